Background: an optimization exercise with open tools, aiming at small area. Do not read the settings as production practice. RTL that was checked went through simulation tests only; none was proved equivalent to the original. The runs stand in the order in which they began. Some may have run side by side, so a run need not build on the results above it, and the first need not be the original design. Not every run is shown, and edits may drop behaviour that the tests do not exercise. For run 13, only the layout was checked, not whether the RTL still works. In runs 9 to 18 the design's own scripts or RTL, not TritonCTS, make the clock network. The flow treats the clock pin as an ideal source. Dropping or thinning the clock tree relies on that and would not hold on a real chip. No activity file was given, so power comes from the tool's default toggle rates.

==> flow/design.v <==
`timescale 1ns / 1ps
module spi_master
    #(
        parameter   p_clkfreq = 100_000_000,
        parameter   p_sclkfreq = 1_000_000,
        parameter   p_cpol = 1'b0,
        parameter   p_cpha = 1'b0
    )
    (   
        input   clk_i, 		
        input   rst_i,
        input   en_i,		
        input [7:0] mosi_data_i, 
        input   miso_i,      
        output reg [7:0] miso_data_o,     
        output reg  data_ready_o,
        output reg  cs_o, 		 
        output reg  sclk_o, 		 
        output reg  mosi_o 		 
    );
    localparam p_edgecntrlimdiv2 = p_clkfreq/(p_sclkfreq*2);
    localparam S_IDLE = 0, S_TRANSFER = 1;
    reg state;    
    reg [7:0] write_reg;	
    reg [7:0] read_reg;	
    reg sclk_en;
    reg sclk;
    reg sclk_next;
    reg sclk_rise;
    reg sclk_fall;
    reg mosi_en;
    reg miso_en;
    reg once;
    reg [clogb2(p_edgecntrlimdiv2)-1:0] edgecntr;
    reg [clogb2(15)-1:0] cntr;
    wire [1:0] pol_phase;
    assign pol_phase = {p_cpol,p_cpha};
    always @(pol_phase, sclk_fall, sclk_rise) begin
        if (pol_phase == 2'b00 || pol_phase == 2'b11) begin
            mosi_en <= sclk_fall;
            miso_en	<= sclk_rise;
        end
        else begin
            mosi_en <= sclk_rise;
            miso_en	<= sclk_fall;
        end
    end        
    always @(sclk, sclk_next) begin
        if (sclk == 1 && sclk_next == 0) begin
            sclk_rise <= 1;
        end    
        else begin
            sclk_rise <= 0;
        end 
        if (sclk == 0 && sclk_next == 1) begin
            sclk_fall <= 1;
        end    
        else begin
            sclk_fall <= 0;
        end 	
    end  
    always @(posedge clk_i) begin
        data_ready_o <= 1'b0;
	    sclk_next	<= sclk;
        if (rst_i == 1) begin
            state			<= S_IDLE;
            cs_o			<= 1;
            mosi_o			<= 0;
            sclk_o			<= p_cpol;
            sclk_en			<= 0;
            sclk_next		<= p_cpol;
            once			<= 0;
            cntr			<= 0;
        end
        else
        case (state)
            S_IDLE : begin
                cs_o			<= 1;
                mosi_o			<= 0;
                data_ready_o	<= 0;			
                sclk_en			<= 0;
                cntr			<= 0; 
                if (p_cpol == 0) begin
                    sclk_o	<= 0;
                end    
                else begin
                    sclk_o	<= 1;
                end 	
                if (en_i == 1) begin
                    state		<= S_TRANSFER;
                    sclk_en		<= 1;
                    write_reg	<= mosi_data_i;
                    mosi_o		<= mosi_data_i [7];
                    read_reg	<= 8'h00;
                end 
            end	
            S_TRANSFER : begin	
                cs_o	<= 0;
                mosi_o	<= write_reg[7];
                if (p_cpha == 1) begin	
                    if (cntr == 0) begin
                        sclk_o	<= sclk;
                        if (miso_en == 1) begin
                            read_reg [0]		<=  miso_i;
                            read_reg [7:1]      <=  read_reg [6:0];
                            cntr				<=  cntr + 1;
                            once                <=  1;
                        end 
                    end    			
                    else if (cntr == 8) begin
                        if (once == 1) begin
                            data_ready_o	<= 1;
                            once            <= 0;				       
                        end 					
                        miso_data_o		<= read_reg;
                        if (mosi_en == 1) begin
                            if (en_i == 1) begin
                                write_reg	<= mosi_data_i;
                                mosi_o		<= mosi_data_i[7];	
                                sclk_o		<= sclk;							
                                cntr		<= 0;
                            end    
                            else begin
                                state	<= S_IDLE;
                                cs_o	<= 1;								
                            end 
                        end 
                    end    
                    else if (cntr == 9) begin
                        if (miso_en == 1) begin
                            state	<= S_IDLE;
                            cs_o	<= 1;
                        end 
                    end    						
                    else begin
                        sclk_o	<= sclk;
                        if (miso_en == 1) begin
                            read_reg [0]				<= miso_i;
                            read_reg [7:1] 	<= read_reg [6:0];
                            cntr					<= cntr + 1;
                        end 
                        if (mosi_en == 1) begin
                            mosi_o	<= write_reg [7];
                            write_reg [7:1]	<= write_reg [6:0];
                        end 
                    end 
                end 
                else begin
                    if (cntr == 0) begin
                        sclk_o	<= sclk;					
                        if (miso_en == 1) begin
                            read_reg [0]				<= miso_i;
                            read_reg [7:1] 	<= read_reg [6:0];
                            cntr					<= cntr + 1;
                            once                    <= 1;
                        end
                    end     
                    else if (cntr == 8) begin			
                        if (once == 1) begin
                            data_ready_o    <= 1;
                            once            <= 0;                       
                        end 
                        miso_data_o		<= read_reg;
                        sclk_o			<= sclk;
                        if (mosi_en == 1) begin
                            if (en_i == 1) begin
                                write_reg	<= mosi_data_i;
                                mosi_o		<= mosi_data_i [7];		
                                cntr		<= 0;
                            end    
                            else begin
                                cntr	<= cntr + 1;
                            end 
                            if (miso_en == 1) begin
                                state	<= S_IDLE;
                                cs_o	<= 1;							
                            end 
                        end 
                    end    		
                    else if (cntr == 9) begin
                        if (miso_en == 1) begin
                            state	<= S_IDLE;
                            cs_o	<= 1;
                        end 
                    end    
                    else begin
                        sclk_o	<= sclk;
                        if (miso_en == 1) begin
                            read_reg [0]				<= miso_i;
                            read_reg [7:1] 	<= read_reg [6:0];
                            cntr					<= cntr + 1;
                        end 
                        if (mosi_en == 1) begin
                            write_reg [7:1] 	<= write_reg [6:0];
                        end 
                    end 			
                end           
            end
            default : begin
                state <= S_IDLE;
            end        
        endcase
    end
    always @(posedge clk_i) begin
        if (rst_i == 1) begin
            edgecntr	<= 0;
            sclk		<= p_cpol;
        end
        else if (sclk_en == 1) begin
            if (edgecntr == p_edgecntrlimdiv2-1) begin
                sclk 		<= (! sclk);
                edgecntr	<= 0;
            end    
            else 
                edgecntr	<= edgecntr + 1;
        end          
        else begin
            edgecntr	<= 0;
            if (p_cpol == 0) begin
                sclk	<= 0;
            end    
            else
                sclk	<= 1;
        end 
    end
    function integer clogb2;
    input integer depth;
    for (clogb2=0; depth>0; clogb2=clogb2+1)
    depth = depth >> 1;
    endfunction
endmodule
`timescale 1ns / 1ps
module uart_tx 
	#(parameter p_clkfreq = 100_000_000,  
      parameter p_baudrate= 10_000_000,  
	  parameter p_stopbit = 2,
	  parameter gonbitsys = 10        
	)  											
    (input clk,												
	 input rst,
	 input [gonbitsys-1:0] din_i,
	 input  tx_start_i,              
	 output reg tx_o,
	 output reg tx_done_tick_o       
    );
	localparam p_bittimerlim = p_clkfreq/p_baudrate;
	localparam p_stopbitlim = (p_clkfreq/p_baudrate)*p_stopbit;
	localparam S_IDLE = 2'b00, S_START = 2'b01, S_DATA = 2'b10, S_STOP = 2'b11;
	reg [5:0] bittimer;
	reg [5:0] bitcntr;
	reg [gonbitsys-1:0] shreg;
	reg [1:0] state;
always @(posedge clk) begin
	if (rst == 1'b1) begin
		state			<= S_IDLE;
		tx_o			<= 1'b1;
		tx_done_tick_o	<= 1'b0;
		bittimer		<= 0;
		bitcntr			<= 0;
	end
	else
	case (state)
        S_IDLE : begin
			tx_o			<= 1'b1;
			tx_done_tick_o	<= 1'b0;
			bitcntr			<=  0 ;			
			if (tx_start_i == 1'b1) begin
				state	<= S_START;
				tx_o	<= 1'b0;
				shreg	<= din_i;
			end
		end	
		S_START : begin	
			if (bittimer == p_bittimerlim-1) begin
				state				<= S_DATA;
				tx_o				<= shreg[0];
				shreg[gonbitsys-1]			<= shreg[0];
				shreg[gonbitsys-2:0]	<= shreg[gonbitsys-1:1];
				bittimer			<= 0;
			end	
			else begin
				bittimer			<= bittimer + 1;
			end 
		end
		S_DATA : begin	
			if (bitcntr == gonbitsys-1) begin
				if (bittimer == p_bittimerlim-1) begin
					bitcntr				<= 0;
					state				<= S_STOP;
					tx_o				<= 1'b1;
					bittimer			<= 0;
				end	
				else begin
					bittimer			<= bittimer + 1;					
				end 
			end			
			else begin
				if (bittimer == p_bittimerlim-1) begin
					shreg[gonbitsys-1]			<= shreg[0];
					shreg[gonbitsys-2:0]	<= shreg[gonbitsys-1:1];					
					tx_o				<= shreg[0];
					bitcntr				<= bitcntr + 1;
					bittimer			<= 0;
				end	
				else begin
					bittimer			<= bittimer + 1;					
				end 
			end 
		end	
		S_STOP : begin		
			if (bittimer == p_stopbitlim-1) begin
				state				<= S_IDLE;
				tx_done_tick_o		<= 1'b1;
				bittimer			<= 0;
			end	
			else begin
				bittimer			<= bittimer + 1;				
			end 	
	    end
		default: begin
			state				<= S_IDLE;
		end	
	endcase
end	
endmodule
`timescale 1ns / 1ps
module ADXL362#(   
parameter p_clkfreq = 100_000_000,
parameter p_sclkfreq = 1_000_000,
parameter p_readfreq = 1_000,
parameter p_cpol = 0,
parameter p_cpha = 0)(
input clk_i, 
input rst_i,
input miso_i,
output mosi_o, 	
output sclk_o, 	
output cs_o, 	
output reg [15:0]  ax_o, 	
output reg [15:0] ay_o, 	
output reg [15:0] az_o, 	
output reg ready_o	
);
localparam timer_rd_lim = p_clkfreq/p_readfreq;
localparam S_CONFIGURE = 0, S_MEASURE = 1;
reg [7:0] mosi_data;
reg en;
wire [7:0] miso_data;
wire data_ready;
reg beginread;
reg [2:0] cntr;  
reg [clogb2(timer_rd_lim)-1:0] timer_rd;
reg timer_rd_tick;
reg state;
spi_master dut (
    .clk_i(clk_i),
    .rst_i(rst_i),
    .en_i(en),
    .mosi_data_i(mosi_data),
    .miso_i(miso_i),
    .miso_data_o(miso_data),
    .data_ready_o(data_ready),
    .cs_o(cs_o),
    .sclk_o(sclk_o),
    .mosi_o(mosi_o)
    );
always @(posedge clk_i) begin
    ready_o <= 1'b0;
    if (rst_i == 1) begin
        state		<= S_CONFIGURE;
        mosi_data	<= 0;
        en			<= 0;
        beginread	<= 0;
        cntr		<= 0;
    end
    else
    case (state)
            S_CONFIGURE : begin
                if (timer_rd_tick == 1) begin
                    beginread	<= 1;
                end 
                if (beginread == 1) begin
                    if (cntr == 0) begin
                        en 			<= 1;
                        mosi_data	<= 'h0A;	 
                        if (data_ready == 1) begin
                            mosi_data	<= 'h2D;	 
                            cntr		<= cntr + 1;
                        end 
                    end    
                    else if (cntr == 1) begin
                        if (data_ready == 1) begin
                            mosi_data	<= 'h02;	 
                            cntr		<= cntr + 1;
                        end 
                    end        
                    else if (cntr == 2) begin
                        if (data_ready == 1) begin
                            cntr		<= 0;
                            en			<= 0;
                            state		<= S_MEASURE;
                            beginread	<= 0;
                        end 
                    end 
                end 
            end	
            S_MEASURE : begin
                if (timer_rd_tick == 1) begin
                    beginread	<= 1;
                end 
                if (beginread == 1) begin
                    if (cntr == 0) begin
                        en 			<= 1;
                        mosi_data	<= 'h0B;	 
                        if (data_ready == 1) begin
                            mosi_data	<= 'h0E;	 
                            cntr		<= cntr + 1;
                        end 
                    end    		
                    else if (cntr == 1) begin
                        if (data_ready == 1) begin
                            mosi_data			<= 'h00;	 
                            cntr				<= cntr + 1;
                        end 
                    end    
                    else if (cntr == 2) begin
                        if (data_ready == 1) begin
                            cntr				<= cntr + 1;
                            ax_o [7:0] 	<= miso_data;
                        end 
                    end    
                    else if (cntr == 3) begin
                        if (data_ready == 1) begin
                            cntr		<= cntr + 1;
                            ax_o [15:8]	<= miso_data;
                        end 	
                    end    	
                    else if (cntr == 4) begin
                        if (data_ready == 1) begin
                            cntr				<= cntr + 1;
                            ay_o [7:0]	<= miso_data;
                        end 
                    end    		
                    else if (cntr == 5) begin
                        if (data_ready == 1) begin
                            cntr				<= cntr + 1;
                            ay_o [15:8]	<= miso_data;
                        end 
                    end    	
                    else if (cntr == 6) begin
                        if (data_ready == 1) begin
                            cntr				<= cntr + 1;
                            az_o [7:0]	<= miso_data;
                        end 
                    end    							
                    else if (cntr == 7) begin
                        if (data_ready == 1) begin
                            cntr				<= 0;
                            az_o [15:8]	<= miso_data;
                            ready_o				<= 1;
                            en 					<= 0;
                            beginread			<= 0;
                        end 						
                    end 
                end 
            end
            default : begin
                state <= S_CONFIGURE;
            end 
    endcase        
end    
always @(posedge clk_i) begin
    if (rst_i == 1) begin
		timer_rd 		<= 0;
		timer_rd_tick	<= 1'b0;
    end
    else if (timer_rd == timer_rd_lim-1) begin
		timer_rd 		<= 0;
		timer_rd_tick	<= 1'b1;
    end    
	else begin
		timer_rd 		<= timer_rd + 1;
		timer_rd_tick	<= 0;
	end 
end	
function integer clogb2;
input integer depth;
for (clogb2=0; depth>0; clogb2=clogb2+1)
depth = depth >> 1;
endfunction
endmodule
`timescale 1ns / 1ps
module top#(
parameter p_clkfreq = 100_000_000,
parameter p_sclkfreq = 1_000_000,
parameter p_cpol = 0,
parameter p_cpha = 0,
parameter p_readfreq = 2,
parameter p_baudrate = 115_200,
parameter p_stopbit	= 2    
)(
input   clk,		
input   rst,
input miso_i, 	
output mosi_o, 	
output sclk_o, 	
output cs_o, 	
output  tx		  
);
wire [15:0] ax;
wire [15:0] ay;
wire [15:0] az;
reg [7:0] din;
reg [6*8-1:0] tx_buffer;
wire ready;
reg tx_start;
wire tx_done_tick;
reg sent_trig;
reg [2:0] cntr;
ADXL362 dut (
.clk_i 	(clk   ),
.rst_i  (rst   ),
.miso_i (miso_i),
.mosi_o (mosi_o),
.sclk_o (sclk_o),
.cs_o 	(cs_o  ), 
.ax_o 	(ax    ), 
.ay_o 	(ay    ), 
.az_o 	(az    ), 
.ready_o(ready )
);
uart_tx dut1 (
.clk			(clk         ),             
.rst			(rst         ),
.din_i			(din         ),
.tx_start_i		(tx_start    ),
.tx_o			(tx          ),
.tx_done_tick_o	(tx_done_tick)
);
always @(posedge clk)  begin
    if (rst == 1) begin
        cntr		<= 0;
        sent_trig	<= 0;
        tx_start	<= 0;
    end
    else begin
    if(ready == 1) begin
        tx_buffer	<= {ax,ay,az};
		cntr		<= 6;
		sent_trig	<= 1;
    end 
    din <= tx_buffer[6*8-1 : 5*8];
    if (sent_trig == 1) begin
        if (cntr == 6) begin
            tx_start					<= 1;
			tx_buffer[6*8-1 : 8]	<= tx_buffer[5*8-1 : 0];
			cntr						<= cntr - 1;
        end
        else if(cntr == 0) begin
            tx_start <= 0;
            if (tx_done_tick == 1) begin
				sent_trig	<= 0;
			end 
        end 
        else begin
            if (tx_done_tick == 1) begin
				cntr						<= cntr - 1;
				tx_buffer[6*8-1 : 8]	<= tx_buffer[5*8-1 : 0];
			end 
        end      
    end            
end
end    
endmodule
==> flow/run.sh <==
#!/bin/bash
# synth_recipe.tcl (not shown) runs the flow's synth.tcl, then flattens the netlist and writes it again
# the make line also repeats each setting of config.mk as NAME=value (left out here)
make -C /OpenROAD-flow-scripts/flow DESIGN_CONFIG=/design/flow/config.mk WORK_HOME=/design/flow/orfs CLKGATE_MAP_FILE= SYNTH_SCRIPT=/design/flow/synth_recipe.tcl finish
==> flow/config.mk <==
export PLATFORM = sky130hd
export DESIGN_NAME = top
export DESIGN_NICKNAME = top
export VERILOG_FILES = /design/flow/design.v
export SDC_FILE = /design/flow/constraint.sdc
export NUM_CORES = 4
export LEC_CHECK = 0
export CAP_MARGIN = 20
export CORE_MARGIN = 2
export CORE_UTILIZATION = 40
export SLEW_MARGIN = 20
==> flow/constraint.sdc <==
create_clock -name core_clock -period 10.0 [get_ports {clk}]
set_input_delay 2.0000 -clock core_clock [delete_from_list [all_inputs] [get_ports {clk}]]
set_output_delay 2.0000 -clock core_clock [all_outputs]
set_load 0.01 [all_outputs]
==> Implementation_results.wiki, run 1 <==
{| class="wikitable"
! Metric !! Value
|-
| Outcome || finished clean
|-
| Number of library cell types mapped by synthesis || 59
|-
| Deepest clock path buffer count || 3
|-
| # placed instances || between 1000 and 1500
|-
| Worst r2r path cells || 5
|-
| Crit path kind || primary input to flop
|-
| DRT antenna net count || 0
|-
| Part of the total power dissipated in the clock network || 0.461
|-
| Drt wl/cell || approximately 15 um
|-
| Height of the chip || ~150 um
|-
| Clock Skew || 0.0106 ns
|-
| Port Buf Inserts || 6
|-
| Fraction of registers with async set/reset || 0
|-
| Final worst path period need || about 3.8 ns
|-
| Fill cell total of the finished layout || a little over 2000
|-
| Setup tns final || 0 ns
|-
| Post-DP HPWL || around 10 mm
|-
| Via density per instance || ~5.1
|-
| Leading register cell type out of synthesis || sky130_fd_sc_hd__edfxtp_1
|-
| Max FFs per register || 48
|-
| Routed Wire Length || around 16 mm
|-
| Post-Synthesis Cells || roughly 770
|-
| Initial antenna violation count || 0
|-
| Count of flip-flops with a built-in enable after synthesis || between 100 and 150
|-
| Sequential share of power || 0.492
|-
| Cell chosen for the clock root || sky130_fd_sc_hd__clkbuf_16
|-
| Non-Filler Instances || approximately 1100
|-
| Signed area change from the synthesized netlist to the final layout || 12.8%
|-
| Count of routing violations after the opening detailed-route iteration || 285
|-
| Start point of the worst hold path || dut.az_o[0]$_DFFE_PP_
|-
| Setup repair after global routing missed its margin || false
|-
| Slack of the worst reg-to-reg path || approximately 7.5 ns
|-
| Actual slew at the worst max-slew pin || around 0.9 ns
|-
| Multiplexer share of the synthesized area || 0.0582
|-
| Start point of the critical path || rst
|-
| Class of the most critical hold timing path || flop to flop
|-
| Top register by number of flip-flops || tx_buffer
|-
| CTS tree || built
|-
| Worst hold margin || a little over 0.4 ns
|-
| Overall power || 1.94 mW
|-
| I/O pin total || 7
|-
| Sequential share of the synthesized area || 0.618
|-
| Clock Pin Slew Worst Setup and Hold Paths || 0.06 ns
|-
| Dominant combinational cell family by area after synthesis || simple AND/OR/NAND/NOR gates
|-
| CP cell instances || clkdlybuf4s50_1, buf_4, or3_1, or2_1, nor2_1
|-
| Slew Limit Fails || 0
|-
| Library cell contributing the largest single delay on the critical path || sky130_fd_sc_hd__nor2_1
|-
| Highest clock frequency the design can meet || between 200 and 300 MHz
|-
| Syn nets || 798
|-
| Endpoint with the worst hold slack || tx_buffer[0]$_DFFE_PP_
|-
| Effective utilization at floorplan || 0.410
|-
| Switch Pwr || approximately 0.41 mW
|-
| Largest net degree at the start of global routing || 81
|-
| Compound-Gate Fraction of Synth Area || 0.0926
|-
| Main area contributors after synthesis || sky130_fd_sc_hd__edfxtp_1 46%, sky130_fd_sc_hd__dfxtp_1 16%, sky130_fd_sc_hd__mux2i_1 5.7%, sky130_fd_sc_hd__nand2_1 3.8%, sky130_fd_sc_hd__ha_1 3.6%
|-
| GP Congestion || roughly 0.74
|-
| Average instance area after synthesis || 11.7 um^2
|-
| Worst Path Max Fanout || 31
|-
| Total routing resource utilization after global routing || 0.135
|-
| Endpoint arrival time on the critical path || between 3 and 4 ns
|-
| Maximum cell stage delay along the critical path || between 0.5 and 0.6 ns
|-
| Worst Setup Slack, final || 6.18 ns
|-
| Top cells by count, synth || 138 x sky130_fd_sc_hd__edfxtp_1, 90 x sky130_fd_sc_hd__nand2_1, 71 x sky130_fd_sc_hd__nor2_1, 70 x sky130_fd_sc_hd__dfxtp_1, 54 x sky130_fd_sc_hd__o21ai_0
|-
| Overall die area || ~24000 um^2
|-
| Leakage || 3.33 nW
|-
| Yosys warns || 5
|-
| Area share of the largest cell type after synthesis || 0.462
|-
| # resized after CTS || 0
|-
| Endpoint of the lowest-slack register-to-register path || dut.ax_o[12]$_DFFE_PP_
|-
| Standard-cell rows || 54
|-
| Cell area after synthesis || 8970 um^2
|-
| Total number of H-tree levels || 1
|-
| Area of the multi-input gates || about 3200 um^2
|-
| Clock Sinks || ~210
|-
| Die Wd || ~150 um
|-
| Inserted Diodes || 0
|-
| WHS Path Cells || 0
|-
| Number of buffers added for setup after CTS || 0
|-
| Adder and majority cell fraction of the synthesized area || 0.0363
|-
| Global-route wire length before repair || between 20 and 30 mm
|-
| Post-synthesis sequential element count || ~210
|-
| Final hold viol count || 0
|-
| DR pass1 iterations || 4
|-
| Storage cell area || between 5000 and 6000 um^2
|-
| Core Region || between 20000 and 25000 um^2
|-
| Worst Setup Slack post-DPL || around 5.3 ns
|-
| Peak supply drop || around 0.11 mV
|-
| CTS Hold Bufs || 0
|-
| Worst slew slack as a fraction of its limit || 0.386
|-
| PD cells || 192 nW/um^2
|-
| Via count of the routed design || between 5000 and 6000
|-
| Synthesized-area fraction occupied by xor and xnor cells || 0.0312
|-
| Number of global-route vias before repair || 5331
|-
| Final setup violating endpoints || 0
|-
| Portion of total power attributed to combinational logic || 0.048
|-
| Max-cap violation count || 0
|-
| Pint || ~1.5 mW
|-
| TritonCTS buffer count || 23
|-
| Synthesized-area fraction occupied by and/or/nand/nor cells || 0.137
|-
| Kind of launch point of the worst setup path || primary input
|-
| Fraction of layout instances using a drive strength above 1 || 0.0773
|-
| Final clock period utilization by the worst path || 0.382
|-
| Reg2reg start || dut.cntr[0]$_SDFFE_PP0P_
|-
| WP data required || between 10 and 15 ns
|-
| Number of design rule violations left after detail routing || 0
|-
| Worst setup EP type || flop
|-
| Clock network latency to the later pin of the worst-skew pair || 0.50 ns
|-
| Biggest registers after layout || tx_buffer: 48 flops, dut.timer_rd: 17 flops
|-
| Total overflow reported by the global router || 0
|-
| Cell type with the largest total area after synthesis || sky130_fd_sc_hd__edfxtp_1
|-
| Cell with the most instances after synthesis || sky130_fd_sc_hd__edfxtp_1
|-
| Nets || roughly 800
|-
| Net switching fraction of the power || 0.211
|}
[final cells by class]
class                      count  share of cell area
sequential                   208               0.548
multi-input combinational    500               0.317
clock buffer                  30              0.0634
tap                          280              0.0346
clock inverter                12              0.0168
inverter                      28              0.0104
timing repair buffer          11             0.00964
[worst max-delay path by stage]
stage	endpoint	slack, ns	depth (start not counted)
final	dut.ay_o[14]$_DFFE_PP_	6.18	5
after global placement	dut.ay_o[3]$_DFFE_PP_	5.37	5
after CTS	dut.ay_o[0]$_DFFE_PP_	5.82	5
after global routing	dut.ay_o[13]$_DFFE_PP_	6.08	5
after floorplan	dut.dut.write_reg[1]$_DFFE_PP_	5.56	3
after detailed placement	dut.ay_o[5]$_DFFE_PP_	5.31	5
[worst max-delay path, delay by kind of cell]
kind / cells / cell delay, ns
simple gates: 3 / 1.29
buf+inv: 2 / 0.65
[logic make-up (layout without fill, tap and decap cells)]
group / count (synthesis) / count (layout)
simple gates: 259 / 259
flops: 208 / 208
compound gates: 131 / 131
buf+inv: 61 / 81
mux: 52 / 52
xor+xnor: 32 / 32
fa+ha+maj: 26 / 26
[power groups by stage]
| stage | Clock (mW) | Sequential [mW] | Combinational [mW] |
|---|---|---|---|
| detailed placement | 0 | 0.974 | 0.0937 |
| global placement | 0 | 0.973 | 0.0930 |
| finish | 0.895 | 0.955 | 0.0929 |
| floorplan | 0 | 0.969 | 0.0744 |
| CTS | 0.915 | 0.955 | 0.0942 |
| global route | 0.953 | 0.958 | 0.106 |
[placed cells by master (no fill, tap or decap), drive strengths merged, types with 6 or more instances in the layout]
cell type,n
clkdlybuf4s50,6
clkinv,6
mux2i,51
xor2,16
o21ai,54
edfxtp,138
dfxtp,70
clkbuf,30
inv,29
o22ai,9
nor3,6
nand4,8
xnor2,16
and3,10
nor2,71
nand3,21
nor2b,10
ha,26
nor3b,7
nand2,91
a21boi,12
nor4,6
a21oi,21
[metrics by stage]
stage           util  cell area [um^2]
6_report       0.463             10100
5_1_grt        0.463             10100
4_1_cts        0.461             10100
3_5_place_dp   0.424              9290
3_3_place_gp   0.424              9290
2_1_floorplan      -              8970
[metal layers]
metal / vias to the layer above / GRT usage / wire length, um
met5: - / 0 / 0
met4: 0 / 0.0345 / 296
met3: 22 / 0.0242 / 414
met2: 51 / 0.219 / 7230
met1: 2607 / 0.188 / 7920
li1: 2765 / - / -
==> run 2: changes to the inputs <==
==> flow/design.v (replaced) <==
`timescale 1ns / 1ps
module top#(
parameter p_clkfreq = 100_000_000,
parameter p_sclkfreq = 1_000_000,
parameter p_cpol = 0,
parameter p_cpha = 0,
parameter p_readfreq = 2,
parameter p_baudrate = 115_200,
parameter p_stopbit	= 2    
)(
input   clk,		
input   rst,
input miso_i, 	
output mosi_o, 	
output sclk_o, 	
output cs_o, 	
output  tx		  
);
reg [5:0] p;     
reg [3:0] hb;    
reg [6:0] by;    
reg wa;          
reg wb;          
wire pw = p[5] & p[4] & p[0];           
wire hw = pw & (&hb);                   
wire bw = hw & (&by[6:2]);              
wire tick = (&by[6:2]) & (&hb) & p[5] & p[3] & p[2] & ~p[1] & p[0];
always @(posedge clk) begin
    if (rst) begin
        p  <= 6'd46;
        hb <= 4'd15;
        by <= 7'd124;
        wa <= 1'b0;
        wb <= 1'b0;
    end else begin
        p <= pw ? 6'd0 : p + 6'd1;
        if (pw) hb <= hb + 4'd1;
        if (hw) by <= bw ? 7'd0 : by + 7'd1;
        if (tick) begin
            wa <= 1'b1;
            wb <= wa;
        end
    end
end
wire cs_act = wa & (wb ? (by[6:3] == 4'd0 || (by == 7'd8 && hb == 4'd0))
                       : (by < 7'd3     || (by == 7'd3 && hb == 4'd0)));
assign cs_o   = ~cs_act;
assign sclk_o = cs_act & hb[0];
reg [7:0] mbyte;
always @(*) begin
    mbyte = 8'h00;
    if (wb) begin
        if (by == 7'd0) mbyte = 8'h0B;
        if (by == 7'd1) mbyte = 8'h0E;
    end else begin
        if (by == 7'd0) mbyte = 8'h0A;
        if (by == 7'd1) mbyte = 8'h2D;
        if (by == 7'd2) mbyte = 8'h02;
    end
end
reg mosi_r;
always @(posedge clk) begin
    if (rst) mosi_r <= 1'b0;
    else     mosi_r <= wa & mbyte[~hb[3:1]] & ~hw;
end
assign mosi_o = mosi_r;
reg [48:0] r;
wire cap = pw & ~hb[0] & (by[6:3] == 4'd0);
always @(posedge clk) begin
    r <= {r[0], r[48:1]};
    if (cap) begin
        case (by[2:1])
            2'd2:    r[33] <= miso_i;
            2'd3:    r[18] <= miso_i;
            default: r[48] <= miso_i;
        endcase
    end
end
reg act;
reg [3:0] ut;    
reg [3:0] us;    
wire ustart = wb & (by == 7'd7) & (hb == 4'd15) & (p == 6'd4);
wire uend   = (by == 7'd8) & (hb == 4'd14) & (p == 6'd40);
reg act_n;
reg [3:0] ut_n, us_n;
always @(*) begin
    act_n = ustart | (act & ~uend);
    ut_n = ut + 4'd1;
    us_n = us;
    if (ustart || us == 4'd12) begin
        ut_n = 4'd0;
        us_n = 4'd15;
    end else if (ut == 4'd9) begin
        ut_n = 4'd0;
        us_n = us + 4'd1;
    end
end
reg tap;
always @(*) begin
    case (us_n[2:0])
        3'd0: tap = r[19];
        3'd1: tap = r[7];
        3'd2: tap = r[44];
        3'd3: tap = r[32];
        3'd4: tap = r[20];
        3'd5: tap = r[8];
        3'd6: tap = r[45];
        default: tap = r[33];
    endcase
end
reg tx_r;
always @(posedge clk) begin
    ut <= ut_n;
    us <= us_n;
    if (rst) begin
        act  <= 1'b0;
        tx_r <= 1'b1;
    end else begin
        act <= act_n;
        if (!act_n)              tx_r <= 1'b1;
        else if (us_n == 4'd15)  tx_r <= 1'b0;
        else if (!us_n[3])       tx_r <= (ut_n == 4'd0) ? tap : tx_r;
        else                     tx_r <= (us_n[3:1] != 3'b100);
    end
end
assign tx = tx_r;
endmodule
==> Implementation_results.wiki, run 2 <==
{| class="wikitable"
! Metric !! Value
|-
| Total routing resource utilization after global routing || 0.149 (+0.0144)
|-
| Cell with the most instances after synthesis || sky130_fd_sc_hd__dfxtp_1
|-
| Sequential share of the synthesized area || 0.539 (-0.0795)
|-
| DR pass1 iterations || 4 (unchanged)
|-
| Nets || 313 (-61%)
|-
| Commonest non-fill, non-tap cell in the layout || sky130_fd_sc_hd__dfxtp_1
|-
| Average instance area after synthesis || 10.2 um^2 (-13%)
|-
| Biggest registers after layout || r: 49 flops, by: 7 flops, p: 6 flops
|-
| # resized after CTS || 0 (unchanged)
|-
| Setup tns final || 0 ns (unchanged)
|-
| Final hold viol count || 0 (unchanged)
|-
| CP cell instances || nor3_1, nand2_1, a21oi_1, o21ai_0, nor2_1, clkdlybuf4s50_1
|-
| Peak supply drop || 0.177 mV (+67%)
|-
| Effective utilization at floorplan || 0.409 (-0.000624)
|-
| Syn nets || 304 (-62%)
|-
| CTS tree || built
|-
| Library cell contributing the largest single delay on the critical path || sky130_fd_sc_hd__clkdlybuf4s50_1
|-
| Worst slew slack as a fraction of its limit || 0.645 (+0.259)
|-
| Setup repair after global routing missed its margin || false
|-
| Slew Limit Fails || 0 (unchanged)
|-
| Cell type with the largest total area after synthesis || sky130_fd_sc_hd__dfxtp_1
|-
| DRT antenna net count || 0 (unchanged)
|-
| Leading register cell type out of synthesis || sky130_fd_sc_hd__dfxtp_1
|-
| WP data required || 8.00 ns (-2.13 ns)
|-
| Outcome || finished clean
|-
| Via count of the routed design || 2050 (-62%)
|-
| Fraction of layout instances using a drive strength above 1 || 0.103 (+0.0253)
|-
| Overall die area || 8040 um^2 (-66%)
|-
| Deepest clock path buffer count || 2 (-1)
|-
| Post-DP HPWL || 3.73 mm (-63%)
|-
| Non-Filler Instances || 401 (-62%)
|-
| Height of the chip || 89.7 um (-42%)
|-
| Leakage || 1.37 nW (-59%)
|-
| Clock Sinks || 79 (-62%)
|-
| Clock Pin Slew Worst Setup and Hold Paths || 0.08 ns (+0.02 ns)
|-
| Number of design rule violations left after detail routing || 0 (unchanged)
|-
| CTS Hold Bufs || 0 (unchanged)
|-
| Number of buffers added for setup after CTS || 0 (unchanged)
|-
| Class of the most critical hold timing path || flop to flop
|-
| Global-route wire length before repair || 8.95 mm (-67%)
|-
| Count of routing violations after the opening detailed-route iteration || 57 (-80%)
|-
| Endpoint arrival time on the critical path || 2.18 ns (-1.77 ns)
|-
| Commonest cells after routing, fill and taps aside || 79 x sky130_fd_sc_hd__dfxtp_1, 25 x sky130_fd_sc_hd__nand2_1, 21 x sky130_fd_sc_hd__nor2_1, 16 x sky130_fd_sc_hd__a21oi_1, 15 x sky130_fd_sc_hd__o21ai_0
|-
| I/O pin total || 7 (unchanged)
|-
| Post-Synthesis Cells || 288 (-63%)
|-
| Core Region || 7180 um^2 (-67%)
|-
| Top cells by count, synth || 79 x sky130_fd_sc_hd__dfxtp_1, 25 x sky130_fd_sc_hd__nand2_1, 21 x sky130_fd_sc_hd__nor2_1, 16 x sky130_fd_sc_hd__a21oi_1, 15 x sky130_fd_sc_hd__o21ai_0
|-
| Cell area after synthesis || 2940 um^2 (-67%)
|-
| Cell chosen for the clock root || sky130_fd_sc_hd__clkbuf_8
|-
| Top register by number of flip-flops || r
|-
| Routed Wire Length || 5.37 mm (-66%)
|-
| TritonCTS buffer count || 9 (-61%)
|-
| Die Wd || 89.7 um (-42%)
|-
| Port Buf Inserts || 6 (unchanged)
|-
| Crit path kind || flop to primary output
|-
| Max FFs per register || 49 (+2.1%)
|-
| Yosys warns || 1 (-4)
|-
| Via density per instance || 5.11 (+0.37%)
|-
| Area share of the largest cell type after synthesis || 0.539 (+0.0767)
|-
| Number of library cell types mapped by synthesis || 52 (-12%)
|-
| Largest net degree at the start of global routing || 15 (-81%)
|-
| Highest clock frequency the design can meet || 239 MHz (-8.5%)
|-
| Count of flip-flops with a built-in enable after synthesis || 0 (-100%)
|-
| Number of global-route vias before repair || 1899 (-64%)
|-
| Signed area change from the synthesized netlist to the final layout || 11.8%
|-
| Final worst path period need || 4.18 ns (+0.354 ns)
|-
| Maximum cell stage delay along the critical path || 0.53 ns (about the same)
|-
| Worst setup EP type || primary output
|-
| Final setup violating endpoints || 0 (unchanged)
|-
| Final non-filler cell area || 3280 um^2 (-68%)
|-
| Initial antenna violation count || 0 (unchanged)
|-
| Total number of H-tree levels || 3 (+2)
|-
| Cell area after placement || 3090 um^2 (-67%)
|-
| Max-cap violation count || 0 (unchanged)
|-
| Drt wl/cell || 13.4 um (-9.8%)
|-
| Main area contributors after synthesis || sky130_fd_sc_hd__dfxtp_1 54%, sky130_fd_sc_hd__ha_1 5.5%, sky130_fd_sc_hd__nand2_1 3.2%, sky130_fd_sc_hd__a21oi_1 2.7%, sky130_fd_sc_hd__nor2_1 2.7%
|-
| Worst Path Max Fanout || 6 (-81%)
|-
| Total overflow reported by the global router || 0 (unchanged)
|-
| # placed instances || 385 (-63%)
|-
| Kind of cell adding the most delay to the critical path || simple AND/OR/NAND/NOR gates
|-
| GP Congestion || 0.888 (+20%)
|-
| PD cells || 185 nW/um^2 (-3.7%)
|-
| Inserted Diodes || 0 (unchanged)
|-
| Standard-cell rows || 31 (-43%)
|-
| Final clock period utilization by the worst path || 0.418 (+0.0354)
|-
| Kind of launch point of the worst setup path || flop
|-
| Clock network latency to the later pin of the worst-skew pair || 0.34 ns (-0.16 ns)
|-
| Fraction of registers with async set/reset || 0 (unchanged)
|-
| Overall power || 0.607 mW (-69%)
|-
| Actual slew at the worst max-slew pin || 0.529 ns (-0.390 ns)
|-
| Clock Skew || 0.00708 ns (-0.00348 ns)
|-
| Number of buffer and inverter instances along the worst setup path || 1 (-1)
|-
| Post-synthesis sequential element count || 79 (-62%)
|}
==> run 2: cell types whose count changed after synthesis, moves of 9 or more <==
cell and change:
sky130_fd_sc_hd__clkbuf_1 -16, sky130_fd_sc_hd__nand2_1 -65, sky130_fd_sc_hd__xor2_1 -11, sky130_fd_sc_hd__ha_1 -13, sky130_fd_sc_hd__xnor2_1 -12, sky130_fd_sc_hd__inv_1 -14
sky130_fd_sc_hd__dfxtp_1 +9, sky130_fd_sc_hd__a21boi_0 -10, sky130_fd_sc_hd__nand3_1 -9, sky130_fd_sc_hd__o21ai_0 -39, sky130_fd_sc_hd__nor2_1 -50, sky130_fd_sc_hd__edfxtp_1 -138
sky130_fd_sc_hd__mux2i_1 -46
==> run 2: where the power goes <==
| group | internal, mW | leakage [nW] | total [mW] | switching, mW |
|---|---|---|---|---|
| Sequential | 0.323 | 0.642 | 0.338 | 0.0153 |
| Clock | 0.117 | 0.0891 | 0.227 | 0.110 |
| Combinational | 0.0193 | 0.636 | 0.0419 | 0.0226 |
==> run 2: logic make-up (layout without fill, tap and decap cells) <==
logic type | Yosys count | after routing | share of synthesized area
simple gates | 102 | 102 | 0.190
flops | 79 | 79 | 0.539
compound gates | 54 | 54 | 0.127
buf+inv | 22 | 36 | 0.0294
fa+ha+maj | 13 | 13 | 0.0554
xor+xnor | 9 | 9 | 0.0268
mux | 9 | 9 | 0.0324
==> run 2: worst paths after layout <==
| path | end | startpoint | slack [ns] | depth (start not counted) |
|---|---|---|---|---|
| hold / removal | r[21]$_DFF_P_ | r[22]$_DFF_P_ | 0.33 | 0 |
| hold reg to reg | r[21]$_DFF_P_ | r[22]$_DFF_P_ | 0.33 | 0 |
| setup / recovery | sclk_o | by[5]$_SDFFE_PP1P_ | 5.82 | 6 |
| setup reg to reg | tx_r$_SDFFE_PP1P_ | us[0]$_DFF_P_ | 7.93 | 8 |
==> run 2: cell type report <==
cell class                      instances  area [um^2]
Clock inverter                          6         70.1
Multi-Input combinational cell        187         1270
Sequential cell                        79         1580
Tap cell                               99          124
Timing Repair Buffer                    6         60.1
Clock buffer                           10          128
Fill cell                             680         3890
Inverter                               14         52.6
==> run 2: stage by stage <==
stage / worst slack [ns] / hold slack [ns] / util
after global routing: 5.63 / 0.330 / 0.458
after CTS: 5.82 / 0.331 / 0.458
after global placement: 6.21 / 0.312 / 0.430
after floorplan: 6.66 / 0.310 / -
final: 5.82 / 0.330 / 0.458
after detailed placement: 6.17 / 0.312 / 0.430
==> run 2: worst register-to-register path, cell delays in order, from the launching register on <==
cell,delay (ns)
sky130_fd_sc_hd__dfxtp_1,0.51
sky130_fd_sc_hd__inv_1,0.20
sky130_fd_sc_hd__ha_1,0.42
sky130_fd_sc_hd__mux2i_1,0.23
sky130_fd_sc_hd__o211ai_1,0.11
sky130_fd_sc_hd__nand3_1,0.10
sky130_fd_sc_hd__nand3_1,0.07
sky130_fd_sc_hd__o22ai_1,0.22
sky130_fd_sc_hd__a22oi_1,0.09
==> run 2: layer usage <==
layer,share of wire,vias to the layer above,global-route usage
met5,0,-,0
met4,0.011,0,0.0611
met3,0.032,5,0.0411
met2,0.48,27,0.245
met1,0.48,981,0.185
li1,-,1037,-
==> run 3: changes to the inputs <==
--- a/flow/config.mk
+++ b/flow/config.mk
@@ -7,2 +7,3 @@
 export LEC_CHECK = 0
+export ABC_AREA = 1
 export CAP_MARGIN = 20
==> Implementation_results.wiki, run 3 <==
{| class="wikitable"
! Metric !! Value
|-
| Number of global-route vias before repair || 1904 (+0.26%)
|-
| Average instance area after synthesis || 9.14 um^2 (-10%)
|-
| Initial antenna violation count || 0 (unchanged)
|-
| Worst Path Max Fanout || 4 (-2)
|-
| Main area contributors after synthesis || sky130_fd_sc_hd__dfxtp_1 54%, sky130_fd_sc_hd__nand2_1 6.8%, sky130_fd_sc_hd__ha_1 5.6%, sky130_fd_sc_hd__inv_1 5.4%, sky130_fd_sc_hd__a21oi_1 2.9%
|-
| Overall die area || 7960 um^2 (-0.98%)
|-
| Final worst path period need || 4.19 ns (+0.0134 ns)
|-
| Leading register cell type out of synthesis || sky130_fd_sc_hd__dfxtp_1
|-
| # placed instances || 422 (+9.6%)
|-
| Biggest registers after layout || r: 49 flops, by: 7 flops, p: 6 flops
|-
| Endpoint arrival time on the critical path || 2.19 ns (about the same)
|-
| Final clock period utilization by the worst path || 0.419 (+0.00134)
|-
| I/O pin total || 7 (unchanged)
|-
| Cell area after synthesis || 2910 um^2 (-1.0%)
|-
| Height of the chip || 89.2 um (-0.49%)
|-
| Deepest clock path buffer count || 2 (unchanged)
|-
| Total overflow reported by the global router || 0 (unchanged)
|-
| Final setup violating endpoints || 0 (unchanged)
|-
| Share of the core filled with cells in the final layout || 0.458 (about the same)
|-
| Die Wd || 89.2 um (-0.49%)
|-
| Clock Pin Slew Worst Setup and Hold Paths || 0.08 ns (about the same)
|-
| Total routing resource utilization after global routing || 0.143 (-0.00644)
|-
| Slack of the worst reg-to-reg path || 8.07 ns (+0.14 ns)
|-
| Largest net degree at the start of global routing || 16 (+1)
|-
| Crit path kind || flop to primary output
|-
| Commonest cells after routing, fill and taps aside || 79 x sky130_fd_sc_hd__dfxtp_1, 53 x sky130_fd_sc_hd__nand2_1, 42 x sky130_fd_sc_hd__inv_1, 20 x sky130_fd_sc_hd__nor2_1, 17 x sky130_fd_sc_hd__a21oi_1
|-
| Effective utilization at floorplan || 0.407 (-0.00198)
|-
| Slew Limit Fails || 0 (unchanged)
|-
| Top register by number of flip-flops || r
|-
| PD cells || 176 nW/um^2 (-4.8%)
|-
| TritonCTS buffer count || 9 (unchanged)
|-
| Syn nets || 334 (+9.9%)
|-
| Drt wl/cell || 11.1 um (-17%)
|-
| Port Buf Inserts || 6 (unchanged)
|-
| Yosys warns || 1 (unchanged)
|-
| Fraction of layout instances using a drive strength above 1 || 0.142 (+0.0389)
|-
| Clock Sinks || 79 (unchanged)
|-
| Setup tns final || 0 ns (unchanged)
|-
| Class of the most critical hold timing path || flop to flop
|-
| Cell chosen for the clock root || sky130_fd_sc_hd__clkbuf_8
|-
| Number of buffer and inverter instances along the worst setup path || 2 (+1)
|-
| Cell with the most instances after synthesis || sky130_fd_sc_hd__dfxtp_1
|-
| Total number of H-tree levels || 3 (unchanged)
|-
| Max-cap violation count || 0 (unchanged)
|-
| CTS Hold Bufs || 0 (unchanged)
|-
| Via density per instance || 4.61 (-9.9%)
|-
| Overall power || 0.575 mW (-5.3%)
|-
| DRT antenna net count || 0 (unchanged)
|-
| Final hold viol count || 0 (unchanged)
|-
| Inserted Diodes || 0 (unchanged)
|-
| Global-route wire length before repair || 8.65 mm (-3.4%)
|-
| Dominant cell type by count on the critical path || sky130_fd_sc_hd__nor2_1
|-
| Post-Synthesis Cells || 318 (+10%)
|-
| Outcome || finished clean
|-
| CP cell instances || nor3_4, inv_1, nor2_1, nand2_1, a21oi_1, o221ai_1, nor2_1, clkdlybuf4s50_1
|-
| Number of buffers added for setup after CTS || 0 (unchanged)
|-
| # resized after CTS || 0 (unchanged)
|-
| Library cell contributing the largest single delay on the critical path || sky130_fd_sc_hd__clkdlybuf4s50_1
|-
| Standard-cell rows || 31 (unchanged)
|-
| Number of design rule violations left after detail routing || 0 (unchanged)
|-
| Top cells by count, synth || 79 x sky130_fd_sc_hd__dfxtp_1, 53 x sky130_fd_sc_hd__nand2_1, 42 x sky130_fd_sc_hd__inv_1, 20 x sky130_fd_sc_hd__nor2_1, 17 x sky130_fd_sc_hd__a21oi_1
|-
| GP Congestion || 0.879 (-1.0%)
|-
| Nets || 350 (+12%)
|-
| Core Region || 7140 um^2 (-0.54%)
|-
| Kind of cell adding the most delay to the critical path || simple AND/OR/NAND/NOR gates
|-
| Non-Filler Instances || 438 (+9.2%)
|-
| Via count of the routed design || 2017 (-1.6%)
|-
| Sequential share of the synthesized area || 0.544 (+0.00556)
|-
| Signed area change from the synthesized netlist to the final layout || 12.4%
|-
| Highest clock frequency the design can meet || 239 MHz (-0.32%)
|-
| Area share of the largest cell type after synthesis || 0.544 (+0.00556)
|-
| Worst setup EP type || primary output
|-
| Setup repair after global routing missed its margin || false
|-
| Peak supply drop || 0.109 mV (-38%)
|-
| Clock network latency to the later pin of the worst-skew pair || 0.34 ns (about the same)
|-
| Worst slew slack as a fraction of its limit || 0.604 (-0.0408)
|-
| Clock Skew || 0.00815 ns (+0.00108 ns)
|-
| Leakage || 1.50 nW (+9.7%)
|-
| CTS tree || built
|-
| Count of flip-flops with a built-in enable after synthesis || 0 (unchanged)
|-
| Max FFs per register || 49 (unchanged)
|-
| Actual slew at the worst max-slew pin || 0.592 ns (+0.0634 ns)
|-
| Post-DP HPWL || 3.60 mm (-3.4%)
|-
| WP data required || 8.00 ns (about the same)
|-
| DR pass1 iterations || 5 (+1)
|-
| Routed Wire Length || 4.87 mm (-9.2%)
|-
| Post-synthesis sequential element count || 79 (unchanged)
|-
| Number of library cell types mapped by synthesis || 35 (-33%)
|-
| Fraction of registers with async set/reset || 0 (unchanged)
|-
| Maximum cell stage delay along the critical path || 0.54 ns (about the same)
|-
| Kind of launch point of the worst setup path || flop
|-
| Commonest non-fill, non-tap cell in the layout || sky130_fd_sc_hd__dfxtp_1
|-
| Count of routing violations after the opening detailed-route iteration || 65 (+14%)
|-
| Cell type with the largest total area after synthesis || sky130_fd_sc_hd__dfxtp_1
|}
[run 3: cell types whose count changed in the layout (fill, tap and decap cells not counted), moves of 4 or more]
cell	delta
sky130_fd_sc_hd__inv_1	+28
sky130_fd_sc_hd__mux2i_1	-5
sky130_fd_sc_hd__and3_1	-5
sky130_fd_sc_hd__nor2_2	+8
sky130_fd_sc_hd__nor2_4	+4
sky130_fd_sc_hd__nand2_1	+28
sky130_fd_sc_hd__nand3_2	+4
sky130_fd_sc_hd__mux2_2	-4
[run 3: area by class of cell]
cell class	instances	area, um^2
fill	731	3870
sequential	79	1580
multi-input combinational	193	1150
inverter	45	171
clock buffer	10	128
tap	99	124
timing repair buffer	6	60.1
clock inverter	6	52.6
[run 3: through the flow]
step / instance area [um^2] / worst slack (ns) / hold WS, ns
after global routing: 3270 / 5.60 / 0.332
after floorplan: 2910 / 6.66 / 0.310
after global placement: 3090 / 6.20 / 0.310
after detailed placement: 3090 / 6.16 / 0.312
after CTS: 3270 / 5.77 / 0.327
final: 3270 / 5.81 / 0.327
[run 3: final timing paths]
kind                           start           endpoint  cells past startpoint
setup / recovery  by[4]$_SDFFE_PP1P_             sclk_o                      8
hold / removal         r[36]$_DFF_P_      r[35]$_DFF_P_                      0
setup reg to reg  hb[1]$_SDFFE_PP1P_  tx_r$_SDFFE_PP1P_                     14
hold reg to reg        r[36]$_DFF_P_      r[35]$_DFF_P_                      0
[run 3: kinds of logic after synthesis]
kind of cell | share of synthesized area
and+or+nand+nor | 0.241
DFF | 0.544
buffers and inverters | 0.0603
AOI/OAI and AO/OA | 0.0809
adders and majority gates | 0.0560
xor gates and xnor gates | 0.0177
[run 3: power breakdown]
part           leakage (nW)  internal (mW)  switching [mW]  total, mW
Combinational         0.770         0.0126          0.0226     0.0352
Sequential            0.644          0.321         0.00818      0.329
Clock                0.0858         0.0945           0.116      0.210
[run 3: routing by layer]
metal	routed length (um)	track usage	vias to the layer above
met4	60	0.0529	0
met1	2480	0.195	921
met2	2130	0.212	31
li1	-	-	1061
met3	197	0.0462	4
met5	0	0	-
==> run 4: changes to the inputs <==
==> flow/flow/run.sh (new file) <==
#!/bin/bash
# Standard layout, except that the combinational logic of the standard
# synthesis is re-mapped by Yosys/ABC's default area-oriented mapping.
# Registers (names, count, cell types) are kept exactly as the standard
# synthesis made them. Each tool writes its own log in this folder.
set -euo pipefail
LIB=$FLOW_HOME/platforms/sky130hd/lib/sky130_fd_sc_hd__tt_025C_1v80.lib
R=orfs/results/$FLOW_PLATFORM/top/base

bash standard.sh ABC_AREA=1 synth > synth.log 2>&1
cp $R/1_2_yosys.v std_synth.v

python3 flow/comblib.py $LIB comb.lib > comblib.log 2>&1
cat > remap.ys <<EOS
read_liberty -ignore_miss_func comb.lib
read_liberty -lib -ignore_redef $LIB
read_verilog -defer std_synth.v
hierarchy -top $FLOW_TOP
flatten
opt -purge
abc -liberty $LIB -dont_use sky130_fd_sc_hd__lpflow_* -dont_use sky130_fd_sc_hd__probe*
read_liberty -lib -ignore_redef $LIB
opt_clean -purge
splitnets
opt_clean -purge
hilomap -singleton -hicell sky130_fd_sc_hd__conb_1 HI -locell sky130_fd_sc_hd__conb_1 LO
insbuf -buf sky130_fd_sc_hd__buf_4 A X
check -assert -mapped
stat -liberty $LIB
write_verilog -noattr -nohex -nodec remapped.v
EOS
yosys -s remap.ys > remap.log 2>&1
cp remapped.v $R/1_2_yosys.v
rm -f $R/1_synth.odb $R/1_synth.sdc
bash standard.sh finish > layout.log 2>&1
==> flow/flow/comblib.py (new file) <==
# writes a liberty holding only the combinational cells of the input liberty
import re,sys
src=open(sys.argv[1]).read()
out=[]; i=src.find('cell (')
head=src[:i]
pos=i; cells=[]
while True:
    j=src.find('cell (',pos)
    if j<0: break
    # find matching brace
    k=src.find('{',j); depth=1; m=k+1
    while depth:
        c=src[m]
        if c=='{': depth+=1
        elif c=='}': depth-=1
        m+=1
    block=src[j:m]
    if not re.search(r'\b(ff|latch|statetable)\s*\(',block):
        cells.append(block)
    pos=m
open(sys.argv[2],'w').write(head+'\n'.join(cells)+'\n}\n')
print(len(cells))
==> flow/standard.sh (new file) <==
#!/bin/bash
# synth_recipe.tcl (not shown) runs the flow's synth.tcl, then flattens the netlist and writes it again
# the make line also repeats each setting of config.mk as NAME=value (left out here)
make -C /OpenROAD-flow-scripts/flow DESIGN_CONFIG=/design/flow/config.mk WORK_HOME=/design/flow/orfs CLKGATE_MAP_FILE= SYNTH_SCRIPT=/design/flow/synth_recipe.tcl "${@:-finish}"
--- a/flow/config.mk
+++ b/flow/config.mk
@@ -7,3 +7,2 @@
 export LEC_CHECK = 0
-export ABC_AREA = 1
 export CAP_MARGIN = 20
removed: flow/run.sh
==> Implementation_results.wiki, run 4 <==
{| class="wikitable"
! Metric !! Value
|-
| Max FFs per register || 49 (unchanged)
|-
| Highest clock frequency the design can meet || 219 MHz (-8.2%)
|-
| Average instance area after synthesis || 10.8 um^2 (+18%)
|-
| Total routing resource utilization after global routing || 0.145 (+0.00178)
|-
| Max-cap violation count || 0 (unchanged)
|-
| Global-route wire length before repair || 7.07 mm (-18%)
|-
| Worst setup EP type || primary output
|-
| Total number of H-tree levels || 3 (unchanged)
|-
| Switch Pwr || 0.145 mW (-1.1%)
|-
| Part of the total power dissipated in the clock network || 0.416 (+0.050)
|-
| Final clock period utilization by the worst path || 0.457 (+0.0376)
|-
| Commonest non-fill, non-tap cell in the layout || sky130_fd_sc_hd__dfxtp_1
|-
| Worst Setup Slack post-DPL || 5.80 ns (-0.360 ns)
|-
| Port Buf Inserts || 6 (unchanged)
|-
| Pint || 0.449 mW (+5.0%)
|-
| Kind of launch point of the worst setup path || flop
|-
| Die Wd || 81.9 um (-8.2%)
|-
| DR pass1 iterations || 4 (-1)
|-
| Crit path kind || flop to primary output
|-
| Clock network latency to the later pin of the worst-skew pair || 0.36 ns (+0.02 ns)
|-
| Height of the chip || 81.9 um (-8.2%)
|-
| Worst slew slack as a fraction of its limit || 0.356 (-0.247)
|-
| Slew Limit Fails || 0 (unchanged)
|-
| Net switching fraction of the power || 0.244 (-0.0113)
|-
| Biggest registers after layout || r: 49 flops, by: 7 flops, p: 6 flops
|-
| Effective utilization at floorplan || 0.413 (+0.00558)
|-
| Overall die area || 6710 um^2 (-16%)
|-
| Count of routing violations after the opening detailed-route iteration || 118 (+82%)
|-
| Worst Path Max Fanout || 6 (+2)
|-
| Cell area after synthesis || 2430 um^2 (-16%)
|-
| GP Congestion || 0.866 (-1.5%)
|-
| Final worst path period need || 4.57 ns (+0.376 ns)
|-
| Portion of total power attributed to combinational logic || 0.032 (-0.029)
|-
| Cell chosen for the clock root || sky130_fd_sc_hd__clkbuf_8
|-
| Clock Pin Slew Worst Setup and Hold Paths || 0.09 ns (about the same)
|-
| Top register by number of flip-flops || r
|-
| Endpoint arrival time on the critical path || 2.57 ns (+0.38 ns)
|-
| Syn nets || 228 (-32%)
|-
| Commonest cells after routing, fill and taps aside || 79 x sky130_fd_sc_hd__dfxtp_1, 17 x sky130_fd_sc_hd__nand2_1, 16 x sky130_fd_sc_hd__nor2_1, 15 x sky130_fd_sc_hd__a21oi_1, 13 x sky130_fd_sc_hd__o21ai_0
|-
| Actual slew at the worst max-slew pin || 0.953 ns (+0.360 ns)
|-
| Sequential share of power || 0.552 (-0.021)
|-
| WP data required || 8.00 ns (about the same)
|-
| I/O pin total || 7 (unchanged)
|-
| Via count of the routed design || 1663 (-18%)
|-
| DRT antenna net count || 0 (unchanged)
|-
| Number of global-route vias before repair || 1446 (-24%)
|-
| Setup tns final || 0 ns (unchanged)
|-
| Number of design rule violations left after detail routing || 0 (unchanged)
|-
| CTS Hold Bufs || 0 (unchanged)
|-
| Routed Wire Length || 4.27 mm (-12%)
|-
| Initial antenna violation count || 0 (unchanged)
|-
| Setup repair after global routing missed its margin || false
|-
| Post-DP HPWL || 2.87 mm (-20%)
|-
| Leakage || 1.05 nW (-30%)
|-
| Worst hold margin || 0.328 ns (+0.00118 ns)
|-
| Fraction of layout instances using a drive strength above 1 || 0.0648 (-0.0768)
|-
| TritonCTS buffer count || 9 (unchanged)
|-
| Drt wl/cell || 13.3 um (+19%)
|-
| Clock Sinks || 79 (unchanged)
|-
| CTS tree || built
|-
| Class of the most critical hold timing path || flop to flop
|-
| Peak supply drop || 0.126 mV (+16%)
|-
| Final hold viol count || 0 (unchanged)
|-
| Final setup violating endpoints || 0 (unchanged)
|-
| Slack of the worst reg-to-reg path || 7.06 ns (-1.01 ns)
|-
| Deepest clock path buffer count || 2 (unchanged)
|-
| Signed area change from the synthesized netlist to the final layout || 15.0%
|-
| Yosys warns || 1 (unchanged)
|-
| Share of the core filled with cells in the final layout || 0.475 (+0.0170)
|-
| Standard-cell rows || 28 (-9.7%)
|-
| Overall power || 0.594 mW (+3.4%)
|-
| Clock Skew || 0.00889 ns (+0.000738 ns)
|-
| Largest net degree at the start of global routing || 17 (+1)
|-
| Core Region || 5890 um^2 (-18%)
|-
| Number of buffers added for setup after CTS || 0 (unchanged)
|-
| Worst Setup Slack, final || 5.43 ns (-0.376 ns)
|-
| Total overflow reported by the global router || 0 (unchanged)
|-
| Outcome || finished clean
|-
| # resized after CTS || 0 (unchanged)
|-
| Nets || 245 (-30%)
|-
| Via density per instance || 5.16 (+12%)
|-
| Post-Synthesis Cells || 225 (-29%)
|-
| Inserted Diodes || 0 (unchanged)
|-
| PD cells || 213 nW/um^2 (+21%)
|}
-- run 4: worst max-delay path: stages (launching register included) --
cell	delay, ns
sky130_fd_sc_hd__dfxtp_1	0.34
sky130_fd_sc_hd__or3_1	0.46
sky130_fd_sc_hd__or4_1	0.52
sky130_fd_sc_hd__o221ai_1	0.16
sky130_fd_sc_hd__nand2_1	0.09
sky130_fd_sc_hd__nor2_1	0.09
sky130_fd_sc_hd__clkdlybuf4s50_1	0.54
-- run 4: layout make-up --
cell class | count | area, um^2
clock inverter | 7 | 86.3
timing repair buffer | 6 | 60.1
clock buffer | 9 | 124
sequential | 79 | 1580
inverter | 8 | 30.0
tap | 75 | 93.8
fill | 555 | 3090
multi-input combinational | 138 | 818
-- run 4: power groups by stage --
stage / clock [mW] / combinational (mW) / sequential [mW]
6_report: 0.247 / 0.0191 / 0.328
5_1_grt: 0.268 / 0.0215 / 0.329
4_1_cts: 0.254 / 0.0191 / 0.328
3_5_place_dp: 0 / 0.0190 / 0.335
3_3_place_gp: 0 / 0.0189 / 0.335
2_1_floorplan: 0 / 0.0143 / 0.333
-- run 4: metal layers --
layer | wire length [um] | vias to the layer above | global-route usage
met4 | 77 | 0 | 0.0750
met5 | 0 | - | 0
met1 | 2270 | 770 | 0.205
met2 | 1720 | 24 | 0.183
li1 | - | 862 | -
met3 | 207 | 7 | 0.0604
-- run 4: worst paths after layout --
check	startpoint	to	cells after the start
setup / recovery	by[5]$_SDFFE_PP1P_	sclk_o	6
hold / removal	r[17]$_DFF_P_	r[16]$_DFF_P_	0
setup reg to reg	by[0]$_SDFFE_PP0P_	tx_r$_SDFFE_PP1P_	8
hold reg to reg	r[17]$_DFF_P_	r[16]$_DFF_P_	0
-- run 4: per-stage QoR --
stage	cell area, um^2	std cells
2_1_floorplan	2430	225
3_3_place_gp	2580	306
3_5_place_dp	2580	306
4_1_cts	2790	322
5_1_grt	2790	322
6_report	2790	322
==> run 5: changes to the inputs <==
==> flow/design.v (replaced) <==
`timescale 1ns / 1ps
module top#(
parameter p_clkfreq = 100_000_000,
parameter p_sclkfreq = 1_000_000,
parameter p_cpol = 0,
parameter p_cpha = 0,
parameter p_readfreq = 2,
parameter p_baudrate = 115_200,
parameter p_stopbit	= 2
)(
input   clk,
input   rst,
input miso_i,
output mosi_o,
output sclk_o,
output cs_o,
output  tx
);
reg [5:0] p;     
reg [3:0] hb;    
reg [6:0] by;    
reg wa;          
reg wb;          
reg act;         
wire pw  = p[5] & p[4] & p[0];          
wire p9  = p[3] & p[0];                 
wire h12 = hb == 4'd12;                 
wire hw  = pw & (&hb);                  
wire bw  = hw & (&by[6:2]);             
wire tick = (&by[6:2]) & (&hb) & p[5] & p[3] & p[2] & ~p[1] & p[0];
wire entry = wb & ~act & (by == 7'd7) & (&hb) & (p == 6'd4);
wire leave = act & h12 & (by == 7'd12);
always @(posedge clk) begin
    if (rst) begin
        p  <= 6'd46;
        hb <= 4'd15;
        by <= 7'd124;
    end else if (leave) begin
        p  <= 6'd41;
        hb <= 4'd14;
        by <= 7'd8;
    end else if (entry) begin
        p  <= 6'd0;
    end else if (act) begin
        p <= (p9 | h12) ? 6'd0 : p + 6'd1;
        if (h12)     hb <= 4'd15;
        else if (p9) hb <= hb + 4'd1;
        if (h12)     by <= by + 7'd1;
    end else begin
        p <= pw ? 6'd0 : p + 6'd1;
        if (pw) hb <= hb + 4'd1;
        if (hw) by <= bw ? 7'd0 : by + 7'd1;
    end
end
always @(posedge clk) begin
    if (rst) begin
        wa  <= 1'b0;
        wb  <= 1'b0;
        act <= 1'b0;
    end else begin
        if (tick) begin
            wa <= 1'b1;
            wb <= wa;
        end
        act <= entry | (act & ~leave);
    end
end
wire p_lt5 = ~p[3] & (~p[2] | ~(p[1] | p[0]));    
wire cs_act = wa & (wb ? (act ? ((by == 7'd7) & (hb == 4'd15 || !hb[3] || (hb == 4'd8 && p_lt5)))
                              : (by[6:3] == 4'd0 || (by == 7'd8 && hb == 4'd0)))
                       : (by < 7'd3 || (by == 7'd3 && hb == 4'd0)));
assign cs_o   = ~cs_act;
assign sclk_o = act ? ((by == 7'd7) & (hb == 4'd15 || hb < 4'd3 || (hb == 4'd3 && p_lt5)))
                    : cs_act & hb[0];
reg [7:0] mbyte;
always @(*) begin
    mbyte = 8'h00;
    if (wb) begin
        if (by == 7'd0) mbyte = 8'h0B;
        if (by == 7'd1) mbyte = 8'h0E;
    end else begin
        if (by == 7'd0) mbyte = 8'h0A;
        if (by == 7'd1) mbyte = 8'h2D;
        if (by == 7'd2) mbyte = 8'h02;
    end
end
reg mosi_r;
always @(posedge clk) begin
    if (rst) mosi_r <= 1'b0;
    else     mosi_r <= wa & mbyte[~hb[3:1]] & ~hw;
end
assign mosi_o = mosi_r;
reg [48:0] r;
wire cap = pw & ~hb[0] & (by[6:3] == 4'd0);
always @(posedge clk) begin
    r <= {r[0], r[48:1]};
    if (cap) begin
        case (by[2:1])
            2'd2:    r[33] <= miso_i;
            2'd3:    r[18] <= miso_i;
            default: r[48] <= miso_i;
        endcase
    end
end
wire       act_n = entry | (act & ~leave);
wire [3:0] hb_n  = (act & h12) ? 4'd15 : (act & p9) ? hb + 4'd1 : hb;
wire       p0_n  = entry | (act & (p9 | h12));
reg tap;
always @(*) begin
    case (hb_n[2:0])
        3'd0: tap = r[19];
        3'd1: tap = r[7];
        3'd2: tap = r[44];
        3'd3: tap = r[32];
        3'd4: tap = r[20];
        3'd5: tap = r[8];
        3'd6: tap = r[45];
        default: tap = r[33];
    endcase
end
reg tx_r;
always @(posedge clk) begin
    if (rst)                  tx_r <= 1'b1;
    else if (!act_n)          tx_r <= 1'b1;
    else if (hb_n == 4'd15)   tx_r <= 1'b0;
    else if (!hb_n[3])        tx_r <= p0_n ? tap : tx_r;
    else                      tx_r <= (hb_n[3:1] != 3'b100);
end
assign tx = tx_r;
endmodule
==> flow/run.sh (new file) <==
#!/bin/bash
# synth_recipe.tcl (not shown) runs the flow's synth.tcl, then flattens the netlist and writes it again
# the make line also repeats each setting of config.mk as NAME=value (left out here)
make -C /OpenROAD-flow-scripts/flow DESIGN_CONFIG=/design/flow/config.mk WORK_HOME=/design/flow/orfs CLKGATE_MAP_FILE= SYNTH_SCRIPT=/design/flow/synth_recipe.tcl finish
--- a/flow/config.mk
+++ b/flow/config.mk
@@ -7,2 +7,3 @@
 export LEC_CHECK = 0
+export ABC_AREA = 1
 export CAP_MARGIN = 20
removed: flow/flow/run.sh
removed: flow/flow/comblib.py
removed: flow/standard.sh
==> Implementation_results.wiki, run 5 <==
{| class="wikitable"
! Metric !! Value
|-
| Global Route met3 Usage || 0.0543 (-0.00615)
|-
| Area share of the largest cell type after synthesis || 0.521
|-
| Largest net degree at the start of global routing || 15 (-2)
|-
| Commonest non-fill, non-tap cell in the layout || sky130_fd_sc_hd__dfxtp_1
|-
| Cell area after synthesis || 2730 um^2 (+12%)
|-
| Clock Pin Slew Worst Setup and Hold Paths || 0.08 ns (about the same)
|-
| Fill cell total of the finished layout || 644 (+16%)
|-
| Overall die area || 7500 um^2 (+12%)
|-
| CTS tree || built
|-
| Fraction of layout instances using a drive strength above 1 || 0.103 (+0.0382)
|-
| Met1 global-route usage || 0.215 (+0.00972)
|-
| Endpoint of the lowest-slack register-to-register path || tx_r$_SDFFE_PP1P_
|-
| Drt wl/cell || 13.2 um (-0.25%)
|-
| Core Region || 6680 um^2 (+14%)
|-
| Nets || 346 (+41%)
|-
| Overall power || 0.595 mW (about the same)
|-
| Setup repair after global routing missed its margin || false
|-
| Worst Path Max Fanout || 4 (-2)
|-
| Port Buf Inserts || 6 (unchanged)
|-
| Clock Sinks || 71 (-10%)
|-
| Reg2reg start || hb[0]$_SDFFE_PP1P_
|-
| Clock Skew || 0.0106 ns (+0.00169 ns)
|-
| Leading register cell type out of synthesis || sky130_fd_sc_hd__dfxtp_1
|-
| Post-synthesis sequential element count || 71
|-
| Dominant cell type by count on the critical path || sky130_fd_sc_hd__inv_1
|-
| GRT met2 Usage || 0.262 (+0.0786)
|-
| Kind of launch point of the worst setup path || flop
|-
| Final clock period utilization by the worst path || 0.440 (-0.0167)
|-
| Number of global-route vias before repair || 2050 (+42%)
|-
| Start point of the critical path || by[0]$_SDFFE_PP0P_
|-
| Class of the most critical hold timing path || flop to flop
|-
| Crit path to || sclk_o
|-
| Inserted Diodes || 0 (unchanged)
|-
| GP Congestion || 0.904 (+4.3%)
|-
| Outcome || finished clean
|-
| Final worst path period need || 4.40 ns (-0.167 ns)
|-
| CP cell instances || inv_1, ha_1, inv_1, nor2_1, a31oi_1, o211ai_1, nand2_1, o21ai_0, clkdlybuf4s50_1
|-
| WHS Path Cells || 0 (unchanged)
|-
| Via density per instance || 5.14 (-0.56%)
|-
| Signed area change from the synthesized netlist to the final layout || 12.8%
|-
| Post-DP HPWL || 3.99 mm (+39%)
|-
| Max FFs per register || 49 (unchanged)
|-
| Top cells by count, synth || 71 x sky130_fd_sc_hd__dfxtp_1, 61 x sky130_fd_sc_hd__nand2_1, 45 x sky130_fd_sc_hd__inv_1, 30 x sky130_fd_sc_hd__nand3_1, 19 x sky130_fd_sc_hd__nor2_1
|-
| Actual slew at the worst max-slew pin || 0.369 ns (-0.583 ns)
|-
| Endpoint arrival time on the critical path || 2.40 ns (-0.17 ns)
|-
| Max-cap violation count || 0 (unchanged)
|-
| Initial antenna violation count || 0 (unchanged)
|-
| Routed Wire Length || 5.56 mm (+30%)
|-
| DRT antenna net count || 0 (unchanged)
|-
| Top register by number of flip-flops || r
|-
| Die Wd || 86.6 um (+5.7%)
|-
| Worst r2r path cells || 14 (+6)
|-
| Highest clock frequency the design can meet || 227 MHz (+3.8%)
|-
| Height of the chip || 86.6 um (+5.7%)
|-
| Cell type with the largest total area after synthesis || sky130_fd_sc_hd__dfxtp_1
|-
| Main area contributors after synthesis || sky130_fd_sc_hd__dfxtp_1 52%, sky130_fd_sc_hd__nand2_1 8.4%, sky130_fd_sc_hd__inv_1 6.2%, sky130_fd_sc_hd__nand3_1 5.5%, sky130_fd_sc_hd__ha_1 3.7%
|-
| Sequential share of the synthesized area || 0.521
|-
| # resized after CTS || 0 (unchanged)
|-
| Number of buffers added for setup after CTS || 0 (unchanged)
|-
| Setup tns final || 0 ns (unchanged)
|-
| TritonCTS buffer count || 9 (unchanged)
|-
| Slack of the worst reg-to-reg path || 7.90 ns (+0.84 ns)
|-
| Slew Limit Fails || 0 (unchanged)
|-
| CTS Hold Bufs || 0 (unchanged)
|-
| Post-Synthesis Cells || 320 (+42%)
|-
| Clock network latency to the later pin of the worst-skew pair || 0.34 ns (-0.02 ns)
|-
| Average instance area after synthesis || 8.53 um^2 (-21%)
|-
| I/O pin total || 7 (unchanged)
|-
| Crit path kind || flop to primary output
|-
| Total number of H-tree levels || 3 (unchanged)
|-
| Library cell contributing the largest single delay on the critical path || sky130_fd_sc_hd__clkdlybuf4s50_1
|-
| Worst slew slack as a fraction of its limit || 0.752 (+0.396)
|-
| Leakage || 1.45 nW (+39%)
|-
| Cell with the most instances after synthesis || sky130_fd_sc_hd__dfxtp_1
|-
| Biggest registers after layout || r: 49 flops, by: 7 flops, p: 6 flops
|-
| DR pass1 iterations || 4 (unchanged)
|-
| Maximum cell stage delay along the critical path || 0.55 ns (about the same)
|-
| Effective utilization at floorplan || 0.408 (-0.00441)
|-
| Number of library cell types mapped by synthesis || 35
|-
| WP data required || 8.00 ns (about the same)
|-
| Final setup violating endpoints || 0 (unchanged)
|-
| Commonest cells after routing, fill and taps aside || 71 x sky130_fd_sc_hd__dfxtp_1, 61 x sky130_fd_sc_hd__nand2_1, 45 x sky130_fd_sc_hd__inv_1, 30 x sky130_fd_sc_hd__nand3_1, 19 x sky130_fd_sc_hd__nor2_1
|-
| Peak-usage layer in the global routing report || met2
|-
| Worst setup EP type || primary output
|-
| Final hold viol count || 0 (unchanged)
|-
| Global-route wire length before repair || 9.65 mm (+36%)
|-
| Deepest clock path buffer count || 2 (unchanged)
|-
| Via count of the routed design || 2157 (+30%)
|-
| Total overflow reported by the global router || 0 (unchanged)
|-
| Peak supply drop || 0.149 mV (+18%)
|-
| Cell chosen for the clock root || sky130_fd_sc_hd__clkbuf_8
|-
| Count of flip-flops with a built-in enable after synthesis || 0
|-
| PD cells || 193 nW/um^2 (-9.2%)
|-
| Syn nets || 331 (+45%)
|-
| Fraction of registers with async set/reset || 0
|-
| Standard-cell rows || 30 (+7.1%)
|-
| Count of routing violations after the opening detailed-route iteration || 99 (-16%)
|-
| Yosys warns || 1 (unchanged)
|-
| Total routing resource utilization after global routing || 0.166 (+0.0212)
|-
| Number of design rule violations left after detail routing || 0 (unchanged)
|}
==> run 5: per-layer routing <==
metal / vias up / wire (um)
li1: 1086 / -
met1: 998 / 2680
met2: 63 / 2490
met3: 10 / 298
met4: 0 / 96
met5: - / 0
==> run 5: final cells by class <==
cell class	instances	area (um^2)	share of cell area
clock buffer	9	124	0.0402
timing repair buffer	6	60.1	0.0195
multi-input combinational	198	1100	0.359
sequential	71	1420	0.462
clock inverter	7	80.1	0.0260
tap	80	100	0.0325
inverter	49	189	0.0614
==> run 5: how the worst min path moves through the flow <==
stage | start | to | slack, ns
final | r[46]$_DFF_P_ | r[45]$_DFF_P_ | 0.33
after global routing | r[46]$_DFF_P_ | r[45]$_DFF_P_ | 0.33
after CTS | r[23]$_DFF_P_ | r[22]$_DFF_P_ | 0.33
after detailed placement | r[1]$_DFF_P_ | r[0]$_DFF_P_ | 0.31
after global placement | r[1]$_DFF_P_ | r[0]$_DFF_P_ | 0.31
after floorplan | r[1]$_DFF_P_ | r[0]$_DFF_P_ | 0.31
==> run 5: through the flow <==
step,cell area (um^2),hold slack [ns],cells,worst slack [ns],utilization
finish,3080,0.327,420,5.60,0.461
global route,3080,0.331,420,5.37,0.461
CTS,3080,0.329,420,5.57,0.461
detailed placement,2870,0.312,404,5.95,0.430
global placement,2870,0.310,404,6.02,0.430
floorplan,2730,0.310,320,6.48,-
==> run 5: critical path, delay by kind of cell, from the launching register on <==
kind,cells,cell delay (ns)
AO/OA/AOI/OAI,3,0.45
buffers and inverters,3,0.74
adder cells (fa/ha/maj),1,0.23
flip-flops,1,0.35
AND/OR/NAND/NOR,2,0.30
==> run 5: where the power goes <==
part           internal (mW)  switching, mW
registers              0.290         0.0120
logic                 0.0201         0.0383
clock network          0.119          0.116
==> run 5: kinds of logic (layout without fill, tap and decap cells) <==
family                   after synthesis  after routing  share of synthesized area
AND/OR/NAND/NOR                      142            142                      0.253
flip-flops                            71             71                      0.521
buffers and inverters                 51             71                     0.0747
AO/OA/AOI/OAI                         45             45                      0.105
adder cells (fa/ha/maj)                8              8                     0.0367
XOR/XNOR                               3              3                    0.00963
==> run 6: changes to the inputs <==
==> flow/flow/run.sh (new file) <==
#!/bin/bash
# Standard layout, except that the combinational logic of the standard
# synthesis is re-mapped by Yosys/ABC's default area-oriented mapping.
# Registers (names, count, cell types) are kept exactly as the standard
# synthesis made them. Each tool writes its own log in this folder.
set -euo pipefail
LIB=$FLOW_HOME/platforms/sky130hd/lib/sky130_fd_sc_hd__tt_025C_1v80.lib
R=orfs/results/$FLOW_PLATFORM/top/base

bash standard.sh synth > synth.log 2>&1
cp $R/1_2_yosys.v std_synth.v

python3 flow/comblib.py $LIB comb.lib > comblib.log 2>&1
cat > remap.ys <<EOS
read_liberty -ignore_miss_func comb.lib
read_liberty -lib -ignore_redef $LIB
read_verilog -defer std_synth.v
hierarchy -top $FLOW_TOP
flatten
opt -purge
abc -liberty $LIB -dont_use sky130_fd_sc_hd__lpflow_* -dont_use sky130_fd_sc_hd__probe*
read_liberty -lib -ignore_redef $LIB
opt_clean -purge
splitnets
opt_clean -purge
hilomap -singleton -hicell sky130_fd_sc_hd__conb_1 HI -locell sky130_fd_sc_hd__conb_1 LO
insbuf -buf sky130_fd_sc_hd__buf_4 A X
check -assert -mapped
stat -liberty $LIB
write_verilog -noattr -nohex -nodec remapped.v
EOS
yosys -s remap.ys > remap.log 2>&1
cp remapped.v $R/1_2_yosys.v
rm -f $R/1_synth.odb $R/1_synth.sdc
bash standard.sh finish > layout.log 2>&1
==> flow/flow/comblib.py (new file) <==
# writes a liberty holding only the combinational cells of the input liberty
import re,sys
src=open(sys.argv[1]).read()
out=[]; i=src.find('cell (')
head=src[:i]
pos=i; cells=[]
while True:
    j=src.find('cell (',pos)
    if j<0: break
    # find matching brace
    k=src.find('{',j); depth=1; m=k+1
    while depth:
        c=src[m]
        if c=='{': depth+=1
        elif c=='}': depth-=1
        m+=1
    block=src[j:m]
    if not re.search(r'\b(ff|latch|statetable)\s*\(',block):
        cells.append(block)
    pos=m
open(sys.argv[2],'w').write(head+'\n'.join(cells)+'\n}\n')
print(len(cells))
==> flow/standard.sh (new file) <==
#!/bin/bash
# synth_recipe.tcl (not shown) runs the flow's synth.tcl, then flattens the netlist and writes it again
# the make line also repeats each setting of config.mk as NAME=value (left out here)
make -C /OpenROAD-flow-scripts/flow DESIGN_CONFIG=/design/flow/config.mk WORK_HOME=/design/flow/orfs CLKGATE_MAP_FILE= SYNTH_SCRIPT=/design/flow/synth_recipe.tcl "${@:-finish}"
removed: flow/run.sh
==> Implementation_results.wiki, run 6 <==
{| class="wikitable"
! Metric !! Value
|-
| Initial antenna violation count || 0 (unchanged)
|-
| Via density per instance || 5.42 (+5.5%)
|-
| Post-DP HPWL || 3.23 mm (-19%)
|-
| Total overflow reported by the global router || 0 (unchanged)
|-
| Average instance area after synthesis || 9.99 um^2 (+17%)
|-
| PD cells || 194 nW/um^2 (+0.52%)
|-
| Routed Wire Length || 4.79 mm (-14%)
|-
| Worst slew slack as a fraction of its limit || 0.394 (-0.358)
|-
| CTS Hold Bufs || 0 (unchanged)
|-
| Cell area after synthesis || 2360 um^2 (-14%)
|-
| Effective utilization at floorplan || 0.420 (+0.0119)
|-
| Biggest registers after layout || r: 49 flops, by: 7 flops, p: 6 flops
|-
| Overall power || 0.521 mW (-12%)
|-
| Setup repair after global routing missed its margin || false
|-
| Clock Skew || 0.00677 ns (-0.00381 ns)
|-
| Final clock period utilization by the worst path || 0.481 (+0.0407)
|-
| Post-Synthesis Cells || 236 (-26%)
|-
| Inserted Diodes || 0 (unchanged)
|-
| Leakage || 1.06 nW (-27%)
|-
| Fraction of layout instances using a drive strength above 1 || 0.0579 (-0.0450)
|-
| GP Congestion || 0.887 (-1.8%)
|-
| DR pass1 iterations || 4 (unchanged)
|-
| Commonest non-fill, non-tap cell in the layout || sky130_fd_sc_hd__dfxtp_1
|-
| Setup tns final || 0 ns (unchanged)
|-
| Class of the most critical hold timing path || flop to flop
|-
| Standard-cell rows || 27 (-10%)
|-
| Highest clock frequency the design can meet || 208 MHz (-8.5%)
|-
| DRT antenna net count || 0 (unchanged)
|-
| Slack of the worst reg-to-reg path || 7.34 ns (-0.56 ns)
|-
| Final non-filler cell area || 2680 um^2 (-13%)
|-
| TritonCTS buffer count || 9 (unchanged)
|-
| Actual slew at the worst max-slew pin || 0.901 ns (+0.532 ns)
|-
| Core Region || 5610 um^2 (-16%)
|-
| Max-cap violation count || 0 (unchanged)
|-
| Nets || 257 (-26%)
|-
| Deepest clock path buffer count || 2 (unchanged)
|-
| Endpoint arrival time on the critical path || 2.81 ns (+0.41 ns)
|-
| Crit path kind || flop to primary output
|-
| Peak supply drop || 0.107 mV (-28%)
|-
| Via count of the routed design || 1794 (-17%)
|-
| Clock Sinks || 71 (unchanged)
|-
| Worst setup EP type || primary output
|-
| Largest net degree at the start of global routing || 16 (+1)
|-
| CP cell instances || nor2_1, nand2_1, o41ai_1, a22oi_1, or3_1, o21ai_0, clkdlybuf4s50_1
|-
| Global-route wire length before repair || 8.11 mm (-16%)
|-
| Commonest cells after routing, fill and taps aside || 71 x sky130_fd_sc_hd__dfxtp_1, 29 x sky130_fd_sc_hd__nand2_1, 23 x sky130_fd_sc_hd__nor2_1, 13 x sky130_fd_sc_hd__o21ai_0, 12 x sky130_fd_sc_hd__nand3_1
|-
| Cell area after placement || 2510 um^2 (-12%)
|-
| Number of buffer and inverter instances along the worst setup path || 1 (-2)
|-
| Port Buf Inserts || 6 (unchanged)
|-
| Count of routing violations after the opening detailed-route iteration || 189 (+91%)
|-
| Library cell contributing the largest single delay on the critical path || sky130_fd_sc_hd__clkdlybuf4s50_1
|-
| Number of design rule violations left after detail routing || 0 (unchanged)
|-
| Drt wl/cell || 14.5 um (+9.3%)
|-
| Die Wd || 80.8 um (-6.7%)
|-
| Outcome || finished clean
|-
| Fill cell total of the finished layout || 552 (-14%)
|-
| CTS tree || built
|-
| Clock network latency to the later pin of the worst-skew pair || 0.35 ns (about the same)
|-
| Signed area change from the synthesized netlist to the final layout || 13.7%
|-
| Height of the chip || 80.8 um (-6.7%)
|-
| Top register by number of flip-flops || r
|-
| Kind of cell adding the most delay to the critical path || simple AND/OR/NAND/NOR gates
|-
| Kind of launch point of the worst setup path || flop
|-
| # resized after CTS || 0 (unchanged)
|-
| Slew Limit Fails || 0 (unchanged)
|-
| Cell chosen for the clock root || sky130_fd_sc_hd__clkbuf_8
|-
| Final worst path period need || 4.81 ns (+0.407 ns)
|-
| Syn nets || 239 (-28%)
|-
| WP data required || 8.00 ns (about the same)
|-
| Max FFs per register || 49 (unchanged)
|-
| Clock Pin Slew Worst Setup and Hold Paths || 0.07 ns (about the same)
|-
| Number of buffers added for setup after CTS || 0 (unchanged)
|-
| Final setup violating endpoints || 0 (unchanged)
|-
| I/O pin total || 7 (unchanged)
|-
| Total number of H-tree levels || 3 (unchanged)
|-
| Number of global-route vias before repair || 1693 (-17%)
|-
| Maximum cell stage delay along the critical path || 0.56 ns (about the same)
|-
| Worst hold margin || 0.328 ns (+0.00130 ns)
|-
| Worst Path Max Fanout || 13 (+9)
|-
| Overall die area || 6520 um^2 (-13%)
|-
| Yosys warns || 1 (unchanged)
|-
| Final hold viol count || 0 (unchanged)
|-
| Total routing resource utilization after global routing || 0.169 (+0.00362)
|}
run 6: stage by stage:
stage	setup WS, ns	util	instances
floorplan	6.17	-	236
global placement	5.67	0.448	315
detailed placement	5.58	0.448	315
CTS	5.18	0.478	331
global route	4.97	0.478	331
finish	5.19	0.478	331
run 6: cell type report:
type                       count  area, um^2  area share
inverter                       6        22.5     0.00840
tap                           72        90.1      0.0336
clock buffer                  11         131      0.0490
multi-input combinational    159         913       0.341
clock inverter                 5        35.0      0.0131
sequential                    71        1420       0.530
timing repair buffer           7        67.6      0.0252
run 6: final timing paths:
check,start,endpoint,cells past startpoint
worst min-delay path,r[48]$_DFF_P_,r[47]$_DFF_P_,0
worst max register to register,hb[2]$_SDFFE_PP1P_,by[0]$_SDFFE_PP0P_,6
worst max-delay path,hb[0]$_SDFFE_PP1P_,sclk_o,7
worst min register to register,r[48]$_DFF_P_,r[47]$_DFF_P_,0
run 6: layer usage:
metal / global-route usage / share of wire
met5: 0 / 0
met4: 0.112 / 0.027
met3: 0.0411 / 0.052
met2: 0.224 / 0.42
met1: 0.242 / 0.50
run 6: report_power, final:
group / leakage (nW) / internal, mW / switching (mW)
Sequential: 0.575 / 0.288 / 0.00924
Combinational: 0.402 / 0.0115 / 0.0172
Clock: 0.0833 / 0.0900 / 0.105
Total: 1.06 / 0.389 / 0.132
==> run 7: changes to the inputs <==
--- a/flow/config.mk
+++ b/flow/config.mk
@@ -11,2 +11,5 @@
 export CORE_UTILIZATION = 40
+export CTS_BUF_LIST = sky130_fd_sc_hd__clkbuf_8
+export CTS_CLUSTER_DIAMETER = 200
+export CTS_CLUSTER_SIZE = 40
 export SLEW_MARGIN = 20
==> Implementation_results.wiki, run 7 <==
{| class="wikitable"
! Metric !! Value
|-
| # placed instances || 315 (unchanged)
|-
| Worst setup EP type || primary output
|-
| Initial antenna violation count || 0 (unchanged)
|-
| Slew Limit Fails || 0 (unchanged)
|-
| I/O pin total || 7 (unchanged)
|-
| Inserted Diodes || 0 (unchanged)
|-
| Commonest non-fill, non-tap cell in the layout || sky130_fd_sc_hd__dfxtp_1
|-
| Clock Pin Slew Worst Setup and Hold Paths || 0.07 ns (about the same)
|-
| Worst Path Max Fanout || 13 (unchanged)
|-
| Cell chosen for the clock root || sky130_fd_sc_hd__clkbuf_8
|-
| CTS Hold Bufs || 0 (unchanged)
|-
| Worst hold margin || 0.328 ns (unchanged)
|-
| Endpoint arrival time on the critical path || 2.81 ns (about the same)
|-
| Outcome || finished clean
|-
| Final setup violating endpoints || 0 (unchanged)
|-
| Global-route wire length before repair || 8.13 mm (+0.17%)
|-
| Largest net degree at the start of global routing || 16 (unchanged)
|-
| Top register by number of flip-flops || r
|-
| Post-DP HPWL || 3.23 mm (unchanged)
|-
| Class of the most critical hold timing path || flop to flop
|-
| Drt wl/cell || 14.5 um (about the same)
|-
| Total routing resource utilization after global routing || 0.170 (+0.000236)
|-
| Final hold viol count || 0 (unchanged)
|-
| Setup tns final || 0 ns (unchanged)
|-
| Cell area after synthesis || 2360 um^2 (unchanged)
|-
| Actual slew at the worst max-slew pin || 0.901 ns (unchanged)
|-
| Kind of launch point of the worst setup path || flop
|-
| CTS tree || built
|-
| Count of routing violations after the opening detailed-route iteration || 189 (unchanged)
|-
| Leakage || 1.07 nW (+0.78%)
|-
| Height of the chip || 80.8 um (unchanged)
|-
| Overall die area || 6520 um^2 (unchanged)
|-
| DRT antenna net count || 0 (unchanged)
|-
| Syn nets || 239 (unchanged)
|-
| Post-Synthesis Cells || 236 (unchanged)
|-
| GP Congestion || 0.887 (unchanged)
|-
| Number of global-route vias before repair || 1688 (-0.30%)
|-
| Number of design rule violations left after detail routing || 0 (unchanged)
|-
| Total number of H-tree levels || 3 (unchanged)
|-
| Yosys warns || 1 (unchanged)
|-
| Biggest registers after layout || r: 49 flops, by: 7 flops, p: 6 flops
|-
| Setup repair after global routing missed its margin || false
|-
| Nets || 257 (unchanged)
|-
| Worst slew slack as a fraction of its limit || 0.394 (unchanged)
|-
| PD cells || 193 nW/um^2 (-0.41%)
|-
| Via density per instance || 5.42 (about the same)
|-
| Commonest cells after routing, fill and taps aside || 71 x sky130_fd_sc_hd__dfxtp_1, 29 x sky130_fd_sc_hd__nand2_1, 23 x sky130_fd_sc_hd__nor2_1, 13 x sky130_fd_sc_hd__o21ai_0, 12 x sky130_fd_sc_hd__nand3_1
|-
| Average instance area after synthesis || 9.99 um^2 (unchanged)
|-
| Port Buf Inserts || 6 (unchanged)
|-
| Clock Sinks || 71 (unchanged)
|-
| Max FFs per register || 49 (unchanged)
|-
| Max-cap violation count || 0 (unchanged)
|-
| Die Wd || 80.8 um (unchanged)
|-
| Final worst path period need || 4.81 ns (-0.000210 ns)
|-
| Effective utilization at floorplan || 0.420 (unchanged)
|-
| Via count of the routed design || 1795 (+0.056%)
|-
| Standard-cell rows || 27 (unchanged)
|-
| Share of the core filled with cells in the final layout || 0.478 (unchanged)
|-
| Core Region || 5610 um^2 (unchanged)
|-
| Signed area change from the synthesized netlist to the final layout || 13.7% (unchanged)
|-
| Clock Skew || 0.00676 ns (-0.0000108 ns)
|-
| Highest clock frequency the design can meet || 208 MHz (about the same)
|-
| Non-Filler Instances || 331 (unchanged)
|-
| Final clock period utilization by the worst path || 0.481 (about the same)
|-
| Fraction of layout instances using a drive strength above 1 || 0.0579 (unchanged)
|-
| TritonCTS buffer count || 9 (unchanged)
|-
| Clock network latency to the later pin of the worst-skew pair || 0.35 ns (about the same)
|-
| Crit path kind || flop to primary output
|-
| DR pass1 iterations || 4 (unchanged)
|-
| Number of buffers added for setup after CTS || 0 (unchanged)
|-
| Deepest clock path buffer count || 2 (unchanged)
|-
| Routed Wire Length || 4.79 mm (about the same)
|-
| Overall power || 0.519 mW (-0.41%)
|-
| WP data required || 8.00 ns (about the same)
|-
| Total overflow reported by the global router || 0 (unchanged)
|-
| # resized after CTS || 0 (unchanged)
|-
| Peak supply drop || 0.107 mV (about the same)
|}
-- run 7: worst max-delay path: stages (launching register included) --
cell and delay, ns:
sky130_fd_sc_hd__dfxtp_1 0.44, sky130_fd_sc_hd__nor2_1 0.32, sky130_fd_sc_hd__nand2_1 0.13, sky130_fd_sc_hd__o41ai_1 0.28
sky130_fd_sc_hd__a22oi_1 0.13, sky130_fd_sc_hd__or3_1 0.40, sky130_fd_sc_hd__o21ai_0 0.19, sky130_fd_sc_hd__clkdlybuf4s50_1 0.56
-- run 7: metal layers --
metal	part of all wire	wire (um)	global-route usage	up-vias
met2	0.42	2000	0.223	57
met5	0	0	0	-
met1	0.50	2420	0.244	829
met4	0.027	128	0.112	0
li1	-	-	-	898
met3	0.052	247	0.0411	11
-- run 7: report_power, final --
part | total [mW] | internal [mW] | switching, mW
logic | 0.0287 | 0.0115 | 0.0171
registers | 0.297 | 0.288 | 0.00924
clock network | 0.193 | 0.0879 | 0.105
-- run 7: final timing paths --
check	start	end	slack [ns]	cells past startpoint
worst min-delay path	r[48]$_DFF_P_	r[47]$_DFF_P_	0.33	0
worst min register to register	r[48]$_DFF_P_	r[47]$_DFF_P_	0.33	0
worst max register to register	hb[2]$_SDFFE_PP1P_	by[0]$_SDFFE_PP0P_	7.34	6
worst max-delay path	hb[0]$_SDFFE_PP1P_	sclk_o	5.19	7
-- run 7: cell type report --
class / instances / area (um^2)
tap: 72 / 90.1
clock buffer: 9 / 124
clock inverter: 7 / 42.5
fill: 552 / 2930
inverter: 6 / 22.5
timing repair buffer: 7 / 67.6
sequential: 71 / 1420
multi-input combinational: 159 / 913
-- run 7: stage by stage --
| stage | setup WS [ns] | instance area [um^2] |
|---|---|---|
| after detailed placement | 5.58 | 2510 |
| after CTS | 5.18 | 2680 |
| after floorplan | 6.17 | 2360 |
| after global placement | 5.67 | 2510 |
| after global routing | 4.97 | 2680 |
| final | 5.19 | 2680 |
==> run 8: changes to the inputs <==
--- a/flow/config.mk
+++ b/flow/config.mk
@@ -11,5 +11,5 @@
 export CORE_UTILIZATION = 40
-export CTS_BUF_LIST = sky130_fd_sc_hd__clkbuf_8
-export CTS_CLUSTER_DIAMETER = 200
-export CTS_CLUSTER_SIZE = 40
+export CTS_BUF_LIST = sky130_fd_sc_hd__clkbuf_16
+export CTS_CLUSTER_DIAMETER = 500
+export CTS_CLUSTER_SIZE = 100
 export SLEW_MARGIN = 20
==> Implementation_results.wiki, run 8 <==
{| class="wikitable"
! Metric !! Value
|-
| CTS Hold Bufs || 0 (unchanged)
|-
| Setup tns final || 0 ns (unchanged)
|-
| Crit path kind || flop to primary output
|-
| Top register by number of flip-flops || r
|-
| Portion of total power attributed to combinational logic || 0.047 (-0.008)
|-
| Port Buf Inserts || 6 (unchanged)
|-
| Total routing resource utilization after global routing || 0.173 (+0.00287)
|-
| Reg2reg start || hb[2]$_SDFFE_PP1P_
|-
| Largest net degree at the start of global routing || 16 (unchanged)
|-
| CTS tree || built
|-
| Overall die area || 6520 um^2 (unchanged)
|-
| Standard-cell rows || 27 (unchanged)
|-
| Actual slew at the worst max-slew pin || 0.892 ns (-0.00925 ns)
|-
| Sequential share of power || 0.491 (-0.082)
|-
| Non-Filler Instances || 331 (unchanged)
|-
| Max FFs per register || 49 (unchanged)
|-
| Pint || 0.465 mW (+20%)
|-
| Height of the chip || 80.8 um (unchanged)
|-
| Clock network latency to the later pin of the worst-skew pair || 0.33 ns (-0.02 ns)
|-
| Inserted Diodes || 0 (unchanged)
|-
| Clock Skew || 0.00468 ns (-0.00207 ns)
|-
| Cell chosen for the clock root || sky130_fd_sc_hd__clkbuf_16
|-
| Clock Sinks || 71 (unchanged)
|-
| Via count of the routed design || 1789 (-0.33%)
|-
| Routed Wire Length || 4.84 mm (+1.1%)
|-
| Kind of launch point of the worst setup path || flop
|-
| Post-Synthesis Cells || 236 (unchanged)
|-
| WP data required || 8.00 ns (about the same)
|-
| Commonest non-fill, non-tap cell in the layout || sky130_fd_sc_hd__dfxtp_1
|-
| Slew Limit Fails || 0 (unchanged)
|-
| Effective utilization at floorplan || 0.420 (unchanged)
|-
| Average instance area after synthesis || 9.99 um^2 (unchanged)
|-
| Die Wd || 80.8 um (unchanged)
|-
| Syn nets || 239 (unchanged)
|-
| Endpoint arrival time on the critical path || 2.78 ns (-0.03 ns)
|-
| Switch Pwr || 0.141 mW (+7.4%)
|-
| Net switching fraction of the power || 0.233 (-0.0207)
|-
| Nets || 257 (unchanged)
|-
| Global-route wire length before repair || 8.27 mm (+1.7%)
|-
| DR pass1 iterations || 5 (+1)
|-
| Drt wl/cell || 14.6 um (+1.1%)
|-
| Fraction of layout instances using a drive strength above 1 || 0.0579 (unchanged)
|-
| Highest clock frequency the design can meet || 209 MHz (+0.49%)
|-
| Total overflow reported by the global router || 0 (unchanged)
|-
| I/O pin total || 7 (unchanged)
|-
| Commonest cells after routing, fill and taps aside || 71 x sky130_fd_sc_hd__dfxtp_1, 29 x sky130_fd_sc_hd__nand2_1, 23 x sky130_fd_sc_hd__nor2_1, 13 x sky130_fd_sc_hd__o21ai_0, 12 x sky130_fd_sc_hd__nand3_1
|-
| Worst Path Max Fanout || 13 (unchanged)
|-
| Post-DP HPWL || 3.23 mm (unchanged)
|-
| Setup repair after global routing missed its margin || false
|-
| Outcome || finished clean
|-
| Final setup violating endpoints || 0 (unchanged)
|-
| Worst setup EP type || primary output
|-
| Max-cap violation count || 0 (unchanged)
|-
| Total number of H-tree levels || 3 (unchanged)
|-
| Via density per instance || 5.40 (-0.33%)
|-
| Deepest clock path buffer count || 2 (unchanged)
|-
| Number of global-route vias before repair || 1682 (-0.36%)
|-
| Initial antenna violation count || 0 (unchanged)
|-
| Part of the total power dissipated in the clock network || 0.462 (+0.090)
|-
| # resized after CTS || 0 (unchanged)
|-
| DRT antenna net count || 0 (unchanged)
|-
| Number of buffers added for setup after CTS || 0 (unchanged)
|-
| TritonCTS buffer count || 9 (unchanged)
|-
| Core Region || 5610 um^2 (unchanged)
|-
| Leakage || 1.11 nW (+4.3%)
|-
| Cell area after synthesis || 2360 um^2 (unchanged)
|-
| Count of routing violations after the opening detailed-route iteration || 199 (+5.3%)
|-
| # placed instances || 315 (unchanged)
|-
| Final clock period utilization by the worst path || 0.478 (-0.00236)
|-
| Final hold viol count || 0 (unchanged)
|-
| Start point of the worst hold path || r[48]$_DFF_P_
|-
| Yosys warns || 1 (unchanged)
|-
| PD cells || 218 nW/um^2 (+13%)
|-
| Final worst path period need || 4.78 ns (-0.0236 ns)
|-
| GP Congestion || 0.887 (unchanged)
|-
| Clock Pin Slew Worst Setup and Hold Paths || 0.06 ns (about the same)
|-
| Class of the most critical hold timing path || flop to flop
|-
| Number of design rule violations left after detail routing || 0 (unchanged)
|-
| Peak supply drop || 0.130 mV (+21%)
|-
| Worst slew slack as a fraction of its limit || 0.401 (+0.00622)
|-
| Biggest registers after layout || r: 49 flops, by: 7 flops, p: 6 flops
|-
| Start point of the critical path || hb[0]$_SDFFE_PP1P_
|-
| Signed area change from the synthesized netlist to the final layout || 18.0%
|}
[run 8: stage by stage]
stage / total power, mW / cell area [um^2] / hold slack, ns / util / setup WS, ns
2_1_floorplan: 0.322 / 2360 / 0.310 / - / 6.17
3_3_place_gp: 0.332 / 2510 / 0.310 / 0.448 / 5.67
3_5_place_dp: 0.332 / 2510 / 0.312 / 0.448 / 5.58
4_1_cts: 0.613 / 2780 / 0.325 / 0.496 / 5.22
5_1_grt: 0.632 / 2780 / 0.330 / 0.496 / 5.00
6_report: 0.606 / 2780 / 0.324 / 0.496 / 5.22
[run 8: area by class of cell]
cell class | instances | area [um^2]
sequential | 71 | 1420
multi-input combinational | 159 | 913
clock inverter | 7 | 42.5
timing repair buffer | 7 | 67.6
fill | 557 | 2830
inverter | 6 | 22.5
clock buffer | 9 | 225
tap | 72 | 90.1
[run 8: path summary, 6_finish.rpt]
| check | end | slack, ns | cells past startpoint |
|---|---|---|---|
| max | sclk_o | 5.22 | 7 |
| min | r[47]$_DFF_P_ | 0.32 | 0 |
| max reg2reg | by[0]$_SDFFE_PP0P_ | 7.36 | 6 |
| min reg2reg | r[47]$_DFF_P_ | 0.32 | 0 |
[run 8: power by group through the flow]
| stage | clock network, mW | registers (mW) | logic [mW] |
|---|---|---|---|
| after detailed placement | 0 | 0.303 | 0.0285 |
| after global routing | 0.300 | 0.299 | 0.0328 |
| after floorplan | 0 | 0.301 | 0.0216 |
| after global placement | 0 | 0.303 | 0.0285 |
| after CTS | 0.287 | 0.297 | 0.0286 |
| final | 0.280 | 0.298 | 0.0287 |
[run 8: per-layer routing]
| metal | GRT usage | vias up | routed length [um] |
|---|---|---|---|
| li1 | - | 904 | - |
| met1 | 0.245 | 826 | 2420 |
| met2 | 0.232 | 50 | 2040 |
| met3 | 0.0511 | 9 | 306 |
| met4 | 0.0966 | 0 | 70 |
| met5 | 0 | - | 0 |
[run 8: worst max-delay path, cell delays in order, from the launching register on]
cell	delay [ns]
sky130_fd_sc_hd__dfxtp_1	0.44
sky130_fd_sc_hd__nor2_1	0.32
sky130_fd_sc_hd__nand2_1	0.12
sky130_fd_sc_hd__o41ai_1	0.28
sky130_fd_sc_hd__a22oi_1	0.13
sky130_fd_sc_hd__or3_1	0.41
sky130_fd_sc_hd__o21ai_0	0.19
sky130_fd_sc_hd__clkdlybuf4s50_1	0.56
==> run 9: changes to the inputs <==
--- a/flow/flow/run.sh
+++ b/flow/flow/run.sh
@@ -1,6 +1,10 @@
 #!/bin/bash
-# Standard layout, except that the combinational logic of the standard
-# synthesis is re-mapped by Yosys/ABC's default area-oriented mapping.
-# Registers (names, count, cell types) are kept exactly as the standard
-# synthesis made them. Each tool writes its own log in this folder.
+# Standard layout with three changes:
+#  1. the combinational logic of the standard synthesis is re-mapped by
+#     Yosys/ABC's default mapping (registers are kept exactly: names, count
+#     and cell types);
+#  2. ports are buffered with sky130_fd_sc_hd__buf_1;
+#  3. after CTS, the clock tree is rebuilt as NLEAF leaf buffers fed by the
+#     clock port, each driving one placement cluster of register clock pins.
+# Each tool writes its own log in this folder.
 set -euo pipefail
@@ -8,2 +12,5 @@
 R=orfs/results/$FLOW_PLATFORM/top/base
+BUFARGS="BUFFER_PORTS_ARGS=-buffer_cell sky130_fd_sc_hd__buf_1"
+LEAF=${LEAF:-sky130_fd_sc_hd__clkbuf_16}
+NLEAF=${NLEAF:-3}
 
@@ -34,2 +41,8 @@
 rm -f $R/1_synth.odb $R/1_synth.sdc
-bash standard.sh finish > layout.log 2>&1
+
+bash standard.sh "$BUFARGS" cts > place_cts.log 2>&1
+cp $R/4_cts.odb cts_standard.odb
+IN_ODB=cts_standard.odb OUT_ODB=cts_rebuilt.odb LEAF_MASTER=$LEAF NLEAF=$NLEAF \
+  openroad -no_init -exit flow/clock_tree.tcl > clock_tree.log 2>&1
+cp cts_rebuilt.odb $R/4_cts.odb
+bash standard.sh "$BUFARGS" finish > route_finish.log 2>&1
==> flow/flow/clock_tree.tcl (new file) <==
read_db $::env(IN_ODB)
set db [ord::get_db]
set block [ord::get_db_block]
set K $::env(NLEAF)
set master [$db findMaster $::env(LEAF_MASTER)]
set root [$block findInst clkbuf_0_clk]
if { $root == "NULL" } { error "no root clock buffer" }
set portnet [[$root findITerm A] getNet]
# collect sinks and remove every CTS cell
set sinks {}
set olds {}
foreach inst [$block getInsts] {
  set n [$inst getName]
  if { [string match clkload* $n] || [string match clkbuf_* $n] } { lappend olds $inst }
}
foreach inst $olds {
  if { [string match clkbuf_* [$inst getName]] } {
    set onet [[$inst findITerm X] getNet]
    foreach it [$onet getITerms] {
      set ii [$it getInst]
      if { [lsearch -exact $olds $ii] < 0 } { lappend sinks $it }
    }
  }
}
set onets {}
foreach inst $olds {
  set x [$inst findITerm X]
  if { $x != "NULL" && [$x getNet] != "NULL" } { lappend onets [$x getNet] }
}
foreach it $sinks { $it disconnect }
foreach inst $olds { odb::dbInst_destroy $inst }
foreach net [lsort -unique $onets] { odb::dbNet_destroy $net }
# k-means on sink locations
set pts {}
foreach it $sinks { lappend pts [[$it getInst] getLocation] }
set n [llength $pts]
set cents {}
for {set k 0} {$k < $K} {incr k} {
  # seed: sinks sorted by x then pick evenly
  lappend cents [lindex [lsort -integer -index 0 $pts] [expr {int(($k + 0.5) * $n / $K)}]]
}
for {set iter 0} {$iter < 50} {incr iter} {
  set asg {}
  foreach p $pts {
    set best 0; set bd 1e30
    for {set k 0} {$k < $K} {incr k} {
      set c [lindex $cents $k]
      set d [expr {pow([lindex $p 0]-[lindex $c 0],2) + pow([lindex $p 1]-[lindex $c 1],2)}]
      if { $d < $bd } { set bd $d; set best $k }
    }
    lappend asg $best
  }
  set nc {}
  for {set k 0} {$k < $K} {incr k} {
    set sx 0; set sy 0; set m 0
    foreach p $pts a $asg { if { $a == $k } { set sx [expr {$sx + [lindex $p 0]}]; set sy [expr {$sy + [lindex $p 1]}]; incr m } }
    if { $m == 0 } { lappend nc [lindex $cents $k] } else { lappend nc [list [expr {$sx / $m}] [expr {$sy / $m}]] }
  }
  set cents $nc
}
for {set k 0} {$k < $K} {incr k} {
  set b [odb::dbInst_create $block $master "clkbuf_leaf_${k}_clk"]
  set net [odb::dbNet_create $block "clknet_leaf_${k}_clk"]
  $net setSigType CLOCK
  [$b findITerm A] connect $portnet
  [$b findITerm X] connect $net
  set c [lindex $cents $k]
  $b setLocation [lindex $c 0] [lindex $c 1]
  $b setPlacementStatus PLACED
  set m 0
  foreach it $sinks a $asg { if { $a == $k } { $it connect $net; incr m } }
  puts "leaf $k: $m sinks"
}
detailed_placement
check_placement -verbose
write_db $::env(OUT_ODB)
--- a/flow/config.mk
+++ b/flow/config.mk
@@ -11,5 +11,2 @@
 export CORE_UTILIZATION = 40
-export CTS_BUF_LIST = sky130_fd_sc_hd__clkbuf_16
-export CTS_CLUSTER_DIAMETER = 500
-export CTS_CLUSTER_SIZE = 100
 export SLEW_MARGIN = 20
==> Implementation_results.wiki, run 9 <==
{| class="wikitable"
! Metric !! Value
|-
| Outcome || finished clean
|-
| WP data required || 8.00 ns (about the same)
|-
| Total routing resource utilization after global routing || 0.153 (-0.0191)
|-
| WHS Path Cells || 0 (unchanged)
|-
| Via count of the routed design || 1703 (-4.8%)
|-
| I/O pin total || 7 (unchanged)
|-
| GP Congestion || 0.898 (+1.3%)
|-
| Worst slew slack as a fraction of its limit || 0.419 (+0.0181)
|-
| Clock Sinks || 71 (unchanged)
|-
| Routed Wire Length || 4.43 mm (-8.6%)
|-
| Slew Limit Fails || 0 (unchanged)
|-
| Met1 global-route usage || 0.223 (-0.0224)
|-
| Peak supply drop || 0.0973 mV (-25%)
|-
| Endpoint arrival time on the critical path || 2.17 ns (-0.61 ns)
|-
| Final worst path period need || 4.17 ns (-0.617 ns)
|-
| Leakage || 0.997 nW (-11%)
|-
| Biggest registers after layout || r: 49 flops, by: 7 flops, p: 6 flops
|-
| Port Buf Inserts || 6 (unchanged)
|-
| PD cells || 174 nW/um^2 (-20%)
|-
| Pint || 0.353 mW (-24%)
|-
| Final setup violating endpoints || 0 (unchanged)
|-
| Count of routing violations after the opening detailed-route iteration || 197 (-1.0%)
|-
| GRT met2 Usage || 0.212 (-0.0200)
|-
| Signed area change from the synthesized netlist to the final layout || 8.28%
|-
| Sequential share of power || 0.667 (+0.176)
|-
| Class of the most critical hold timing path || flop to flop
|-
| DRT antenna net count || 0 (unchanged)
|-
| Library cell contributing the largest single delay on the critical path || sky130_fd_sc_hd__dfxtp_1
|-
| Number of buffer and inverter instances along the worst setup path || 1 (unchanged)
|-
| Average instance area after synthesis || 9.99 um^2 (unchanged)
|-
| Slack of the worst reg-to-reg path || 7.39 ns (+0.03 ns)
|-
| Global Route met3 Usage || 0.0567 (+0.00556)
|-
| Standard-cell rows || 27 (unchanged)
|-
| Syn nets || 239 (unchanged)
|-
| DR pass1 iterations || 4 (-1)
|-
| Clock Skew || 0.0145 ns (+0.00981 ns)
|-
| Kind of launch point of the worst setup path || flop
|-
| Number of global-route vias before repair || 1529 (-9.1%)
|-
| Portion of total power attributed to combinational logic || 0.063 (+0.016)
|-
| Worst hold margin || 0.325 ns (+0.00139 ns)
|-
| Switch Pwr || 0.0917 mW (-35%)
|-
| Clock network latency to the later pin of the worst-skew pair || 0.16 ns (-0.17 ns)
|-
| Largest net degree at the start of global routing || 29 (+13)
|-
| Max FFs per register || 49 (unchanged)
|-
| CP cell instances || nor2_1, nand2_1, o41ai_1, a22oi_1, or3_1, o21ai_0, buf_1
|-
| Total overflow reported by the global router || 0 (unchanged)
|-
| Via density per instance || 5.36 (-0.92%)
|-
| Worst r2r path cells || 6 (unchanged)
|-
| Clock Pin Slew Worst Setup and Hold Paths || 0.09 ns (+0.03 ns)
|-
| Crit path kind || flop to primary output
|-
| Net switching fraction of the power || 0.206 (-0.0269)
|-
| Inserted Diodes || 0 (unchanged)
|-
| Start point of the worst hold path || r[4]$_DFF_P_
|-
| Worst setup EP type || primary output
|-
| Post-DP HPWL || 3.09 mm (-4.5%)
|-
| Number of design rule violations left after detail routing || 0 (unchanged)
|-
| Height of the chip || 80.8 um (unchanged)
|-
| Drt wl/cell || 13.9 um (-4.9%)
|-
| Number of buffers added for setup after CTS || 0 (unchanged)
|-
| Yosys warns || 1 (unchanged)
|-
| Reg2reg start || hb[2]$_SDFFE_PP1P_
|-
| Endpoint with the worst hold slack || r[3]$_DFF_P_
|-
| Top register by number of flip-flops || r
|-
| Fraction of layout instances using a drive strength above 1 || 0.0163 (-0.0417)
|-
| Fill cell total of the finished layout || 567 (+1.8%)
|-
| Final hold viol count || 0 (unchanged)
|-
| Setup repair after global routing missed its margin || false
|-
| CTS Hold Bufs || 0 (unchanged)
|-
| Actual slew at the worst max-slew pin || 0.865 ns (-0.0270 ns)
|-
| Highest clock frequency the design can meet || 240 MHz (+15%)
|-
| Post-Synthesis Cells || 236 (unchanged)
|-
| Initial antenna violation count || 0 (unchanged)
|-
| Endpoint of the lowest-slack register-to-register path || p[4]$_SDFF_PP0_
|-
| Peak-usage layer in the global routing report || met1
|-
| Global-route wire length before repair || 7.68 mm (-7.1%)
|-
| Final clock period utilization by the worst path || 0.417 (-0.0617)
|-
| Core Region || 5610 um^2 (unchanged)
|-
| Commonest cells after routing, fill and taps aside || 71 x sky130_fd_sc_hd__dfxtp_1, 29 x sky130_fd_sc_hd__nand2_1, 23 x sky130_fd_sc_hd__nor2_1, 13 x sky130_fd_sc_hd__o21ai_0, 12 x sky130_fd_sc_hd__nand3_1
|-
| Setup tns final || 0 ns (unchanged)
|-
| Maximum cell stage delay along the critical path || 0.44 ns (-0.12 ns)
|-
| Nets || 251 (-2.3%)
|-
| Part of the total power dissipated in the clock network || 0.270 (-0.192)
|-
| Overall die area || 6520 um^2 (unchanged)
|-
| Commonest non-fill, non-tap cell in the layout || sky130_fd_sc_hd__dfxtp_1
|-
| Cell area after synthesis || 2360 um^2 (unchanged)
|-
| Die Wd || 80.8 um (unchanged)
|-
| # resized after CTS || 0 (unchanged)
|-
| Max-cap violation count || 0 (unchanged)
|-
| Worst Path Max Fanout || 13 (unchanged)
|-
| Effective utilization at floorplan || 0.420 (unchanged)
|-
| Kind of cell adding the most delay to the critical path || simple AND/OR/NAND/NOR gates
|}
[run 9: cell type report]
type | instances | area (um^2) | area share
flip-flops and latches | 71 | 1420 | 0.557
multi-input cells | 159 | 913 | 0.358
well taps | 72 | 90.1 | 0.0353
plain buffers | 3 | 75.1 | 0.0294
repair buffers | 7 | 30.0 | 0.0118
inverters | 6 | 22.5 | 0.00882
[run 9: routing by layer]
| layer | wire length [um] | share of wire |
|---|---|---|
| met1 | 2250 | 0.51 |
| met2 | 1790 | 0.40 |
| met3 | 333 | 0.075 |
| met4 | 53 | 0.012 |
| met5 | 0 | 0 |
[run 9: worst reg2reg max path: stages (launching register included)]
cell and delay [ns]:
sky130_fd_sc_hd__dfxtp_1 0.63, sky130_fd_sc_hd__nand3_1 0.17, sky130_fd_sc_hd__nor3_1 0.69, sky130_fd_sc_hd__nand2_1 0.32, sky130_fd_sc_hd__and2_0 0.44, sky130_fd_sc_hd__o21ai_0 0.17
sky130_fd_sc_hd__a211oi_1 0.07
[run 9: power groups by stage]
stage / combinational [mW] / sequential (mW) / clock (mW)
CTS: 0.0281 / 0.297 / 0.243
finish: 0.0282 / 0.297 / 0.120
global route: 0.0322 / 0.298 / 0.137
floorplan: 0.0216 / 0.301 / 0
global placement: 0.0281 / 0.303 / 0
detailed placement: 0.0279 / 0.303 / 0
[run 9: through the flow]
| stage | worst slack, ns | power (mW) | area (um^2) | cells | utilization |
|---|---|---|---|---|---|
| 2_1_floorplan | 6.17 | 0.322 | 2360 | 236 | - |
| 3_3_place_gp | 6.06 | 0.331 | 2480 | 315 | 0.442 |
| 3_5_place_dp | 6.01 | 0.331 | 2480 | 315 | 0.442 |
| 4_1_cts | 5.61 | 0.568 | 2690 | 331 | 0.479 |
| 5_1_grt | 5.53 | 0.468 | 2550 | 318 | 0.455 |
| 6_report | 5.83 | 0.445 | 2550 | 318 | 0.455 |
[run 9: worst max path at each step]
stage / start / to / cells after the start
floorplan: hb[0]$_SDFFE_PP1P_ / sclk_o / 6
global placement: hb[0]$_SDFFE_PP1P_ / sclk_o / 7
detailed placement: hb[0]$_SDFFE_PP1P_ / sclk_o / 7
CTS: hb[0]$_SDFFE_PP1P_ / sclk_o / 7
global route: hb[0]$_SDFFE_PP1P_ / sclk_o / 7
finish: hb[0]$_SDFFE_PP1P_ / sclk_o / 7
==> run 10: changes to the inputs <==
--- a/flow/design.v
+++ b/flow/design.v
@@ -26,3 +26,5 @@
 wire p9  = p[3] & p[0];                 
-wire h12 = hb == 4'd12;                 
+wire h12  = hb[3] & hb[2] & ~hb[0];     
+wire h15  = hb[3] & hb[2] & hb[0];      
+wire fr0  = ~by[3];                     
 wire hw  = pw & (&hb);                  
@@ -31,3 +33,3 @@
 wire entry = wb & ~act & (by == 7'd7) & (&hb) & (p == 6'd4);
-wire leave = act & h12 & (by == 7'd12);
+wire leave = act & h12 & by[3] & by[2];
 always @(posedge clk) begin
@@ -68,3 +70,3 @@
 wire p_lt5 = ~p[3] & (~p[2] | ~(p[1] | p[0]));    
-wire cs_act = wa & (wb ? (act ? ((by == 7'd7) & (hb == 4'd15 || !hb[3] || (hb == 4'd8 && p_lt5)))
+wire cs_act = wa & (wb ? (act ? (fr0 & (h15 | ~hb[3] | (~hb[2] & ~hb[1] & ~hb[0] & p_lt5)))
                               : (by[6:3] == 4'd0 || (by == 7'd8 && hb == 4'd0)))
@@ -72,3 +74,3 @@
 assign cs_o   = ~cs_act;
-assign sclk_o = act ? ((by == 7'd7) & (hb == 4'd15 || hb < 4'd3 || (hb == 4'd3 && p_lt5)))
+assign sclk_o = act ? (fr0 & (h15 | (~hb[3] & ~hb[2] & (~(hb[1] & hb[0]) | p_lt5))))
                     : cs_act & hb[0];
@@ -104,15 +106,12 @@
 end
-wire       act_n = entry | (act & ~leave);
-wire [3:0] hb_n  = (act & h12) ? 4'd15 : (act & p9) ? hb + 4'd1 : hb;
-wire       p0_n  = entry | (act & (p9 | h12));
 reg tap;
 always @(*) begin
-    case (hb_n[2:0])
-        3'd0: tap = r[19];
-        3'd1: tap = r[7];
-        3'd2: tap = r[44];
-        3'd3: tap = r[32];
-        3'd4: tap = r[20];
-        3'd5: tap = r[8];
-        3'd6: tap = r[45];
+    case (hb[2:0])
+        3'd7: tap = r[19];
+        3'd0: tap = r[7];
+        3'd1: tap = r[44];
+        3'd2: tap = r[32];
+        3'd3: tap = r[20];
+        3'd4: tap = r[8];
+        3'd5: tap = r[45];
         default: tap = r[33];
@@ -122,7 +121,5 @@
 always @(posedge clk) begin
-    if (rst)                  tx_r <= 1'b1;
-    else if (!act_n)          tx_r <= 1'b1;
-    else if (hb_n == 4'd15)   tx_r <= 1'b0;
-    else if (!hb_n[3])        tx_r <= p0_n ? tap : tx_r;
-    else                      tx_r <= (hb_n[3:1] != 3'b100);
+    if (rst || !(act || entry) || leave) tx_r <= 1'b1;
+    else if (entry || h12)               tx_r <= 1'b0;
+    else if (p9)                         tx_r <= (h15 | (~hb[3] & ~(&hb[2:0]))) ? tap : (hb[3] & (|hb[2:0]));
 end
--- a/flow/flow/run.sh
+++ b/flow/flow/run.sh
@@ -3,4 +3,5 @@
 #  1. the combinational logic of the standard synthesis is re-mapped by
-#     Yosys/ABC's default mapping (registers are kept exactly: names, count
-#     and cell types);
+#     Yosys/ABC (flow/remap.py: several area-oriented scripts, the smallest
+#     result proven equivalent is kept; registers are kept exactly: names,
+#     count and cell types);
 #  2. ports are buffered with sky130_fd_sc_hd__buf_1;
@@ -19,22 +20,3 @@
 
-python3 flow/comblib.py $LIB comb.lib > comblib.log 2>&1
-cat > remap.ys <<EOS
-read_liberty -ignore_miss_func comb.lib
-read_liberty -lib -ignore_redef $LIB
-read_verilog -defer std_synth.v
-hierarchy -top $FLOW_TOP
-flatten
-opt -purge
-abc -liberty $LIB -dont_use sky130_fd_sc_hd__lpflow_* -dont_use sky130_fd_sc_hd__probe*
-read_liberty -lib -ignore_redef $LIB
-opt_clean -purge
-splitnets
-opt_clean -purge
-hilomap -singleton -hicell sky130_fd_sc_hd__conb_1 HI -locell sky130_fd_sc_hd__conb_1 LO
-insbuf -buf sky130_fd_sc_hd__buf_4 A X
-check -assert -mapped
-stat -liberty $LIB
-write_verilog -noattr -nohex -nodec remapped.v
-EOS
-yosys -s remap.ys > remap.log 2>&1
+python3 flow/remap.py $LIB std_synth.v remapped.v $FLOW_TOP > remap.log 2>&1
 cp remapped.v $R/1_2_yosys.v
==> flow/flow/remap.py (new file) <==
#!/usr/bin/env python3
"""Re-map the combinational logic of the standard synthesis netlist.

The registers (their names, count and cell types) are kept as the standard
synthesis made them; only the combinational cells between them are rebuilt.
Several ABC scripts are tried, rounds are repeated on the best result, and
the smallest netlist that Yosys proves equivalent to the input (registers
paired by name) is written.  usage: remap.py LIB IN.v OUT.v TOP
"""
import os, re, subprocess, sys

lib, src, dst, top = sys.argv[1:5]
work = os.path.abspath('remap')
os.makedirs(work, exist_ok=True)
comb = os.path.join(work, 'comb.lib')
dont = '-dont_use sky130_fd_sc_hd__lpflow_* -dont_use sky130_fd_sc_hd__probe*'

# liberty holding only the combinational cells
text = open(lib).read()
first = text.find('cell (')
cells, pos = [], first
while True:
    j = text.find('cell (', pos)
    if j < 0:
        break
    k = text.find('{', j); depth = 1; m = k + 1
    while depth:
        c = text[m]
        depth += (c == '{') - (c == '}')
        m += 1
    block = text[j:m]
    if not re.search(r'\b(ff|latch|statetable)\s*\(', block):
        cells.append(block)
    pos = m
open(comb, 'w').write(text[:first] + '\n'.join(cells) + '\n}\n')

log = open(os.path.join(work, 'remap_driver.log'), 'w')

def yosys(script, tag):
    path = os.path.join(work, tag + '.ys')
    open(path, 'w').write(script)
    r = subprocess.run(['yosys', '-q', '-l', os.path.join(work, tag + '.log'), path],
                       stdout=subprocess.DEVNULL, stderr=subprocess.STDOUT)
    return r.returncode == 0

def remap(inp, abc_script, tag):
    out = os.path.join(work, tag + '.v')
    stat = os.path.join(work, tag + '.stat')
    s = abc_script and '-script "%s"' % abc_script or ''
    ok = yosys(f"""read_liberty -ignore_miss_func {comb}
read_liberty -lib -ignore_redef {lib}
read_verilog -defer {inp}
hierarchy -top {top}
flatten
opt -purge
abc -liberty {lib} {dont} {s}
read_liberty -lib -ignore_redef {lib}
opt_clean -purge
check -assert -mapped
tee -q -o {stat} stat -liberty {lib}
write_verilog -noattr -nohex -nodec {out}
""", tag)
    if not ok or not os.path.exists(stat):
        return None
    m = re.search(r'Chip area for module .*?: ([\d.]+)', open(stat).read())
    return (float(m.group(1)), out) if m else None

def equivalent(gold, gate, tag):
    g = open(gold).read().replace('module %s(' % top, 'module gold(', 1)
    h = open(gate).read().replace('module %s(' % top, 'module gate(', 1)
    g = re.sub(r'\b_(\d+)_\b', r'gd_\1_', g)
    h = re.sub(r'\b_(\d+)_\b', r'gx_\1_', h)
    gp, hp = os.path.join(work, tag + '_gold.v'), os.path.join(work, tag + '_gate.v')
    open(gp, 'w').write(g); open(hp, 'w').write(h)
    return yosys(f"""read_liberty -ignore_miss_func {lib}
read_verilog {gp}
read_verilog {hp}
flatten gold gate
opt_clean
equiv_make gold gate equiv
hierarchy -top equiv
equiv_simple -seq 2
equiv_induct
equiv_status -assert
""", tag + '_equiv')

scripts = [
    '',
    '+strash;dch,-f;amap',
    '+strash;dc2;dch,-f;amap;dnsize',
    '+strash;dc2;dch,-f;amap;strash;dc2;dch,-f;amap',
    '+strash;dc2;dch,-f;amap;strash;dc2;dch,-f;amap;strash;dc2;dch,-f;amap',
]
results = []
cur = src
for rnd in range(6):
    best = None
    for i, sc in enumerate(scripts):
        r = remap(cur, sc, 'r%d_s%d' % (rnd, i))
        print(rnd, i, sc, r and r[0], file=log, flush=True)
        if r and (best is None or r[0] < best[0]):
            best = r
    if best is None:
        break
    results.append(best)
    cur = best[1]

for area, path in sorted(results):
    if equivalent(src, path, os.path.basename(path)[:-2]):
        print('chosen', area, path, file=log, flush=True)
        open(dst, 'w').write(open(path).read())
        sys.exit(0)
    print('not proven equivalent', area, path, file=log, flush=True)
print('no re-mapped netlist was proven equivalent; keeping the input', file=log)
open(dst, 'w').write(open(src).read())
removed: flow/flow/comblib.py
==> Implementation_results.wiki, run 10 <==
{| class="wikitable"
! Metric !! Value
|-
| CP cell instances || nor2_1, nand2_1, nor2_1, a31oi_1, o311ai_0, o211ai_1, o32ai_1, buf_1
|-
| Commonest cells after routing, fill and taps aside || 71 x sky130_fd_sc_hd__dfxtp_1, 39 x sky130_fd_sc_hd__nor2_1, 29 x sky130_fd_sc_hd__clkinv_1, 14 x sky130_fd_sc_hd__o21ai_0, 13 x sky130_fd_sc_hd__nand2_1
|-
| Inserted Diodes || 0 (unchanged)
|-
| Initial antenna violation count || 0 (unchanged)
|-
| Signed area change from the synthesized netlist to the final layout || 8.48%
|-
| Dominant cell type by count on the critical path || sky130_fd_sc_hd__nor2_1
|-
| Average instance area after synthesis || 9.79 um^2 (-2.0%)
|-
| Total routing resource utilization after global routing || 0.153 (-0.000582)
|-
| Standard-cell rows || 27 (unchanged)
|-
| Non-Filler Instances || 307 (-3.5%)
|-
| Height of the chip || 78.4 um (-3.0%)
|-
| Number of global-route vias before repair || 1464 (-4.3%)
|-
| Max FFs per register || 49 (unchanged)
|-
| WP data required || 8.00 ns (about the same)
|-
| Net switching fraction of the power || 0.198 (-0.00802)
|-
| Final setup violating endpoints || 0 (unchanged)
|-
| Biggest registers after layout || r: 49 flops, by: 7 flops, p: 6 flops
|-
| Part of the total power dissipated in the clock network || 0.282 (+0.012)
|-
| Global-route wire length before repair || 7.29 mm (-5.1%)
|-
| Fraction of layout instances using a drive strength above 1 || 0.0128 (-0.00349)
|-
| Number of design rule violations left after detail routing || 0 (unchanged)
|-
| Peak supply drop || 0.139 mV (+43%)
|-
| Slack of the worst reg-to-reg path || 7.48 ns (+0.09 ns)
|-
| Outcome || finished clean
|-
| Clock Pin Slew Worst Setup and Hold Paths || 0.11 ns (+0.02 ns)
|-
| PD cells || 181 nW/um^2 (+3.7%)
|-
| Worst hold margin || 0.290 ns (-0.0355 ns)
|-
| Endpoint arrival time on the critical path || 2.10 ns (-0.07 ns)
|-
| Final hold viol count || 0 (unchanged)
|-
| # resized after CTS || 0 (unchanged)
|-
| Library cell contributing the largest single delay on the critical path || sky130_fd_sc_hd__dfxtp_1
|-
| Sequential share of power || 0.670 (+0.003)
|-
| # placed instances || 304 (-3.5%)
|-
| Cell area after placement || 2320 um^2 (-6.2%)
|-
| Commonest non-fill, non-tap cell in the layout || sky130_fd_sc_hd__dfxtp_1
|-
| Total overflow reported by the global router || 0 (unchanged)
|-
| Final worst path period need || 4.10 ns (-0.0640 ns)
|-
| Via count of the routed design || 1584 (-7.0%)
|-
| Setup tns final || 0 ns (unchanged)
|-
| Die Wd || 78.4 um (-3.0%)
|-
| Leakage || 0.873 nW (-12%)
|-
| Count of routing violations after the opening detailed-route iteration || 74 (-62%)
|-
| Largest net degree at the start of global routing || 36 (+24%)
|-
| Share of the core filled with cells in the final layout || 0.441 (-0.0139)
|-
| Switch Pwr || 0.0859 mW (-6.3%)
|-
| Class of the most critical hold timing path || flop to flop
|-
| Clock network latency to the later pin of the worst-skew pair || 0.17 ns (about the same)
|-
| Port Buf Inserts || 6 (unchanged)
|-
| Top register by number of flip-flops || r
|-
| Crit path kind || flop to primary output
|-
| I/O pin total || 7 (unchanged)
|-
| Max-cap violation count || 0 (unchanged)
|-
| Final clock period utilization by the worst path || 0.410 (-0.00640)
|-
| Via density per instance || 5.16 (-3.7%)
|-
| Worst slew slack as a fraction of its limit || 0.568 (+0.150)
|-
| DR pass1 iterations || 4 (unchanged)
|-
| Portion of total power attributed to combinational logic || 0.049 (-0.014)
|-
| Core Region || 5440 um^2 (-3.0%)
|-
| Setup repair after global routing missed its margin || false
|-
| Maximum cell stage delay along the critical path || 0.36 ns (-0.08 ns)
|-
| Post-DP HPWL || 3.17 mm (+2.7%)
|-
| GP Congestion || 0.897 (-0.17%)
|-
| Clock Sinks || 71 (unchanged)
|-
| Pint || 0.348 mW (-1.6%)
|-
| Cell area after synthesis || 2210 um^2 (-6.2%)
|-
| CTS Hold Bufs || 0 (unchanged)
|-
| Worst setup EP type || primary output
|-
| Syn nets || 229 (-4.2%)
|-
| Kind of launch point of the worst setup path || flop
|-
| Overall die area || 6140 um^2 (-5.9%)
|-
| Highest clock frequency the design can meet || 244 MHz (+1.6%)
|-
| Number of buffers added for setup after CTS || 0 (unchanged)
|-
| Final non-filler cell area || 2400 um^2 (-6.0%)
|-
| Drt wl/cell || 14.3 um (+2.6%)
|-
| DRT antenna net count || 0 (unchanged)
|-
| Worst Path Max Fanout || 6 (-7)
|-
| Actual slew at the worst max-slew pin || 0.641 ns (-0.224 ns)
|-
| Effective utilization at floorplan || 0.407 (-0.0136)
|-
| Yosys warns || 1 (unchanged)
|-
| Post-Synthesis Cells || 226 (-4.2%)
|-
| Routed Wire Length || 4.39 mm (-0.93%)
|-
| Nets || 240 (-4.4%)
|-
| Clock Skew || 0.0347 ns (+0.0202 ns)
|-
| Slew Limit Fails || 0 (unchanged)
|}
[run 10: final timing paths]
path	startpoint	end	cells after the start
worst max-delay path	hb[1]$_SDFFE_PP1P_	sclk_o	8
worst min-delay path	r[17]$_DFF_P_	r[16]$_DFF_P_	0
worst max register to register	hb[2]$_SDFFE_PP1P_	by[4]$_SDFFE_PP1P_	13
worst min register to register	r[17]$_DFF_P_	r[16]$_DFF_P_	0
[run 10: per-layer routing]
| layer | up-vias | wire [um] | GRT usage |
|---|---|---|---|
| li1 | 810 | - | - |
| met1 | 732 | 2210 | 0.209 |
| met2 | 36 | 1910 | 0.234 |
| met3 | 6 | 199 | 0.0368 |
| met4 | 0 | 65 | 0.0596 |
| met5 | - | 0 | 0 |
[run 10: area by class of cell]
cell class	count	area, um^2
buffer	3	75.1
fill	522	3040
inverter	29	109
multi-input combinational	126	682
sequential	71	1420
tap	72	90.1
timing repair buffer	6	22.5
[run 10: power by group through the flow]
stage | clock network (mW) | registers [mW] | logic (mW)
2_1_floorplan | 0 | 0.296 | 0.0156
3_3_place_gp | 0 | 0.297 | 0.0215
3_5_place_dp | 0 | 0.297 | 0.0210
4_1_cts | 0.252 | 0.290 | 0.0211
5_1_grt | 0.136 | 0.291 | 0.0241
6_report | 0.122 | 0.290 | 0.0212
[run 10: critical path, delay by kind of cell (launching register included)]
kind	cells	cell delay, ns
AO/OA/AOI/OAI	4	0.89
flip-flops	1	0.36
buffers and inverters	1	0.19
AND/OR/NAND/NOR	3	0.52
[run 10: stage by stage]
| step | worst slack (ns) | power [mW] |
|---|---|---|
| CTS | 5.71 | 0.564 |
| detailed placement | 6.09 | 0.318 |
| floorplan | 6.25 | 0.311 |
| global placement | 6.15 | 0.318 |
| finish | 5.90 | 0.434 |
| global route | 5.72 | 0.451 |
==> run 11: changes to the inputs <==
--- a/flow/design.v
+++ b/flow/design.v
@@ -23,5 +23,5 @@
 reg wb;          
-reg act;         
-wire pw  = p[5] & p[4] & p[0];          
-wire p9  = p[3] & p[0];                 
+wire act = p[5] & p[4] & (p[3] | p[2] | p[1]);    
+wire pw  = p[5] & p[4] & ~p[3] & ~p[2] & ~p[1] & p[0];    
+wire p9  = p[3] & p[1] & p[0];          
 wire h12  = hb[3] & hb[2] & ~hb[0];     
@@ -32,3 +32,3 @@
 wire tick = (&by[6:2]) & (&hb) & p[5] & p[3] & p[2] & ~p[1] & p[0];
-wire entry = wb & ~act & (by == 7'd7) & (&hb) & (p == 6'd4);
+wire entry = wb & (by == 7'd7) & (&hb) & (p == 6'd4);
 wire leave = act & h12 & by[3] & by[2];
@@ -44,5 +44,5 @@
     end else if (entry) begin
-        p  <= 6'd0;
+        p  <= 6'd50;
     end else if (act) begin
-        p <= (p9 | h12) ? 6'd0 : p + 6'd1;
+        p <= (p9 | h12) ? 6'd50 : p + 6'd1;
         if (h12)     hb <= 4'd15;
@@ -60,12 +60,8 @@
         wb  <= 1'b0;
-        act <= 1'b0;
-    end else begin
-        if (tick) begin
-            wa <= 1'b1;
-            wb <= wa;
-        end
-        act <= entry | (act & ~leave);
+    end else if (tick) begin
+        wa <= 1'b1;
+        wb <= wa;
     end
 end
-wire p_lt5 = ~p[3] & (~p[2] | ~(p[1] | p[0]));    
+wire p_lt5 = ~p[3] & ~(p[2] & p[1] & p[0]);    
 wire cs_act = wa & (wb ? (act ? (fr0 & (h15 | ~hb[3] | (~hb[2] & ~hb[1] & ~hb[0] & p_lt5)))
--- a/flow/flow/run.sh
+++ b/flow/flow/run.sh
@@ -20,3 +20,3 @@
 
-python3 flow/remap.py $LIB std_synth.v remapped.v $FLOW_TOP > remap.log 2>&1
+NUM_CORES=${NUM_CORES:-4} python3 flow/remap.py $LIB std_synth.v remapped.v $FLOW_TOP > remap.log 2>&1
 cp remapped.v $R/1_2_yosys.v
--- a/flow/flow/remap.py
+++ b/flow/flow/remap.py
@@ -92,18 +92,24 @@
     '+strash;dc2;dch,-f;amap;strash;dc2;dch,-f;amap;strash;dc2;dch,-f;amap',
+    '+strash;ifraig;dch,-f;amap',
+    '+strash;drw;drf;dch,-f;amap',
+    '+strash;dc2;dch,-f;if,-a;amap',
+    '+strash;dc2;rewrite,-z;refactor,-z;dch,-f;amap',
 ]
-results = []
-cur = src
-for rnd in range(6):
-    best = None
-    for i, sc in enumerate(scripts):
-        r = remap(cur, sc, 'r%d_s%d' % (rnd, i))
-        print(rnd, i, sc, r and r[0], file=log, flush=True)
-        if r and (best is None or r[0] < best[0]):
-            best = r
-    if best is None:
-        break
-    results.append(best)
-    cur = best[1]
+from concurrent.futures import ThreadPoolExecutor
+jobs = int(os.environ.get('NUM_CORES', '4'))
+results = {}
+beam = [src]
+for rnd in range(8):
+    tasks = [(b, i, sc, 'r%d_b%d_s%d' % (rnd, bi, i))
+             for bi, b in enumerate(beam) for i, sc in enumerate(scripts)]
+    with ThreadPoolExecutor(jobs) as ex:
+        outs = list(ex.map(lambda t: remap(t[0], t[2], t[3]), tasks))
+    for t, r in zip(tasks, outs):
+        print(rnd, t[3], t[2], r and r[0], file=log, flush=True)
+        if r:
+            results[r[1]] = r[0]
+    ranked = sorted(((a, p) for p, a in results.items()))
+    beam = [p for a, p in ranked[:2]]
 
-for area, path in sorted(results):
+for path, area in sorted(results.items(), key=lambda x: x[1])[:5]:
     if equivalent(src, path, os.path.basename(path)[:-2]):
==> Implementation_results.wiki, run 11 <==
{| class="wikitable"
! Metric !! Value
|-
| Global-route wire length before repair || 6.97 mm (-4.4%)
|-
| Number of global-route vias before repair || 1473 (+0.61%)
|-
| GP Congestion || 0.880 (-1.9%)
|-
| Dominant cell type by count on the critical path || sky130_fd_sc_hd__nand3_1
|-
| CP cell instances || clkinv_1, o21ai_0, nand3_1, nand3_1, o221ai_1, o32ai_1, buf_1
|-
| Count of routing violations after the opening detailed-route iteration || 76 (+2.7%)
|-
| Syn nets || 224 (-2.2%)
|-
| Setup tns final || 0 ns (unchanged)
|-
| Max FFs per register || 49 (unchanged)
|-
| Effective utilization at floorplan || 0.421 (+0.0142)
|-
| DR pass1 iterations || 4 (unchanged)
|-
| Final hold viol count || 0 (unchanged)
|-
| Max-cap violation count || 0 (unchanged)
|-
| Clock Skew || 0.00588 ns (-0.0288 ns)
|-
| Peak supply drop || 0.126 mV (-9.8%)
|-
| Overall die area || 6050 um^2 (-1.5%)
|-
| Inserted Diodes || 0 (unchanged)
|-
| Number of design rule violations left after detail routing || 0 (unchanged)
|-
| Standard-cell rows || 26 (-3.7%)
|-
| PD cells || 193 nW/um^2 (+6.8%)
|-
| WP data required || 8.00 ns (about the same)
|-
| Core Region || 5170 um^2 (-4.9%)
|-
| Nets || 235 (-2.1%)
|-
| Routed Wire Length || 4.08 mm (-6.9%)
|-
| Kind of launch point of the worst setup path || flop
|-
| Height of the chip || 77.8 um (-0.75%)
|-
| Number of buffers added for setup after CTS || 0 (unchanged)
|-
| I/O pin total || 7 (unchanged)
|-
| Post-DP HPWL || 2.97 mm (-6.4%)
|-
| Fraction of layout instances using a drive strength above 1 || 0.0130 (+0.000278)
|-
| Drt wl/cell || 13.6 um (-4.7%)
|-
| Average instance area after synthesis || 9.85 um^2 (+0.64%)
|-
| Top register by number of flip-flops || r
|-
| Class of the most critical hold timing path || flop to flop
|-
| Worst slew slack as a fraction of its limit || 0.337 (-0.231)
|-
| Initial antenna violation count || 0 (unchanged)
|-
| Largest net degree at the start of global routing || 26 (-28%)
|-
| Highest clock frequency the design can meet || 240 MHz (-1.4%)
|-
| Post-Synthesis Cells || 221 (-2.2%)
|-
| Total overflow reported by the global router || 0 (unchanged)
|-
| Clock network latency to the later pin of the worst-skew pair || 0.15 ns (-0.02 ns)
|-
| Worst Path Max Fanout || 10 (+4)
|-
| Endpoint arrival time on the critical path || 2.16 ns (+0.06 ns)
|-
| # resized after CTS || 0 (unchanged)
|-
| Final worst path period need || 4.16 ns (+0.0595 ns)
|-
| Outcome || finished clean
|-
| Crit path kind || flop to primary output
|-
| Maximum cell stage delay along the critical path || 0.53 ns (+0.17 ns)
|-
| Worst setup EP type || primary output
|-
| Signed area change from the synthesized netlist to the final layout || 8.51% (about the same)
|-
| Clock Pin Slew Worst Setup and Hold Paths || 0.09 ns (-0.02 ns)
|-
| Via count of the routed design || 1547 (-2.3%)
|-
| Total routing resource utilization after global routing || 0.146 (-0.00702)
|-
| Yosys warns || 1 (unchanged)
|-
| Clock Sinks || 70 (-1.4%)
|-
| Final clock period utilization by the worst path || 0.416 (+0.00595)
|-
| Worst hold margin || 0.327 ns (+0.0366 ns)
|-
| CTS Hold Bufs || 0 (unchanged)
|-
| Actual slew at the worst max-slew pin || 0.985 ns (+0.344 ns)
|-
| Slew Limit Fails || 0 (unchanged)
|-
| Leakage || 0.856 nW (-2.0%)
|-
| Port Buf Inserts || 6 (unchanged)
|-
| Biggest registers after layout || r: 49 flops, by: 7 flops, p: 6 flops
|-
| Setup repair after global routing missed its margin || false
|-
| Commonest non-fill, non-tap cell in the layout || sky130_fd_sc_hd__dfxtp_1
|-
| Cell area after synthesis || 2180 um^2 (-1.6%)
|-
| DRT antenna net count || 0 (unchanged)
|-
| Via density per instance || 5.16 (about the same)
|-
| Die Wd || 77.8 um (-0.75%)
|-
| Library cell contributing the largest single delay on the critical path || sky130_fd_sc_hd__dfxtp_1
|-
| Commonest cells after routing, fill and taps aside || 70 x sky130_fd_sc_hd__dfxtp_1, 34 x sky130_fd_sc_hd__nor2_1, 19 x sky130_fd_sc_hd__clkinv_1, 14 x sky130_fd_sc_hd__nand2_1, 14 x sky130_fd_sc_hd__o21ai_0
|-
| Final setup violating endpoints || 0 (unchanged)
|}
-- run 11: path summary, 6_finish.rpt --
path,from,to,slack (ns),depth (start not counted)
worst max-delay path,hb[0]$_SDFFE_PP1P_,sclk_o,5.84,7
worst max register to register,p[4]$_SDFF_PP0_,by[3]$_SDFFE_PP1P_,7.10,9
worst min register to register,r[38]$_DFF_P_,r[37]$_DFF_P_,0.33,0
worst min-delay path,r[38]$_DFF_P_,r[37]$_DFF_P_,0.33,0
-- run 11: per-stage QoR --
| stage | instance area [um^2] | total power [mW] | setup WS, ns | instances | util |
|---|---|---|---|---|---|
| after CTS | 2510 | 0.589 | 5.65 | 313 | 0.485 |
| after detailed placement | 2290 | 0.342 | 6.05 | 297 | 0.442 |
| final | 2360 | 0.456 | 5.84 | 300 | 0.457 |
| after global routing | 2360 | 0.478 | 5.59 | 300 | 0.457 |
| after floorplan | 2180 | 0.331 | 6.21 | 221 | - |
| after global placement | 2290 | 0.342 | 6.09 | 297 | 0.442 |
-- run 11: metal layers --
layer	track usage	wire, um	vias to the layer above
li1	-	-	814
met1	0.207	2070	700
met2	0.206	1770	27
met3	0.0337	151	6
met4	0.0714	92	0
met5	0	0	-
-- run 11: critical path: cells and delay by family, from the launching register on --
kind                   cells  cell delay [ns]
AND/OR/NAND/NOR            2             0.25
buffers and inverters      2             0.46
flip-flops                 1             0.53
AO/OA/AOI/OAI              3             0.77
-- run 11: where the power goes --
part	leakage, nW	switching, mW	internal [mW]
logic	0.253	0.0263	0.0143
registers	0.566	0.0104	0.285
clock network	0.0370	0.0648	0.0547
-- run 11: area by class of cell --
cell class | count | area (um^2)
buffer | 3 | 75.1
fill | 484 | 2810
inverter | 19 | 71.3
multi-input combinational | 132 | 704
sequential | 70 | 1400
tap | 70 | 87.6
timing repair buffer | 6 | 22.5
==> run 12: changes to the inputs <==
--- a/flow/flow/run.sh
+++ b/flow/flow/run.sh
@@ -14,4 +14,4 @@
 BUFARGS="BUFFER_PORTS_ARGS=-buffer_cell sky130_fd_sc_hd__buf_1"
-LEAF=${LEAF:-sky130_fd_sc_hd__clkbuf_16}
-NLEAF=${NLEAF:-3}
+LEAF=${LEAF:-sky130_fd_sc_hd__clkbuf_8}
+NLEAF=${NLEAF:-4}
 
--- a/flow/flow/clock_tree.tcl
+++ b/flow/flow/clock_tree.tcl
@@ -32,29 +32,37 @@
 foreach net [lsort -unique $onets] { odb::dbNet_destroy $net }
-# k-means on sink locations
+# balanced recursive bisection of the sink locations into K groups
 set pts {}
-foreach it $sinks { lappend pts [[$it getInst] getLocation] }
-set n [llength $pts]
+set idx 0
+foreach it $sinks { set l [[$it getInst] getLocation]; lappend pts [list [lindex $l 0] [lindex $l 1] $idx]; incr idx }
+proc bisect { pts k } {
+  if { $k <= 1 } { return [list $pts] }
+  set xs [lsort -integer [lmap p $pts {lindex $p 0}]]
+  set ys [lsort -integer [lmap p $pts {lindex $p 1}]]
+  set axis [expr {([lindex $xs end] - [lindex $xs 0]) >= ([lindex $ys end] - [lindex $ys 0]) ? 0 : 1}]
+  set s [lsort -integer -index $axis $pts]
+  set h [expr {[llength $s] / 2}]
+  set k1 [expr {$k / 2}]
+  return [concat [bisect [lrange $s 0 [expr {$h - 1}]] $k1] [bisect [lrange $s $h end] [expr {$k - $k1}]]]
+}
+set groups [bisect $pts $K]
+set asg [lrepeat [llength $sinks] 0]
 set cents {}
-for {set k 0} {$k < $K} {incr k} {
-  # seed: sinks sorted by x then pick evenly
-  lappend cents [lindex [lsort -integer -index 0 $pts] [expr {int(($k + 0.5) * $n / $K)}]]
+set k 0
+foreach g $groups {
+  set sx 0; set sy 0
+  foreach p $g { lset asg [lindex $p 2] $k; set sx [expr {$sx + [lindex $p 0]}]; set sy [expr {$sy + [lindex $p 1]}] }
+  lappend cents [list [expr {$sx / [llength $g]}] [expr {$sy / [llength $g]}]]
+  incr k
 }
-for {set iter 0} {$iter < 50} {incr iter} {
-  set asg {}
-  foreach p $pts {
-    set best 0; set bd 1e30
-    for {set k 0} {$k < $K} {incr k} {
-      set c [lindex $cents $k]
-      set d [expr {pow([lindex $p 0]-[lindex $c 0],2) + pow([lindex $p 1]-[lindex $c 1],2)}]
-      if { $d < $bd } { set bd $d; set best $k }
-    }
-    lappend asg $best
-  }
-  set nc {}
-  for {set k 0} {$k < $K} {incr k} {
-    set sx 0; set sy 0; set m 0
-    foreach p $pts a $asg { if { $a == $k } { set sx [expr {$sx + [lindex $p 0]}]; set sy [expr {$sy + [lindex $p 1]}]; incr m } }
-    if { $m == 0 } { lappend nc [lindex $cents $k] } else { lappend nc [list [expr {$sx / $m}] [expr {$sy / $m}]] }
-  }
-  set cents $nc
+set feed $portnet
+if { [info exists ::env(ROOT_MASTER)] && $::env(ROOT_MASTER) ne "" } {
+  set rb [odb::dbInst_create $block [$db findMaster $::env(ROOT_MASTER)] "clkbuf_root_clk"]
+  set feed [odb::dbNet_create $block "clknet_root_clk"]
+  $feed setSigType CLOCK
+  [$rb findITerm A] connect $portnet
+  [$rb findITerm X] connect $feed
+  set sx 0; set sy 0
+  foreach c $cents { set sx [expr {$sx + [lindex $c 0]}]; set sy [expr {$sy + [lindex $c 1]}] }
+  $rb setLocation [expr {$sx / $K}] [expr {$sy / $K}]
+  $rb setPlacementStatus PLACED
 }
@@ -64,3 +72,3 @@
   $net setSigType CLOCK
-  [$b findITerm A] connect $portnet
+  [$b findITerm A] connect $feed
   [$b findITerm X] connect $net
--- a/flow/config.mk
+++ b/flow/config.mk
@@ -10,3 +10,4 @@
 export CORE_MARGIN = 2
-export CORE_UTILIZATION = 40
+export CORE_UTILIZATION = 65
+export PLACE_DENSITY = 0.75
 export SLEW_MARGIN = 20
==> Implementation_results.wiki, run 12 <==
{| class="wikitable"
! Metric !! Value
|-
| Yosys warns || 1 (unchanged)
|-
| Post-DP HPWL || 2.99 mm (+0.88%)
|-
| Fraction of layout instances using a drive strength above 1 || 0.0216 (+0.00860)
|-
| Part of the total power dissipated in the clock network || 0.230 (-0.032)
|-
| Total overflow reported by the global router || 0 (unchanged)
|-
| Core Region || 3280 um^2 (-37%)
|-
| Average instance area after synthesis || 9.85 um^2 (unchanged)
|-
| Final worst path period need || 4.18 ns (+0.0202 ns)
|-
| Initial antenna violation count || 0 (unchanged)
|-
| Number of buffer and inverter instances along the worst setup path || 1 (-1)
|-
| Port Buf Inserts || 6 (unchanged)
|-
| Commonest non-fill, non-tap cell in the layout || sky130_fd_sc_hd__dfxtp_1
|-
| # resized after CTS || 0 (unchanged)
|-
| Worst setup EP type || primary output
|-
| Clock network latency to the later pin of the worst-skew pair || 0.16 ns (about the same)
|-
| Signed area change from the synthesized netlist to the final layout || 6.49%
|-
| Crit path to || sclk_o
|-
| Largest net degree at the start of global routing || 19 (-27%)
|-
| Slack of the worst reg-to-reg path || 7.40 ns (+0.30 ns)
|-
| Class of the most critical hold timing path || flop to flop
|-
| GP Congestion || 0.917 (+4.2%)
|-
| Height of the chip || 61.9 um (-20%)
|-
| Via density per instance || 5.79 (+12%)
|-
| Library cell contributing the largest single delay on the critical path || sky130_fd_sc_hd__or3_1
|-
| Setup tns final || 0 ns (unchanged)
|-
| Total stage count of the critical path || 6 (-1)
|-
| Biggest registers after layout || r: 49 flops, by: 7 flops, p: 6 flops
|-
| Fill cell total of the finished layout || 255 (-47%)
|-
| Number of design rule violations left after detail routing || 0 (unchanged)
|-
| Start point of the critical path || by[4]$_SDFFE_PP1P_
|-
| CP cell instances || or3_1, or3_1, a21oi_1, o221ai_1, o32ai_1, buf_1
|-
| Clock Skew || 0.0113 ns (+0.00547 ns)
|-
| DR pass1 iterations || 5 (+1)
|-
| Number of buffers added for setup after CTS || 0 (unchanged)
|-
| Leakage || 0.848 nW (-0.92%)
|-
| Switch Pwr || 0.100 mW (-1.2%)
|-
| Maximum cell stage delay along the critical path || 0.42 ns (-0.11 ns)
|-
| Post-Synthesis Cells || 221 (unchanged)
|-
| PD cells || 189 nW/um^2 (-2.3%)
|-
| Syn nets || 224 (unchanged)
|-
| Pint || 0.337 mW (-4.9%)
|-
| Clock Sinks || 70 (unchanged)
|-
| Net switching fraction of the power || 0.229 (+0.00683)
|-
| Effective utilization at floorplan || 0.663 (+0.242)
|-
| Portion of total power attributed to combinational logic || 0.093 (+0.004)
|-
| CTS Hold Bufs || 0 (unchanged)
|-
| Overall die area || 3830 um^2 (-37%)
|-
| Sequential share of power || 0.677 (+0.028)
|-
| Crit path kind || flop to primary output
|-
| Kind of launch point of the worst setup path || flop
|-
| Worst r2r path cells || 11 (+2)
|-
| Via count of the routed design || 1604 (+3.7%)
|-
| Worst slew slack as a fraction of its limit || 0.599 (+0.262)
|-
| Overall power || 0.437 mW (-4.1%)
|-
| Actual slew at the worst max-slew pin || 0.596 ns (-0.389 ns)
|-
| Peak supply drop || 0.168 mV (+34%)
|-
| WP data required || 8.00 ns (about the same)
|-
| Max-cap violation count || 0 (unchanged)
|-
| Outcome || finished clean
|-
| Commonest cells after routing, fill and taps aside || 70 x sky130_fd_sc_hd__dfxtp_1, 34 x sky130_fd_sc_hd__nor2_1, 19 x sky130_fd_sc_hd__clkinv_1, 14 x sky130_fd_sc_hd__nand2_1, 14 x sky130_fd_sc_hd__o21ai_0
|-
| Count of routing violations after the opening detailed-route iteration || 181 (+140%)
|-
| Final clock period utilization by the worst path || 0.418 (+0.00202)
|-
| Endpoint of the lowest-slack register-to-register path || hb[3]$_SDFFE_PP1P_
|-
| Final setup violating endpoints || 0 (unchanged)
|-
| Standard-cell rows || 21 (-19%)
|-
| Cell area after synthesis || 2180 um^2 (unchanged)
|-
| Highest clock frequency the design can meet || 239 MHz (-0.48%)
|-
| Die Wd || 61.9 um (-20%)
|-
| Final hold viol count || 0 (unchanged)
|-
| Drt wl/cell || 14.6 um (+7.5%)
|-
| Number of global-route vias before repair || 1366 (-7.3%)
|-
| Routed Wire Length || 4.05 mm (-0.76%)
|-
| Clock Pin Slew Worst Setup and Hold Paths || 0.10 ns (about the same)
|-
| Max FFs per register || 49 (unchanged)
|-
| Start point of the worst hold path || r[2]$_DFF_P_
|-
| Worst Path Max Fanout || 5 (-5)
|-
| Reg2reg start || p[4]$_SDFF_PP0_
|-
| Inserted Diodes || 0 (unchanged)
|-
| Kind of cell adding the most delay to the critical path || simple AND/OR/NAND/NOR gates
|-
| I/O pin total || 7 (unchanged)
|-
| Nets || 236 (+0.43%)
|-
| Dominant cell type by count on the critical path || sky130_fd_sc_hd__or3_1
|-
| DRT antenna net count || 0 (unchanged)
|-
| Global-route wire length before repair || 6.44 mm (-7.6%)
|-
| Endpoint arrival time on the critical path || 2.18 ns (+0.02 ns)
|-
| Share of the core filled with cells in the final layout || 0.706 (+0.249)
|-
| Slew Limit Fails || 0 (unchanged)
|-
| Setup repair after global routing missed its margin || false
|-
| Total routing resource utilization after global routing || 0.229 (+0.0833)
|-
| Top register by number of flip-flops || r
|}
[run 12: worst min path at each step]
stage | endpoint | slack, ns | cells past startpoint
floorplan | r[0]$_DFF_P_ | 0.31 | 0
global placement | r[2]$_DFF_P_ | 0.31 | 0
global route | r[0]$_DFF_P_ | 0.34 | 0
CTS | r[35]$_DFF_P_ | 0.34 | 0
detailed placement | r[22]$_DFF_P_ | 0.31 | 0
finish | r[1]$_DFF_P_ | 0.33 | 0
[run 12: layer usage]
layer	vias up	GRT usage	wire, um
met4	0	0.0821	72
met2	74	0.325	1740
met3	9	0.0435	293
li1	802	-	-
met5	-	0	0
met1	719	0.348	1950
[run 12: cell type report]
type	count	area, um^2	area share
multi-input combinational	132	711	0.307
sequential	70	1400	0.604
inverter	19	71.3	0.0308
timing repair buffer	6	22.5	0.00971
buffer	4	55.1	0.0237
tap	46	57.6	0.0248
[run 12: power groups by stage]
stage	clock network (mW)	registers (mW)	logic, mW
after global placement	0	0.301	0.0390
after global routing	0.111	0.297	0.0462
after detailed placement	0	0.302	0.0398
after floorplan	0	0.299	0.0314
final	0.100	0.296	0.0408
after CTS	0.199	0.296	0.0401
[run 12: metrics by stage]
stage          worst slack (ns)  hold WS (ns)  area, um^2  instances
3_3_place_gp               6.15         0.310        2260        273
2_1_floorplan              6.21         0.310        2180        221
3_5_place_dp               6.10         0.313        2260        273
4_1_cts                    5.61         0.336        2410        288
6_report                   5.82         0.325        2320        277
5_1_grt                    5.63         0.340        2320        277
==> run 13: changes to the inputs <==
--- a/flow/design.v
+++ b/flow/design.v
@@ -31,4 +31,3 @@
 wire bw  = hw & (&by[6:2]);             
-wire tick = (&by[6:2]) & (&hb) & p[5] & p[3] & p[2] & ~p[1] & p[0];
-wire entry = wb & (by == 7'd7) & (&hb) & (p == 6'd4);
+wire entry = wa & wb & (by == 7'd7) & (&hb) & (p == 6'd4);
 wire leave = act & h12 & by[3] & by[2];
@@ -60,5 +59,5 @@
         wb  <= 1'b0;
-    end else if (tick) begin
-        wa <= 1'b1;
-        wb <= wa;
+    end else if (bw) begin
+        wa <= wa | wb;
+        wb <= wa | ~wb;
     end
==> Implementation_results.wiki, run 13 <==
{| class="wikitable"
! Metric !! Value
|-
| Syn nets || 232 (+3.6%)
|-
| Switch Pwr || 0.0932 mW (-7.1%)
|-
| Port Buf Inserts || 6 (unchanged)
|-
| Clock Pin Slew Worst Setup and Hold Paths || 0.09 ns (about the same)
|-
| Overall die area || 3850 um^2 (+0.53%)
|-
| Biggest registers after layout || r: 49 flops, by: 7 flops, p: 6 flops
|-
| Commonest non-fill, non-tap cell in the layout || sky130_fd_sc_hd__dfxtp_1
|-
| PD cells || 183 nW/um^2 (-2.9%)
|-
| Sequential share of power || 0.682 (+0.005)
|-
| Standard-cell rows || 21 (unchanged)
|-
| GP Congestion || 0.990 (+8.0%)
|-
| Met3 Wirelength || 353 um (+20%)
|-
| Signed area change from the synthesized netlist to the final layout || 6.17%
|-
| Storage cell area || 1400 um^2 (unchanged)
|-
| Via density per instance || 5.88 (+1.6%)
|-
| Fraction of layout instances using a drive strength above 1 || 0.0167 (-0.00491)
|-
| Leakage || 0.862 nW (+1.7%)
|-
| Count of routing violations after the opening detailed-route iteration || 115 (-36%)
|-
| Final worst path period need || 4.11 ns (-0.0713 ns)
|-
| DRT antenna net count || 0 (unchanged)
|-
| Largest net degree at the start of global routing || 19 (unchanged)
|-
| Post-DP HPWL || 3.39 mm (+13%)
|-
| Fill cell total of the finished layout || 238 (-6.7%)
|-
| Final setup violating endpoints || 0 (unchanged)
|-
| Max FFs per register || 49 (unchanged)
|-
| Area of the multi-input gates || 687 um^2 (-3.3%)
|-
| Clock Sinks || 70 (unchanged)
|-
| Global-route wire length before repair || 7.25 mm (+13%)
|-
| Initial antenna violation count || 0 (unchanged)
|-
| Routed Wire Length || 4.67 mm (+15%)
|-
| Cell area after synthesis || 2190 um^2 (+0.57%)
|-
| Clock Skew || 0.0110 ns (-0.000299 ns)
|-
| CTS Hold Bufs || 0 (unchanged)
|-
| Net switching fraction of the power || 0.219 (-0.0105)
|-
| DRT met1 WL || 1.95 mm (about the same)
|-
| Post-Synthesis Cells || 229 (+3.6%)
|-
| Top sig layer || met4
|-
| Part of the total power dissipated in the clock network || 0.237 (+0.007)
|-
| Endpoint arrival time on the critical path || 2.11 ns (-0.07 ns)
|-
| Drt wl/cell || 16.4 um (+12%)
|-
| Metal2 WL || 2.25 mm (+29%)
|-
| Max-cap violation count || 0 (unchanged)
|-
| Number of buffers added for setup after CTS || 0 (unchanged)
|-
| Library cell contributing the largest single delay on the critical path || sky130_fd_sc_hd__dfxtp_1
|-
| Worst slew slack as a fraction of its limit || 0.565 (-0.0342)
|-
| Setup repair after global routing missed its margin || false
|-
| Height of the chip || 62.0 um (+0.27%)
|-
| Portion of total power attributed to combinational logic || 0.081 (-0.012)
|-
| Average instance area after synthesis || 9.56 um^2 (-2.9%)
|-
| Slew Limit Fails || 0 (unchanged)
|-
| Crit path kind || flop to primary output
|-
| Top register by number of flip-flops || r
|-
| Actual slew at the worst max-slew pin || 0.646 ns (+0.0503 ns)
|-
| Final clock period utilization by the worst path || 0.411 (-0.00713)
|-
| Worst Path Max Fanout || 5 (unchanged)
|-
| I/O pin total || 7 (unchanged)
|-
| # resized after CTS || 0 (unchanged)
|-
| CP cell instances || nor3_1, nor2_1, clkinv_1, nor4_1, or3_1, o221ai_1, o32ai_1, buf_1
|-
| Cell area after placement || 2270 um^2 (+0.55%)
|-
| Setup tns final || 0 ns (unchanged)
|-
| Nets || 244 (+3.4%)
|-
| Maximum cell stage delay along the critical path || 0.39 ns (-0.03 ns)
|-
| Number of global-route vias before repair || 1562 (+14%)
|-
| Peak supply drop || 0.111 mV (-34%)
|-
| DR pass1 iterations || 5 (unchanged)
|-
| Via count of the routed design || 1677 (+4.6%)
|-
| Inserted Diodes || 0 (unchanged)
|-
| Core Region || 3280 um^2 (unchanged)
|-
| Total overflow reported by the global router || 0 (unchanged)
|-
| Number of design rule violations left after detail routing || 0 (unchanged)
|-
| Final non-filler cell area || 2320 um^2 (+0.27%)
|-
| Worst hold margin || 0.334 ns (+0.00875 ns)
|-
| WP data required || 8.00 ns (about the same)
|-
| Clock network latency to the later pin of the worst-skew pair || 0.16 ns (about the same)
|-
| Total routing resource utilization after global routing || 0.266 (+0.0370)
|-
| Highest clock frequency the design can meet || 243 MHz (+1.7%)
|-
| Class of the most critical hold timing path || flop to flop
|-
| Yosys warns || 1 (unchanged)
|-
| Effective utilization at floorplan || 0.667 (+0.00381)
|-
| Pint || 0.332 mW (-1.3%)
|-
| Final hold viol count || 0 (unchanged)
|-
| Kind of launch point of the worst setup path || flop
|-
| Die Wd || 62.0 um (+0.27%)
|-
| Outcome || finished clean
|-
| Commonest cells after routing, fill and taps aside || 70 x sky130_fd_sc_hd__dfxtp_1, 42 x sky130_fd_sc_hd__nor2_1, 27 x sky130_fd_sc_hd__clkinv_1, 16 x sky130_fd_sc_hd__nand2_1, 13 x sky130_fd_sc_hd__a21oi_1
|-
| Worst setup EP type || primary output
|}
-- run 13: metrics by stage --
stage	utilization	cells	setup WS (ns)	total power, mW
floorplan	-	229	6.29	0.320
detailed placement	0.691	281	6.10	0.330
global route	0.708	285	5.70	0.441
CTS	0.738	296	5.63	0.522
finish	0.708	285	5.89	0.426
global placement	0.691	281	6.24	0.329
-- run 13: final timing paths --
kind / start / to / slack [ns] / cells past startpoint
hold / removal: r[28]$_DFF_P_ / r[27]$_DFF_P_ / 0.33 / 0
hold reg to reg: r[28]$_DFF_P_ / r[27]$_DFF_P_ / 0.33 / 0
setup / recovery: p[3]$_SDFF_PP1_ / sclk_o / 5.89 / 8
setup reg to reg: hb[0]$_SDFFE_PP1P_ / tx_r$_SDFFE_PP1P_ / 7.33 / 7
-- run 13: routing by layer --
layer  up-vias  GRT usage
met5         -          0
met4         0     0.0821
met3        18     0.0725
met2        93      0.466
met1       752      0.316
li1        814          -
-- run 13: layout make-up --
class,instances,area share
multi-input combinational,132,0.295
inverter,27,0.0436
sequential,70,0.603
buffer,4,0.0237
tap,46,0.0248
timing repair buffer,6,0.00969
-- run 13: critical path, delay by kind of cell, from the launching register on --
| kind | cells | cell delay [ns] |
|---|---|---|
| AOI/OAI and AO/OA | 2 | 0.40 |
| buffers and inverters | 2 | 0.37 |
| DFF | 1 | 0.39 |
| and+or+nand+nor | 4 | 0.79 |
-- run 13: power by group through the flow --
stage	Sequential [mW]	Combinational, mW	Clock (mW)
2_1_floorplan	0.295	0.0255	0
3_3_place_gp	0.296	0.0325	0
3_5_place_dp	0.296	0.0334	0
4_1_cts	0.290	0.0338	0.198
5_1_grt	0.291	0.0386	0.112
6_report	0.290	0.0346	0.101
==> run 14: changes to the inputs <==
--- a/flow/design.v
+++ b/flow/design.v
@@ -31,3 +31,4 @@
 wire bw  = hw & (&by[6:2]);             
-wire entry = wa & wb & (by == 7'd7) & (&hb) & (p == 6'd4);
+wire tick = (&by[6:2]) & (&hb) & p[5] & p[3] & p[2] & ~p[1] & p[0];
+wire entry = wb & (by == 7'd7) & (&hb) & (p == 6'd4);
 wire leave = act & h12 & by[3] & by[2];
@@ -59,5 +60,5 @@
         wb  <= 1'b0;
-    end else if (bw) begin
-        wa <= wa | wb;
-        wb <= wa | ~wb;
+    end else if (tick) begin
+        wa <= 1'b1;
+        wb <= wa;
     end
--- a/flow/flow/remap.py
+++ b/flow/flow/remap.py
@@ -101,3 +101,3 @@
 beam = [src]
-for rnd in range(8):
+for rnd in range(10):
     tasks = [(b, i, sc, 'r%d_b%d_s%d' % (rnd, bi, i))
@@ -111,3 +111,3 @@
     ranked = sorted(((a, p) for p, a in results.items()))
-    beam = [p for a, p in ranked[:2]]
+    beam = [p for a, p in ranked[:4]]
 
==> Implementation_results.wiki, run 14 <==
{| class="wikitable"
! Metric !! Value
|-
| Outcome || finished clean
|-
| Clock Sinks || 70 (unchanged)
|-
| Setup repair after global routing missed its margin || false
|-
| Highest clock frequency the design can meet || 239 MHz (-1.7%)
|-
| Endpoint with the worst hold slack || r[1]$_DFF_P_
|-
| Clock Pin Slew Worst Setup and Hold Paths || 0.10 ns (about the same)
|-
| CTS Hold Bufs || 0 (unchanged)
|-
| Effective utilization at floorplan || 0.663 (-0.00381)
|-
| Syn nets || 224 (-3.4%)
|-
| Cell area after synthesis || 2180 um^2 (-0.57%)
|-
| Count of routing violations after the opening detailed-route iteration || 181 (+57%)
|-
| PD cells || 189 nW/um^2 (+3.0%)
|-
| Global-route wire length before repair || 6.44 mm (-11%)
|-
| Peak supply drop || 0.168 mV (+52%)
|-
| Yosys warns || 1 (unchanged)
|-
| Port Buf Inserts || 6 (unchanged)
|-
| Fraction of layout instances using a drive strength above 1 || 0.0216 (+0.00491)
|-
| Final setup violating endpoints || 0 (unchanged)
|-
| Number of design rule violations left after detail routing || 0 (unchanged)
|-
| Number of buffers added for setup after CTS || 0 (unchanged)
|-
| Via density per instance || 5.79 (-1.6%)
|-
| DR pass1 iterations || 5 (unchanged)
|-
| Signed area change from the synthesized netlist to the final layout || 6.49%
|-
| Overall power || 0.437 mW (+2.7%)
|-
| Max FFs per register || 49 (unchanged)
|-
| Start point of the critical path || by[4]$_SDFFE_PP1P_
|-
| Final worst path period need || 4.18 ns (+0.0713 ns)
|-
| Drt wl/cell || 14.6 um (-11%)
|-
| Endpoint of the lowest-slack register-to-register path || hb[3]$_SDFFE_PP1P_
|-
| Worst Setup Slack post-DPL || 6.10 ns (-0.00174 ns)
|-
| Clock network latency to the later pin of the worst-skew pair || 0.16 ns (about the same)
|-
| Total overflow reported by the global router || 0 (unchanged)
|-
| Worst Setup Slack, final || 5.82 ns (-0.0713 ns)
|-
| Worst Path Max Fanout || 5 (unchanged)
|-
| Setup tns final || 0 ns (unchanged)
|-
| Clock Skew || 0.0113 ns (+0.000299 ns)
|-
| Top register by number of flip-flops || r
|-
| Initial antenna violation count || 0 (unchanged)
|-
| Actual slew at the worst max-slew pin || 0.596 ns (-0.0503 ns)
|-
| Largest net degree at the start of global routing || 19 (unchanged)
|-
| Worst setup EP type || primary output
|-
| Average instance area after synthesis || 9.85 um^2 (+3.0%)
|-
| # placed instances || 273 (-2.8%)
|-
| DRT antenna net count || 0 (unchanged)
|-
| Final hold viol count || 0 (unchanged)
|-
| Via count of the routed design || 1604 (-4.4%)
|-
| Biggest registers after layout || r: 49 flops, by: 7 flops, p: 6 flops
|-
| # resized after CTS || 0 (unchanged)
|-
| Total routing resource utilization after global routing || 0.229 (-0.0370)
|-
| I/O pin total || 7 (unchanged)
|-
| Commonest cells after routing, fill and taps aside || 70 x sky130_fd_sc_hd__dfxtp_1, 34 x sky130_fd_sc_hd__nor2_1, 19 x sky130_fd_sc_hd__clkinv_1, 14 x sky130_fd_sc_hd__nand2_1, 14 x sky130_fd_sc_hd__o21ai_0
|-
| Final clock period utilization by the worst path || 0.418 (+0.00713)
|-
| Slew Limit Fails || 0 (unchanged)
|-
| Max-cap violation count || 0 (unchanged)
|-
| Crit path kind || flop to primary output
|-
| Number of global-route vias before repair || 1366 (-13%)
|-
| Die Wd || 61.9 um (-0.27%)
|-
| Commonest non-fill, non-tap cell in the layout || sky130_fd_sc_hd__dfxtp_1
|-
| Routed Wire Length || 4.05 mm (-13%)
|-
| Worst slew slack as a fraction of its limit || 0.599 (+0.0342)
|-
| Nets || 236 (-3.3%)
|-
| Slack of the worst reg-to-reg path || 7.40 ns (+0.07 ns)
|-
| Kind of launch point of the worst setup path || flop
|-
| Leakage || 0.848 nW (-1.7%)
|-
| Core Region || 3280 um^2 (unchanged)
|-
| Non-Filler Instances || 277 (-2.8%)
|-
| Post-DP HPWL || 2.99 mm (-12%)
|-
| Standard-cell rows || 21 (unchanged)
|-
| Endpoint arrival time on the critical path || 2.18 ns (+0.07 ns)
|-
| WP data required || 8.00 ns (about the same)
|-
| Post-Synthesis Cells || 221 (-3.5%)
|-
| Share of the core filled with cells in the final layout || 0.706 (-0.00191)
|-
| Worst r2r path cells || 11 (+4)
|-
| Height of the chip || 61.9 um (-0.27%)
|-
| Reg2reg start || p[4]$_SDFF_PP0_
|-
| WHS Path Cells || 0 (unchanged)
|-
| GP Congestion || 0.917 (-7.4%)
|-
| Inserted Diodes || 0 (unchanged)
|-
| Overall die area || 3830 um^2 (-0.53%)
|-
| Class of the most critical hold timing path || flop to flop
|-
| Start point of the worst hold path || r[2]$_DFF_P_
|}
run 14: power breakdown:
part           internal, mW  leakage [nW]  switching [mW]  total [mW]
Sequential            0.285         0.566          0.0105       0.296
Clock                0.0371        0.0288          0.0633       0.100
Combinational        0.0143         0.254          0.0265      0.0408
run 14: layer usage:
layer	wire (um)	GRT usage
met5	0	0
met4	72	0.0821
met2	1740	0.325
met1	1950	0.348
met3	293	0.0435
run 14: worst max-delay path, stage by stage (launching register included):
cell and delay (ns):
sky130_fd_sc_hd__dfxtp_1 0.37, sky130_fd_sc_hd__or3_1 0.41, sky130_fd_sc_hd__or3_1 0.42, sky130_fd_sc_hd__a21oi_1 0.14, sky130_fd_sc_hd__o221ai_1 0.15, sky130_fd_sc_hd__o32ai_1 0.34
sky130_fd_sc_hd__buf_1 0.19
run 14: metrics by stage:
stage | hold slack, ns | area (um^2)
finish | 0.325 | 2320
global route | 0.340 | 2320
CTS | 0.336 | 2410
detailed placement | 0.313 | 2260
global placement | 0.310 | 2260
floorplan | 0.310 | 2180
run 14: how the worst max path moves through the flow:
stage                  end  slack (ns)  depth (start not counted)
floorplan           sclk_o        6.21                          5
global placement    sclk_o        6.15                          6
detailed placement  sclk_o        6.10                          7
CTS                 sclk_o        5.61                          6
global route        sclk_o        5.63                          7
finish              sclk_o        5.82                          6
run 14: final cells by class:
class | count | area (um^2)
flip-flops and latches | 70 | 1400
fillers | 255 | 966
multi-input cells | 132 | 711
inverters | 19 | 71.3
well taps | 46 | 57.6
plain buffers | 4 | 55.1
repair buffers | 6 | 22.5
==> run 15: changes to the inputs <==
--- a/flow/flow/run.sh
+++ b/flow/flow/run.sh
@@ -14,4 +14,4 @@
 BUFARGS="BUFFER_PORTS_ARGS=-buffer_cell sky130_fd_sc_hd__buf_1"
-LEAF=${LEAF:-sky130_fd_sc_hd__clkbuf_8}
-NLEAF=${NLEAF:-4}
+LEAF=${LEAF:-sky130_fd_sc_hd__clkbuf_16}
+NLEAF=${NLEAF:-2}
 
--- a/flow/flow/clock_tree.tcl
+++ b/flow/flow/clock_tree.tcl
@@ -42,4 +42,4 @@
   set s [lsort -integer -index $axis $pts]
-  set h [expr {[llength $s] / 2}]
   set k1 [expr {$k / 2}]
+  set h [expr {([llength $s] * $k1) / $k}]
   return [concat [bisect [lrange $s 0 [expr {$h - 1}]] $k1] [bisect [lrange $s $h end] [expr {$k - $k1}]]]
--- a/flow/config.mk
+++ b/flow/config.mk
@@ -10,4 +10,4 @@
 export CORE_MARGIN = 2
-export CORE_UTILIZATION = 65
-export PLACE_DENSITY = 0.75
+export CORE_UTILIZATION = 75
+export PLACE_DENSITY = 0.85
 export SLEW_MARGIN = 20
==> Implementation_results.wiki, run 15 <==
{| class="wikitable"
! Metric !! Value
|-
| Outcome || finished clean
|-
| Die Wd || 57.9 um (-6.5%)
|-
| Global-route wire length before repair || 8.31 mm (+29%)
|-
| Drt wl/cell || 19.9 um (+36%)
|-
| Worst setup EP type || primary output
|-
| Class of the most critical hold timing path || flop to flop
|-
| DRT antenna net count || 0 (unchanged)
|-
| Syn nets || 224 (unchanged)
|-
| Post-DP HPWL || 3.66 mm (+22%)
|-
| Final clock period utilization by the worst path || 0.414 (-0.00450)
|-
| Initial antenna violation count || 0 (unchanged)
|-
| PD cells || 194 nW/um^2 (+3.0%)
|-
| Signed area change from the synthesized netlist to the final layout || 5.11%
|-
| Top register by number of flip-flops || r
|-
| Clock network latency to the later pin of the worst-skew pair || 0.18 ns (+0.02 ns)
|-
| Average instance area after synthesis || 9.85 um^2 (unchanged)
|-
| Worst Setup Slack, final || 5.86 ns (+0.0450 ns)
|-
| Fraction of layout instances using a drive strength above 1 || 0.00873 (-0.0129)
|-
| Cell area after synthesis || 2180 um^2 (unchanged)
|-
| Count of routing violations after the opening detailed-route iteration || 232 (+28%)
|-
| Crit path kind || flop to primary output
|-
| Met3 Wirelength || 405 um (+38%)
|-
| Endpoint arrival time on the critical path || 2.14 ns (-0.04 ns)
|-
| Setup tns final || 0 ns (unchanged)
|-
| Via density per instance || 6.85 (+18%)
|-
| Number of buffers added for setup after CTS || 0 (unchanged)
|-
| Standard-cell rows || 19 (-9.5%)
|-
| DR pass1 iterations || 5 (unchanged)
|-
| Nets || 234 (-0.85%)
|-
| Top sig layer || met4
|-
| Actual slew at the worst max-slew pin || 1.10 ns (+0.503 ns)
|-
| Worst Path Max Fanout || 10 (+5)
|-
| Final hold viol count || 0 (unchanged)
|-
| Metal2 WL || 2.52 mm (+45%)
|-
| WP data required || 8.00 ns (about the same)
|-
| Total overflow reported by the global router || 0 (unchanged)
|-
| Inserted Diodes || 0 (unchanged)
|-
| Commonest non-fill, non-tap cell in the layout || sky130_fd_sc_hd__dfxtp_1
|-
| Via count of the routed design || 1782 (+11%)
|-
| # resized after CTS || 0 (unchanged)
|-
| I/O pin total || 7 (unchanged)
|-
| Biggest registers after layout || r: 49 flops, by: 7 flops, p: 6 flops
|-
| Max-cap violation count || 0 (unchanged)
|-
| Port Buf Inserts || 6 (unchanged)
|-
| Effective utilization at floorplan || 0.789 (+0.127)
|-
| Yosys warns || 1 (unchanged)
|-
| Clock Pin Slew Worst Setup and Hold Paths || 0.11 ns (about the same)
|-
| Overall die area || 3350 um^2 (-13%)
|-
| Peak supply drop || 0.204 mV (+21%)
|-
| Worst slew slack as a fraction of its limit || 0.260 (-0.339)
|-
| Clock Sinks || 70 (unchanged)
|-
| Leakage || 0.844 nW (-0.53%)
|-
| Slack of the worst reg-to-reg path || 6.64 ns (-0.76 ns)
|-
| Highest clock frequency the design can meet || 242 MHz (+1.1%)
|-
| Number of global-route vias before repair || 1718 (+26%)
|-
| Commonest cells after routing, fill and taps aside || 70 x sky130_fd_sc_hd__dfxtp_1, 34 x sky130_fd_sc_hd__nor2_1, 19 x sky130_fd_sc_hd__clkinv_1, 14 x sky130_fd_sc_hd__nand2_1, 14 x sky130_fd_sc_hd__o21ai_0
|-
| Max FFs per register || 49 (unchanged)
|-
| CTS Hold Bufs || 0 (unchanged)
|-
| Worst Setup Slack post-DPL || 6.13 ns (+0.0377 ns)
|-
| Post-Synthesis Cells || 221 (unchanged)
|-
| DRT met1 WL || 2.09 mm (+7.4%)
|-
| Final setup violating endpoints || 0 (unchanged)
|-
| Fill cell total of the finished layout || 162 (-36%)
|-
| Routed Wire Length || 5.17 mm (+28%)
|-
| Setup repair after global routing missed its margin || false
|-
| Clock Skew || 0.0118 ns (+0.000416 ns)
|-
| Kind of launch point of the worst setup path || flop
|-
| Total routing resource utilization after global routing || 0.329 (+0.0995)
|-
| GP Congestion || 0.983 (+7.2%)
|-
| Final worst path period need || 4.14 ns (-0.0450 ns)
|-
| Slew Limit Fails || 0 (unchanged)
|-
| Height of the chip || 57.9 um (-6.5%)
|-
| Largest net degree at the start of global routing || 36 (+17)
|-
| Core Region || 2760 um^2 (-16%)
|-
| Number of design rule violations left after detail routing || 0 (unchanged)
|}
-- run 15: final timing paths --
path,startpoint,end,depth (start not counted)
worst max-delay path,hb[2]$_SDFFE_PP1P_,sclk_o,6
worst min-delay path,r[25]$_DFF_P_,r[24]$_DFF_P_,0
worst max register to register,p[4]$_SDFF_PP0_,by[3]$_SDFFE_PP1P_,9
worst min register to register,r[25]$_DFF_P_,r[24]$_DFF_P_,0
-- run 15: metrics by stage --
| step | cells | power, mW | hold WS [ns] | utilization | area, um^2 |
|---|---|---|---|---|---|
| 6_report | 260 | 0.445 | 0.334 | 0.830 | 2290 |
| 5_1_grt | 260 | 0.457 | 0.345 | 0.830 | 2290 |
| 2_1_floorplan | 221 | 0.331 | 0.310 | - | 2180 |
| 4_1_cts | 274 | 0.519 | 0.337 | 0.864 | 2380 |
| 3_3_place_gp | 258 | 0.341 | 0.311 | 0.812 | 2240 |
| 3_5_place_dp | 258 | 0.344 | 0.312 | 0.812 | 2240 |
-- run 15: power by group --
group / internal, mW / switching (mW) / total (mW)
clock: 0.0375 / 0.0650 / 0.103
combinational: 0.0143 / 0.0307 / 0.0450
sequential: 0.286 / 0.0115 / 0.297
total: 0.337 / 0.107 / 0.445
-- run 15: critical path, stage by stage, from the launching register on --
cell                       delay, ns
sky130_fd_sc_hd__dfxtp_1        0.42
sky130_fd_sc_hd__nor3_1         0.49
sky130_fd_sc_hd__a31oi_1        0.16
sky130_fd_sc_hd__nor4_1         0.26
sky130_fd_sc_hd__o221ai_1       0.19
sky130_fd_sc_hd__o32ai_1        0.27
sky130_fd_sc_hd__buf_1          0.18
-- run 15: routing by layer --
metal | GRT usage | vias up
li1 | - | 803
met1 | 0.423 | 828
met2 | 0.549 | 130
met3 | 0.0469 | 21
met4 | 0.153 | 0
met5 | 0 | -
-- run 15: layout make-up --
type | instances | area (um^2) | share of cell area
buffer | 2 | 50.0 | 0.0219
tap | 31 | 38.8 | 0.0169
timing repair buffer | 6 | 22.5 | 0.00984
multi-input combinational | 132 | 704 | 0.308
sequential | 70 | 1400 | 0.612
inverter | 19 | 71.3 | 0.0312
==> run 16: changes to the inputs <==
--- a/flow/design.v
+++ b/flow/design.v
@@ -115,9 +115,7 @@
 end
-reg tx_r;
+reg dbit;
 always @(posedge clk) begin
-    if (rst || !(act || entry) || leave) tx_r <= 1'b1;
-    else if (entry || h12)               tx_r <= 1'b0;
-    else if (p9)                         tx_r <= (h15 | (~hb[3] & ~(&hb[2:0]))) ? tap : (hb[3] & (|hb[2:0]));
+    if (p9) dbit <= tap;
 end
-assign tx = tx_r;
+assign tx = ~act | (hb[3] & (hb[2] ^ hb[1])) | (~hb[3] & dbit);
 endmodule
--- a/flow/flow/run.sh
+++ b/flow/flow/run.sh
@@ -14,4 +14,4 @@
 BUFARGS="BUFFER_PORTS_ARGS=-buffer_cell sky130_fd_sc_hd__buf_1"
-LEAF=${LEAF:-sky130_fd_sc_hd__clkbuf_16}
-NLEAF=${NLEAF:-2}
+LEAF=${LEAF:-sky130_fd_sc_hd__clkbuf_8}
+NLEAF=${NLEAF:-4}
 
--- a/flow/flow/clock_tree.tcl
+++ b/flow/flow/clock_tree.tcl
@@ -42,4 +42,4 @@
   set s [lsort -integer -index $axis $pts]
+  set h [expr {[llength $s] / 2}]
   set k1 [expr {$k / 2}]
-  set h [expr {([llength $s] * $k1) / $k}]
   return [concat [bisect [lrange $s 0 [expr {$h - 1}]] $k1] [bisect [lrange $s $h end] [expr {$k - $k1}]]]
--- a/flow/flow/remap.py
+++ b/flow/flow/remap.py
@@ -96,2 +96,4 @@
     '+strash;dc2;rewrite,-z;refactor,-z;dch,-f;amap',
+    '+strash;&get,-n;&deepsyn,-T,10;&put;dch,-f;amap',
+    '+strash;&get,-n;&deepsyn,-T,10;&put;dch,-f;amap;strash;dch,-f;amap',
 ]
@@ -101,3 +103,3 @@
 beam = [src]
-for rnd in range(10):
+for rnd in range(6):
     tasks = [(b, i, sc, 'r%d_b%d_s%d' % (rnd, bi, i))
@@ -111,3 +113,3 @@
     ranked = sorted(((a, p) for p, a in results.items()))
-    beam = [p for a, p in ranked[:4]]
+    beam = [p for a, p in ranked[:3]]
 
--- a/flow/config.mk
+++ b/flow/config.mk
@@ -10,4 +10,4 @@
 export CORE_MARGIN = 2
-export CORE_UTILIZATION = 75
-export PLACE_DENSITY = 0.85
+export CORE_UTILIZATION = 65
+export PLACE_DENSITY = 0.75
 export SLEW_MARGIN = 20
==> Implementation_results.wiki, run 16 <==
{| class="wikitable"
! Metric !! Value
|-
| Kind of launch point of the worst setup path || flop
|-
| Via count of the routed design || 1675 (-6.0%)
|-
| Leakage || 0.867 nW (+2.7%)
|-
| Signed area change from the synthesized netlist to the final layout || 6.22%
|-
| Total overflow reported by the global router || 0 (unchanged)
|-
| Commonest cells after routing, fill and taps aside || 69 x sky130_fd_sc_hd__dfxtp_1, 33 x sky130_fd_sc_hd__nor2_1, 23 x sky130_fd_sc_hd__clkinv_1, 23 x sky130_fd_sc_hd__nand2_1, 15 x sky130_fd_sc_hd__o21ai_0
|-
| Final hold viol count || 0 (unchanged)
|-
| Final worst path period need || 4.07 ns (-0.0681 ns)
|-
| Endpoint arrival time on the critical path || 2.07 ns (-0.07 ns)
|-
| Actual slew at the worst max-slew pin || 0.648 ns (-0.451 ns)
|-
| # resized after CTS || 0 (unchanged)
|-
| Core Region || 3080 um^2 (+12%)
|-
| Count of routing violations after the opening detailed-route iteration || 174 (-25%)
|-
| Highest clock frequency the design can meet || 246 MHz (+1.7%)
|-
| Largest net degree at the start of global routing || 19 (-47%)
|-
| Worst slew slack as a fraction of its limit || 0.564 (+0.304)
|-
| CTS Hold Bufs || 0 (unchanged)
|-
| Max-cap violation count || 0 (unchanged)
|-
| Class of the most critical hold timing path || flop to flop
|-
| Endpoint with the worst hold slack || r[36]$_DFF_P_
|-
| Reg2reg start || p[4]$_SDFF_PP0_
|-
| Post-Synthesis Cells || 218 (-1.4%)
|-
| WP data required || 8.00 ns (about the same)
|-
| Setup repair after global routing missed its margin || false
|-
| Clock network latency to the later pin of the worst-skew pair || 0.17 ns (about the same)
|-
| Crit path kind || flop to primary output
|-
| Nets || 233 (-0.43%)
|-
| Storage cell area || 1410 um^2 (+0.71%)
|-
| Via density per instance || 6.16 (-10%)
|-
| Clock Sinks || 70 (unchanged)
|-
| Fraction of layout instances using a drive strength above 1 || 0.0175 (+0.00881)
|-
| Drt wl/cell || 16.3 um (-18%)
|-
| WHS Path Cells || 0 (unchanged)
|-
| Peak supply drop || 0.173 mV (-15%)
|-
| Setup tns final || 0 ns (unchanged)
|-
| Worst r2r path cells || 10 (+1)
|-
| Clock Pin Slew Worst Setup and Hold Paths || 0.11 ns (about the same)
|-
| I/O pin total || 7 (unchanged)
|-
| Number of buffers added for setup after CTS || 0 (unchanged)
|-
| Fill cell total of the finished layout || 225 (+39%)
|-
| Standard-cell rows || 20 (+1)
|-
| Die Wd || 61.3 um (+5.9%)
|-
| Slack of the worst reg-to-reg path || 7.26 ns (+0.62 ns)
|-
| Worst hold margin || 0.327 ns (-0.00730 ns)
|-
| Start point of the worst hold path || r[37]$_DFF_P_
|-
| Final setup violating endpoints || 0 (unchanged)
|-
| Post-DP HPWL || 3.29 mm (-10%)
|-
| Effective utilization at floorplan || 0.693 (-0.0968)
|-
| Final clock period utilization by the worst path || 0.407 (-0.00681)
|-
| Worst setup EP type || primary output
|-
| Worst Path Max Fanout || 7 (-3)
|-
| Top register by number of flip-flops || r
|-
| Area of the multi-input gates || 634 um^2 (-9.9%)
|-
| GP Congestion || 0.933 (-5.1%)
|-
| DRT antenna net count || 0 (unchanged)
|-
| Routed Wire Length || 4.45 mm (-14%)
|-
| Overall power || 0.450 mW (+1.2%)
|-
| Total routing resource utilization after global routing || 0.262 (-0.0661)
|-
| Number of global-route vias before repair || 1500 (-13%)
|-
| Endpoint of the lowest-slack register-to-register path || hb[1]$_SDFFE_PP1P_
|-
| Max FFs per register || 49 (unchanged)
|-
| Final non-filler cell area || 2260 um^2 (-1.0%)
|-
| Syn nets || 221 (-1.3%)
|-
| Initial antenna violation count || 0 (unchanged)
|-
| Yosys warns || 1 (unchanged)
|-
| Port Buf Inserts || 6 (unchanged)
|-
| Global-route wire length before repair || 7.03 mm (-15%)
|-
| Height of the chip || 61.3 um (+5.9%)
|-
| Inserted Diodes || 0 (unchanged)
|-
| Cell area after synthesis || 2130 um^2 (-2.1%)
|-
| Biggest registers after layout || r: 49 flops, by: 7 flops, p: 6 flops
|-
| Slew Limit Fails || 0 (unchanged)
|-
| Outcome || finished clean
|-
| Overall die area || 3750 um^2 (+12%)
|-
| Clock Skew || 0.0182 ns (+0.00639 ns)
|-
| PD cells || 199 nW/um^2 (+2.3%)
|-
| Cell area after placement || 2210 um^2 (-1.3%)
|-
| Number of design rule violations left after detail routing || 0 (unchanged)
|-
| Commonest non-fill, non-tap cell in the layout || sky130_fd_sc_hd__dfxtp_1
|-
| Average instance area after synthesis || 9.78 um^2 (-0.72%)
|-
| DR pass1 iterations || 7 (+2)
|}
[run 16: cell types whose count changed in the layout (fill, tap and decap cells not counted), sizes merged, moves of 2 or more]
cell,before,now
a222oi,0,2
clkinv,19,23
nor3,9,7
nand2,14,23
nor4,6,1
o21a,3,0
o32a,3,0
clkbuf,2,4
o31ai,4,0
[run 16: worst max path at each step]
stage,from,end,slack [ns],cells past startpoint
finish,hb[2]$_SDFFE_PP1P_,sclk_o,5.93,10
detailed placement,hb[2]$_SDFFE_PP1P_,sclk_o,6.21,10
global placement,by[4]$_SDFFE_PP1P_,sclk_o,6.25,6
floorplan,p[2]$_SDFF_PP1_,sclk_o,6.34,7
CTS,hb[2]$_SDFFE_PP1P_,sclk_o,5.73,10
global route,hb[2]$_SDFFE_PP1P_,sclk_o,5.73,10
[run 16: routing by layer]
layer  vias to the layer above  wire (um)  global-route usage
met5                         -          0                   0
met4                         0        161              0.0901
met3                        23        438              0.0441
met2                       114       2000               0.439
met1                       767       1850               0.345
li1                        771          -                   -
[run 16: worst max-delay path, cell delays in order (launching register included)]
cell and delay (ns):
sky130_fd_sc_hd__dfxtp_1 0.39, sky130_fd_sc_hd__nor2_1 0.26, sky130_fd_sc_hd__nand2_1 0.11, sky130_fd_sc_hd__nor2_1 0.14
sky130_fd_sc_hd__a31oi_1 0.11, sky130_fd_sc_hd__nor4b_1 0.28, sky130_fd_sc_hd__nor3_1 0.10, sky130_fd_sc_hd__nor2_1 0.09
sky130_fd_sc_hd__o21ai_0 0.11, sky130_fd_sc_hd__o22ai_1 0.15, sky130_fd_sc_hd__buf_1 0.16
[run 16: final cells by class]
type	instances	area share
Tap cell	44	0.0243
Sequential cell	70	0.623
Inverter	23	0.0381
Multi-Input combinational cell	125	0.280
Timing Repair Buffer	6	0.00994
Buffer	4	0.0243
[run 16: metrics by stage]
step                      utilization  instances  setup WS, ns
after floorplan                     -        218          6.34
after global placement          0.718        268          6.25
after detailed placement        0.718        268          6.21
after CTS                       0.757        284          5.73
after global routing            0.736        272          5.73
final                           0.736        272          5.93
[run 16: power breakdown]
| part | switching (mW) | internal [mW] | total [mW] | leakage, nW |
|---|---|---|---|---|
| clock | 0.0638 | 0.0371 | 0.101 | 0.0288 |
| sequential | 0.0104 | 0.289 | 0.299 | 0.571 |
| combinational | 0.0337 | 0.0165 | 0.0502 | 0.267 |
| total | 0.108 | 0.342 | 0.450 | 0.867 |
==> run 17: changes to the inputs <==
--- a/flow/design.v
+++ b/flow/design.v
@@ -29,2 +29,3 @@
 wire fr0  = ~by[3];                     
+wire tail = by[3] & by[2] & by[0];      
 wire hw  = pw & (&hb);                  
@@ -33,3 +34,3 @@
 wire entry = wb & (by == 7'd7) & (&hb) & (p == 6'd4);
-wire leave = act & h12 & by[3] & by[2];
+wire leave = act & tail & p[2] & p[1] & ~p[0];
 always @(posedge clk) begin
@@ -40,3 +41,3 @@
     end else if (leave) begin
-        p  <= 6'd41;
+        p  <= 6'd46;
         hb <= 4'd14;
@@ -119,3 +120,3 @@
 end
-assign tx = ~act | (hb[3] & (hb[2] ^ hb[1])) | (~hb[3] & dbit);
+assign tx = ~act | tail | (hb[3] & (hb[2] ^ hb[1])) | (~hb[3] & dbit);
 endmodule
==> Implementation_results.wiki, run 17 <==
{| class="wikitable"
! Metric !! Value
|-
| Outcome || finished clean
|-
| WP data required || 8.00 ns (about the same)
|-
| Slew Limit Fails || 0 (unchanged)
|-
| Clock Skew || 0.0209 ns (+0.00274 ns)
|-
| Overall die area || 3790 um^2 (+1.0%)
|-
| Actual slew at the worst max-slew pin || 0.715 ns (+0.0663 ns)
|-
| Drt wl/cell || 17.1 um (+4.7%)
|-
| Number of buffers added for setup after CTS || 0 (unchanged)
|-
| Final hold viol count || 0 (unchanged)
|-
| Height of the chip || 61.6 um (+0.50%)
|-
| Top register by number of flip-flops || r
|-
| Post-Synthesis Cells || 224 (+2.8%)
|-
| Die Wd || 61.6 um (+0.50%)
|-
| I/O pin total || 7 (unchanged)
|-
| # placed instances || 274 (+2.2%)
|-
| Inserted Diodes || 0 (unchanged)
|-
| Nets || 239 (+2.6%)
|-
| Clock network latency to the later pin of the worst-skew pair || 0.17 ns (about the same)
|-
| CP cell instances || clkinv_1, nand2_1, nor2_1, nor2_1, nand2_1, o41ai_1, a311oi_1, nor2_1, o21ai_0, o32ai_1, buf_1
|-
| Clock Sinks || 70 (unchanged)
|-
| Syn nets || 227 (+2.7%)
|-
| DR pass1 iterations || 5 (-2)
|-
| Total routing resource utilization after global routing || 0.284 (+0.0213)
|-
| Via density per instance || 5.96 (-3.2%)
|-
| PD cells || 188 nW/um^2 (-5.4%)
|-
| Peak-usage layer in the global routing report || met2
|-
| Setup repair after global routing missed its margin || false
|-
| WHS Path Cells || 0 (unchanged)
|-
| Number of design rule violations left after detail routing || 0 (unchanged)
|-
| Library cell contributing the largest single delay on the critical path || sky130_fd_sc_hd__dfxtp_1
|-
| Peak supply drop || 0.128 mV (-26%)
|-
| Initial antenna violation count || 0 (unchanged)
|-
| Max-cap violation count || 0 (unchanged)
|-
| Overall power || 0.430 mW (-4.5%)
|-
| Largest net degree at the start of global routing || 19 (unchanged)
|-
| Final clock period utilization by the worst path || 0.421 (+0.0139)
|-
| Total overflow reported by the global router || 0 (unchanged)
|-
| Dominant cell type by count on the critical path || sky130_fd_sc_hd__nor2_1
|-
| Final setup violating endpoints || 0 (unchanged)
|-
| Worst slew slack as a fraction of its limit || 0.519 (-0.0453)
|-
| Worst Path Max Fanout || 6 (-1)
|-
| Cell area after synthesis || 2150 um^2 (+1.1%)
|-
| Number of buffer and inverter instances along the worst setup path || 2 (+1)
|-
| Core Region || 3100 um^2 (+0.81%)
|-
| Leakage || 0.885 nW (+2.1%)
|-
| Kind of launch point of the worst setup path || flop
|-
| GRT met2 Usage || 0.480 (+0.0405)
|-
| Class of the most critical hold timing path || flop to flop
|-
| Setup tns final || 0 ns (unchanged)
|-
| Kind of cell adding the most delay to the critical path || simple AND/OR/NAND/NOR gates
|-
| Highest clock frequency the design can meet || 238 MHz (-3.3%)
|-
| Average instance area after synthesis || 9.62 um^2 (-1.7%)
|-
| GP Congestion || 0.981 (+5.1%)
|-
| Maximum cell stage delay along the critical path || 0.39 ns (about the same)
|-
| Signed area change from the synthesized netlist to the final layout || 6.16% (about the same)
|-
| Port Buf Inserts || 6 (unchanged)
|-
| Post-DP HPWL || 3.52 mm (+6.9%)
|-
| Max FFs per register || 49 (unchanged)
|-
| # resized after CTS || 0 (unchanged)
|-
| Met1 global-route usage || 0.336 (-0.00946)
|-
| Yosys warns || 1 (unchanged)
|-
| Final worst path period need || 4.21 ns (+0.139 ns)
|-
| Routed Wire Length || 4.76 mm (+7.0%)
|-
| Global-route wire length before repair || 7.59 mm (+8.0%)
|-
| DRT antenna net count || 0 (unchanged)
|-
| Via count of the routed design || 1658 (-1.0%)
|-
| Crit path kind || flop to primary output
|-
| Total stage count of the critical path || 11 (+1)
|-
| Non-Filler Instances || 278 (+2.2%)
|-
| CTS Hold Bufs || 0 (unchanged)
|-
| Worst r2r path cells || 12 (+2)
|-
| Worst setup EP type || primary output
|-
| Fraction of layout instances using a drive strength above 1 || 0.0171 (-0.000450)
|-
| Count of routing violations after the opening detailed-route iteration || 130 (-25%)
|-
| Number of global-route vias before repair || 1626 (+8.4%)
|-
| Endpoint arrival time on the critical path || 2.21 ns (+0.14 ns)
|-
| Biggest registers after layout || r: 49 flops, by: 7 flops, p: 6 flops
|-
| Commonest non-fill, non-tap cell in the layout || sky130_fd_sc_hd__dfxtp_1
|-
| Effective utilization at floorplan || 0.694 (+0.00167)
|-
| Commonest cells after routing, fill and taps aside || 69 x sky130_fd_sc_hd__dfxtp_1, 38 x sky130_fd_sc_hd__nor2_1, 27 x sky130_fd_sc_hd__clkinv_1, 15 x sky130_fd_sc_hd__o21ai_0, 14 x sky130_fd_sc_hd__nand2_1
|-
| Standard-cell rows || 20 (unchanged)
|-
| Global Route met3 Usage || 0.0903 (+0.0462)
|-
| Clock Pin Slew Worst Setup and Hold Paths || 0.11 ns (about the same)
|}
==> run 17: where the power goes <==
part	internal (mW)	switching (mW)
Combinational	0.0111	0.0254
Clock	0.0371	0.0647
Sequential	0.285	0.00675
==> run 17: routing by layer <==
metal	up-vias	wire, um
met5	-	0
met4	0	125
met3	15	401
met2	81	2430
met1	769	1800
li1	793	-
==> run 17: worst reg2reg max path: cells and delay by family (launching register included) <==
family	cells	cell delay, ns
and+or+nand+nor	6	1.59
AOI/OAI and AO/OA	3	0.63
buffers and inverters	3	0.51
DFF	1	0.39
==> run 17: metrics by stage <==
step,hold slack (ns),worst slack [ns],util,cell area (um^2)
final,0.334,5.79,0.737,2290
after global routing,0.340,5.56,0.737,2290
after CTS,0.323,5.55,0.758,2350
after detailed placement,0.312,6.02,0.719,2230
after global placement,0.312,6.09,0.719,2230
after floorplan,0.310,6.16,-,2150
==> run 17: layout make-up <==
| class | count | area (um^2) |
|---|---|---|
| inverter | 27 | 101 |
| sequential | 70 | 1410 |
| fill | 249 | 816 |
| tap | 44 | 55.1 |
| buffer | 4 | 55.1 |
| timing repair buffer | 6 | 22.5 |
| multi-input combinational | 127 | 642 |
==> run 17: path summary, 6_finish.rpt <==
check / startpoint / to / slack, ns
max: p[1]$_SDFF_PP1_ / sclk_o / 5.79
min: r[9]$_DFF_P_ / r[8]$_DFF_P_ / 0.33
max reg2reg: p[1]$_SDFF_PP1_ / by[6]$_SDFFE_PP1P_ / 6.80
min reg2reg: r[9]$_DFF_P_ / r[8]$_DFF_P_ / 0.33
==> run 18: changes to the inputs <==
--- a/flow/design.v
+++ b/flow/design.v
@@ -29,3 +29,2 @@
 wire fr0  = ~by[3];                     
-wire tail = by[3] & by[2] & by[0];      
 wire hw  = pw & (&hb);                  
@@ -34,3 +33,3 @@
 wire entry = wb & (by == 7'd7) & (&hb) & (p == 6'd4);
-wire leave = act & tail & p[2] & p[1] & ~p[0];
+wire leave = act & h12 & by[3] & by[2];
 always @(posedge clk) begin
@@ -41,3 +40,3 @@
     end else if (leave) begin
-        p  <= 6'd46;
+        p  <= 6'd41;
         hb <= 4'd14;
@@ -120,3 +119,3 @@
 end
-assign tx = ~act | tail | (hb[3] & (hb[2] ^ hb[1])) | (~hb[3] & dbit);
+assign tx = ~act | (hb[3] & (hb[2] ^ hb[1])) | (~hb[3] & dbit);
 endmodule
--- a/flow/flow/remap.py
+++ b/flow/flow/remap.py
@@ -103,3 +103,3 @@
 beam = [src]
-for rnd in range(6):
+for rnd in range(8):
     tasks = [(b, i, sc, 'r%d_b%d_s%d' % (rnd, bi, i))
@@ -113,3 +113,3 @@
     ranked = sorted(((a, p) for p, a in results.items()))
-    beam = [p for a, p in ranked[:3]]
+    beam = [p for a, p in ranked[:5]]
 
==> Implementation_results.wiki, run 18 <==
{| class="wikitable"
! Metric !! Value
|-
| Average instance area after synthesis || 9.94 um^2 (+3.3%)
|-
| DR pass1 iterations || 4 (-1)
|-
| Biggest registers after layout || r: 49 flops, by: 7 flops, p: 6 flops
|-
| Yosys warns || 1 (unchanged)
|-
| Top register by number of flip-flops || r
|-
| DRT antenna net count || 0 (unchanged)
|-
| # resized after CTS || 0 (unchanged)
|-
| WP data required || 8.00 ns (about the same)
|-
| Net switching fraction of the power || 0.237 (+0.0119)
|-
| CTS Hold Bufs || 0 (unchanged)
|-
| Signed area change from the synthesized netlist to the final layout || 6.24% (about the same)
|-
| Drt wl/cell || 15.7 um (-8.2%)
|-
| Max-cap violation count || 0 (unchanged)
|-
| Global-route wire length before repair || 7.01 mm (-7.6%)
|-
| Initial antenna violation count || 0 (unchanged)
|-
| Commonest cells after routing, fill and taps aside || 69 x sky130_fd_sc_hd__dfxtp_1, 35 x sky130_fd_sc_hd__nor2_1, 20 x sky130_fd_sc_hd__clkinv_1, 17 x sky130_fd_sc_hd__nand2_1, 14 x sky130_fd_sc_hd__o21ai_0
|-
| Slew Limit Fails || 0 (unchanged)
|-
| Clock Pin Slew Worst Setup and Hold Paths || 0.10 ns (about the same)
|-
| Highest clock frequency the design can meet || 227 MHz (-4.6%)
|-
| Final setup violating endpoints || 0 (unchanged)
|-
| Via density per instance || 5.89 (-1.2%)
|-
| Max FFs per register || 49 (unchanged)
|-
| Post-DP HPWL || 3.03 mm (-14%)
|-
| Die Wd || 61.2 um (-0.60%)
|-
| Peak supply drop || 0.154 mV (+20%)
|-
| Cell area after synthesis || 2130 um^2 (-1.3%)
|-
| Inserted Diodes || 0 (unchanged)
|-
| Routed Wire Length || 4.21 mm (-12%)
|-
| Nets || 229 (-4.2%)
|-
| Post-Synthesis Cells || 214 (-4.5%)
|-
| Worst setup EP type || primary output
|-
| Actual slew at the worst max-slew pin || 0.568 ns (-0.147 ns)
|-
| Total routing resource utilization after global routing || 0.257 (-0.0269)
|-
| Via count of the routed design || 1579 (-4.8%)
|-
| Final worst path period need || 4.41 ns (+0.203 ns)
|-
| Setup tns final || 0 ns (unchanged)
|-
| Core Region || 3080 um^2 (-0.81%)
|-
| Number of design rule violations left after detail routing || 0 (unchanged)
|-
| Kind of launch point of the worst setup path || flop
|-
| Port Buf Inserts || 6 (unchanged)
|-
| Endpoint arrival time on the critical path || 2.41 ns (+0.20 ns)
|-
| Worst r2r path cells || 10 (-2)
|-
| Outcome || finished clean
|-
| Leakage || 0.875 nW (-1.1%)
|-
| Syn nets || 217 (-4.4%)
|-
| GP Congestion || 1.04 (+6.0%)
|-
| Switch Pwr || 0.106 mW (+9.8%)
|-
| Class of the most critical hold timing path || flop to flop
|-
| Total overflow reported by the global router || 0 (unchanged)
|-
| WHS Path Cells || 0 (unchanged)
|-
| Clock Skew || 0.00567 ns (-0.0152 ns)
|-
| Worst Path Max Fanout || 5 (-1)
|-
| Fraction of layout instances using a drive strength above 1 || 0.0179 (+0.000763)
|-
| Setup repair after global routing missed its margin || false
|-
| Height of the chip || 61.2 um (-0.60%)
|-
| Clock Sinks || 70 (unchanged)
|-
| Overall die area || 3750 um^2 (-1.2%)
|-
| Final hold viol count || 0 (unchanged)
|-
| Part of the total power dissipated in the clock network || 0.221 (-0.016)
|-
| Worst slew slack as a fraction of its limit || 0.618 (+0.0994)
|-
| Slack of the worst reg-to-reg path || 7.04 ns (+0.24 ns)
|-
| Largest net degree at the start of global routing || 19 (unchanged)
|-
| Sequential share of power || 0.665 (-0.014)
|-
| Standard-cell rows || 20 (unchanged)
|-
| Count of routing violations after the opening detailed-route iteration || 119 (-8.5%)
|-
| I/O pin total || 7 (unchanged)
|-
| Cell area after placement || 2200 um^2 (-1.2%)
|-
| Commonest non-fill, non-tap cell in the layout || sky130_fd_sc_hd__dfxtp_1
|-
| Number of global-route vias before repair || 1472 (-9.5%)
|-
| Number of buffers added for setup after CTS || 0 (unchanged)
|-
| Pint || 0.342 mW (+2.7%)
|-
| Effective utilization at floorplan || 0.691 (-0.00330)
|-
| Fill cell total of the finished layout || 203 (-18%)
|-
| Clock network latency to the later pin of the worst-skew pair || 0.15 ns (-0.02 ns)
|-
| PD cells || 198 nW/um^2 (+5.5%)
|-
| Final clock period utilization by the worst path || 0.441 (+0.0203)
|-
| Crit path kind || flop to primary output
|-
| Final non-filler cell area || 2260 um^2 (-1.2%)
|-
| Portion of total power attributed to combinational logic || 0.114 (+0.029)
|}
-- run 18: worst paths after layout --
path                         from                 end
setup / recovery  p[5]$_SDFF_PP1_              sclk_o
setup reg to reg  p[5]$_SDFF_PP1_  hb[1]$_SDFFE_PP1P_
hold reg to reg      r[9]$_DFF_P_        r[8]$_DFF_P_
hold / removal       r[9]$_DFF_P_        r[8]$_DFF_P_
-- run 18: routing by layer --
| layer | GRT usage | share of wire |
|---|---|---|
| met4 | 0.0776 | 0.014 |
| met3 | 0.0483 | 0.067 |
| met2 | 0.427 | 0.49 |
| met1 | 0.342 | 0.43 |
| met5 | 0 | 0 |
-- run 18: cell type report --
| class | count | area (um^2) | area share |
|---|---|---|---|
| sequential | 70 | 1410 | 0.625 |
| multi-input combinational | 124 | 641 | 0.283 |
| inverter | 20 | 75.1 | 0.0332 |
| buffer | 4 | 55.1 | 0.0244 |
| tap | 44 | 55.1 | 0.0244 |
| timing repair buffer | 6 | 22.5 | 0.00997 |
-- run 18: metrics by stage --
stage | power [mW] | setup slack [ns] | utilization | instances | hold slack (ns)
CTS | 0.535 | 5.40 | 0.766 | 280 | 0.332
global placement | 0.348 | 6.00 | 0.716 | 264 | 0.311
finish | 0.448 | 5.59 | 0.734 | 268 | 0.334
detailed placement | 0.352 | 5.85 | 0.716 | 264 | 0.312
floorplan | 0.338 | 6.04 | - | 214 | 0.310
global route | 0.467 | 5.34 | 0.734 | 268 | 0.339
-- run 18: critical path, stage by stage (launching register included) --
cell and delay (ns):
sky130_fd_sc_hd__dfxtp_1 0.39, sky130_fd_sc_hd__clkinv_1 0.13, sky130_fd_sc_hd__nor3_1 0.50, sky130_fd_sc_hd__clkinv_1 0.18, sky130_fd_sc_hd__nor4_1 0.31, sky130_fd_sc_hd__nor3_1 0.08
sky130_fd_sc_hd__a21oi_1 0.13, sky130_fd_sc_hd__o21ai_0 0.11, sky130_fd_sc_hd__o32ai_1 0.24, sky130_fd_sc_hd__buf_1 0.18
-- run 18: power groups by stage --
stage / combinational (mW) / clock, mW / sequential, mW
6_report: 0.0511 / 0.0989 / 0.298
5_1_grt: 0.0567 / 0.111 / 0.300
4_1_cts: 0.0492 / 0.188 / 0.298
3_5_place_dp: 0.0484 / 0 / 0.304
3_3_place_gp: 0.0451 / 0 / 0.303
2_1_floorplan: 0.0365 / 0 / 0.301

-- what the ideal ports hide --
Ports are ideal in the flow. The routed layouts listed here were re-timed in OpenROAD.
Step 1 (the two cells are an assumption about what drives the block):
set clk [get_ports {clk}]
set_driving_cell -lib_cell sky130_fd_sc_hd__clkbuf_16 $clk
set_driving_cell -lib_cell sky130_fd_sc_hd__buf_2 [delete_from_list [all_inputs] $clk]
Step 2 also shifts input and output timing later by t, the mid clock arrival at the registers, as if the neighbouring blocks saw the same clock.
a / b / c = ideal / step 1 / step 2; a / b = the first two.
run	t, ns	setup slack, ns	worst data-port slew with drivers (ns)
run 1	0.544	6.177 / 6.197 / 5.653	0.03
run 2	0.360	5.822 / 5.793 / 6.154	0.03
run 3	0.363	5.809 / 5.780 / 6.143	0.03
run 4	0.381	5.433 / 5.402 / 5.783	0.03
run 5	0.366	5.599 / 5.571 / 5.937	0.03
run 6	0.374	5.192 / 5.164 / 5.538	0.03
run 7	0.374	5.192 / 5.165 / 5.539	0.03
run 8	0.361	5.216 / 5.183 / 5.544	0.03
run 9	0.211	5.833 / 5.770 / 5.981	0.03
run 10	0.217	5.897 / 5.835 / 6.052	0.04
run 11	0.209	5.838 / 5.778 / 5.987	0.03
run 12	0.201	5.817 / 5.767 / 5.968	0.03
run 13	0.208	5.889 / 5.835 / 6.043	0.03
run 14	0.201	5.817 / 5.767 / 5.968	0.03
run 15	0.219	5.862 / 5.815 / 6.034	0.03
run 16	0.208	5.931 / 5.880 / 6.087	0.03
run 17	0.212	5.792 / 5.737 / 5.949	0.03
run 18	0.201	5.589 / 5.539 / 5.740	0.03
After both steps setup and hold are still met in every run listed. The setup slack of run 1, which loses most, moves by +0.020 ns with the drivers and by -0.524 ns with both steps.
